Context: an optimization exercise on an open-source flow, tuned for small area. The choices shown serve that exercise and are no tape-out recipe. At most, simulation tests tie the RTL to the original design; equivalence was not proved. Runs are listed by start time; runs that overlapped did not see each other's results, and the first one shown may already differ from the original design. Not every run is shown, and edits may drop behaviour that the tests do not exercise. No functional check of the RTL was part of run 4. The clock input has no modelled driver; a real chip could not lean on it and would need a root buffer or a full tree.

<file path="flow/config.mk">
export PLATFORM = sky130hd
export DESIGN_NAME = conectBox
export DESIGN_NICKNAME = conectBox
export VERILOG_FILES = /design/flow/design.v
export SDC_FILE = /design/flow/constraint.sdc
export NUM_CORES = 4
export LEC_CHECK = 0
export CAP_MARGIN = 20
export CORE_MARGIN = 2
export CORE_UTILIZATION = 40
export SLEW_MARGIN = 20
</file>
<file path="flow/constraint.sdc">
create_clock -name core_clock -period 5.0 [get_ports {iClock}]
set_input_delay 1.0000 -clock core_clock [delete_from_list [all_inputs] [get_ports {iClock}]]
set_output_delay 1.0000 -clock core_clock [all_outputs]
set_load 0.01 [all_outputs]
</file>
<file path="flow/design.v">
module drawBox(go, erase, iClock, iResetn, iColour, iX, iY, X_DIM, Y_DIM, oX, oY, oColour, oPlot, oDone);
   parameter X_SCREEN_PIXELS = 10'd640;
   parameter Y_SCREEN_PIXELS = 9'd480;
   input wire go, iResetn, erase, iClock;
   input wire [5:0] iColour;
   input wire [7:0] X_DIM, Y_DIM;
   input wire [7:0] iX;
   input wire [6:0] iY;
   output wire [7:0] oX;          
   output wire [6:0] oY;
   output wire [5:0] oColour;      
   output wire 	     oPlot;        
   output wire       oDone;        
   wire ld_count, ld_xyc, ld_draw;
  control c(go, iClock, iResetn, oDone,ld_count,ld_xyc,ld_draw);
  datapath d(iClock, iResetn, erase, iColour, iX, iY, X_DIM, Y_DIM ,ld_count, ld_xyc, ld_draw, oX, oY, oColour, oPlot, oDone);
endmodule
module control(go, iClock, iResetn, oDone,ld_count,ld_xyc,ld_draw);
input go, iClock, iResetn, oDone;
output reg ld_count, ld_xyc, ld_draw;
reg [5:0] current_state, next_state;
   localparam   
		START           =4'd1, 
		ACCEPT        = 4'd2,
                DRAW   = 4'd3;
  always@(*)
    begin: state_table
            case (current_state)
		START: next_state = go ? ACCEPT : START;
		ACCEPT: next_state = DRAW;
		DRAW: next_state = oDone ? START : DRAW;  
		default: next_state = START;
        endcase
    	end  
	always @(*)
    	begin: enable_signals
       ld_count=1'b0;
       ld_xyc = 1'b0;
       ld_draw = 1'b0;
  case (current_state)
	    START: ld_count=1'b1;
            ACCEPT: ld_xyc = 1'b1;
            DRAW: ld_draw = 1'b1;
       endcase
end  
    always@(posedge iClock)
    begin: state_FFs
        if(!iResetn)
            current_state <= START;
        else
            current_state <= next_state;
    end  
endmodule  
module datapath(iClock, iResetn, erase, iColour, iX, iY, X_DIM, Y_DIM ,ld_count, ld_xyc, ld_draw, oX, oY, oColour, oPlot, oDone);
   input iClock, iResetn, erase, ld_count, ld_xyc, ld_draw;
input[7:0] X_DIM, Y_DIM ;
   parameter X_SCREEN_PIXELS = 8'd160, 
             Y_SCREEN_PIXELS = 7'd120;
   input [5:0] iColour;
   input [7:0] iX;
   input [6:0] iY;
    output reg [7:0] oX;        
    output reg [6:0] oY;
    reg [7:0] oX1;          
    reg [6:0] oY1;
    output reg oDone; 
    reg [7:0] xDim, yDim;  
    output reg [5:0] oColour;  
    output oPlot; 
    reg [5:0] xcounter, ycounter;
assign oPlot= ld_draw;
	always @ (posedge iClock) 
	begin
	oDone<=(xcounter==(xDim) && ycounter==(yDim) &&(ld_draw) );
		if(ld_count)
		begin
		xcounter<=0;
		ycounter<=1;
		end
  		else if(ld_xyc)
		begin
		oX1<= iX;
		oX<= iX;
		oY<= iY;
		oY1<= iY;
	        oColour <= (erase ? 6'b111111 : iColour);  
		xDim <=X_DIM;  
		yDim <=Y_DIM;
		end
	else if(xcounter<=(xDim-1) && ycounter<=(yDim)&&(ld_draw) )
	begin
	oX<=oX1+xcounter;
	xcounter<=xcounter+1;
	end
	else if (xcounter>(xDim-1) && ycounter<=(yDim-1) && (ld_draw))
	begin
	oX<=oX1;
	oY<=oY1+ycounter;
	ycounter<=ycounter+1;
	xcounter<=1;
	end
	end
	endmodule
module moveBox(iColour, iResetn, iClock, moveNow, FINALDONE, counter, nextStep, stepsLeft, iX, iY, X_DIM, Y_DIM, oX, oY, oColour, oPlot, FrameCounter, oDone); 
   input wire [5:0] iColour;
   output wire [5:0] oColour;      
   input wire iResetn;
   input wire iClock;
   input [1:0] counter;
   input[7:0] stepsLeft;
   input nextStep;
   input wire [7:0] iX;
   input wire [6:0] iY;
   input wire [7:0] X_DIM, Y_DIM;
   input wire moveNow, FINALDONE;
   output wire [7:0] oX;          
   output wire [6:0] oY;
   output wire 	     oPlot;        
   output wire oDone;
   wire set, erase, go, _wait;
   output wire[6:0] FrameCounter;  
   parameter
     X_BOXSIZE = 8'd4,    
     Y_BOXSIZE = 7'd4,    
     X_SCREEN_PIXELS = 9,   
     Y_SCREEN_PIXELS = 7,   
     CLOCKS_PER_SECOND = 5000,  
     X_MAX = X_SCREEN_PIXELS - 1 - X_BOXSIZE,  
     Y_MAX = Y_SCREEN_PIXELS - 1 - Y_BOXSIZE,
     FRAMES_PER_UPDATE = 60,
     PULSES_PER_SIXTIETH_SECOND = CLOCKS_PER_SECOND / 60
	       ;
Control C_move(iResetn, iClock, oDone, counter, moveNow, nextStep, stepsLeft, FrameCounter, FINALDONE, set, erase, go, _wait);
Datapath D_move(iResetn, iClock, set, _wait, FrameCounter);
drawBox draw(go, erase, iClock, iResetn, iColour, iX, iY, X_DIM, Y_DIM, oX, oY, oColour, oPlot, oDone);  
endmodule
 module Control(iResetn, iClock, oDone, counter, moveNow, nextStep, stepsLeft, FrameCounter, FINALDONE, set, erase, go, _wait);
   input iResetn, iClock, oDone, moveNow, FINALDONE, nextStep;
   input [1:0] counter;
   input wire [6:0] FrameCounter;
   input wire [7:0] stepsLeft;
output reg set, erase, go, _wait;
reg [4:0] current_state, next_state;
   localparam 
		START=4'd0,	
		SET_UP=4'd1,
                DRAW = 4'd2,
                WAIT = 4'd3,
                CLEAR = 4'd4;
	always@(*)
    begin: state_table
            case (current_state)
		START: next_state=SET_UP;
		SET_UP: begin
		if(FINALDONE==1)
		next_state=WAIT;
		else
		next_state = counter ? CLEAR : DRAW;
		end
		DRAW: begin
		next_state= oDone ? SET_UP : DRAW;
		end
		WAIT: next_state= (((nextStep==1'b1 || stepsLeft!=0) && counter==2'b1 && FrameCounter==0 )|| moveNow==1) ? SET_UP : WAIT; 
	 	CLEAR: next_state= oDone ? SET_UP : CLEAR;
		default: next_state=START;
	endcase
	end
	always @(*)
    begin: enable_signals
	set=0;
	_wait=0;
	erase=0;
	go=0;
  case (current_state)
	   SET_UP: set=1;
           DRAW: begin
		erase=0;
		go=1;
		end
	   WAIT: _wait=1;
	   CLEAR: begin
		erase=1;
		go=1;
		end	
       endcase
end  
    always@(posedge iClock)
    begin: state_FFs
        if(!iResetn)  
            current_state <= START;
        else
            current_state <= next_state;
    end  
endmodule  
module Datapath(iResetn, iClock, set, _wait, FrameCounter);
input iResetn, iClock, set, _wait; 
output reg [6:0] FrameCounter;
   parameter
     X_BOXSIZE = 8'd4,    
     Y_BOXSIZE = 7'd4,    
     X_SCREEN_PIXELS = 9,   
     Y_SCREEN_PIXELS = 7,   
     CLOCKS_PER_SECOND = 5000,  
     X_MAX = X_SCREEN_PIXELS - 1 - X_BOXSIZE,  
     Y_MAX = Y_SCREEN_PIXELS - 1 - Y_BOXSIZE,
     STEP_SIZE=8'd2,
     FRAMES_PER_UPDATE = 7'd100,
     PULSES_PER_SIXTIETH_SECOND = CLOCKS_PER_SECOND / 60
	       ;
always @ (posedge iClock)
begin
	if (set==1)
	begin
	FrameCounter<=FRAMES_PER_UPDATE;
	end
	else if (_wait==1)
	begin
	FrameCounter<=FrameCounter-1;
	end
end
endmodule
module conectBox(iResetn, iClock, nextStep, up, down, left, right, oX, oY, oColour, oPlot);
parameter CHARACTER_WIDTH=7'd12;
input iResetn, iClock, nextStep, up, down, left, right;
output oPlot;
output wire [7:0] oX;
output wire [6:0] oY;
output wire [5:0] oColour;  
wire oDone, body, face, Leye, Reye, moveNow, FINALDONE;
wire start, increm;
wire [7:0]  iX;
wire [6:0]  iY;
wire [6:0] FrameCounter;
wire [7:0] stepsLeft;
wire [5:0] iColour;
wire [1:0] counter;
wire [7:0] X_DIM, Y_DIM;
cData cdata(iResetn, iClock, start, body, face, Leye, Reye, FINALDONE ,increm, up, down, left, right, iX, iY, X_DIM, Y_DIM, iColour, counter, stepsLeft, moveNow);
cControl ccontrol(iResetn, iClock, nextStep, oDone, counter, FrameCounter, stepsLeft, start, body, face, Leye, Reye, FINALDONE, increm);
moveBox move(iColour, iResetn, iClock, moveNow, FINALDONE, counter, nextStep, stepsLeft, iX, iY, X_DIM, Y_DIM, oX, oY, oColour, oPlot, FrameCounter, oDone); 
endmodule
module cControl(iResetn, iClock, nextStep, oDone, counter, FrameCounter, stepsLeft, start, body, face, Leye, Reye, FINALDONE, increm);
input iResetn, iClock, nextStep, oDone;
input [1:0] counter;
input [6:0] FrameCounter;
input [7:0] stepsLeft;
output reg start, body, face, Leye, Reye, FINALDONE, increm;
reg [4:0] current_state, next_state;
localparam 
		START=5'd0,
		loadBODY=5'd1,
		BODY=5'd2,
		loadFACE=5'd3,
                FACE = 5'd4,
		loadL_EYE=5'd5,
                L_EYE = 5'd6,
		loadR_EYE=5'd7,
                R_EYE = 5'd8, 
                WAIT =5'd9,
		INCREM=5'd10;
	always@(*)
    begin: state_table
            case (current_state)
		START: next_state=loadBODY;
		loadBODY: next_state=BODY;
		BODY: next_state=oDone ? loadFACE : BODY;
		loadFACE: next_state=FACE;
		FACE: next_state=oDone ? loadL_EYE : FACE;
		loadL_EYE: next_state=L_EYE;
		L_EYE: next_state=oDone ? loadR_EYE : L_EYE;
		loadR_EYE: next_state=R_EYE;
	 	R_EYE: next_state=oDone ? WAIT : R_EYE;
		WAIT: begin 
		if((nextStep==1'b1 || stepsLeft!=1'b0) && counter==2'b1)
		next_state= FrameCounter==0 ? loadBODY : WAIT ;
		else
		next_state=counter? WAIT: INCREM;
		end
		INCREM: next_state=loadBODY;
		default: next_state=START;
	endcase
	end
	always @(*)
    begin: enable_signals
	start=1'b0;
	body=1'b0;
	face=1'b0; 
	Leye=1'b0;
	Reye=1'b0; 
	FINALDONE=1'b0;
	increm=1'b0;
  case (current_state)
	   START: start=1'b1;
	   loadBODY: begin
                body=1'b1;
                end
           loadFACE: begin
		face=1'b1;
		end
	   loadL_EYE: begin
		Leye=1'b1;
		end
	   loadR_EYE: begin
		Reye=1'b1; 
		end	
	WAIT: begin
		FINALDONE=1'b1;  
		end
	INCREM: begin
		increm=1'b1;
		end	
       endcase
end  
    always@(posedge iClock)
    begin: state_FFs
        if(!iResetn)  
            current_state <= START;
        else
            current_state <= next_state;
    end  
endmodule
module cData(iResetn, iClock, start, body, face, Leye, Reye, FINALDONE ,increm, up, down, left, right, iX, iY, X_DIM, Y_DIM, iColour, counter, stepsLeft, moveNow);  
parameter CHARACTER_WIDTH=7'd12,
	  START_X=8'd20,
	  START_Y=7'd20,
	  STEP_SIZE=8'd2;
input iResetn, iClock, start, body, face, Leye, Reye, FINALDONE ,increm, up, down, left, right;
output reg [7:0] iX;
output reg [6:0] iY;
output reg [5:0] iColour;
output reg [1:0] counter;
output reg [7:0] stepsLeft;
output reg moveNow;
output reg [7:0] X_DIM, Y_DIM;
reg [7:0] ix;
reg [6:0] iy;
always @ (posedge iClock)
begin
if(start==1)
begin
ix<=START_X;
iy<=START_Y;
counter<=2'b0;
stepsLeft<=0;
moveNow<=0;
end
else if(body==1)
begin
begin
iX<=ix+CHARACTER_WIDTH/2'd3;  
iY<=iy+CHARACTER_WIDTH-1;
iColour<=6'b101011;
X_DIM<=CHARACTER_WIDTH/2'd3;
Y_DIM<=CHARACTER_WIDTH;
end
begin
if(stepsLeft==0 && counter==1)
stepsLeft<=STEP_SIZE;
end
moveNow<=0;
end
else if(face==1)
begin
iX<=ix;
iY<=iy;
iColour<=6'b111100;
X_DIM<=CHARACTER_WIDTH;
Y_DIM<=CHARACTER_WIDTH-2;
end
else if (Leye==1)
begin
iX<=ix+CHARACTER_WIDTH/5;
iY<=iy+CHARACTER_WIDTH/4;
iColour<=6'b111111;
X_DIM<=CHARACTER_WIDTH/3'd5;
Y_DIM<=CHARACTER_WIDTH/3'd5;
end
else if (Reye==1)
begin
iX<=ix+CHARACTER_WIDTH*3/5;
iY<=iy+CHARACTER_WIDTH/4;
iColour<=6'b111111;
X_DIM<=CHARACTER_WIDTH/3'd5;
Y_DIM<=CHARACTER_WIDTH/3'd5;
begin 
if(counter==1)
begin
stepsLeft<=stepsLeft-1;
counter<=2'd0;
end
else  
counter<=2'd1;
end
end
else if (increm==1)
begin
moveNow<=1;
begin
if(up==1)
iy<=iy-3;
else if(down==1)
iy<=iy+3;
else if(right==1)
ix<=ix+3;
else if(left==1)
ix<=ix-3;
end
end
end
endmodule 
</file>
<file path="flow/run.sh">
#!/bin/bash
# synth_recipe.tcl (not shown) runs the flow's synth.tcl, then flattens the netlist and writes it again
# the make line also repeats each setting of config.mk as NAME=value (left out here)
make -C /OpenROAD-flow-scripts/flow DESIGN_CONFIG=/design/flow/config.mk WORK_HOME=/design/flow/orfs CLKGATE_MAP_FILE= SYNTH_SCRIPT=/design/flow/synth_recipe.tcl finish
</file>
==> results of run 1 <==
## registers in the layout, summed over array words and instances (netlist names), 7 cells and up
signal                    count
cdata.iX                      8
cdata.iY                      7
cdata.ix                      8
cdata.iy                      7
cdata.stepsLeft               8
move.D_move.FrameCounter      7
move.draw.d.oX                8
move.draw.d.oX1               8
move.draw.d.oY                7
move.draw.d.oY1               7
## worst max-delay path, stage by stage (launching register included)
cell and delay, ps:
edfxtp_1 450, or3_1 450, ha_1 320, and3_1 190
a221o_1 150, and3_1 320, nor3_1 90, buf_4 180
nor2_1 360, o21ai_0 500
## synthesized netlist by cell type, types with 4 or more instances
cell,n
xor2_1,21
o21ai_1,7
a21oi_1,35
o31ai_1,6
nor4_1,8
o211ai_1,4
a221o_1,4
inv_1,41
mux2i_1,9
o21a_1,4
edfxtp_1,58
ha_1,47
nand2b_1,12
and3_1,9
dfxtp_1,54
nor3_1,12
buf_4,4
nor2b_1,8
nand2_1,56
clkbuf_1,18
nor3b_1,4
nor2_1,56
a211oi_1,4
a31oi_1,4
o21ai_0,31
nand4_1,8
nand3_1,16
xnor2_1,27
a21o_1,10
## through the flow
step / worst slack, ps / instances / hold slack, ps / utilization (%) / cell area [sq um]
final: 1603 / 849 / 439.8 / 45.78 / 6959
after global placement: 1803 / 833 / 407.9 / 43.95 / 6681
after CTS: 1598 / 849 / 442.5 / 45.78 / 6959
after floorplan: 1953 / 637 / 400.3 / - / 6237
after detailed placement: 1600 / 833 / 421.0 / 43.95 / 6681
after global routing: 1395 / 849 / 456.4 / 45.78 / 6959
## cell families (layout without fill, tap and decap cells)
group	after synthesis	after routing	share of synthesized area, %
XOR/XNOR	48	48	6.744
flip-flops	112	112	45.28
other	1	2	0.06016
multiplexers	10	10	1.626
AO/OA/AOI/OAI	131	131	13.53
AND/OR/NAND/NOR	216	216	17.90
adder cells (fa/ha/maj)	51	51	10.56
buffers and inverters	67	91	4.295
## path summary, 6_finish.rpt
check	slack, ps	end	cells past startpoint	from
max reg2reg	1600	move.draw.d.oX[1]$_DFFE_PP_	9	move.draw.d.xDim[2]$_DFFE_PP_
min reg2reg	440	move.draw.d.xDim[3]$_DFFE_PP_	0	cdata.X_DIM[3]$_SDFFCE_PP0P_
min	440	move.draw.d.xDim[3]$_DFFE_PP_	0	cdata.X_DIM[3]$_SDFFCE_PP0P_
max	1600	move.draw.d.oX[1]$_DFFE_PP_	9	move.draw.d.xDim[2]$_DFFE_PP_
## metal layers
layer,track usage [%],vias to the layer above,share of wire [%]
met3,2.703,22,2.4
met5,0,-,0
li1,-,2314,-
met1,20.83,2194,48
met2,26.86,63,47
met4,7.992,0,2.5
## layout make-up
class / count / area, sq um / share of cell area, %
Inverter: 44 / 165.2 / 2.373
Clock inverter: 7 / 52.55 / 0.7551
Clock buffer: 9 / 225.2 / 3.236
Sequential cell: 112 / 2823 / 40.56
Tap cell: 188 / 235.2 / 3.380
Multi-Input combinational cell: 458 / 3161 / 45.42
Timing Repair Buffer: 31 / 297.8 / 4.279
==> results.toml, run 1 <==
[global_routing]
grt_overflow = 0
grt_pass1_vias = 4394
grt_max_degree = 47
grt_pass1_wl_um = 21220
antenna_found_initial = 0
grt_usage_pct = 16.30

[place]
hpwl_um = 9490
io_buffers = 26
place.gp.congestion = 0.8751

[die]
rows = 45
core_sq_mm = 0.01520
pin_count = 29
initial_core_util_pct = 41.00
die-area_sq_mm = 0.01660
fp.dieH_um = 128.8
die_width_um = 128.8

[timing]
slew_headroom_pct = 30.56
setup_tns_ps = 0
post-route-period-util_pct = 67.93
max_freq_mhz = 294.4
setup_viol = 0
rsz0062_at_grt = "no"
period_minus_slack_ps = 3397
hold_violations = 0
drv_slew = 0
fin_skew_ps = 8.311
worstMarginPinSlew_ps = 1031

[layout]
drive_above_1_share_pct = 5.598
layout_commonest_cell = "edfxtp_1"
antenna_cells = 0
final_cell_mix = "edfxtp_1 (58), nor2_1 (56), nand2_1 (56)"
layout-area-overhead-vs-synth_pct = 11.64
fin_nets = 713
fillers = 1408

[run]
max_cap_violations = 0

[synthesis]
ys_warn_count = 6
synth_top_cell_area_share_pct = 27.94
synth_cells = 636
synth-async-reset-ratio_pct = 0
ys_seq_area_share_pct = 45.28
syn_area_per_cell_sq_um = 9.801
synth_cell_types = 70
synth_edf_count = 58
ys.flop_type = "edfxtp_1"
synth.area.top_cells = "edfxtp_1 (28%), dfxtp_1 (17%), ha_1 (9.4%)"
syn-cell-area_sq_mm = 0.006233
yosys.area.top_type = "edfxtp_1"
ys_ff_latch = 112

[detailed_routing]
drc = 0
vias = 4593
drtIter0Drc = 284
wire_per_inst_um = 15.00
dr.pass1.iters = 4
ant_nets = 0
wl_um = 12740
vias_per_cell = 5.410

[clock_tree]
clock-root-buffer = "clkbuf_16"
cts_num_sinks = 112
clk_pin_slew_ps = 80
cts_inserted_buffers = 9
worstSkewPairLatency_ps = 360
htreeDepth = 3
cts_buffer_depth = 2
cts_resized = 0
cts_setup_buffers = 0
cts_tree = "done"
ctsHoldBuffers = 0

[setup_path]
cp_data_arrival_time_ps = 3370
crit_type = "reg2reg"
critPathCaptureType = "flip-flop"
worstPathMaxFanout = 12
startpoint_type = "flip-flop"
required_ps = 4970

[hold_path]
min_path_type = "reg2reg"

[status]
status = "no timing/DRC/antenna violations"
Power of run 1 is not shown: the default activity estimate is doubtful for this run.
==> run 2: changes to the inputs <==
==> flow/design.v (replaced) <==
module conectBox(iResetn, iClock, nextStep, up, down, left, right, oX, oY, oColour, oPlot);
input iResetn, iClock, nextStep, up, down, left, right;
output oPlot;
output [7:0] oX;
output [6:0] oY;
output [5:0] oColour;
localparam PRE=3'd0, RUN=3'd1, POST=3'd2, GAP=3'd3, TAIL=3'd4, GO=3'd5;
reg [7:0] ix;
reg [6:0] iy;
reg erase, pend;
reg [1:0] r;
reg [2:0] ph;
reg [3:0] sx;
reg [4:0] sy;
reg [6:0] tc;
function [3:0] xb; input [1:0] k; case (k) 2'd0: xb=4'd4; 2'd1: xb=4'd0; 2'd2: xb=4'd2; default: xb=4'd7; endcase endfunction
function [3:0] xe; input [1:0] k; case (k) 2'd0: xe=4'd7; 2'd1: xe=4'd11; 2'd2: xe=4'd3; default: xe=4'd8; endcase endfunction
function [4:0] yb; input [1:0] k; case (k) 2'd0: yb=5'd11; 2'd1: yb=5'd0; default: yb=5'd3; endcase endfunction
function [4:0] ye; input [1:0] k; case (k) 2'd0: ye=5'd22; 2'd1: ye=5'd9; default: ye=5'd4; endcase endfunction
assign oPlot = (ph == PRE) | (ph == RUN) | (ph == POST);
assign oX = ix + sx;
assign oY = iy + sy;
assign oColour = (erase | r[1]) ? 6'b111111 : (r[0] ? 6'b111100 : 6'b101011);
always @(posedge iClock) begin
  if (!iResetn) begin
    ix <= 8'd20; iy <= 7'd20;
    erase <= 1'b0; pend <= 1'b0;
    ph <= GO; tc <= 7'd0;
  end else begin
    case (ph)
      PRE: ph <= RUN;
      RUN: begin
        if (sx == xe(r)) begin
          if (sy == ye(r)) ph <= POST;
          else begin sx <= xb(r); sy <= sy + 5'd1; end
        end else sx <= sx + 4'd1;
      end
      POST: begin
        tc <= 7'd0;
        ph <= (r == 2'd3) ? TAIL : GAP;
      end
      GAP: begin
        tc <= tc + 7'd1;
        if (tc[1]) begin
          ph <= PRE; r <= r + 2'd1; sx <= xb(r + 2'd1); sy <= yb(r + 2'd1);
        end
      end
      TAIL: begin
        tc <= tc + 7'd1;
        if (erase) begin
          if (tc == 7'd1) begin
            ph <= GO; tc <= 7'd0; erase <= 1'b0; pend <= ~pend;
            if (up) iy <= iy - 7'd3;
            else if (down) iy <= iy + 7'd3;
            else if (right) ix <= ix + 8'd3;
            else if (left) ix <= ix - 8'd3;
          end
        end else if (tc == 7'd101 && (nextStep || pend)) begin
          ph <= GO; tc <= 7'd1; erase <= 1'b1;
        end
      end
      default: begin  
        tc <= tc + 7'd1;
        if (tc == 7'd3) begin
          ph <= PRE; r <= 2'd0; sx <= xb(2'd0); sy <= yb(2'd0);
        end
      end
    endcase
  end
end
endmodule
==> run 2 against run 1 <==
  * Still clean
  * Synthesized area shrank 52%
  * Global-route usage grew 0.18 points
  * Via count shrank 47%
==> results.toml, run 2 <==
[die]
initial_core_util_pct = 41.21
die_width_um = 90.21
pin_count = 29
fp.dieH_um = 90.21
core_sq_mm = 0.007214
die-area_sq_mm = 0.008138
rows = 31

[layout]
final_cell_mix = "ha_1 (31), dfxtp_1 (27), nand2_1 (26), clkdlybuf4s50_1 (26), nor2_1 (22)"
largest_register_ffs = 8
antenna_cells = 0
drive_above_1_share_pct = 4.420
fin_nets = 403
top_regs = "ix: 8 flops, iy: 7 flops, tc: 7 flops"
layout_commonest_cell = "ha_1"
layout-area-overhead-vs-synth_pct = 14.06
fin_util_pct = 47.00
top_register = "ix"
fillers = 720

[global_routing]
antenna_found_initial = 0
grt_pass1_vias = 2334
grt_max_degree = 32
grt_overflow = 0
grt_pass1_wl_um = 11040
grt_usage_pct = 16.48

[detailed_routing]
wl_um = 6385
wire_per_inst_um = 13.85
drc = 0
dr.pass1.iters = 4
vias = 2421
ant_nets = 0
drtIter0Drc = 93
vias_per_cell = 5.252

[clock_tree]
cts_inserted_buffers = 5
ctsHoldBuffers = 0
htreeDepth = 2
cts_resized = 0
clock-root-buffer = "clkbuf_8"
cts_buffer_depth = 2
clk_pin_slew_ps = 90
cts_setup_buffers = 0
worstSkewPairLatency_ps = 290
cts_tree = "done"
cts_num_sinks = 38

[timing]
slew_headroom_pct = 39.95
fin_skew_ps = 17.35
hold_violations = 0
rsz0062_at_grt = "no"
period_minus_slack_ps = 3855
hold_slack_ps = 486.9
worstMarginPinSlew_ps = 892.5
drv_slew = 0
setup_tns_ps = 0
max_freq_mhz = 259.4
setup_viol = 0
post-route-period-util_pct = 77.11

[setup_path]
critPathMaxStageDelay_ps = 550
cp_data_arrival_time_ps = 2860
critPathCaptureType = "primary output"
slowest_stage = "clkdlybuf4s50_1"
startpoint_type = "flip-flop"
crit_chain = "ha_1 -> fa_1 -> a21o_1 -> a21oi_1 -> nor2b_1 -> o21ai_0 -> xnor2_1 -> clkdlybuf4s50_1"
worstPathMaxFanout = 6
crit_type = "reg2out"
required_ps = 4000

[synthesis]
ys_seq_area_share_pct = 29.29
yosys.area.top_type = "dfxtp_1"
synth_cells = 342
synth-async-reset-ratio_pct = 0
syn-cell-area_sq_mm = 0.002973
synth_edf_count = 11
ys.flop_type = "dfxtp_1"
synth_cell_types = 54
synth_top_cell_area_share_pct = 18.18
syn_area_per_cell_sq_um = 8.693
synth.area.top_cells = "dfxtp_1 (18%), ha_1 (13%), edfxtp_1 (11%)"
yosysMostFrequentCell = "ha_1"
ys_ff_latch = 38
synthTopCellsByCount = "ha_1 (31), dfxtp_1 (27), nand2_1 (26)"
ys_warn_count = 1

[place]
hpwl_um = 4807
place.gp.congestion = 0.7939
io_buffers = 26

[run]
max_cap_violations = 0

[hold_path]
min_path_type = "reg2reg"

[status]
status = "no timing/DRC/antenna violations"
## run 2: changes by cell type after synthesis, moves of 7 or more
| cell | delta |
|---|---|
| ha_1 | -16 |
| dfxtp_1 | -27 |
| inv_1 | -25 |
| o21ai_1 | -7 |
| nor2_1 | -34 |
| clkbuf_1 | -8 |
| nor3_1 | -7 |
| edfxtp_1 | -47 |
| xnor2_1 | -9 |
| nand2_1 | -30 |
| and3_1 | -9 |
| xor2_1 | -10 |
| o21ai_0 | -12 |
| a21oi_1 | -19 |
## run 2: area by class of cell
class	instances	area, sq um	share of cell area [%]
repair buffers	27	267.8	7.897
multi-input cells	273	1962	57.86
flip-flops and latches	38	870.8	25.68
clock buffers	7	76.32	2.251
clock inverters	1	30.03	0.8856
well taps	99	123.9	3.653
inverters	16	60.06	1.771
## run 2: metrics by stage
step           std cells  setup slack (ps)  area [sq um]
2_1_floorplan        343              2172          2977
3_3_place_gp         453              1491          3284
3_5_place_dp         453              1471          3284
4_1_cts              461              1116          3391
5_1_grt              461              1006          3391
6_report             461              1145          3391
## run 2: worst max-delay path: cells and delay by family, from the launching register on
family | cells | cell delay (ps)
AOI/OAI and AO/OA | 3 | 660
xor gates and xnor gates | 1 | 150
adders and majority gates | 2 | 660
buffers and inverters | 1 | 550
DFF | 1 | 480
and+or+nand+nor | 1 | 70
## run 2: logic make-up (layout without fill, tap and decap cells)
logic type               Yosys count  count (layout)  share of synthesized area (%)
buffers and inverters             32              51                          4.840
AO/OA/AOI/OAI                     82              82                          18.18
multiplexers                       5               5                          1.726
XOR/XNOR                          29              29                          8.544
flip-flops                        38              38                          29.29
AND/OR/NAND/NOR                  120             120                          21.55
adder cells (fa/ha/maj)           35              35                          15.74
other                              1               2                         0.1261
## run 2: path summary, 6_finish.rpt
kind                 startpoint            endpoint  slack [ps]  cells after the start
min          iy[6]$_SDFFE_PN0P_  iy[6]$_SDFFE_PN0P_         490                      2
min reg2reg  iy[6]$_SDFFE_PN0P_  iy[6]$_SDFFE_PN0P_         490                      2
max reg2reg  r[0]$_SDFFCE_PP0P_     sy[4]$_DFFE_PP_        2260                      5
max             sy[0]$_DFFE_PP_               oY[6]        1140                      8
## run 2: per-layer routing
layer	share of wire (%)	global-route usage [%]	up-vias
met5	0	0	-
met4	1.1	5.128	0
met3	2.1	2.682	5
met2	46	26.94	27
met1	50	22.32	1120
li1	-	-	1269
Power of run 2 is not shown: the default activity estimate is doubtful for this run.
==> run 3: changes to the inputs <==
==> flow/design.v (replaced) <==
module conectBox(iResetn, iClock, nextStep, up, down, left, right, oX, oY, oColour, oPlot);
input iResetn, iClock, nextStep, up, down, left, right;
output oPlot;
output [7:0] oX;
output [6:0] oY;
output [5:0] oColour;
localparam PRE=3'd0, RUN=3'd1, POST=3'd2, GAP=3'd3, TAIL=3'd4, GO=3'd5;
reg [7:0] cx;
reg [6:0] cy;
reg erase, pend;
reg [1:0] r;
reg [2:0] ph;
reg [3:0] xc;
reg [3:0] yc;
wire [3:0] xl = (r == 2'd0) ? 4'd3 : (r == 2'd1) ? 4'd11 : 4'd1;
wire [3:0] yl = (r == 2'd0) ? 4'd11 : (r == 2'd1) ? 4'd9 : 4'd1;
wire run = (ph == RUN);
wire rowend = run ? (xc == xl) : (xc == 4'd15);
wire [3:0] xcn = (run & rowend) ? 4'd0 : xc + 4'd1;
wire [3:0] ycn = yc + {3'd0, rowend};
reg [7:0] dx;
reg [6:0] dy;
reg [2:0] phn;
reg ld0, rinc, etog, mv;
always @(*) begin
  dx = 8'd0; dy = 7'd0; phn = ph; ld0 = 1'b0; rinc = 1'b0; etog = 1'b0; mv = 1'b0;
  case (ph)
    PRE: begin phn = RUN; ld0 = 1'b1; end
    RUN: begin
      if (rowend) begin
        if (yc == yl) phn = POST;
        else begin dx = -{4'd0, xl}; dy = 7'd1; end
      end else dx = 8'd1;
    end
    POST: begin
      ld0 = 1'b1;
      phn = (r == 2'd3) ? TAIL : GAP;
      case (r)
        2'd0: begin dx = -8'd7; dy = -7'd22; end
        2'd1: begin dx = -8'd9; dy = -7'd6; end
        2'd2: begin dx = 8'd4; dy = -7'd1; end
        default: begin dx = -8'd4; dy = 7'd7; end
      endcase
    end
    GAP: if (xc == 4'd2) begin phn = PRE; ld0 = 1'b1; rinc = 1'b1; end
    TAIL: begin
      if (erase) begin
        if (xc == 4'd1) begin
          phn = GO; ld0 = 1'b1; etog = 1'b1; mv = 1'b1;
          if (up) dy = -7'd3;
          else if (down) dy = 7'd3;
          else if (right) dx = 8'd3;
          else if (left) dx = -8'd3;
        end
      end else if ({yc[2:0], xc} == 7'd101 && (nextStep || pend)) begin
        phn = GO; ld0 = 1'b1; etog = 1'b1;
      end
    end
    default: if (xc == 4'd3) begin phn = PRE; ld0 = 1'b1; rinc = 1'b1; end
  endcase
end
assign oPlot = (ph == PRE) | (ph == RUN) | (ph == POST);
assign oX = cx;
assign oY = cy;
assign oColour = (erase | r[1]) ? 6'b111111 : (r[0] ? 6'b111100 : 6'b101011);
always @(posedge iClock) begin
  if (!iResetn) begin
    cx <= 8'd24; cy <= 7'd31;
    erase <= 1'b0; pend <= 1'b0;
    r <= 2'd3; ph <= GO; xc <= 4'd0; yc <= 4'd0;
  end else begin
    cx <= cx + dx;
    cy <= cy + dy;
    ph <= phn;
    if (rinc) r <= r + 2'd1;
    if (etog) erase <= ~erase;
    if (mv) pend <= ~pend;
    if (ld0) begin
      xc <= {3'd0, (ph == TAIL) & ~erase};
      yc <= 4'd0;
    end else begin
      xc <= xcn;
      yc <= ycn;
    end
  end
end
endmodule
==> run 3 against run 2 <==
  * Still clean on timing, DRC and antenna
  * Fmax rose by 11%
  * Worst hold slack improved by 80 ps
  * Register-to-register slack got worse by 750 ps
  * Non-clock buffer count down 1
  * Synthesized cell count down 30%
  * Flip-flop and latch count fell by 8
  * Setup slack improved by 370 ps
  * Largest cell class unchanged
  * Highest routed layer unchanged
==> results.toml, run 3 <==
[status]
status = "no timing/DRC/antenna violations"

[layout]
antenna_cells = 0
layout_commonest_cell = "dfxtp_1"
top_regs = "cx: 8 flops, cy: 7 flops"
drive_above_1_share_pct = 5.660
fin_nets = 297
layout-area-overhead-vs-synth_pct = 18.02
final_cell_mix = "dfxtp_1 (30), clkdlybuf4s50_1 (26), ha_1 (24)"
largest_register_ffs = 8
design_area_sq_mm = 0.002482
top_register = "cx"

[clock_tree]
worstSkewPairLatency_ps = 290
cts_num_sinks = 30
ctsHoldBuffers = 0
htreeDepth = 2
cts_tree = "done"
cts_inserted_buffers = 5
clock-root-buffer = "clkbuf_8"
clk_pin_slew_ps = 70
cts_buffer_depth = 2
cts_setup_buffers = 0
cts_resized = 0

[setup_path]
rr_endpoint = "cx[7]$_SDFF_PN0_"
startpoint_type = "flip-flop"
cp_num_buf_inv = 2
reg2reg_slack_ps = 1510
required_ps = 5180
critPathCaptureType = "flip-flop"
crit_chain = "inv_1 -> ha_1 -> nor4bb_1 -> a311o_2 -> nand3_1 -> nor2_1 -> a222oi_1 -> inv_1 -> ha_1 -> a21oi_1 -> nor2_1 -> o21ai_0 -> or3b_1 -> xor2_1 -> and2_1"
slowest_stage = "dfxtp_1"
reg2reg_from = "r[0]$_SDFFE_PN1P_"
path_delay_family = "compound AO/OA/AOI/OAI gates"
worstPathMaxFanout = 7
cp_data_arrival_time_ps = 3670
crit_type = "reg2reg"
critPathMaxStageDelay_ps = 450
reg2regPathDepth = 15

[timing]
setup_tns_ps = 0
hold_violations = 0
hold_slack_ps = 567.2
drv_slew = 0
period_minus_slack_ps = 3488
slew_headroom_pct = 45.33
fin_skew_ps = 2.177
max_freq_mhz = 286.7
post-route-period-util_pct = 69.76
setup_viol = 0
rsz0062_at_grt = "no"
worstMarginPinSlew_ps = 817.5

[synthesis]
synthTopCellsByCount = "dfxtp_1 (30), ha_1 (24), nand2_1 (20), nor2_1 (20)"
yosysMostFrequentCell = "dfxtp_1"
yosys.area.top_type = "dfxtp_1"
synth_edf_count = 0
syn_area_per_cell_sq_um = 8.764
synth_cells = 240
synth-async-reset-ratio_pct = 0
synth_cell_types = 56
ys_warn_count = 1
synth_top_cell_area_share_pct = 28.55
ys_ff_latch = 30
syn-cell-area_sq_mm = 0.002103
ys.flop_type = "dfxtp_1"
ys_seq_area_share_pct = 28.55
synth.area.top_cells = "dfxtp_1 (29%), ha_1 (14%), xnor2_1 (4.2%)"

[global_routing]
antenna_found_initial = 0
grt_max_degree = 26
grt_pass1_wl_um = 7645
grt_pass1_vias = 1647
grt_usage_pct = 16.23
grt_overflow = 0

[hold_path]
hold-path-endpoint = "cy[0]$_SDFF_PN1_"
min_from = "cy[0]$_SDFF_PN1_"
min_path_type = "reg2reg"
min_path_cells = 2

[detailed_routing]
wl_um = 4275
ant_nets = 0
wire_per_inst_um = 12.76
dr.pass1.iters = 4
drc = 0
vias_per_cell = 5.078
vias = 1701
drtIter0Drc = 123

[place]
dpl-instance-area_sq_mm = 0.002391
io_buffers = 26
hpwl_um = 3254
place.gp.congestion = 0.7694

[die]
fp.dieH_um = 76.52
rows = 26
core_sq_mm = 0.005075
die_width_um = 76.52
pin_count = 29
die-area_sq_mm = 0.005855
initial_core_util_pct = 41.44

[run]
max_cap_violations = 0
==> run 3: cell types whose count changed in the layout (fill, tap and decap cells not counted), sizes merged, moves of 5 or more <==
cell    previous run  this run
nor2b             12         6
xor2              11         6
inv               16         9
edfxtp            11         0
xnor2             18        10
ha                31        24
nand2             26        20
or4                5         0
and2               4        12
a21o               7         2
nand3             15         9
a211oi             8         0
==> run 3: routing by layer <==
layer	vias to the layer above	track usage [%]	routed length [um]	share of wire [%]
li1	886	-	-	-
met1	780	22.20	2151	50
met2	28	24.69	1918	45
met3	7	3.673	136	3.2
met4	0	6.545	68	1.6
met5	-	0	0	0
==> run 3: how the worst max path moves through the flow <==
| stage | startpoint | end | slack (ps) | cells after the start |
|---|---|---|---|---|
| floorplan | r[0]$_SDFFE_PN1P_ | cx[7]$_SDFF_PN0_ | 1790 | 15 |
| global placement | up | cx[7]$_SDFF_PN0_ | 1520 | 11 |
| detailed placement | up | cx[7]$_SDFF_PN0_ | 1500 | 11 |
| CTS | r[0]$_SDFFE_PN1P_ | cx[7]$_SDFF_PN0_ | 1500 | 15 |
| global route | r[0]$_SDFFE_PN1P_ | cx[7]$_SDFF_PN0_ | 1180 | 15 |
| finish | r[0]$_SDFFE_PN1P_ | cx[7]$_SDFF_PN0_ | 1510 | 15 |
==> run 3: cells by family (layout without fill, tap and decap cells) <==
family / after synthesis / count (layout) / synth area share [%]
fa+ha+maj: 26 / 26 / 16.18
flops: 30 / 30 / 28.55
compound gates: 56 / 56 / 19.45
simple gates: 91 / 91 / 23.20
xor+xnor: 17 / 17 / 7.793
other cells: 1 / 2 / 0.1783
buf+inv: 19 / 43 / 4.640
==> run 3: area by class of cell <==
class                   count  area (sq um)
repair buffers             26         260.3
clock buffers               7         86.33
clock inverters             1         5.005
inverters                   9         33.78
flip-flops and latches     30         600.6
multi-input cells         192          1409
well taps                  70         87.58
fillers                   513          2592
==> run 3: through the flow <==
stage / util [%] / worst slack (ps) / std cells
6_report: 48.92 / 1512 / 335
5_1_grt: 48.92 / 1182 / 335
4_1_cts: 48.92 / 1500 / 335
3_5_place_dp: 47.12 / 1498 / 327
3_3_place_gp: 47.12 / 1520 / 327
2_1_floorplan: - / 1792 / 241
==> run 3: tightest hold or removal path, cell delays in order (launching register included) <==
cell      delay, ps
dfxtp_1         330
ha_1            120
nand2b_1         80
Power of run 3 is not shown: the default activity estimate is doubtful for this run.
==> run 4: changes to the inputs <==
--- a/flow/design.v
+++ b/flow/design.v
@@ -14,10 +14,19 @@
 reg [3:0] yc;
 wire [3:0] xl = (r == 2'd0) ? 4'd3 : (r == 2'd1) ? 4'd11 : 4'd1;
 wire [3:0] yl = (r == 2'd0) ? 4'd11 : (r == 2'd1) ? 4'd9 : 4'd1;
+function [7:0] add8; input [7:0] a; input [7:0] b; integer i; reg c;
+  begin c = 1'b0; for (i = 0; i < 8; i = i + 1) begin add8[i] = a[i] ^ b[i] ^ c; c = (a[i] & b[i]) | (c & (a[i] ^ b[i])); end end
+endfunction
+function [6:0] add7; input [6:0] a; input [6:0] b; integer i; reg c;
+  begin c = 1'b0; for (i = 0; i < 7; i = i + 1) begin add7[i] = a[i] ^ b[i] ^ c; c = (a[i] & b[i]) | (c & (a[i] ^ b[i])); end end
+endfunction
+function [3:0] inc4; input [3:0] a; input ci; integer i; reg c;
+  begin c = ci; for (i = 0; i < 4; i = i + 1) begin inc4[i] = a[i] ^ c; c = a[i] & c; end end
+endfunction
 wire run = (ph == RUN);
 wire rowend = run ? (xc == xl) : (xc == 4'd15);
-wire [3:0] xcn = (run & rowend) ? 4'd0 : xc + 4'd1;
-wire [3:0] ycn = yc + {3'd0, rowend};
+wire [3:0] xcn = (run & rowend) ? 4'd0 : inc4(xc, 1'b1);
+wire [3:0] ycn = inc4(yc, rowend);
 reg [7:0] dx;
 reg [6:0] dy;
 reg [2:0] phn;
@@ -69,8 +78,8 @@
     erase <= 1'b0; pend <= 1'b0;
     r <= 2'd3; ph <= GO; xc <= 4'd0; yc <= 4'd0;
   end else begin
-    cx <= cx + dx;
-    cy <= cy + dy;
+    cx <= add8(cx, dx);
+    cy <= add7(cy, dy);
     ph <= phn;
     if (rinc) r <= r + 2'd1;
     if (etog) erase <= ~erase;
--- a/flow/config.mk
+++ b/flow/config.mk
@@ -8,4 +8,7 @@
 export CAP_MARGIN = 20
 export CORE_MARGIN = 2
 export CORE_UTILIZATION = 40
+export CTS_BUF_LIST = sky130_fd_sc_hd__clkbuf_4
+export CTS_CLUSTER_DIAMETER = 500
+export CTS_CLUSTER_SIZE = 50
 export SLEW_MARGIN = 20
==> run 4 against run 3 <==
  * Still clean on timing, DRC and antenna
  * Setup slack worse by 1200 ps
  * Global-route usage up 0.61 points
  * Fmax shrank 25%
==> results.toml, run 4 <==
[place]
io_buffers = 26
dpl-instance-area_sq_mm = 0.002252
place.gp.congestion = 0.7349
dp_cells = 280
hpwl_um = 3024
place_ws_ps = 143.2

[clock_tree]
cts_setup_buffers = 0
cts_inserted_buffers = 5
ctsHoldBuffers = 0
cts_num_sinks = 30
cts_buffer_depth = 2
cts_tree = "done"
clock-root-buffer = "clkbuf_4"
worstSkewPairLatency_ps = 340
cts_resized = 0
htreeDepth = 2
clk_pin_slew_ps = 90

[hold_path]
min_path_type = "reg2reg"

[global_routing]
grt_usage_pct = 16.84
antenna_found_initial = 0
grt_overflow = 0
grt_max_degree = 21
grt_pass1_vias = 1465
grt_pass1_wl_um = 7010

[die]
die_width_um = 74.57
initial_core_util_pct = 41.89
fp.dieH_um = 74.57
die-area_sq_mm = 0.005560
rows = 25
pin_count = 29
core_sq_mm = 0.004755

[timing]
max_freq_mhz = 214.4
worstMarginPinSlew_ps = 540.2
fin_skew_ps = 9.424
slew_headroom_pct = 63.94
rsz0062_at_grt = "no"
post-route-period-util_pct = 93.30
drv_slew = 0
setup_slack_ps = 334.8
hold_violations = 0
setup_tns_ps = 0
period_minus_slack_ps = 4665
setup_viol = 0

[setup_path]
crit_type = "reg2reg"
cp_data_arrival_time_ps = 4930
worstPathMaxFanout = 6
startpoint_type = "flip-flop"
required_ps = 5270
critPathCaptureType = "flip-flop"

[layout]
fin_nets = 251
antenna_cells = 0
top_regs = "cx: 8 flops, cy: 7 flops"
final_cell_mix = "dfxtp_1 (30), clkdlybuf4s50_1 (26), nor2_1 (13), nand2_1 (13), ha_1 (13)"
layout-area-overhead-vs-synth_pct = 15.14
top_register = "cx"
largest_register_ffs = 8
layout_commonest_cell = "dfxtp_1"
drive_above_1_share_pct = 11.87
layout.cells.non_filler = 286
fillers = 486
design_area_sq_mm = 0.002293

[detailed_routing]
met1_length_um = 2005
wl_met2_um = 1742
vias = 1446
drtIter0Drc = 107
wl_um = 3987
drc = 0
highest-signal-layer = "met4"
dr.pass1.iters = 4
ant_nets = 0
wire_per_inst_um = 13.94
vias_per_cell = 5.056
met3_wirelength_um = 162

[synthesis]
synth-simple-area-share_pct = 25.13
synthMuxAreaShare_pct = 1.068
synth_cell_types = 54
synth_xor_area_share_pct = 3.957
synth_compound_area_share_pct = 13.82
ys.flop_type = "dfxtp_1"
synth_cells = 197
ys_ff_latch = 30
ys_seq_area_share_pct = 30.15
synth.area.top_cells = "dfxtp_1 (30%), fa_1 (11%), ha_1 (8.2%)"
synthTopCellsByCount = "dfxtp_1 (30), ha_1 (13), nand2_1 (13), nor2_1 (13), fa_1 (11)"
synth_top_cell_area_share_pct = 30.15
syn-cell-area_sq_mm = 0.001992
synth_top_family_by_area = "simple AND/OR/NAND/NOR gates"
synth-adder-area-share_pct = 19.22
ys_warn_count = 1
syn_area_per_cell_sq_um = 10.11
yosys.area.top_type = "dfxtp_1"
synth_edf_count = 0
synth-async-reset-ratio_pct = 0
yosysMostFrequentCell = "dfxtp_1"

[run]
max_cap_violations = 0

[status]
status = "no timing/DRC/antenna violations"
[run 4: cell types whose count changed after synthesis, sizes merged, moves of 6 or more]
cell	before	now
a21oi	13	5
ha	24	13
nand2	20	13
fa	2	11
o21ai	15	6
nor2b	6	0
nor2	21	13
[run 4: final cells by class]
cell class	count	area [sq um]	share of cell area, %
clock buffers	5	37.54	1.637
clock inverters	1	3.754	0.1637
inverters	9	33.78	1.473
multi-input cells	147	1266	55.21
flip-flops and latches	30	600.6	26.19
well taps	67	83.83	3.655
repair buffers	27	267.8	11.67
[run 4: path summary, 6_finish.rpt]
path | startpoint | endpoint | slack (ps) | depth (start not counted)
setup reg to reg | r[0]$_SDFFE_PN1P_ | cx[7]$_SDFF_PN0_ | 330 | 19
hold reg to reg | pend$_SDFFE_PN0P_ | pend$_SDFFE_PN0P_ | 550 | 2
setup / recovery | r[0]$_SDFFE_PN1P_ | cx[7]$_SDFF_PN0_ | 330 | 19
hold / removal | pend$_SDFFE_PN0P_ | pend$_SDFFE_PN0P_ | 550 | 2
[run 4: per-stage QoR]
step	hold slack, ps	util [%]
2_1_floorplan	484.4	-
3_3_place_gp	527.7	47.37
3_5_place_dp	528.0	47.37
4_1_cts	556.1	48.24
5_1_grt	621.6	48.24
6_report	547.0	48.24
[run 4: cell families (layout without fill, tap and decap cells)]
| kind of cell | after synthesis | after routing |
|---|---|---|
| simple gates | 75 | 75 |
| compound gates | 35 | 35 |
| flops | 30 | 30 |
| fa+ha+maj | 24 | 24 |
| buf+inv | 21 | 42 |
| xor+xnor | 9 | 9 |
| mux | 2 | 2 |
| other cells | 1 | 2 |
[run 4: worst max-delay path, cell delays in order, from the launching register on]
cell	delay, ps
dfxtp_1	430
inv_1	100
ha_1	300
xor2_1	210
o31ai_4	320
nand3_1	120
nand2_1	120
nand3_1	90
ha_1	180
inv_1	60
fa_1	160
inv_1	50
fa_1	370
fa_1	390
fa_1	380
fa_1	380
fa_1	390
xor2_1	160
or2_2	270
mux2i_1	120
[run 4: per-layer routing]
layer,vias to the layer above,GRT usage (%)
li1,726,-
met1,681,23.58
met2,31,24.68
met3,8,3.794
met4,0,7.738
met5,-,0
Power of run 4 is not shown: the default activity estimate is doubtful for this run.
==> run 5: changes to the inputs <==
==> flow/design.v (replaced) <==
module conectBox(iResetn, iClock, nextStep, up, down, left, right, oX, oY, oColour, oPlot);
input iResetn, iClock, nextStep, up, down, left, right;
output oPlot;
output [7:0] oX;
output [6:0] oY;
output [5:0] oColour;
localparam RUN=2'd0, IDLE=2'd1, WAIT=2'd2;
reg [7:0] cx;
reg [6:0] cy;
reg erase, pend;
reg [1:0] r;
reg [1:0] ph;
reg [3:0] xc;
reg [3:0] yc;
function [7:0] add8; input [7:0] a; input [7:0] b; integer i; reg c;
  begin c = 1'b0; for (i = 0; i < 8; i = i + 1) begin add8[i] = a[i] ^ b[i] ^ c; c = (a[i] & b[i]) | (c & (a[i] ^ b[i])); end end
endfunction
function [6:0] add7; input [6:0] a; input [6:0] b; integer i; reg c;
  begin c = 1'b0; for (i = 0; i < 7; i = i + 1) begin add7[i] = a[i] ^ b[i] ^ c; c = (a[i] & b[i]) | (c & (a[i] ^ b[i])); end end
endfunction
function [3:0] inc4; input [3:0] a; input ci; integer i; reg c;
  begin c = ci; for (i = 0; i < 4; i = i + 1) begin inc4[i] = a[i] ^ c; c = a[i] & c; end end
endfunction
wire [3:0] xl = {r == 2'd1, 1'b0, ~r[1], 1'b1};
wire [3:0] yl = {~r[1], 1'b0, r == 2'd0, 1'b1};
wire r3 = (r == 2'd3);
wire run = (ph == RUN);
wire x15 = (xc == 4'd15);
wire rowend = run & (xc == xl);
wire last = (yc == yl);
reg [7:0] dx;
reg [6:0] dy;
reg [1:0] phn;
reg [3:0] xcn;
reg [3:0] ycn;
reg start;
always @(*) begin
  dx = 8'd0; dy = 7'd0; phn = ph; start = 1'b0;
  xcn = inc4(xc, 1'b1);
  ycn = inc4(yc, run ? rowend : x15);
  case (ph)
    RUN: begin
      if (rowend) begin
        if (last) begin phn = IDLE; xcn = 4'd15; end
        else begin dx = -{4'd0, xl}; dy = 7'd1; xcn = 4'd0; end
      end else if (!x15) dx = 8'd1;
    end
    IDLE: begin
      if (x15) begin
        if (r3 & ~erase) phn = WAIT;
        case (r)
          2'd0: begin dx = -8'd7; dy = -7'd22; end
          2'd1: begin dx = -8'd9; dy = -7'd6; end
          2'd2: begin dx = 8'd4; dy = -7'd1; end
          default: begin dx = -8'd4; dy = 7'd7; end
        endcase
      end
      if (xc == 4'd1 && r3 && erase) begin
        if (up) dy = -7'd3;
        else if (down) dy = 7'd3;
        else if (right) dx = 8'd3;
        else if (left) dx = -8'd3;
      end
      if (xc == {1'b0, r3, ~r3, r3}) begin
        phn = RUN; start = 1'b1; xcn = 4'd15; ycn = 4'd0;
      end
    end
    default: begin
      if (yc[2:0] == 3'd1 && xc == 4'd5 && (nextStep || pend)) begin
        phn = IDLE; xcn = 4'd3;
      end
    end
  endcase
end
assign oPlot = run | ((ph == IDLE) & x15);
assign oX = cx;
assign oY = cy;
assign oColour = (erase | r[1]) ? 6'b111111 : (r[0] ? 6'b111100 : 6'b101011);
always @(posedge iClock) begin
  if (!iResetn) begin
    cx <= 8'd24; cy <= 7'd31;
    erase <= 1'b1; pend <= 1'b1;
    r <= 2'd3; ph <= IDLE; xc <= 4'd2;
  end else begin
    cx <= add8(cx, dx);
    cy <= add7(cy, dy);
    ph <= phn;
    xc <= xcn;
    yc <= ycn;
    if (start) begin
      r <= r + 2'd1;
      if (r3) begin
        erase <= ~erase;
        if (erase) pend <= ~pend;
      end
    end
  end
end
endmodule
==> run 5 against run 4 <==
  * Flip-flop and latch count is 1 lower
  * Die area shrank 8.5%
  * Still clean on timing, DRC and antenna
  * Critical path depth is the same
==> results.toml, run 5 <==
[global_routing]
grt_pass1_vias = 1425
grt-busiest-layer = "met2"
grt_max_degree = 27
grt_pass1_wl_um = 6665
grt_overflow = 0
antenna_found_initial = 0
grt_usage_pct = 16.87
grtUsageMet3_pct = 3.797
use_met1_pct = 20.98
grtUsageMet2_pct = 28.60

[synthesis]
synthTopCellsByCount = "dfxtp_1 (25), ha_1 (14), nor2_1 (13)"
synth_cell_types = 43
synth.area.top_cells = "dfxtp_1 (28%), fa_1 (12%), ha_1 (9.7%)"
syn-cell-area_sq_mm = 0.001813
ys_seq_area_share_pct = 34.23
ys_warn_count = 1
synth_top_cell_area_share_pct = 27.61
ys_ff_latch = 29
synth_edf_count = 4
ys.flop_type = "dfxtp_1"
syn_area_per_cell_sq_um = 9.853
yosys.area.top_type = "dfxtp_1"
synth_cells = 184
yosysMostFrequentCell = "dfxtp_1"
synth-async-reset-ratio_pct = 0

[detailed_routing]
ant_nets = 0
dr.pass1.iters = 6
vias = 1393
drtIter0Drc = 79
wire_per_inst_um = 14.60
vias_per_cell = 5.217
wl_um = 3898
drc = 0

[die]
fp.dieH_um = 71.33
core_sq_mm = 0.004354
die_width_um = 71.33
initial_core_util_pct = 41.64
rows = 24
die-area_sq_mm = 0.005087
pin_count = 29

[timing]
period_minus_slack_ps = 4685
drv_slew = 0
setup_viol = 0
fin_skew_ps = 11.03
slew_headroom_pct = 54.89
max_freq_mhz = 213.5
rsz0062_at_grt = "no"
setup_tns_ps = 0
hold_violations = 0
worstMarginPinSlew_ps = 671.5
post-route-period-util_pct = 93.69

[layout]
fillers = 417
ff_latch_area_sq_um = 620.6
top_regs = "cx: 8 flops, cy: 7 flops"
largest_register_ffs = 8
top_register = "cx"
layout_commonest_cell = "clkdlybuf4s50_1"
final_cell_mix = "clkdlybuf4s50_1 (26), dfxtp_1 (25), ha_1 (14)"
layout.cells.non_filler = 267
antenna_cells = 0
layout-area-overhead-vs-synth_pct = 20.98
multi_input_area_sq_mm = 0.001124
drive_above_1_share_pct = 9.302
fin_nets = 246

[setup_path]
required_ps = 5230
critPathCaptureType = "flip-flop"
startpoint_type = "flip-flop"
crit_type = "reg2reg"
reg2reg_slack_ps = 320
crit_start = "r[0]$_SDFFE_PN1P_"
cpMostUsedCell = "fa_1"
reg2regPathDepth = 19
worstPathMaxFanout = 6
slowest_stage = "dfxtp_1"
reg2reg_from = "r[0]$_SDFFE_PN1P_"
critPathMaxStageDelay_ps = 450
rr_endpoint = "cx[7]$_SDFF_PN0_"
crit_chain = "inv_1 -> ha_1 -> xnor2_1 -> nor3b_2 -> nand2_1 -> a21oi_1 -> a311oi_1 -> ha_1 -> inv_1 -> fa_1 -> inv_1 -> fa_1 -> fa_1 -> fa_1 -> fa_1 -> fa_1 -> xnor2_1 -> and2_1 -> mux2_2"
crit_end = "cx[7]$_SDFF_PN0_"
cp_data_arrival_time_ps = 4920

[hold_path]
min_path_type = "reg2reg"

[clock_tree]
htreeDepth = 2
cts_resized = 0
ctsHoldBuffers = 0
cts_setup_buffers = 0
cts_num_sinks = 29
cts_tree = "done"
cts_buffer_depth = 2
cts_inserted_buffers = 5
clock-root-buffer = "clkbuf_4"
worstSkewPairLatency_ps = 330
clk_pin_slew_ps = 100

[place]
dp_cells = 259
hpwl_um = 2932
io_buffers = 26
place.gp.congestion = 0.8728

[run]
max_cap_violations = 0

[status]
status = "no timing/DRC/antenna violations"
[run 5: cell types whose count changed after synthesis, moves of 4 or more]
| cell | before | now |
|---|---|---|
| a21oi_1 | 5 | 12 |
| a31oi_1 | 0 | 4 |
| dfxtp_1 | 30 | 25 |
| edfxtp_1 | 0 | 4 |
| o211ai_1 | 7 | 2 |
| xnor2_1 | 5 | 9 |
[run 5: layout make-up]
cell class / instances / share of cell area, %
multi-input cells: 139 / 51.23
flip-flops and latches: 29 / 28.29
repair buffers: 30 / 13.23
well taps: 52 / 2.966
clock buffers: 8 / 2.738
inverters: 9 / 1.540
[run 5: stage by stage]
step / hold WS [ps] / worst slack [ps] / area [sq um] / utilization, %
3_3_place_gp: 485.7 / 183.1 / 2120 / 48.68
5_1_grt: 522.5 / 2.741 / 2193 / 50.37
2_1_floorplan: 465.8 / 428.9 / 1817 / -
3_5_place_dp: 489.0 / 38.96 / 2120 / 48.68
4_1_cts: 510.3 / 183.1 / 2180 / 50.06
6_report: 504.5 / 315.4 / 2193 / 50.37
[run 5: kinds of logic (layout without fill, tap and decap cells)]
kind of cell,after synthesis,count (layout),share of synthesized area [%]
and+or+nand+nor,63,63,19.94
buffers and inverters,17,47,4.762
AOI/OAI and AO/OA,36,36,12.49
adders and majority gates,25,25,21.81
xor gates and xnor gates,11,11,5.314
muxes,2,2,1.242
DFF,29,29,34.23
other,1,2,0.2068
[run 5: critical path, delay by kind of cell, from the launching register on]
| kind | cells | cell delay, ps |
|---|---|---|
| adders and majority gates | 8 | 2580 |
| and+or+nand+nor | 3 | 480 |
| DFF | 1 | 450 |
| xor gates and xnor gates | 2 | 360 |
| buffers and inverters | 3 | 260 |
| muxes | 1 | 250 |
| AOI/OAI and AO/OA | 2 | 230 |
[run 5: routing by layer]
metal | vias to the layer above | wire (um)
li1 | 691 | -
met1 | 676 | 1845
met2 | 22 | 1893
met3 | 4 | 111
met4 | 0 | 48
met5 | - | 0
[run 5: worst min-delay path by stage]
| stage | end | cells past startpoint | slack, ps | start |
|---|---|---|---|---|
| finish | pend$_SDFFE_PN1P_ | 2 | 500 | pend$_SDFFE_PN1P_ |
| global route | pend$_SDFFE_PN1P_ | 2 | 520 | pend$_SDFFE_PN1P_ |
| CTS | pend$_SDFFE_PN1P_ | 2 | 510 | pend$_SDFFE_PN1P_ |
| detailed placement | pend$_SDFFE_PN1P_ | 2 | 490 | pend$_SDFFE_PN1P_ |
| global placement | pend$_SDFFE_PN1P_ | 2 | 490 | pend$_SDFFE_PN1P_ |
| floorplan | pend$_SDFFE_PN1P_ | 2 | 470 | pend$_SDFFE_PN1P_ |
Power of run 5 is not shown: the default activity estimate is doubtful for this run.
==> run 6: changes to the inputs <==
--- a/flow/design.v
+++ b/flow/design.v
@@ -21,9 +21,11 @@
 function [3:0] inc4; input [3:0] a; input ci; integer i; reg c;
   begin c = ci; for (i = 0; i < 4; i = i + 1) begin inc4[i] = a[i] ^ c; c = a[i] & c; end end
 endfunction
-wire [3:0] xl = {r == 2'd1, 1'b0, ~r[1], 1'b1};
-wire [3:0] yl = {~r[1], 1'b0, r == 2'd0, 1'b1};
-wire r3 = (r == 2'd3);
+wire body = ~r[1] & ~r[0];
+wire face = ~r[1] & r[0];
+wire r3 = r[1] & ~r[0];
+wire [3:0] xl = {face, 1'b0, ~r[1], 1'b1};
+wire [3:0] yl = {~r[1], 1'b0, body, 1'b1};
 wire run = (ph == RUN);
 wire x15 = (xc == 4'd15);
 wire rowend = run & (xc == xl);
@@ -49,9 +51,9 @@
       if (x15) begin
         if (r3 & ~erase) phn = WAIT;
         case (r)
-          2'd0: begin dx = -8'd7; dy = -7'd22; end
-          2'd1: begin dx = -8'd9; dy = -7'd6; end
-          2'd2: begin dx = 8'd4; dy = -7'd1; end
+          2'b00: begin dx = -8'd7; dy = -7'd22; end
+          2'b01: begin dx = -8'd9; dy = -7'd6; end
+          2'b11: begin dx = 8'd4; dy = -7'd1; end
           default: begin dx = -8'd4; dy = 7'd7; end
         endcase
       end
@@ -76,19 +78,19 @@
 assign oX = cx;
 assign oY = cy;
 assign oColour = (erase | r[1]) ? 6'b111111 : (r[0] ? 6'b111100 : 6'b101011);
+always @(posedge iClock) yc <= ycn;
 always @(posedge iClock) begin
   if (!iResetn) begin
     cx <= 8'd24; cy <= 7'd31;
     erase <= 1'b1; pend <= 1'b1;
-    r <= 2'd3; ph <= IDLE; xc <= 4'd2;
+    r <= 2'b10; ph <= IDLE; xc <= 4'd2;
   end else begin
     cx <= add8(cx, dx);
     cy <= add7(cy, dy);
     ph <= phn;
     xc <= xcn;
-    yc <= ycn;
     if (start) begin
-      r <= r + 2'd1;
+      r <= {r[0], ~r[1]};
       if (r3) begin
         erase <= ~erase;
         if (erase) pend <= ~pend;
==> flow/flow/run.sh (new file) <==
#!/bin/bash
# The standard layout (standard.sh), except that the port buffers are
# made from the smallest buffer cell instead of the default one.
set -euo pipefail
export BUFFER_PORTS_ARGS="-buffer_cell sky130_fd_sc_hd__buf_1"
bash standard.sh > standard.log 2>&1
==> flow/standard.sh (new file) <==
#!/bin/bash
# synth_recipe.tcl (not shown) runs the flow's synth.tcl, then flattens the netlist and writes it again
# the make line also repeats each setting of config.mk as NAME=value (left out here)
make -C /OpenROAD-flow-scripts/flow DESIGN_CONFIG=/design/flow/config.mk WORK_HOME=/design/flow/orfs CLKGATE_MAP_FILE= SYNTH_SCRIPT=/design/flow/synth_recipe.tcl "${@:-finish}"
removed: flow/run.sh
==> run 6 against run 5 <==
  * Die area fell by 2.4%
  * Synthesized cell count is 1.1% higher
  * Sequential share of layout area increased by 1.2 points
  * Flip-flop and latch count did not move
  * Design area decreased by 10%
  * Core utilization decreased by 4.5 points
  * Synthesized area fell by 2.6%
  * Register-to-register slack better by 260 ps
  * Routed wire length is 9.0% lower
  * Via count fell by 3.2%
  * Critical path type unchanged
  * Largest cell class unchanged
==> results.toml, run 6 <==
[status]
status = "no timing/DRC/antenna violations"

[clock_tree]
cts_tree = "done"
worstSkewPairLatency_ps = 330
cts_buffer_depth = 2
cts_inserted_buffers = 5
cts_setup_buffers = 0
clock-root-buffer = "clkbuf_4"
cts_num_sinks = 29
ctsHoldBuffers = 0
cts_resized = 0
clk_pin_slew_ps = 100
htreeDepth = 2

[layout]
top_register = "cx"
layout_commonest_cell = "dfxtp_1"
largest_register_ffs = 8
fillers = 450
fin_nets = 238
antenna_cells = 0
top_regs = "cx: 8 flops, cy: 7 flops"
drive_above_1_share_pct = 7.042
layout-area-overhead-vs-synth_pct = 11.54
final_cell_mix = "dfxtp_1 (29), buf_1 (26), nand2_1 (18)"

[setup_path]
worstPathMaxFanout = 4
critPathCaptureType = "flip-flop"
required_ps = 5260
crit_type = "reg2reg"
startpoint_type = "flip-flop"
cp_data_arrival_time_ps = 4690

[timing]
setup_tns_ps = 0
setup_slack_ps = 575.1
slew_headroom_pct = 33.83
setup_viol = 0
hold_violations = 0
drv_slew = 0
worstMarginPinSlew_ps = 992.5
fin_skew_ps = 10.97
max_freq_mhz = 226.0
period_minus_slack_ps = 4425
rsz0062_at_grt = "no"
post-route-period-util_pct = 88.50

[detailed_routing]
vias = 1349
dr.pass1.iters = 4
ant_nets = 0
wl_um = 3546
drtIter0Drc = 74
wire_per_inst_um = 13.38
vias_per_cell = 5.091
drc = 0

[synthesis]
synth-async-reset-ratio_pct = 0
synth_cells = 186
synth_top_family_by_area = "simple AND/OR/NAND/NOR gates"
syn_area_per_cell_sq_um = 9.498
yosysMostFrequentCell = "dfxtp_1"
ys_ff_latch = 29
synth-simple-area-share_pct = 25.28
ys_seq_area_share_pct = 32.86
synth_cell_types = 45
synth_top_cell_area_share_pct = 32.86
synthTopCellsByCount = "dfxtp_1 (29), nand2_1 (18), fa_1 (11)"
syn-cell-area_sq_mm = 0.001767
ys.flop_type = "dfxtp_1"
synth-adder-area-share_pct = 18.13
synth_xor_area_share_pct = 3.966
synth_compound_area_share_pct = 12.32
synthMuxAreaShare_pct = 2.337
yosys.area.top_type = "dfxtp_1"
synth.area.top_cells = "dfxtp_1 (33%), fa_1 (12%), ha_1 (5.7%)"
ys_warn_count = 1
synth_edf_count = 0

[die]
fp.dieH_um = 70.46
rows = 24
die_width_um = 70.46
pin_count = 29
die-area_sq_mm = 0.004965
core_sq_mm = 0.004294
initial_core_util_pct = 41.14

[global_routing]
grt_pass1_wl_um = 6072
grt_usage_pct = 15.64
grt_max_degree = 27
antenna_found_initial = 0
grt_overflow = 0
grt_pass1_vias = 1313

[place]
io_buffers = 26
place_ws_ps = 539.4
place.gp.congestion = 0.9090
hpwl_um = 2664

[run]
max_cap_violations = 0

[hold_path]
min_path_type = "reg2reg"
[run 6: layout make-up]
class	instances	area [sq um]	share of cell area, %
Inverter	8	30.03	1.524
Sequential cell	29	580.6	29.46
Multi-Input combinational cell	140	1104	56.00
Timing Repair Buffer	28	112.6	5.714
Clock inverter	2	33.78	1.714
Clock buffer	6	45.04	2.286
Tap cell	52	65.06	3.302
[run 6: cells by family (layout without fill, tap and decap cells)]
kind of cell,after synthesis,after routing
AOI/OAI and AO/OA,34,34
xor gates and xnor gates,8,8
adders and majority gates,19,19
buffers and inverters,18,44
DFF,29,29
muxes,4,4
other,1,2
and+or+nand+nor,73,73
[run 6: layer usage]
layer  global-route usage, %  vias up  share of wire (%)
met5                       0        -                  0
met4                   5.769        0                1.5
met3                   5.051        6                4.6
met2                   25.05       23                 47
met1                   19.64      634                 47
li1                        -      686                  -
[run 6: path summary, 6_finish.rpt]
path,slack (ps),cells past startpoint,start,to
worst max-delay path,580,17,yc[3]$_DFF_P_,cx[7]$_SDFF_PN0_
worst max register to register,580,17,yc[3]$_DFF_P_,cx[7]$_SDFF_PN0_
worst min register to register,550,1,xc[0]$_SDFF_PN0_,xc[0]$_SDFF_PN0_
worst min-delay path,550,1,xc[0]$_SDFF_PN0_,xc[0]$_SDFF_PN0_
[run 6: through the flow]
stage | instance area, sq um | util, % | hold slack, ps | cells
global route | 1971 | 45.89 | 591.2 | 265
global placement | 1892 | 44.06 | 518.7 | 257
floorplan | 1770 | - | 484.0 | 187
CTS | 1971 | 45.89 | 550.7 | 265
detailed placement | 1892 | 44.06 | 530.3 | 257
finish | 1971 | 45.89 | 554.7 | 265
[run 6: critical path, cell delays in order (launching register included)]
cell and delay [ps]:
dfxtp_1 390, or4bb_1 490, o22ai_1 240, and2_1 260
or3_1 130, a21oi_1 70, ha_1 190, inv_1 60
fa_1 150, inv_1 50, fa_1 370, fa_1 380
fa_1 390, fa_1 380, fa_1 380, xor2_1 160
nand2b_1 140, mux2i_1 150
Power of run 6 is not shown: the default activity estimate is doubtful for this run.
==> run 7: changes to the inputs <==
==> flow/flow/run.sh (replaced) <==
#!/bin/bash
# The standard layout (standard.sh) with two changes:
#  - synthesis is ORFS's synthesis exactly as standard.sh runs it, except that
#    ABC maps the logic between the registers with an area-oriented script
#    (flow/abc_area_iter.script); registers and their names are unchanged;
#  - the port buffers are made from the smallest buffer cell.
set -euo pipefail
here=$(pwd)
mkdir -p mysynth
# ORFS's synth.tcl with only the ABC script replaced
sed "s|log_cmd abc {\*}\$abc_args|log_cmd abc -script $here/flow/abc_area_iter.script {*}[lrange \$abc_args 2 end]|" \
  "$FLOW_HOME/scripts/synth.tcl" > mysynth/synth.tcl
grep -q "abc_area_iter.script" mysynth/synth.tcl
# The standard flow's synthesis script, sourcing that copy
sed "s|source \$::env(SCRIPTS_DIR)/synth.tcl|source $here/mysynth/synth.tcl|" synth_recipe.tcl > mysynth/synth_recipe.tcl
grep -q "mysynth/synth.tcl" mysynth/synth_recipe.tcl
sed "s|SYNTH_SCRIPT=[^ ]*|SYNTH_SCRIPT=$here/mysynth/synth_recipe.tcl|" standard.sh > mysynth/standard.sh
grep -q "mysynth/synth_recipe.tcl" mysynth/standard.sh
export BUFFER_PORTS_ARGS="-buffer_cell sky130_fd_sc_hd__buf_1"
bash mysynth/standard.sh > standard.log 2>&1
==> flow/flow/abc_area_iter.script (new file) <==
strash
dc2
&get -n
&st
&dch -f
&nf -R 1000
&put
strash
dc2
&get -n
&st
&dch -f
&nf -R 1000
&put
topo
==> run 7 against run 6 <==
  * Sequential share of layout area increased by 2.1 points
  * Critical path depth grew 4
  * Fmax shrank 4.1%
  * Design area fell by 6.8%
  * Register-to-register slack worse by 190 ps
==> results.toml, run 7 <==
[synthesis]
synth_cells = 175
ys_seq_area_share_pct = 35.89
syn_area_per_cell_sq_um = 9.245
synth_edf_count = 0
ys_warn_count = 1
synth_top_cell_area_share_pct = 35.89
synth_cell_types = 36
synth-async-reset-ratio_pct = 0
synthTopCellsByCount = "dfxtp_1 (29), nand2_1 (20), nor2_1 (18)"
syn-cell-area_sq_mm = 0.001618
yosys.area.top_type = "dfxtp_1"
synth.area.top_cells = "dfxtp_1 (36%), fa_1 (14%), ha_1 (6.2%)"
yosysMostFrequentCell = "dfxtp_1"
ys_ff_latch = 29
ys.flop_type = "dfxtp_1"

[clock_tree]
ctsHoldBuffers = 0
cts_inserted_buffers = 5
worstSkewPairLatency_ps = 330
clk_pin_slew_ps = 90
cts_buffer_depth = 2
cts_tree = "done"
cts_num_sinks = 29
htreeDepth = 2
clock-root-buffer = "clkbuf_4"

[hold_path]
min_path_type = "reg2reg"
min_from = "pend$_SDFFE_PN1P_"
min_path_cells = 2
hold-path-endpoint = "pend$_SDFFE_PN1P_"

[global_routing]
grt_overflow = 0
grt_usage_pct = 16.80
grt_pass1_wl_um = 5589
grt_max_degree = 26
grt_pass1_vias = 1211
antenna_found_initial = 0

[die]
pin_count = 29
rows = 23
initial_core_util_pct = 41.03
fp.dieH_um = 67.60
die_width_um = 67.60
core_sq_mm = 0.003943
die-area_sq_mm = 0.004569

[setup_path]
reg2regPathDepth = 21
rr_endpoint = "cx[7]$_SDFF_PN0_"
critPathCaptureType = "flip-flop"
critPathMaxStageDelay_ps = 400
crit_chain = "clkinv_1 -> ha_1 -> nor2b_1 -> nand4b_1 -> nor3_1 -> nand2_1 -> o211ai_1 -> a221o_1 -> ha_1 -> clkinv_1 -> fa_1 -> clkinv_1 -> fa_1 -> fa_1 -> fa_1 -> fa_1 -> fa_1 -> xor2_1 -> nand2_1 -> nand2_1 -> nor2_1"
reg2reg_slack_ps = 390
worstPathMaxFanout = 5
required_ps = 5230
startpoint_type = "flip-flop"
slowest_stage = "dfxtp_1"
crit_type = "reg2reg"
cp.depth = 21
reg2reg_from = "xc[1]$_SDFF_PN1_"
cp_data_arrival_time_ps = 4840
path_delay_family = "adder cells"
cp_num_buf_inv = 3
cpMostUsedCell = "fa_1"

[timing]
slew_headroom_pct = 31.42
setup_slack_ps = 387.8
setup_viol = 0
drv_slew = 0
fin_skew_ps = 9.951
worstMarginPinSlew_ps = 1029
setup_tns_ps = 0
period_minus_slack_ps = 4612
rsz0062_at_grt = "no"
max_freq_mhz = 216.8
hold_violations = 0
post-route-period-util_pct = 92.24

[layout]
layout.cells.non_filler = 260
largest_register_ffs = 8
final_cell_mix = "dfxtp_1 (29), buf_1 (26), nand2_1 (20)"
top_regs = "cx: 8 flops, cy: 7 flops"
fillers = 399
top_register = "cx"
fin_nets = 235
layout_commonest_cell = "dfxtp_1"
drive_above_1_share_pct = 5.714
fin_util_pct = 46.59
layout-area-overhead-vs-synth_pct = 13.53
antenna_cells = 0

[detailed_routing]
drc = 0
vias_per_cell = 4.931
vias = 1282
wl_um = 3138
wire_per_inst_um = 12.07
drtIter0Drc = 68
dr.pass1.iters = 4
ant_nets = 0

[place]
place.gp.congestion = 0.8227
place_ws_ps = 253.6
hpwl_um = 2348
dp_cells = 251
io_buffers = 26

[run]
max_cap_violations = 0

[status]
status = "no timing/DRC/antenna violations"
## run 7: cell types whose count changed after synthesis, moves of 3 or more
cell / previous run / this run
nor2_1: 7 / 18
and2_1: 9 / 0
inv_1: 8 / 0
clkinv_1: 0 / 6
and2_0: 0 / 5
nor2b_1: 5 / 9
buf_2: 3 / 0
clkbuf_1: 3 / 0
nand3b_1: 3 / 0
nand4bb_1: 3 / 0
## run 7: final cells by class
| cell class | count | area (sq um) | share of cell area (%) |
|---|---|---|---|
| multi-input cells | 137 | 988.4 | 53.81 |
| well taps | 50 | 62.56 | 3.406 |
| inverters | 6 | 22.52 | 1.226 |
| clock buffers | 6 | 45.04 | 2.452 |
| clock inverters | 2 | 10.01 | 0.5450 |
| repair buffers | 30 | 127.6 | 6.948 |
| flip-flops and latches | 29 | 580.6 | 31.61 |
## run 7: timing repair
item	in CTS	in global routing
gates resized for setup	0	0
endpoints found under the setup margin	0	1
setup buffers	0	1
## run 7: worst max path at each step
stage,from,end,slack [ps]
after floorplan,down,cx[7]$_SDFF_PN0_,640
after global placement,down,cx[7]$_SDFF_PN0_,370
after detailed placement,down,cx[7]$_SDFF_PN0_,250
after CTS,xc[1]$_SDFF_PN1_,cx[7]$_SDFF_PN0_,310
after global routing,xc[1]$_SDFF_PN1_,cx[7]$_SDFF_PN0_,50
final,xc[1]$_SDFF_PN1_,cx[7]$_SDFF_PN0_,390
## run 7: metal layers
layer / part of all wire [%] / track usage, % / vias to the layer above
met5: 0 / 0 / -
met4: 1.7 / 6.122 / 0
met3: 3.6 / 5.500 / 5
met2: 47 / 25.86 / 20
met1: 48 / 21.91 / 598
li1: - / - / 659
## run 7: kinds of logic after synthesis
| group | after synthesis | synth area share (%) |
|---|---|---|
| flops | 29 | 35.89 |
| other cells | 1 | 0.2318 |
| mux | 1 | 0.6187 |
| fa+ha+maj | 19 | 19.80 |
| buf+inv | 10 | 3.248 |
| xor+xnor | 7 | 3.790 |
| compound gates | 33 | 13.38 |
| simple gates | 75 | 23.05 |
## run 7: worst register-to-register path, stage by stage (launching register included)
cell      delay (ps)
dfxtp_1          400
clkinv_1         120
ha_1             200
nor2b_1          140
nand4b_1         180
nor3_1           100
nand2_1          150
o211ai_1         110
a221o_1          320
ha_1             190
clkinv_1          50
fa_1             150
clkinv_1          70
fa_1             380
fa_1             380
fa_1             390
fa_1             390
fa_1             380
xor2_1           180
nand2_1           70
nand2_1          100
nor2_1            50
## run 7: stage by stage
step | area (sq um) | hold WS (ps)
5_1_grt | 1837 | 548.6
6_report | 1837 | 517.3
2_1_floorplan | 1622 | 463.9
3_5_place_dp | 1774 | 489.2
3_3_place_gp | 1774 | 488.9
4_1_cts | 1829 | 518.7
Power of run 7 is not shown: the default activity estimate is doubtful for this run.
==> run 8: changes to the inputs <==
--- a/flow/flow/run.sh
+++ b/flow/flow/run.sh
@@ -16,5 +16,6 @@
 grep -q "mysynth/synth.tcl" mysynth/synth_recipe.tcl
 sed "s|SYNTH_SCRIPT=[^ ]*|SYNTH_SCRIPT=$here/mysynth/synth_recipe.tcl|" standard.sh > mysynth/standard.sh
 grep -q "mysynth/synth_recipe.tcl" mysynth/standard.sh
+export CTS_ARGS="-sink_clustering_enable -repair_clock_nets -buf_list sky130_fd_sc_hd__clkbuf_4 -sink_clustering_size 50 -sink_clustering_max_diameter 500 -dont_use_dummy_load"
 export BUFFER_PORTS_ARGS="-buffer_cell sky130_fd_sc_hd__buf_1"
 bash mysynth/standard.sh > standard.log 2>&1
==> run 8 against run 7 <==
  * Non-clock buffer count decreased by 1
  * Die area unchanged
  * Global-route usage increased by 0.11 points
  * Synthesized cell count unchanged
  * Fmax decreased by 0.53%
  * Final cell count decreased by 1.5%
  * Sequential share of layout area increased by 0.44 points
==> results.toml, run 8 <==
[clock_tree]
cts_num_sinks = 29
cts_setup_buffers = 0
ctsHoldBuffers = 0
cts_inserted_buffers = 5
cts_buffer_depth = 2
clock-root-buffer = "clkbuf_4"
htreeDepth = 2
cts_tree = "done"
worstSkewPairLatency_ps = 320
cts_resized = 0
clk_pin_slew_ps = 90

[synthesis]
synth_xor_area_share_pct = 3.790
syn_area_per_cell_sq_um = 9.245
synth_edf_count = 0
synth-simple-area-share_pct = 23.05
synth_cells = 175
synth.area.top_cells = "dfxtp_1 (36%), fa_1 (14%), ha_1 (6.2%)"
synth_cell_types = 36
yosys.area.top_type = "dfxtp_1"
yosysMostFrequentCell = "dfxtp_1"
synth-adder-area-share_pct = 19.80
synthMuxAreaShare_pct = 0.6187
synth-async-reset-ratio_pct = 0
ys.flop_type = "dfxtp_1"
ys_warn_count = 1
synth_top_cell_area_share_pct = 35.89
ys_ff_latch = 29
synth_top_family_by_area = "simple AND/OR/NAND/NOR gates"
syn-cell-area_sq_mm = 0.001618
synth_compound_area_share_pct = 13.38
ys_seq_area_share_pct = 35.89
synthTopCellsByCount = "dfxtp_1 (29), nand2_1 (20), nor2_1 (18)"

[timing]
fin_skew_ps = 17.72
max_freq_mhz = 215.7
drv_slew = 0
worstMarginPinSlew_ps = 1026
period_minus_slack_ps = 4637
post-route-period-util_pct = 92.74
setup_tns_ps = 0
hold_violations = 0
slew_headroom_pct = 31.62
setup_viol = 0
rsz0062_at_grt = "no"

[die]
fp.dieH_um = 67.60
initial_core_util_pct = 41.03
die-area_sq_mm = 0.004569
die_width_um = 67.60
pin_count = 29
core_sq_mm = 0.003943
rows = 23

[detailed_routing]
vias = 1294
dr.pass1.iters = 4
wire_per_inst_um = 12.14
ant_nets = 0
wl_um = 3109
drtIter0Drc = 57
drc = 0
vias_per_cell = 5.055

[hold_path]
min_path_type = "reg2reg"
min_from = "pend$_SDFFE_PN1P_"
hold-path-endpoint = "pend$_SDFFE_PN1P_"
min_path_cells = 2

[setup_path]
reg2reg_from = "xc[1]$_SDFF_PN1_"
reg2regPathDepth = 21
reg2reg_slack_ps = 360
rr_endpoint = "cx[7]$_SDFF_PN0_"
required_ps = 5230
cp_data_arrival_time_ps = 4870
critPathCaptureType = "flip-flop"
crit_type = "reg2reg"
startpoint_type = "flip-flop"
worstPathMaxFanout = 5

[place]
hpwl_um = 2348
io_buffers = 26
place.gp.congestion = 0.8227

[layout]
fin_nets = 234
largest_register_ffs = 8
top_regs = "cx: 8 flops, cy: 7 flops"
drive_above_1_share_pct = 3.883
top_register = "cx"
antenna_cells = 0
final_cell_mix = "dfxtp_1 (29), buf_1 (26), nand2_1 (20)"
layout-area-overhead-vs-synth_pct = 11.99
layout_commonest_cell = "dfxtp_1"

[global_routing]
grt_usage_pct = 16.91
grt_max_degree = 26
grt_overflow = 0
grt_pass1_wl_um = 5616
grt_pass1_vias = 1225
antenna_found_initial = 0

[run]
max_cap_violations = 0

[status]
status = "no timing/DRC/antenna violations"
[run 8: routing by layer]
| metal | part of all wire [%] | vias to the layer above | track usage, % |
|---|---|---|---|
| li1 | - | 655 | - |
| met2 | 47 | 30 | 26.23 |
| met5 | 0 | - | 0 |
| met1 | 46 | 603 | 21.60 |
| met3 | 5.0 | 6 | 5.500 |
| met4 | 1.8 | 0 | 6.888 |
[run 8: kinds of logic (layout without fill, tap and decap cells)]
| family | Yosys count | count (layout) |
|---|---|---|
| xor gates and xnor gates | 7 | 7 |
| DFF | 29 | 29 |
| adders and majority gates | 19 | 19 |
| AOI/OAI and AO/OA | 33 | 33 |
| muxes | 1 | 1 |
| other | 1 | 2 |
| buffers and inverters | 10 | 40 |
| and+or+nand+nor | 75 | 75 |
[run 8: layout make-up]
cell class                      count  area [sq um]
Clock buffer                        5         37.54
Fill cell                         399          2131
Inverter                            6         22.52
Multi-Input combinational cell    137         988.4
Sequential cell                    29         580.6
Tap cell                           50         62.56
Timing Repair Buffer               29         120.1
[run 8: critical path, cell delays in order, from the launching register on]
cell,delay (ps)
dfxtp_1,390
clkinv_1,120
ha_1,200
nor2b_1,140
nand4b_1,210
nor3_1,120
nand2_1,160
o211ai_1,110
a221o_1,310
ha_1,190
clkinv_1,50
fa_1,150
clkinv_1,70
fa_1,370
fa_1,380
fa_1,390
fa_1,390
fa_1,380
xor2_1,180
nand2_1,70
nand2_1,100
nor2_1,50
[run 8: per-stage QoR]
| step | util, % | setup WS (ps) | hold slack [ps] | cells | instance area, sq um |
|---|---|---|---|---|---|
| after CTS | 45.95 | 332.8 | 514.8 | 256 | 1812 |
| final | 45.95 | 363.2 | 515.0 | 256 | 1812 |
| after detailed placement | 45.00 | 253.6 | 489.2 | 251 | 1774 |
| after global routing | 45.95 | 19.01 | 544.4 | 256 | 1812 |
| after global placement | 45.00 | 371.6 | 488.9 | 251 | 1774 |
| after floorplan | - | 640.2 | 463.9 | 176 | 1622 |
[run 8: how the worst max path moves through the flow]
stage	cells past startpoint	slack (ps)	start	end
5_1_grt	21	20	xc[1]$_SDFF_PN1_	cx[7]$_SDFF_PN0_
3_5_place_dp	18	250	down	cx[7]$_SDFF_PN0_
6_report	21	360	xc[1]$_SDFF_PN1_	cx[7]$_SDFF_PN0_
3_3_place_gp	18	370	down	cx[7]$_SDFF_PN0_
4_1_cts	21	330	xc[1]$_SDFF_PN1_	cx[7]$_SDFF_PN0_
2_1_floorplan	17	640	down	cx[7]$_SDFF_PN0_
Power of run 8 is not shown: the default activity estimate is doubtful for this run.
==> run 9: changes to the inputs <==
--- a/flow/config.mk
+++ b/flow/config.mk
@@ -11,4 +11,5 @@
 export CTS_BUF_LIST = sky130_fd_sc_hd__clkbuf_4
 export CTS_CLUSTER_DIAMETER = 500
 export CTS_CLUSTER_SIZE = 50
+export GPL_TIMING_DRIVEN = 0
 export SLEW_MARGIN = 20
==> run 9 against run 8 <==
  * Clock skew down 0.92 ps
  * Worst hold slack better by 8.2 ps
  * Flip-flop and latch count unchanged
  * Critical path type unchanged
==> results.toml, run 9 <==
[synthesis]
synth-simple-area-share_pct = 23.05
synthTopCellsByCount = "dfxtp_1 (29), nand2_1 (20), nor2_1 (18)"
synth_edf_count = 0
synth_cells = 175
synthMuxAreaShare_pct = 0.6187
synth-async-reset-ratio_pct = 0
syn_area_per_cell_sq_um = 9.245
yosysMostFrequentCell = "dfxtp_1"
synth-adder-area-share_pct = 19.80
yosys.area.top_type = "dfxtp_1"
synth_cell_types = 36
ys_ff_latch = 29
synth_top_family_by_area = "simple AND/OR/NAND/NOR gates"
ys_seq_area_share_pct = 35.89
ys.flop_type = "dfxtp_1"
syn-cell-area_sq_mm = 0.001618
synth_xor_area_share_pct = 3.790
ys_warn_count = 1
synth_top_cell_area_share_pct = 35.89
synth.area.top_cells = "dfxtp_1 (36%), fa_1 (14%), ha_1 (6.2%)"
synth_compound_area_share_pct = 13.38

[global_routing]
grt_pass1_vias = 1187
grt_pass1_wl_um = 5533
grt_overflow = 0
grt_max_degree = 26
grt_usage_pct = 16.78
antenna_found_initial = 0

[setup_path]
cp_data_arrival_time_ps = 4910
reg2reg_from = "r[0]$_SDFFE_PN0P_"
critPathMaxStageDelay_ps = 480
worstPathMaxFanout = 8
cpMostUsedCell = "fa_1"
startpoint_type = "flip-flop"
slowest_stage = "dfxtp_1"
critPathCaptureType = "flip-flop"
crit_start = "r[0]$_SDFFE_PN0P_"
crit_chain = "nor2b_1 -> xor2_1 -> nor4_2 -> nor3_1 -> a221o_1 -> ha_1 -> clkinv_1 -> fa_1 -> clkinv_1 -> fa_1 -> fa_1 -> fa_1 -> fa_1 -> fa_1 -> xor2_1 -> nand2_1 -> nand2_1 -> nor2_1"
crit_type = "reg2reg"
required_ps = 5240

[detailed_routing]
vias = 1293
wl_um = 3175
wire_per_inst_um = 12.31
vias_per_cell = 5.012
ant_nets = 0
dr.pass1.iters = 4
drtIter0Drc = 47
drc = 0

[timing]
slew_headroom_pct = 40.26
period_minus_slack_ps = 4673
max_freq_mhz = 214.0
fin_skew_ps = 16.81
post-route-period-util_pct = 93.46
setup_tns_ps = 0
hold_violations = 0
rsz0062_at_grt = "no"
drv_slew = 0
setup_viol = 0
worstMarginPinSlew_ps = 888.6

[hold_path]
min_from = "pend$_SDFFE_PN1P_"
min_path_type = "reg2reg"

[clock_tree]
clk_pin_slew_ps = 90
worstSkewPairLatency_ps = 330
cts_inserted_buffers = 5
cts_num_sinks = 29
clock-root-buffer = "clkbuf_4"
cts_buffer_depth = 2
cts_tree = "done"
htreeDepth = 2

[status]
status = "no timing/DRC/antenna violations"

[layout]
fin_nets = 236
drive_above_1_share_pct = 6.250
layout-area-overhead-vs-synth_pct = 13.46
top_regs = "cx: 8 flops, cy: 7 flops"
antenna_cells = 0
top_register = "cx"
largest_register_ffs = 8
final_cell_mix = "dfxtp_1 (28), buf_1 (25), nand2_1 (20)"
layout_commonest_cell = "dfxtp_1"

[die]
die-area_sq_mm = 0.004569
initial_core_util_pct = 41.03
fp.dieH_um = 67.60
core_sq_mm = 0.003943
rows = 23
pin_count = 29
die_width_um = 67.60

[place]
hpwl_um = 2273
io_buffers = 26
place.gp.congestion = 0.8076

[run]
max_cap_violations = 0
run 9: cell count changes in the layout (fill, tap and decap cells not counted):
cell,previous run,this run
clkbuf_2,0,1
nor4_2,0,1
nor4_1,1,0
dfxtp_1,29,28
buf_4,3,5
buf_1,26,25
dfxtp_2,0,1
run 9: metal layers:
metal / track usage (%) / up-vias / part of all wire, %
met5: 0 / - / 0
met4: 6.888 / 0 / 1.6
met3: 5.500 / 5 / 4.8
met2: 25.49 / 23 / 44
met1: 21.85 / 608 / 49
li1: - / 657 / -
run 9: cell type report:
| class | count | area [sq um] |
|---|---|---|
| timing repair buffer | 27 | 106.4 |
| clock buffer | 5 | 37.54 |
| inverter | 6 | 22.52 |
| multi-input combinational | 137 | 994.7 |
| fill | 404 | 2107 |
| buffer | 4 | 30.03 |
| sequential | 29 | 581.8 |
| tap | 50 | 62.56 |
run 9: worst max-delay path: cells and delay by family (launching register included):
family                     cells  cell delay [ps]
xor gates and xnor gates       2              330
buffers and inverters          2              120
AOI/OAI and AO/OA              1              390
and+or+nand+nor                6              970
adders and majority gates      7             2290
DFF                            1              480
run 9: timing repair:
item,CTS,global route
hold buffers,0,0
resized for setup,0,2
setup buffers,0,1
setup endpoints to repair,0,2
run 9: path summary, 6_finish.rpt:
kind                        to  slack [ps]  depth (start not counted)
max           cx[7]$_SDFF_PN0_         330                         18
min          pend$_SDFFE_PN1P_         520                          2
max reg2reg   cx[7]$_SDFF_PN0_         330                         18
min reg2reg  pend$_SDFFE_PN1P_         520                          2
run 9: cell families (layout without fill, tap and decap cells):
logic type      count (synthesis)  in the layout
simple gates                   75             75
compound gates                 33             33
flops                          29             29
fa+ha+maj                      19             19
buf+inv                        10             42
xor+xnor                        7              7
other cells                     1              2
mux                             1              1
run 9: metrics by stage:
step                      hold slack [ps]  instances  area [sq um]  utilization [%]  setup slack [ps]
after global placement              485.5        252          1782            45.19             150.0
final                               523.2        258          1836            46.56             327.2
after CTS                           520.2        257          1819            46.14             124.1
after global routing                559.0        258          1836            46.56             5.510
after detailed placement            497.0        252          1782            45.19             163.0
after floorplan                     463.9        176          1622                -             640.2
Power of run 9 is not shown: the default activity estimate is doubtful for this run.
==> run 10: changes to the inputs <==
--- a/flow/config.mk
+++ b/flow/config.mk
@@ -5,11 +5,11 @@
 export SDC_FILE = /design/flow/constraint.sdc
 export NUM_CORES = 4
 export LEC_CHECK = 0
-export CAP_MARGIN = 20
+export CAP_MARGIN = 0
 export CORE_MARGIN = 2
 export CORE_UTILIZATION = 40
 export CTS_BUF_LIST = sky130_fd_sc_hd__clkbuf_4
 export CTS_CLUSTER_DIAMETER = 500
 export CTS_CLUSTER_SIZE = 50
 export GPL_TIMING_DRIVEN = 0
-export SLEW_MARGIN = 20
+export SLEW_MARGIN = 0
==> run 10 against run 9 <==
  * Global-route usage is the same
  * Register-to-register slack is essentially flat
  * First-iteration DRC count is the same
  * Clock skew is the same
  * Design area is essentially flat
  * Final cell count is the same
  * Setup slack lost 5.4 ps
  * Still clean
  * Critical path depth is the same
==> results.toml, run 10 <==
[detailed_routing]
ant_nets = 0
dr.pass1.iters = 4
drtIter0Drc = 47
vias_per_cell = 5.012
drc = 0
wl_um = 3174
wire_per_inst_um = 12.30
vias = 1293

[setup_path]
slowest_stage = "dfxtp_1"
startpoint_type = "flip-flop"
required_ps = 5240
critPathMaxStageDelay_ps = 480
cp_data_arrival_time_ps = 4920
cpMostUsedCell = "fa_1"
critPathCaptureType = "flip-flop"
crit_chain = "nor2b_1 -> xor2_1 -> nor4_2 -> nor3_1 -> a221o_1 -> ha_1 -> clkinv_1 -> fa_1 -> clkinv_1 -> fa_1 -> fa_1 -> fa_1 -> fa_1 -> fa_1 -> xor2_1 -> nand2_1 -> nand2_1 -> nor2_1"
crit_type = "reg2reg"
worstPathMaxFanout = 8
reg2regPathDepth = 18

[clock_tree]
clock-root-buffer = "clkbuf_4"
cts_tree = "done"
clk_pin_slew_ps = 90
cts_buffer_depth = 2
cts_inserted_buffers = 5
htreeDepth = 2
worstSkewPairLatency_ps = 330
cts_num_sinks = 29

[layout]
layout.cells.non_filler = 258
antenna_cells = 0
top_register = "cx"
multi_input_area_sq_um = 994.7
top_regs = "cx: 8 flops, cy: 7 flops"
ff_latch_area_sq_um = 581.8
final_cell_mix = "dfxtp_1 (28), buf_1 (26), nand2_1 (20)"
layout-area-overhead-vs-synth_pct = 13.38
largest_register_ffs = 8
design_area_sq_mm = 0.001834
fillers = 404
drive_above_1_share_pct = 5.769
layout_commonest_cell = "dfxtp_1"
fin_nets = 236

[global_routing]
grt_overflow = 0
grt_pass1_vias = 1187
antenna_found_initial = 0
grt_pass1_wl_um = 5533
grt_usage_pct = 16.78
grt_max_degree = 26

[timing]
drv_slew = 0
slew_headroom_pct = 28.29
fin_skew_ps = 16.81
period_minus_slack_ps = 4678
max_freq_mhz = 213.8
setup_viol = 0
hold_violations = 0
worstMarginPinSlew_ps = 1076
post-route-period-util_pct = 93.56

[synthesis]
syn_area_per_cell_sq_um = 9.245
synth-async-reset-ratio_pct = 0
synth_cell_types = 36
syn-cell-area_sq_mm = 0.001618
yosysMostFrequentCell = "dfxtp_1"
synth_edf_count = 0
yosys.area.top_type = "dfxtp_1"
synthTopCellsByCount = "dfxtp_1 (29), nand2_1 (20), nor2_1 (18)"
ys.flop_type = "dfxtp_1"
synth_cells = 175
synth_top_cell_area_share_pct = 35.89
ys_ff_latch = 29
synth.area.top_cells = "dfxtp_1 (36%), fa_1 (14%), ha_1 (6.2%)"
ys_seq_area_share_pct = 35.89
ys_warn_count = 1

[hold_path]
min_path_type = "reg2reg"
min_path_cells = 2

[die]
die_width_um = 67.60
core_sq_mm = 0.003943
initial_core_util_pct = 41.03
pin_count = 29
rows = 23
die-area_sq_mm = 0.004569
fp.dieH_um = 67.60

[place]
dp_cells = 252
io_buffers = 26
hpwl_um = 2273
place.gp.congestion = 0.8076
dpl-instance-area_sq_mm = 0.001782

[status]
status = "no timing/DRC/antenna violations"

[run]
max_cap_violations = 0
==> run 10: cell counts after synthesis <==
Identical to the previous run, type by type.
==> run 10: layer usage <==
layer / share of wire (%) / vias to the layer above / track usage (%)
met1: 49 / 608 / 21.85
met3: 4.8 / 5 / 5.500
met2: 44 / 23 / 25.49
met4: 1.6 / 0 / 6.888
li1: - / 657 / -
met5: 0 / - / 0
==> run 10: cells by family after synthesis <==
| logic type | after synthesis | share of synthesized area [%] |
|---|---|---|
| muxes | 1 | 0.6187 |
| DFF | 29 | 35.89 |
| buffers and inverters | 10 | 3.248 |
| and+or+nand+nor | 75 | 23.05 |
| xor gates and xnor gates | 7 | 3.790 |
| adders and majority gates | 19 | 19.80 |
| AOI/OAI and AO/OA | 33 | 13.38 |
| other | 1 | 0.2318 |
==> run 10: final timing paths <==
path,startpoint,end,slack (ps)
worst max-delay path,r[0]$_SDFFE_PN0P_,cx[7]$_SDFF_PN0_,320
worst min-delay path,pend$_SDFFE_PN1P_,pend$_SDFFE_PN1P_,520
worst max register to register,r[0]$_SDFFE_PN0P_,cx[7]$_SDFF_PN0_,320
worst min register to register,pend$_SDFFE_PN1P_,pend$_SDFFE_PN1P_,520
==> run 10: worst max-delay path: cells and delay by family, from the launching register on <==
kind / cells / cell delay [ps]
buf+inv: 2 / 120
xor+xnor: 2 / 330
simple gates: 6 / 980
compound gates: 1 / 390
flops: 1 / 480
fa+ha+maj: 7 / 2290
==> run 10: cell type report <==
class                           instances  share of cell area [%]
Timing Repair Buffer                   27                   5.730
Inverter                                6                   1.228
Clock buffer                            5                   2.046
Sequential cell                        29                   31.72
Tap cell                               50                   3.411
Multi-Input combinational cell        137                   54.23
Buffer                                  4                   1.637
==> run 10: through the flow <==
step                util (%)  TNS, ps  hold WS [ps]  setup slack, ps
floorplan                  -        0         463.9            640.2
global placement       45.19        0         485.5            150.0
detailed placement     45.19        0         497.0            163.0
CTS                    46.14        0         520.2            124.1
global route           46.52   -1.675         559.0           -1.675
finish                 46.52        0         523.2            321.8
==> run 10: timing repair <==
item                                    CTS  global route
gates resized for setup                   0             2
hold endpoints to repair                  0             0
endpoints found under the setup margin    0             2
buffers inserted                          0             1
hold buffers                              0             0
Power of run 10 is not shown: the default activity estimate is doubtful for this run.
==> run 11: changes to the inputs <==
--- a/flow/config.mk
+++ b/flow/config.mk
@@ -11,5 +11,4 @@
 export CTS_BUF_LIST = sky130_fd_sc_hd__clkbuf_4
 export CTS_CLUSTER_DIAMETER = 500
 export CTS_CLUSTER_SIZE = 50
-export GPL_TIMING_DRIVEN = 0
 export SLEW_MARGIN = 0
==> run 11 against run 10 <==
  * Synthesized area did not move
  * Synthesized cell count did not move
  * Routed wire length fell by 2.0%
  * Highest routed layer unchanged
  * Critical path type unchanged
  * Setup slack improved by 41 ps
  * Still clean on timing, DRC and antenna
==> results.toml, run 11 <==
[status]
status = "no timing/DRC/antenna violations"

[timing]
setup_tns_ps = 0
period_minus_slack_ps = 4637
slew_headroom_pct = 31.62
worstMarginPinSlew_ps = 1026
hold_violations = 0
post-route-period-util_pct = 92.74
rsz0062_at_grt = "no"
fin_skew_ps = 17.72
drv_slew = 0
setup_viol = 0
max_freq_mhz = 215.7

[synthesis]
ys_ff_latch = 29
synthTopCellsByCount = "dfxtp_1 (29), nand2_1 (20), nor2_1 (18)"
syn-cell-area_sq_mm = 0.001618
syn_area_per_cell_sq_um = 9.245
synth_top_family_by_area = "simple AND/OR/NAND/NOR gates"
yosys.area.top_type = "dfxtp_1"
synth_xor_area_share_pct = 3.790
synth-simple-area-share_pct = 23.05
yosysMostFrequentCell = "dfxtp_1"
synth_top_cell_area_share_pct = 35.89
synth_cells = 175
synth_compound_area_share_pct = 13.38
synth.area.top_cells = "dfxtp_1 (36%), fa_1 (14%), ha_1 (6.2%)"
ys_seq_area_share_pct = 35.89
synth_edf_count = 0
ys_warn_count = 1
ys.flop_type = "dfxtp_1"
synth-async-reset-ratio_pct = 0
synth_cell_types = 36
synthMuxAreaShare_pct = 0.6187
synth-adder-area-share_pct = 19.80

[run]
max_cap_violations = 0

[setup_path]
reg2reg_slack_ps = 360
critPathCaptureType = "flip-flop"
cp_data_arrival_time_ps = 4870
worstPathMaxFanout = 5
startpoint_type = "flip-flop"
slowest_stage = "dfxtp_1"
required_ps = 5230
cpMostUsedCell = "fa_1"
crit_chain = "clkinv_1 -> ha_1 -> nor2b_1 -> nand4b_1 -> nor3_1 -> nand2_1 -> o211ai_1 -> a221o_1 -> ha_1 -> clkinv_1 -> fa_1 -> clkinv_1 -> fa_1 -> fa_1 -> fa_1 -> fa_1 -> fa_1 -> xor2_1 -> nand2_1 -> nand2_1 -> nor2_1"
critPathMaxStageDelay_ps = 390
crit_type = "reg2reg"

[detailed_routing]
vias_per_cell = 5.055
ant_nets = 0
dr.pass1.iters = 4
wl_um = 3109
vias = 1294
drc = 0
wire_per_inst_um = 12.14
drtIter0Drc = 57

[layout]
final_cell_mix = "dfxtp_1 (29), buf_1 (26), nand2_1 (20)"
fin_nets = 234
layout_commonest_cell = "dfxtp_1"
fillers = 399
top_register = "cx"
layout-area-overhead-vs-synth_pct = 11.99
top_regs = "cx: 8 flops, cy: 7 flops"
drive_above_1_share_pct = 3.883
largest_register_ffs = 8
antenna_cells = 0

[clock_tree]
clk_pin_slew_ps = 90
ctsHoldBuffers = 0
cts_setup_buffers = 0
cts_inserted_buffers = 5
worstSkewPairLatency_ps = 320
clock-root-buffer = "clkbuf_4"
cts_tree = "done"
cts_resized = 0
htreeDepth = 2
cts_buffer_depth = 2
cts_num_sinks = 29

[global_routing]
grt_pass1_wl_um = 5616
grt_overflow = 0
grt_pass1_vias = 1225
grt_usage_pct = 16.91
antenna_found_initial = 0
grt_max_degree = 26

[die]
pin_count = 29
core_sq_mm = 0.003943
initial_core_util_pct = 41.03
die-area_sq_mm = 0.004569
fp.dieH_um = 67.60
die_width_um = 67.60
rows = 23

[place]
hpwl_um = 2348
io_buffers = 26
place.gp.congestion = 0.8227

[hold_path]
min_path_type = "reg2reg"
==> run 11: per-stage QoR <==
step | hold WS, ps | worst slack [ps] | util (%) | std cells | instance area, sq um
global placement | 488.9 | 371.6 | 45.00 | 251 | 1774
detailed placement | 489.2 | 253.6 | 45.00 | 251 | 1774
CTS | 514.8 | 332.8 | 45.95 | 256 | 1812
finish | 515.0 | 363.2 | 45.95 | 256 | 1812
floorplan | 463.9 | 640.2 | - | 176 | 1622
global route | 544.4 | 19.01 | 45.95 | 256 | 1812
==> run 11: cells by family (layout without fill, tap and decap cells) <==
group,count (synthesis),after routing
fa+ha+maj,19,19
other cells,1,2
buf+inv,10,40
xor+xnor,7,7
flops,29,29
simple gates,75,75
mux,1,1
compound gates,33,33
==> run 11: layout make-up <==
| type | instances | area (sq um) | area share [%] |
|---|---|---|---|
| Multi-Input combinational cell | 137 | 988.4 | 54.56 |
| Clock buffer | 5 | 37.54 | 2.072 |
| Sequential cell | 29 | 580.6 | 32.04 |
| Timing Repair Buffer | 29 | 120.1 | 6.630 |
| Inverter | 6 | 22.52 | 1.243 |
| Tap cell | 50 | 62.56 | 3.453 |
==> run 11: layer usage <==
metal | wire (um) | global-route usage, %
met1 | 1445 | 21.60
met2 | 1452 | 26.23
met3 | 154 | 5.500
met4 | 55 | 6.888
met5 | 0 | 0
==> run 11: worst paths after layout <==
check,from,end,depth (start not counted)
setup reg to reg,xc[1]$_SDFF_PN1_,cx[7]$_SDFF_PN0_,21
hold reg to reg,pend$_SDFFE_PN1P_,pend$_SDFFE_PN1P_,2
setup / recovery,xc[1]$_SDFF_PN1_,cx[7]$_SDFF_PN0_,21
hold / removal,pend$_SDFFE_PN1P_,pend$_SDFFE_PN1P_,2
==> run 11: worst max-delay path: cells and delay by family, from the launching register on <==
family | cells | cell delay, ps
AO/OA/AOI/OAI | 2 | 420
XOR/XNOR | 1 | 180
buffers and inverters | 3 | 240
adder cells (fa/ha/maj) | 8 | 2450
AND/OR/NAND/NOR | 7 | 850
flip-flops | 1 | 390
Power of run 11 is not shown: the default activity estimate is doubtful for this run.
==> run 12: changes to the inputs <==
--- a/flow/flow/run.sh
+++ b/flow/flow/run.sh
@@ -16,6 +16,6 @@
 grep -q "mysynth/synth.tcl" mysynth/synth_recipe.tcl
 sed "s|SYNTH_SCRIPT=[^ ]*|SYNTH_SCRIPT=$here/mysynth/synth_recipe.tcl|" standard.sh > mysynth/standard.sh
 grep -q "mysynth/synth_recipe.tcl" mysynth/standard.sh
-export CTS_ARGS="-sink_clustering_enable -repair_clock_nets -buf_list sky130_fd_sc_hd__clkbuf_4 -sink_clustering_size 50 -sink_clustering_max_diameter 500 -dont_use_dummy_load"
+export CTS_ARGS="-repair_clock_nets -buf_list sky130_fd_sc_hd__clkbuf_8 -root_buf sky130_fd_sc_hd__clkbuf_8 -dont_use_dummy_load"
 export BUFFER_PORTS_ARGS="-buffer_cell sky130_fd_sc_hd__buf_1"
 bash mysynth/standard.sh > standard.log 2>&1
--- a/flow/config.mk
+++ b/flow/config.mk
@@ -5,10 +5,10 @@
 export SDC_FILE = /design/flow/constraint.sdc
 export NUM_CORES = 4
 export LEC_CHECK = 0
-export CAP_MARGIN = 0
+export CAP_MARGIN = 20
 export CORE_MARGIN = 2
 export CORE_UTILIZATION = 40
 export CTS_BUF_LIST = sky130_fd_sc_hd__clkbuf_4
 export CTS_CLUSTER_DIAMETER = 500
 export CTS_CLUSTER_SIZE = 50
-export SLEW_MARGIN = 0
+export SLEW_MARGIN = 20
==> run 12 against run 11 <==
  * Fmax up 0.11%
  * Routed wire length up 0.68%
  * Die area unchanged
  * Worst hold slack worse by 7.1 ps
  * Clock-buffer cell count unchanged
  * First-iteration DRC count down 11%
  * Core utilization up 0.79 points
  * Final cell count unchanged
  * Non-clock buffer count unchanged
  * Global-route usage down 0.42 points
  * Register-to-register slack about the same
  * Sequential share of layout area down 0.54 points
  * Critical path type unchanged
==> results.toml, run 12 <==
[status]
status = "no timing/DRC/antenna violations"

[detailed_routing]
wl_um = 3130
dr.pass1.iters = 4
vias = 1281
drtIter0Drc = 51
drc = 0
ant_nets = 0
vias_per_cell = 5.004
wire_per_inst_um = 12.23

[setup_path]
required_ps = 5170
slowest_stage = "fa_1"
path_delay_family = "adder cells"
cpMostUsedCell = "fa_1"
crit_type = "reg2reg"
cp_num_buf_inv = 3
critPathMaxStageDelay_ps = 390
critPathCaptureType = "flip-flop"
cp_data_arrival_time_ps = 4800
startpoint_type = "flip-flop"
crit_chain = "clkinv_1 -> ha_1 -> nor2b_1 -> nand4b_1 -> nor3_1 -> nand2_1 -> o211ai_1 -> a221o_1 -> ha_1 -> clkinv_1 -> fa_1 -> clkinv_1 -> fa_1 -> fa_1 -> fa_1 -> fa_1 -> fa_1 -> xor2_1 -> nand2_1 -> nand2_1 -> nor2_1"
worstPathMaxFanout = 5

[synthesis]
synth_cells = 175
ys_seq_area_share_pct = 35.89
synth_cell_types = 36
ys_warn_count = 1
ys_ff_latch = 29
synthTopCellsByCount = "dfxtp_1 (29), nand2_1 (20), nor2_1 (18)"
syn-cell-area_sq_mm = 0.001618
ys.flop_type = "dfxtp_1"
yosys.area.top_type = "dfxtp_1"
syn_area_per_cell_sq_um = 9.245
synth.area.top_cells = "dfxtp_1 (36%), fa_1 (14%), ha_1 (6.2%)"
synth-async-reset-ratio_pct = 0
yosysMostFrequentCell = "dfxtp_1"
synth_top_cell_area_share_pct = 35.89
synth_edf_count = 0

[global_routing]
grt_max_degree = 26
grt_pass1_vias = 1205
antenna_found_initial = 0
grt_pass1_wl_um = 5554
grt_overflow = 0
grt_usage_pct = 16.49

[die]
die-area_sq_mm = 0.004569
fp.dieH_um = 67.60
rows = 23
core_sq_mm = 0.003943
die_width_um = 67.60
pin_count = 29
initial_core_util_pct = 41.03

[run]
max_cap_violations = 0

[place]
io_buffers = 26
hpwl_um = 2348
place.gp.congestion = 0.8227

[clock_tree]
cts_buffer_depth = 2
worstSkewPairLatency_ps = 270
htreeDepth = 2
clk_pin_slew_ps = 60
cts_inserted_buffers = 5
cts_setup_buffers = 0
clock-root-buffer = "clkbuf_8"
cts_resized = 0
cts_tree = "done"
cts_num_sinks = 29
ctsHoldBuffers = 0

[layout]
top_register = "cx"
multi_input_area_sq_um = 988.4
antenna_cells = 0
top_regs = "cx: 8 flops, cy: 7 flops"
final_cell_mix = "dfxtp_1 (29), buf_1 (26), nand2_1 (20)"
fillers = 394
layout_commonest_cell = "dfxtp_1"
layout-area-overhead-vs-synth_pct = 13.92
fin_nets = 234
largest_register_ffs = 8
drive_above_1_share_pct = 3.883
ff_latch_area_sq_um = 580.6

[hold_path]
min_path_type = "reg2reg"

[timing]
setup_viol = 0
worstMarginPinSlew_ps = 1049
slew_headroom_pct = 30.05
hold_violations = 0
max_freq_mhz = 215.9
fin_skew_ps = 9.708
setup_tns_ps = 0
post-route-period-util_pct = 92.63
period_minus_slack_ps = 4632
drv_slew = 0
rsz0062_at_grt = "no"
==> run 12: changes by cell type in the layout (fill, tap and decap cells not counted) <==
cell	delta
clkbuf_4	-5
clkbuf_8	+5
==> run 12: final timing paths <==
path,start,to,slack (ps),depth (start not counted)
max,xc[1]$_SDFF_PN1_,cx[7]$_SDFF_PN0_,370,21
min,pend$_SDFFE_PN1P_,pend$_SDFFE_PN1P_,510,2
min reg2reg,pend$_SDFFE_PN1P_,pend$_SDFFE_PN1P_,510,2
max reg2reg,xc[1]$_SDFF_PN1_,cx[7]$_SDFF_PN0_,370,21
==> run 12: area by class of cell <==
cell class / instances / share of cell area [%]
multi-input cells: 137 / 53.63
clock buffers: 5 / 3.734
inverters: 6 / 1.222
well taps: 50 / 3.394
repair buffers: 29 / 6.517
flip-flops and latches: 29 / 31.50
==> run 12: metrics by stage <==
stage	setup slack [ps]	instances	area, sq um	util, %	hold slack (ps)
floorplan	640.2	176	1622	-	463.9
global placement	371.6	251	1774	45.00	488.9
detailed placement	253.6	251	1774	45.00	489.2
CTS	328.6	256	1843	46.75	508.9
global route	15.89	256	1843	46.75	537.4
finish	368.5	256	1843	46.75	507.9
==> run 12: metal layers <==
metal	share of wire, %	global-route usage, %	up-vias
met5	0	0	-
met4	1.4	6.122	0
met2	47	25.74	22
li1	-	-	654
met3	3.9	4.000	5
met1	47	22.01	600
==> run 12: kinds of logic after synthesis <==
kind of cell / share of synthesized area, %
compound gates: 13.38
xor+xnor: 3.790
other cells: 0.2318
fa+ha+maj: 19.80
buf+inv: 3.248
simple gates: 23.05
flops: 35.89
mux: 0.6187
==> run 12: worst reg2reg max path, cell delays in order, from the launching register on <==
cell and delay (ps):
dfxtp_1 380, clkinv_1 120, ha_1 200, nor2b_1 140
nand4b_1 210, nor3_1 120, nand2_1 160, o211ai_1 110
a221o_1 310, ha_1 190, clkinv_1 50, fa_1 150
clkinv_1 70, fa_1 370, fa_1 380, fa_1 390
fa_1 390, fa_1 380, xor2_1 180, nand2_1 70
nand2_1 100, nor2_1 50
Power of run 12 is not shown: the default activity estimate is doubtful for this run.
==> run 13: changes to the inputs <==
--- a/flow/flow/run.sh
+++ b/flow/flow/run.sh
@@ -16,6 +16,6 @@
 grep -q "mysynth/synth.tcl" mysynth/synth_recipe.tcl
 sed "s|SYNTH_SCRIPT=[^ ]*|SYNTH_SCRIPT=$here/mysynth/synth_recipe.tcl|" standard.sh > mysynth/standard.sh
 grep -q "mysynth/synth_recipe.tcl" mysynth/standard.sh
-export CTS_ARGS="-repair_clock_nets -buf_list sky130_fd_sc_hd__clkbuf_8 -root_buf sky130_fd_sc_hd__clkbuf_8 -dont_use_dummy_load"
+export CTS_ARGS="-sink_clustering_enable -repair_clock_nets -buf_list sky130_fd_sc_hd__clkbuf_8 -root_buf sky130_fd_sc_hd__clkbuf_8 -sink_clustering_size 100 -sink_clustering_max_diameter 1000 -sink_clustering_levels 1 -dont_use_dummy_load"
 export BUFFER_PORTS_ARGS="-buffer_cell sky130_fd_sc_hd__buf_1"
 bash mysynth/standard.sh > standard.log 2>&1
==> run 13 against run 12 <==
  * Still clean
  * Critical path depth is the same
  * Sequential share of layout area is the same
  * Worst hold slack is the same
  * Design area is the same
  * Clock skew is the same
  * Setup slack is the same
  * Via count is the same
  * Largest cell class unchanged
==> results.toml, run 13 <==
[timing]
hold_violations = 0
worstMarginPinSlew_ps = 1049
drv_slew = 0
post-route-period-util_pct = 92.63
setup_tns_ps = 0
max_freq_mhz = 215.9
setup_viol = 0
rsz0062_at_grt = "no"
fin_skew_ps = 9.708
period_minus_slack_ps = 4632
slew_headroom_pct = 30.05

[layout]
drive_above_1_share_pct = 3.883
layout_commonest_cell = "dfxtp_1"
ff_latch_area_sq_um = 580.6
fin_nets = 234
layout.cells.non_filler = 256
top_regs = "cx: 8 flops, cy: 7 flops"
multi_input_area_sq_um = 988.4
fillers = 394
top_register = "cx"
antenna_cells = 0
final_cell_mix = "dfxtp_1 (29), buf_1 (26), nand2_1 (20)"
layout-area-overhead-vs-synth_pct = 13.92
largest_register_ffs = 8

[die]
die-area_sq_mm = 0.004569
core_sq_mm = 0.003943
rows = 23
fp.dieH_um = 67.60
die_width_um = 67.60
initial_core_util_pct = 41.03
pin_count = 29

[synthesis]
ys.flop_type = "dfxtp_1"
synth_cell_types = 36
synth.area.top_cells = "dfxtp_1 (36%), fa_1 (14%), ha_1 (6.2%)"
ys_seq_area_share_pct = 35.89
synth_top_cell_area_share_pct = 35.89
synthTopCellsByCount = "dfxtp_1 (29), nand2_1 (20), nor2_1 (18)"
synth-async-reset-ratio_pct = 0
ys_ff_latch = 29
ys_warn_count = 1
yosys.area.top_type = "dfxtp_1"
syn_area_per_cell_sq_um = 9.245
synth_cells = 175
yosysMostFrequentCell = "dfxtp_1"
synth_edf_count = 0
syn-cell-area_sq_mm = 0.001618

[clock_tree]
cts_num_sinks = 29
cts_buffer_depth = 2
clock-root-buffer = "clkbuf_8"
cts_inserted_buffers = 5
cts_tree = "done"
worstSkewPairLatency_ps = 270
cts_resized = 0
cts_setup_buffers = 0
htreeDepth = 2
clk_pin_slew_ps = 60
ctsHoldBuffers = 0

[global_routing]
grt_pass1_vias = 1205
grt_overflow = 0
grt_pass1_wl_um = 5554
grt_usage_pct = 16.49
grt_max_degree = 26
antenna_found_initial = 0

[detailed_routing]
vias = 1281
drtIter0Drc = 51
vias_per_cell = 5.004
ant_nets = 0
dr.pass1.iters = 4
wire_per_inst_um = 12.23
wl_um = 3130
drc = 0

[setup_path]
critPathCaptureType = "flip-flop"
startpoint_type = "flip-flop"
crit_type = "reg2reg"
required_ps = 5170
worstPathMaxFanout = 5
cp_data_arrival_time_ps = 4800

[place]
hpwl_um = 2348
place.gp.congestion = 0.8227
io_buffers = 26
dp_cells = 251

[run]
max_cap_violations = 0

[hold_path]
min_path_type = "reg2reg"

[status]
status = "no timing/DRC/antenna violations"
-- run 13: cells by family after synthesis --
family                     after synthesis  synth area share (%)
DFF                                     29                 35.89
AOI/OAI and AO/OA                       33                 13.38
adders and majority gates               19                 19.80
xor gates and xnor gates                 7                 3.790
other                                    1                0.2318
muxes                                    1                0.6187
and+or+nand+nor                         75                 23.05
buffers and inverters                   10                 3.248
-- run 13: metrics by stage --
step | utilization [%] | setup slack [ps] | instance area [sq um] | hold WS, ps
after floorplan | - | 640.2 | 1622 | 463.9
after global placement | 45.00 | 371.6 | 1774 | 488.9
after detailed placement | 45.00 | 253.6 | 1774 | 489.2
after CTS | 46.75 | 328.6 | 1843 | 508.9
after global routing | 46.75 | 15.89 | 1843 | 537.4
final | 46.75 | 368.5 | 1843 | 507.9
-- run 13: critical path: stages (launching register included) --
cell and delay [ps]:
dfxtp_1 380, clkinv_1 120, ha_1 200, nor2b_1 140
nand4b_1 210, nor3_1 120, nand2_1 160, o211ai_1 110
a221o_1 310, ha_1 190, clkinv_1 50, fa_1 150
clkinv_1 70, fa_1 370, fa_1 380, fa_1 390
fa_1 390, fa_1 380, xor2_1 180, nand2_1 70
nand2_1 100, nor2_1 50
-- run 13: layout make-up --
| cell class | instances | share of cell area (%) |
|---|---|---|
| Inverter | 6 | 1.222 |
| Clock buffer | 5 | 3.734 |
| Timing Repair Buffer | 29 | 6.517 |
| Tap cell | 50 | 3.394 |
| Multi-Input combinational cell | 137 | 53.63 |
| Sequential cell | 29 | 31.50 |
-- run 13: metal layers --
layer  global-route usage, %  up-vias  routed length, um
met2                   25.74       22               1482
met3                   4.000        5                123
met4                   6.122        0                 44
met1                   22.01      600               1480
met5                       0        -                  0
li1                        -      654                  -
-- run 13: path summary, 6_finish.rpt --
| path | start | endpoint | slack [ps] | cells past startpoint |
|---|---|---|---|---|
| worst max-delay path | xc[1]$_SDFF_PN1_ | cx[7]$_SDFF_PN0_ | 370 | 21 |
| worst min-delay path | pend$_SDFFE_PN1P_ | pend$_SDFFE_PN1P_ | 510 | 2 |
| worst max register to register | xc[1]$_SDFF_PN1_ | cx[7]$_SDFF_PN0_ | 370 | 21 |
| worst min register to register | pend$_SDFFE_PN1P_ | pend$_SDFFE_PN1P_ | 510 | 2 |
Power of run 13 is not shown: the default activity estimate is doubtful for this run.
==> run 14: changes to the inputs <==
--- a/flow/flow/run.sh
+++ b/flow/flow/run.sh
@@ -16,6 +16,7 @@
 grep -q "mysynth/synth.tcl" mysynth/synth_recipe.tcl
 sed "s|SYNTH_SCRIPT=[^ ]*|SYNTH_SCRIPT=$here/mysynth/synth_recipe.tcl|" standard.sh > mysynth/standard.sh
 grep -q "mysynth/synth_recipe.tcl" mysynth/standard.sh
-export CTS_ARGS="-sink_clustering_enable -repair_clock_nets -buf_list sky130_fd_sc_hd__clkbuf_8 -root_buf sky130_fd_sc_hd__clkbuf_8 -sink_clustering_size 100 -sink_clustering_max_diameter 1000 -sink_clustering_levels 1 -dont_use_dummy_load"
+export CTS_ARGS="-sink_clustering_enable -repair_clock_nets -buf_list sky130_fd_sc_hd__clkbuf_4 -sink_clustering_size 50 -sink_clustering_max_diameter 500 -dont_use_dummy_load"
+export GPL_KEEP_OVERFLOW=0
 export BUFFER_PORTS_ARGS="-buffer_cell sky130_fd_sc_hd__buf_1"
 bash mysynth/standard.sh > standard.log 2>&1
==> run 14 against run 13 <==
  * Still clean
  * Fmax barely moved
  * Critical path depth stayed put
  * Register-to-register slack about the same
  * Synthesized cell count did not move
  * Core utilization down 1.3 points
  * Critical path type unchanged
  * Largest cell class unchanged
==> results.toml, run 14 <==
[global_routing]
grt_overflow = 0
antenna_found_initial = 0
grt_usage_pct = 16.36
grt_max_degree = 26
grt_pass1_wl_um = 5402
grt_pass1_vias = 1145

[detailed_routing]
dr.pass1.iters = 4
ant_nets = 0
drc = 0
vias = 1280
wire_per_inst_um = 12.53
wl_um = 3170
drtIter0Drc = 99
vias_per_cell = 5.059

[setup_path]
crit_chain = "clkinv_1 -> ha_1 -> nor2b_1 -> nand4b_1 -> nor3_1 -> nand2_1 -> o211ai_1 -> a221o_1 -> ha_1 -> clkinv_1 -> fa_1 -> clkinv_1 -> fa_1 -> fa_1 -> fa_1 -> fa_1 -> fa_1 -> xor2_1 -> nand2_1 -> nand2_1 -> nor2_1"
critPathMaxStageDelay_ps = 390
cpMostUsedCell = "fa_1"
slowest_stage = "dfxtp_1"
cp_data_arrival_time_ps = 4850
crit_type = "reg2reg"
worstPathMaxFanout = 5
required_ps = 5220
startpoint_type = "flip-flop"
critPathCaptureType = "flip-flop"

[timing]
fin_skew_ps = 8.188
period_minus_slack_ps = 4629
post-route-period-util_pct = 92.58
slew_headroom_pct = 31.93
worstMarginPinSlew_ps = 1021
max_freq_mhz = 216.0
drv_slew = 0
rsz0062_at_grt = "no"
hold_violations = 0
setup_tns_ps = 0
setup_slack_ps = 370.8
setup_viol = 0
hold_slack_ps = 510.5

[synthesis]
yosys.area.top_type = "dfxtp_1"
synth_cells = 175
ys_ff_latch = 29
synth_cell_types = 36
yosysMostFrequentCell = "dfxtp_1"
synth_edf_count = 0
synth_top_cell_area_share_pct = 35.89
ys_seq_area_share_pct = 35.89
synthTopCellsByCount = "dfxtp_1 (29), nand2_1 (20), nor2_1 (18)"
ys.flop_type = "dfxtp_1"
synth-async-reset-ratio_pct = 0
syn-cell-area_sq_mm = 0.001618
ys_warn_count = 1
syn_area_per_cell_sq_um = 9.245
synth.area.top_cells = "dfxtp_1 (36%), fa_1 (14%), ha_1 (6.2%)"

[clock_tree]
worstSkewPairLatency_ps = 320
clock-root-buffer = "clkbuf_4"
clk_pin_slew_ps = 90
ctsHoldBuffers = 0
cts_tree = "done"
cts_inserted_buffers = 5
cts_buffer_depth = 2
cts_num_sinks = 29
htreeDepth = 2

[die]
fp.dieH_um = 67.60
die_width_um = 67.60
die-area_sq_mm = 0.004569
rows = 23
core_sq_mm = 0.003943
initial_core_util_pct = 41.03
pin_count = 29

[run]
max_cap_violations = 0

[layout]
antenna_cells = 0
largest_register_ffs = 8
drive_above_1_share_pct = 2.956
fillers = 383
fin_nets = 231
top_regs = "cx: 8 flops, cy: 7 flops"
fin_util_pct = 45.41
final_cell_mix = "dfxtp_1 (28), buf_1 (26), nand2_1 (20)"
layout-area-overhead-vs-synth_pct = 10.67
layout_commonest_cell = "dfxtp_1"
top_register = "cx"

[place]
place_ws_ps = 251.8
io_buffers = 26
hpwl_um = 2393
place.gp.congestion = 0.8037

[hold_path]
min_path_type = "reg2reg"

[status]
status = "no timing/DRC/antenna violations"
## run 14: changes by cell type in the layout (fill, tap and decap cells not counted), sizes merged
cell  before  now
buf       29   26
## run 14: worst max-delay path: cells and delay by family (launching register included)
| kind | cells | cell delay (ps) |
|---|---|---|
| xor+xnor | 1 | 170 |
| simple gates | 7 | 880 |
| buf+inv | 3 | 240 |
| fa+ha+maj | 8 | 2460 |
| flops | 1 | 390 |
| compound gates | 2 | 420 |
## run 14: logic make-up (layout without fill, tap and decap cells)
logic type | count (synthesis) | after routing | share of synthesized area [%]
buffers and inverters | 10 | 37 | 3.248
and+or+nand+nor | 75 | 75 | 23.05
DFF | 29 | 29 | 35.89
adders and majority gates | 19 | 19 | 19.80
muxes | 1 | 1 | 0.6187
other | 1 | 2 | 0.2318
xor gates and xnor gates | 7 | 7 | 3.790
AOI/OAI and AO/OA | 33 | 33 | 13.38
## run 14: area by class of cell
cell class / instances / area [sq um] / share of cell area [%]
repair buffers: 26 / 97.59 / 5.451
clock buffers: 5 / 37.54 / 2.096
well taps: 50 / 62.56 / 3.494
multi-input cells: 137 / 988.4 / 55.21
flip-flops and latches: 29 / 581.8 / 32.49
inverters: 6 / 22.52 / 1.258
## run 14: final timing paths
kind / cells past startpoint / from / slack (ps) / to
min reg2reg: 2 / pend$_SDFFE_PN1P_ / 510 / pend$_SDFFE_PN1P_
min: 2 / pend$_SDFFE_PN1P_ / 510 / pend$_SDFFE_PN1P_
max: 21 / xc[1]$_SDFF_PN1_ / 370 / cx[7]$_SDFF_PN0_
max reg2reg: 21 / xc[1]$_SDFF_PN1_ / 370 / cx[7]$_SDFF_PN0_
## run 14: timing repair
action	in CTS	in global routing
setup buffers	0	0
setup endpoints to repair	0	1
hold endpoints to repair	0	0
resized for setup	0	1
## run 14: metrics by stage
| step | instances | area (sq um) |
|---|---|---|
| 2_1_floorplan | 176 | 1622 |
| 3_3_place_gp | 248 | 1752 |
| 3_5_place_dp | 248 | 1752 |
| 4_1_cts | 253 | 1789 |
| 5_1_grt | 253 | 1790 |
| 6_report | 253 | 1790 |
## run 14: per-layer routing
layer	wire, um	global-route usage (%)	vias to the layer above
met2	1522	23.90	28
li1	-	-	648
met5	0	0	-
met4	57	6.888	0
met3	164	5.500	5
met1	1425	21.95	599
Power of run 14 is not shown: the default activity estimate is doubtful for this run.
==> run 15: changes to the inputs <==
--- a/flow/flow/run.sh
+++ b/flow/flow/run.sh
@@ -17,6 +17,5 @@
 sed "s|SYNTH_SCRIPT=[^ ]*|SYNTH_SCRIPT=$here/mysynth/synth_recipe.tcl|" standard.sh > mysynth/standard.sh
 grep -q "mysynth/synth_recipe.tcl" mysynth/standard.sh
 export CTS_ARGS="-sink_clustering_enable -repair_clock_nets -buf_list sky130_fd_sc_hd__clkbuf_4 -sink_clustering_size 50 -sink_clustering_max_diameter 500 -dont_use_dummy_load"
-export GPL_KEEP_OVERFLOW=0
 export BUFFER_PORTS_ARGS="-buffer_cell sky130_fd_sc_hd__buf_1"
 bash mysynth/standard.sh > standard.log 2>&1
==> flow/flow/abc_area_iter.script (replaced) <==
strash
&get -n
&deepsyn -T 60
&put
strash
&get -n
&st
&dch -f
&nf -R 1000
&put
topo
==> run 15 against run 14 <==
  * Global-route usage fell by 1.0 points
  * Non-clock buffer count grew 2
  * Register-to-register slack better by 340 ps
  * Design area shrank 4.3%
  * Worst hold slack gained 1.1 ps
  * Final cell count shrank 6.3%
  * First-iteration DRC count shrank 54%
  * Routed wire length decreased by 9.8%
  * Flip-flop and latch count stayed put
  * Critical path type unchanged
  * Largest cell class unchanged
==> results.toml, run 15 <==
[layout]
final_cell_mix = "dfxtp_1 (29), buf_1 (26), nand2_1 (11), nor2_1 (11), fa_1 (11)"
antenna_cells = 0
largest_register_ffs = 8
top_register = "cx"
layout_commonest_cell = "dfxtp_1"
fillers = 360
ff_latch_area_sq_um = 580.6
top_regs = "cx: 8 flops, cy: 7 flops"
multi_input_area_sq_um = 897.1
drive_above_1_share_pct = 3.704
fin_nets = 217
layout-area-overhead-vs-synth_pct = 12.02

[timing]
setup_viol = 0
fin_skew_ps = 11.70
drv_slew = 0
hold_violations = 0
worstMarginPinSlew_ps = 860.7
rsz0062_at_grt = "no"
period_minus_slack_ps = 4286
post-route-period-util_pct = 85.73
setup_tns_ps = 0
slew_headroom_pct = 42.50
max_freq_mhz = 233.3

[hold_path]
min_path_type = "reg2reg"
min_path_cells = 2
hold-path-endpoint = "pend$_SDFFE_PN1P_"
min_from = "pend$_SDFFE_PN1P_"

[synthesis]
synth-async-reset-ratio_pct = 0
ys.flop_type = "dfxtp_1"
synth_top_cell_area_share_pct = 37.94
synth.area.top_cells = "dfxtp_1 (38%), fa_1 (14%), ha_1 (6.5%)"
synthTopCellsByCount = "dfxtp_1 (29), fa_1 (11), nand2_1 (11), nor2_1 (11), nand2b_1 (10)"
yosys.area.top_type = "dfxtp_1"
yosysMostFrequentCell = "dfxtp_1"
ys_seq_area_share_pct = 37.94
ys_warn_count = 1
synth_cells = 159
ys_ff_latch = 29
synth_cell_types = 32
syn_area_per_cell_sq_um = 9.624
synth_edf_count = 0
syn-cell-area_sq_mm = 0.001530

[global_routing]
grt_max_degree = 22
antenna_found_initial = 0
grt-busiest-layer = "met2"
grt_pass1_vias = 1088
grt_overflow = 0
grtUsageMet3_pct = 5.281
use_met1_pct = 19.59
grtUsageMet2_pct = 23.99
grt_usage_pct = 15.33
grt_pass1_wl_um = 4981

[die]
initial_core_util_pct = 41.80
core_sq_mm = 0.003661
fp.dieH_um = 65.85
pin_count = 29
die-area_sq_mm = 0.004336
die_width_um = 65.85
rows = 22

[detailed_routing]
dr.pass1.iters = 4
wl_um = 2859
wire_per_inst_um = 12.06
ant_nets = 0
vias = 1181
drc = 0
drtIter0Drc = 46
vias_per_cell = 4.983

[setup_path]
reg2reg_from = "r[1]$_SDFFE_PN1P_"
required_ps = 5210
startpoint_type = "flip-flop"
cp_data_arrival_time_ps = 4500
slowest_stage = "dfxtp_1"
rr_endpoint = "cx[7]$_SDFF_PN0_"
critPathMaxStageDelay_ps = 520
cpMostUsedCell = "fa_1"
worstPathMaxFanout = 9
crit_chain = "clkinv_1 -> nand2_1 -> a21oi_1 -> nand2b_1 -> nor4_1 -> a41oi_1 -> nand3_1 -> ha_1 -> clkinv_1 -> fa_1 -> clkinv_1 -> fa_1 -> fa_1 -> fa_1 -> fa_1 -> fa_1 -> o21ai_0 -> a21oi_1"
reg2regPathDepth = 18
reg2reg_slack_ps = 710
critPathCaptureType = "flip-flop"
crit_type = "reg2reg"

[clock_tree]
worstSkewPairLatency_ps = 310
cts_inserted_buffers = 5
htreeDepth = 2
cts_buffer_depth = 2
cts_num_sinks = 29
clk_pin_slew_ps = 80
cts_tree = "done"
cts_setup_buffers = 0
clock-root-buffer = "clkbuf_4"
ctsHoldBuffers = 0
cts_resized = 0

[run]
max_cap_violations = 0

[place]
hpwl_um = 2251
io_buffers = 26
place.gp.congestion = 0.8362

[status]
status = "no timing/DRC/antenna violations"
[run 15: changes by cell type in the layout (fill, tap and decap cells not counted), moves of 2 or more]
cell / change
or2_0: +2
nor3_1: +3
nand2_1: -9
o211a_1: -2
o21ai_0: +2
a21o_1: -2
buf_4: +2
o22ai_1: -2
nand3_1: +2
nor2_1: -7
[run 15: how the worst max path moves through the flow]
stage	startpoint	end	slack (ps)	cells after the start
final	r[1]$_SDFFE_PN1P_	cx[7]$_SDFF_PN0_	710	18
after global routing	r[1]$_SDFFE_PN1P_	cx[7]$_SDFF_PN0_	390	17
after CTS	r[1]$_SDFFE_PN1P_	cx[7]$_SDFF_PN0_	700	18
after detailed placement	up	cy[6]$_SDFF_PN0_	640	13
after global placement	up	cx[7]$_SDFF_PN0_	710	15
after floorplan	down	cx[7]$_SDFF_PN0_	960	14
[run 15: logic make-up (layout without fill, tap and decap cells)]
logic type      count (synthesis)  count (layout)  synth area share [%]
simple gates                   64              64                 22.16
buf+inv                        11              40                 3.680
compound gates                 28              28                 11.04
other cells                     1               2                0.2451
xor+xnor                        7               7                 4.007
flops                          29              29                 37.94
fa+ha+maj                      19              19                 20.93
[run 15: routing by layer]
layer  part of all wire, %  routed length (um)
met3                   5.5                 157
met5                     0                   0
met2                    46                1301
met4                   1.7                  50
met1                    47                1350
[run 15: worst max-delay path: cells and delay by family, from the launching register on]
family / cells / cell delay (ps)
adders and majority gates: 7 / 2260
buffers and inverters: 3 / 340
AOI/OAI and AO/OA: 4 / 560
DFF: 1 / 520
and+or+nand+nor: 4 / 500
[run 15: cell type report]
class                   count  share of cell area, %
clock buffers               5                  2.190
inverters                   7                  1.533
repair buffers             28                  6.569
flip-flops and latches     29                  33.87
multi-input cells         120                  52.34
well taps                  48                  3.504
[run 15: metrics by stage]
step                instances  instance area, sq um  hold WS [ps]  util (%)  worst slack [ps]
floorplan                 160                  1534         463.9         -             961.6
global placement          232                  1677         492.5     45.80             714.7
CTS                       237                  1714         515.3     46.82             704.4
global route              237                  1714         555.8     46.82             391.6
detailed placement        232                  1677         489.4     45.80             639.0
finish                    237                  1714         511.6     46.82             713.7
Power of run 15 is not shown: the default activity estimate is doubtful for this run.
==> run 16: changes to the inputs <==
==> flow/flow/run.sh (replaced) <==
#!/bin/bash
# The standard layout (standard.sh) with these changes:
#  - synthesis is ORFS's synthesis exactly as standard.sh runs it, except that
#    ABC maps the logic between the registers with an area-oriented script
#    (flow/abc_area.script); the registers and their names are unchanged;
#  - the port buffers are made from the smallest buffer cell;
#  - clock tree synthesis adds no dummy loads;
#  - timing-driven global placement does not keep its trial buffers.
set -euo pipefail
here=$(pwd)
mkdir -p mysynth
# ORFS's synth.tcl with only the ABC script replaced
sed "s|log_cmd abc {\*}\$abc_args|log_cmd abc -script $here/flow/abc_area.script {*}[lrange \$abc_args 2 end]|" \
  "$FLOW_HOME/scripts/synth.tcl" > mysynth/synth.tcl
grep -q "flow/abc_area.script" mysynth/synth.tcl
# The standard flow's synthesis script, sourcing that copy
sed "s|source \$::env(SCRIPTS_DIR)/synth.tcl|source $here/mysynth/synth.tcl|" synth_recipe.tcl > mysynth/synth_recipe.tcl
grep -q "mysynth/synth.tcl" mysynth/synth_recipe.tcl
sed "s|SYNTH_SCRIPT=[^ ]*|SYNTH_SCRIPT=$here/mysynth/synth_recipe.tcl|" standard.sh > mysynth/standard.sh
grep -q "mysynth/synth_recipe.tcl" mysynth/standard.sh
export BUFFER_PORTS_ARGS="-buffer_cell sky130_fd_sc_hd__buf_1"
export CTS_ARGS="-sink_clustering_enable -repair_clock_nets -buf_list sky130_fd_sc_hd__clkbuf_4 -sink_clustering_size 50 -sink_clustering_max_diameter 500 -dont_use_dummy_load"
export GPL_KEEP_OVERFLOW=0
bash mysynth/standard.sh > standard.log 2>&1
==> flow/flow/abc_area.script (new file) <==
strash
&get -n
&deepsyn -T 60
&put
strash
&get -n
&st
&dch -f
&nf -R 1000
&put
topo
removed: flow/flow/abc_area_iter.script
==> run 16 against run 15 <==
  * Clock skew increased by 4.7 ps
  * Core utilization decreased by 0.41 points
  * Via count decreased by 0.85%
  * Synthesized cell count unchanged
  * Largest cell class unchanged
  * Routed wire length increased by 3.3%
  * First-iteration DRC count increased by 50%
  * Critical path depth unchanged
  * Sequential share of layout area increased by 0.30 points
  * Die area unchanged
==> results.toml, run 16 <==
[setup_path]
required_ps = 5220
worstPathMaxFanout = 9
critPathCaptureType = "flip-flop"
startpoint_type = "flip-flop"
reg2reg_slack_ps = 580
reg2regPathDepth = 18
rr_endpoint = "cx[7]$_SDFF_PN0_"
reg2reg_from = "r[1]$_SDFFE_PN1P_"
cp_data_arrival_time_ps = 4640
crit_type = "reg2reg"

[layout]
layout_commonest_cell = "dfxtp_1"
fin_nets = 215
final_cell_mix = "dfxtp_1 (29), buf_1 (26), nand2_1 (11), nor2_1 (11), fa_1 (11)"
antenna_cells = 0
largest_register_ffs = 8
drive_above_1_share_pct = 2.674
top_regs = "cx: 8 flops, cy: 7 flops"
fillers = 373
layout-area-overhead-vs-synth_pct = 11.04
layout.cells.non_filler = 235
top_register = "cx"

[synthesis]
synth_top_cell_area_share_pct = 37.94
synth_edf_count = 0
ys.flop_type = "dfxtp_1"
synth_cell_types = 32
synth.area.top_cells = "dfxtp_1 (38%), fa_1 (14%), ha_1 (6.5%)"
synth-async-reset-ratio_pct = 0
synthTopCellsByCount = "dfxtp_1 (29), fa_1 (11), nand2_1 (11), nor2_1 (11), nand2b_1 (10)"
ys_ff_latch = 29
syn_area_per_cell_sq_um = 9.624
ys_warn_count = 1
syn-cell-area_sq_mm = 0.001530
ys_seq_area_share_pct = 37.94
synth_cells = 159
yosys.area.top_type = "dfxtp_1"
yosysMostFrequentCell = "dfxtp_1"

[timing]
fin_skew_ps = 16.38
worstMarginPinSlew_ps = 949.6
setup_viol = 0
post-route-period-util_pct = 88.47
slew_headroom_pct = 36.11
hold_violations = 0
rsz0062_at_grt = "no"
setup_tns_ps = 0
max_freq_mhz = 226.1
drv_slew = 0
period_minus_slack_ps = 4423

[run]
max_cap_violations = 0

[hold_path]
hold-path-endpoint = "pend$_SDFFE_PN1P_"
min_from = "pend$_SDFFE_PN1P_"
min_path_type = "reg2reg"
min_path_cells = 2

[clock_tree]
ctsHoldBuffers = 0
cts_tree = "done"
worstSkewPairLatency_ps = 320
htreeDepth = 2
cts_inserted_buffers = 5
cts_num_sinks = 29
cts_setup_buffers = 0
clock-root-buffer = "clkbuf_4"
clk_pin_slew_ps = 90
cts_resized = 0
cts_buffer_depth = 2

[detailed_routing]
ant_nets = 0
drtIter0Drc = 69
vias_per_cell = 4.983
wl_um = 2952
vias = 1171
wire_per_inst_um = 12.56
drc = 0
dr.pass1.iters = 4

[global_routing]
grt_pass1_vias = 1139
grt_overflow = 0
grt_max_degree = 22
antenna_found_initial = 0
grt_pass1_wl_um = 5285
grt_usage_pct = 16.44

[place]
hpwl_um = 2300
place.gp.congestion = 0.8193
io_buffers = 26
dp_cells = 230

[die]
pin_count = 29
rows = 22
die-area_sq_mm = 0.004336
initial_core_util_pct = 41.80
die_width_um = 65.85
core_sq_mm = 0.003661
fp.dieH_um = 65.85

[status]
status = "no timing/DRC/antenna violations"
[run 16: cell types whose count changed in the layout (fill, tap and decap cells not counted)]
cell / delta
buf_4: -2
[run 16: worst max path at each step]
stage,end,startpoint,depth (start not counted),slack (ps)
2_1_floorplan,cx[7]$_SDFF_PN0_,down,14,960
3_3_place_gp,cy[6]$_SDFF_PN0_,up,13,680
3_5_place_dp,cy[6]$_SDFF_PN0_,up,13,560
4_1_cts,cx[7]$_SDFF_PN0_,r[1]$_SDFFE_PN1P_,18,600
5_1_grt,cx[7]$_SDFF_PN0_,r[1]$_SDFFE_PN1P_,18,210
6_report,cx[7]$_SDFF_PN0_,r[1]$_SDFFE_PN1P_,18,580
[run 16: metal layers]
layer  routed length, um  vias to the layer above  GRT usage [%]  part of all wire [%]
met5                   0                        -              0                     0
met4                  60                        0          7.031                   2.0
met3                 166                        7          5.281                   5.6
met2                1363                       30          25.88                    46
met1                1362                      539          20.63                    46
li1                    -                      595              -                     -
[run 16: cells by family (layout without fill, tap and decap cells)]
logic type,Yosys count,count (layout),share of synthesized area (%)
buffers and inverters,11,38,3.680
and+or+nand+nor,64,64,22.16
DFF,29,29,37.94
xor gates and xnor gates,7,7,4.007
adders and majority gates,19,19,20.93
other,1,2,0.2451
AOI/OAI and AO/OA,28,28,11.04
[run 16: area by class of cell]
class,instances,area (sq um),share of cell area [%]
multi-input combinational,120,897.1,52.80
inverter,7,26.28,1.546
timing repair buffer,26,97.59,5.744
clock buffer,5,37.54,2.209
tap,48,60.06,3.535
sequential,29,580.6,34.17
[run 16: through the flow]
stage | setup WS [ps] | utilization [%] | cell area, sq um | hold slack, ps
final | 576.7 | 46.41 | 1699 | 513.8
after global placement | 682.9 | 45.39 | 1662 | 492.0
after CTS | 601.8 | 46.41 | 1699 | 517.4
after floorplan | 961.6 | - | 1534 | 463.9
after detailed placement | 563.0 | 45.39 | 1662 | 489.3
after global routing | 207.2 | 46.41 | 1699 | 564.3
[run 16: worst max-delay path: stages, from the launching register on]
cell and delay [ps]:
dfxtp_1 530, clkinv_1 220, nand2_1 160, a21oi_1 90
nand2b_1 130, nor4_1 130, a41oi_1 270, nand3_1 120
ha_1 190, clkinv_1 50, fa_1 150, clkinv_1 80
fa_1 380, fa_1 390, fa_1 400, fa_1 420
fa_1 390, o21ai_0 170, a21oi_1 60
Power of run 16 is not shown: the default activity estimate is doubtful for this run.
==> run 17: changes to the inputs <==
==> flow/flow/run.sh (replaced) <==
#!/bin/bash
# The standard layout (standard.sh) with two changes:
#  - synthesis is ORFS's synthesis exactly as standard.sh runs it, except that
#    ABC maps the logic between the registers with an area-oriented script
#    (flow/abc_area_iter.script); registers and their names are unchanged;
#  - the port buffers are made from the smallest buffer cell.
set -euo pipefail
here=$(pwd)
mkdir -p mysynth
# ORFS's synth.tcl with only the ABC script replaced
sed "s|log_cmd abc {\*}\$abc_args|log_cmd abc -script $here/flow/abc_area_iter.script {*}[lrange \$abc_args 2 end]|" \
  "$FLOW_HOME/scripts/synth.tcl" > mysynth/synth.tcl
grep -q "abc_area_iter.script" mysynth/synth.tcl
# The standard flow's synthesis script, sourcing that copy
sed "s|source \$::env(SCRIPTS_DIR)/synth.tcl|source $here/mysynth/synth.tcl|" synth_recipe.tcl > mysynth/synth_recipe.tcl
grep -q "mysynth/synth.tcl" mysynth/synth_recipe.tcl
sed "s|SYNTH_SCRIPT=[^ ]*|SYNTH_SCRIPT=$here/mysynth/synth_recipe.tcl|" standard.sh > mysynth/standard.sh
grep -q "mysynth/synth_recipe.tcl" mysynth/standard.sh
export CTS_ARGS="-sink_clustering_enable -repair_clock_nets -buf_list sky130_fd_sc_hd__clkbuf_4 -sink_clustering_size 50 -sink_clustering_max_diameter 500 -dont_use_dummy_load"
export GPL_KEEP_OVERFLOW=0
export BUFFER_PORTS_ARGS="-buffer_cell sky130_fd_sc_hd__buf_1"
bash mysynth/standard.sh > standard.log 2>&1
==> flow/flow/abc_area_iter.script (new file) <==
strash
dc2
&get -n
&st
&dch -f
&nf -R 1000
&put
strash
dc2
&get -n
&st
&dch -f
&nf -R 1000
&put
topo
--- a/flow/config.mk
+++ b/flow/config.mk
@@ -7,8 +7,9 @@
 export LEC_CHECK = 0
 export CAP_MARGIN = 20
 export CORE_MARGIN = 2
-export CORE_UTILIZATION = 40
+export CORE_UTILIZATION = 65
 export CTS_BUF_LIST = sky130_fd_sc_hd__clkbuf_4
 export CTS_CLUSTER_DIAMETER = 500
 export CTS_CLUSTER_SIZE = 50
+export PLACE_DENSITY = 0.75
 export SLEW_MARGIN = 20
removed: flow/flow/abc_area.script
==> run 17 against run 16 <==
  * Die area is 33% lower
  * Register-to-register slack worse by 180 ps
  * Critical endpoint unchanged
  * Critical path depth stayed put
  * Routed wire length is 6.9% higher
  * Still clean
  * Non-clock buffer count is 2 higher
  * Synthesized area is 5.7% higher
  * Worst hold slack better by 23 ps
  * Setup slack worse by 180 ps
  * Design area is 5.2% higher
==> results.toml, run 17 <==
[timing]
worstMarginPinSlew_ps = 990.4
setup_tns_ps = 0
rsz0062_at_grt = "no"
hold_slack_ps = 536.9
max_freq_mhz = 217.4
hold_violations = 0
post-route-period-util_pct = 91.99
setup_viol = 0
slew_headroom_pct = 33.97
fin_skew_ps = 23.91
drv_slew = 0
period_minus_slack_ps = 4599

[synthesis]
yosysMostFrequentCell = "dfxtp_1"
synthTopCellsByCount = "dfxtp_1 (29), nand2_1 (20), nor2_1 (18)"
syn-cell-area_sq_mm = 0.001618
ys.flop_type = "dfxtp_1"
synthMuxAreaShare_pct = 0.6187
ys_warn_count = 1
yosys.area.top_type = "dfxtp_1"
syn_area_per_cell_sq_um = 9.245
synth_top_cell_area_share_pct = 35.89
synth-simple-area-share_pct = 23.05
synth-async-reset-ratio_pct = 0
synth_compound_area_share_pct = 13.38
synth_top_family_by_area = "simple AND/OR/NAND/NOR gates"
synth_xor_area_share_pct = 3.790
synth.area.top_cells = "dfxtp_1 (36%), fa_1 (14%), ha_1 (6.2%)"
ys_seq_area_share_pct = 35.89
ys_ff_latch = 29
synth_cells = 175
synth_edf_count = 0
synth-adder-area-share_pct = 19.80
synth_cell_types = 36

[layout]
fillers = 188
top_regs = "cx: 8 flops, cy: 7 flops"
fin_nets = 233
ff_latch_area_sq_um = 581.8
multi_input_area_sq_um = 994.7
final_cell_mix = "dfxtp_1 (28), buf_1 (26), nand2_1 (20)"
antenna_cells = 0
top_register = "cx"
fin_util_pct = 74.14
drive_above_1_share_pct = 4.390
layout_commonest_cell = "dfxtp_1"
largest_register_ffs = 8
layout-area-overhead-vs-synth_pct = 10.44

[detailed_routing]
drc = 0
drtIter0Drc = 47
vias = 1334
ant_nets = 0
wire_per_inst_um = 13.43
wl_um = 3156
vias_per_cell = 5.677
dr.pass1.iters = 4

[die]
fp.dieH_um = 53.89
die_width_um = 53.89
initial_core_util_pct = 67.13
die-area_sq_mm = 0.002904
pin_count = 29
rows = 18
core_sq_mm = 0.002410

[setup_path]
crit_start = "r[0]$_SDFFE_PN0P_"
required_ps = 5230
startpoint_type = "flip-flop"
worstPathMaxFanout = 8
reg2reg_slack_ps = 400
rr_endpoint = "cx[7]$_SDFF_PN0_"
reg2reg_from = "r[0]$_SDFFE_PN0P_"
cp_data_arrival_time_ps = 4830
crit_type = "reg2reg"
crit_end = "cx[7]$_SDFF_PN0_"
critPathCaptureType = "flip-flop"
reg2regPathDepth = 18

[run]
max_cap_violations = 0

[place]
place.gp.congestion = 0.7799
io_buffers = 26
hpwl_um = 2386

[clock_tree]
cts_buffer_depth = 2
cts_tree = "done"
cts_num_sinks = 29
clock-root-buffer = "clkbuf_4"
worstSkewPairLatency_ps = 330
clk_pin_slew_ps = 90
htreeDepth = 2
cts_inserted_buffers = 5

[global_routing]
grt_usage_pct = 26.07
grt_max_degree = 26
grt_pass1_wl_um = 5237
grt_pass1_vias = 1236
antenna_found_initial = 0
grt_overflow = 0

[hold_path]
min_path_type = "reg2reg"

[status]
status = "no timing/DRC/antenna violations"
-- run 17: cell type report --
class                   instances  share of cell area, %
clock buffers                   5                  2.101
inverters                       6                  1.261
multi-input cells             137                  55.67
flip-flops and latches         29                  32.56
well taps                      30                  2.101
repair buffers                 28                  6.303
-- run 17: layer usage --
metal  routed length (um)  track usage, %  vias to the layer above
met5                    0               0                        -
met4                   69           11.97                        0
met3                  195           9.167                        8
met2                 1558           45.53                       52
met1                 1333           27.92                      617
li1                     -               -                      657
-- run 17: logic make-up (layout without fill, tap and decap cells) --
logic type	after synthesis	after routing
multiplexers	1	1
AND/OR/NAND/NOR	75	75
XOR/XNOR	7	7
AO/OA/AOI/OAI	33	33
other	1	2
flip-flops	29	29
adder cells (fa/ha/maj)	19	19
buffers and inverters	10	39
-- run 17: critical path: stages, from the launching register on --
cell and delay [ps]:
dfxtp_1 450, nor2b_1 340, xor2_1 150, nor4_2 260, nor3_1 140, a221o_1 370, ha_1 180, clkinv_1 50
fa_1 160, clkinv_1 70, fa_1 380, fa_1 390, fa_1 390, fa_1 380, fa_1 380, xor2_1 170
nand2_1 80, nand2_1 110, nor2_1 60
-- run 17: repair_timing --
action / 4_1_cts / 5_1_grt
setup buffers: 0 / 2
hold buffers: 0 / 0
setup endpoints to repair: 0 / 1
gates resized for setup: 0 / 2
-- run 17: worst min-delay path by stage --
stage	from	end	cells after the start
2_1_floorplan	pend$_SDFFE_PN1P_	pend$_SDFFE_PN1P_	2
3_3_place_gp	pend$_SDFFE_PN1P_	pend$_SDFFE_PN1P_	2
3_5_place_dp	pend$_SDFFE_PN1P_	pend$_SDFFE_PN1P_	2
4_1_cts	pend$_SDFFE_PN1P_	pend$_SDFFE_PN1P_	2
5_1_grt	pend$_SDFFE_PN1P_	pend$_SDFFE_PN1P_	2
6_report	pend$_SDFFE_PN1P_	pend$_SDFFE_PN1P_	2
-- run 17: metrics by stage --
step	instance area [sq um]	setup WS [ps]	cells
finish	1787	400.6	235
global route	1787	75.48	235
CTS	1764	212.2	233
detailed placement	1727	219.4	228
global placement	1727	358.7	228
floorplan	1622	640.2	176
Power of run 17 is not shown: the default activity estimate is doubtful for this run.
==> run 18: changes to the inputs <==
==> flow/flow/run.sh (replaced) <==
#!/bin/bash
# The standard layout (standard.sh) with these changes:
#  - synthesis is ORFS's synthesis exactly as standard.sh runs it, except that
#    ABC maps the logic between the registers with an area-oriented script
#    (flow/abc_area.script); the registers and their names are unchanged;
#  - the port buffers are made from the smallest buffer cell;
#  - clock tree synthesis adds no dummy loads;
#  - timing-driven global placement does not keep its trial buffers.
set -euo pipefail
here=$(pwd)
mkdir -p mysynth
# ORFS's synth.tcl with only the ABC script replaced
sed "s|log_cmd abc {\*}\$abc_args|log_cmd abc -script $here/flow/abc_area.script {*}[lrange \$abc_args 2 end]|" \
  "$FLOW_HOME/scripts/synth.tcl" | sed "s/^  extract_fa {\*}\[dont_use_extract_fa_args\]/  # extract_fa skipped/" > mysynth/synth.tcl
grep -q "extract_fa skipped" mysynth/synth.tcl
grep -q "flow/abc_area.script" mysynth/synth.tcl
# The standard flow's synthesis script, sourcing that copy
sed "s|source \$::env(SCRIPTS_DIR)/synth.tcl|source $here/mysynth/synth.tcl|" synth_recipe.tcl > mysynth/synth_recipe.tcl
grep -q "mysynth/synth.tcl" mysynth/synth_recipe.tcl
sed "s|SYNTH_SCRIPT=[^ ]*|SYNTH_SCRIPT=$here/mysynth/synth_recipe.tcl|" standard.sh > mysynth/standard.sh
grep -q "mysynth/synth_recipe.tcl" mysynth/standard.sh
export BUFFER_PORTS_ARGS="-buffer_cell sky130_fd_sc_hd__buf_1"
export CTS_ARGS="-sink_clustering_enable -repair_clock_nets -buf_list sky130_fd_sc_hd__clkbuf_4 -sink_clustering_size 50 -sink_clustering_max_diameter 500 -dont_use_dummy_load"
export GPL_KEEP_OVERFLOW=0
bash mysynth/standard.sh > standard.log 2>&1
==> flow/flow/abc_area.script (new file) <==
strash
&get -n
&deepsyn -T 60
&put
strash
&get -n
&st
&dch -f
&nf -R 1000
&put
topo
--- a/flow/config.mk
+++ b/flow/config.mk
@@ -7,9 +7,8 @@
 export LEC_CHECK = 0
 export CAP_MARGIN = 20
 export CORE_MARGIN = 2
-export CORE_UTILIZATION = 65
+export CORE_UTILIZATION = 40
 export CTS_BUF_LIST = sky130_fd_sc_hd__clkbuf_4
 export CTS_CLUSTER_DIAMETER = 500
 export CTS_CLUSTER_SIZE = 50
-export PLACE_DENSITY = 0.75
 export SLEW_MARGIN = 20
removed: flow/flow/abc_area_iter.script
==> run 18 against run 17 <==
  * Still clean
  * Via count up 9.5%
  * First-iteration DRC count up 23%
  * Core utilization down 28 points
  * Highest routed layer unchanged
  * Non-clock buffer count down 2
  * Critical endpoint unchanged
  * Final cell count up 18%
  * Register-to-register slack better by 630 ps
==> results.toml, run 18 <==
[status]
status = "no timing/DRC/antenna violations"

[timing]
setup_tns_ps = 0
drv_slew = 0
post-route-period-util_pct = 79.37
period_minus_slack_ps = 3968
hold_violations = 0
max_freq_mhz = 252.0
rsz0062_at_grt = "no"
setup_slack_ps = 1032
slew_headroom_pct = 53.20
worstMarginPinSlew_ps = 702.0
setup_viol = 0
fin_skew_ps = 17.17

[global_routing]
grt_pass1_wl_um = 5892
grt_max_degree = 18
antenna_found_initial = 0
grt_overflow = 0
grt_pass1_vias = 1338
grt_usage_pct = 17.73

[synthesis]
ys_ff_latch = 29
synth_compound_area_share_pct = 24.59
synth-async-reset-ratio_pct = 0
ys_seq_area_share_pct = 38.16
synth-simple-area-share_pct = 27.06
synth_cell_types = 39
synth-adder-area-share_pct = 0.6579
synth.area.top_cells = "dfxtp_1 (38%), o21ai_0 (7.2%), nor2_1 (6.9%)"
synth_xor_area_share_pct = 4.030
synthTopCellsByCount = "dfxtp_1 (29), nor2_1 (28), o21ai_0 (22)"
yosys.area.top_type = "dfxtp_1"
ys.flop_type = "dfxtp_1"
synth_top_cell_area_share_pct = 38.16
syn-cell-area_sq_mm = 0.001521
synth_edf_count = 0
synthMuxAreaShare_pct = 1.316
synth_cells = 201
ys_warn_count = 1
synth_top_family_by_area = "simple AND/OR/NAND/NOR gates"
yosysMostFrequentCell = "dfxtp_1"
syn_area_per_cell_sq_um = 7.569

[layout]
ff_latch_area_sq_um = 580.6
top_regs = "cx: 8 flops, cy: 7 flops"
final_cell_mix = "dfxtp_1 (29), nor2_1 (28), buf_1 (26)"
top_register = "cx"
layout-area-overhead-vs-synth_pct = 11.10
drive_above_1_share_pct = 2.183
antenna_cells = 0
fin_nets = 238
fin_util_pct = 46.17
multi_input_area_sq_um = 884.6
largest_register_ffs = 8
fillers = 412
layout_commonest_cell = "dfxtp_1"

[die]
die_width_um = 65.68
pin_count = 29
initial_core_util_pct = 41.56
die-area_sq_mm = 0.004313
fp.dieH_um = 65.68
core_sq_mm = 0.003661
rows = 22

[detailed_routing]
vias = 1461
wire_per_inst_um = 12.39
vias_per_cell = 5.274
drc = 0
dr.pass1.iters = 4
wl_um = 3431
drtIter0Drc = 58
ant_nets = 0

[setup_path]
critPathMaxStageDelay_ps = 480
reg2reg_slack_ps = 1030
slowest_stage = "dfxtp_1"
crit_chain = "nor2b_1 -> a32oi_1 -> nor4_1 -> a21o_1 -> nand2_1 -> nand3_1 -> nor2_1 -> a21o_1 -> nor2_1 -> xnor2_1 -> or2_0 -> o21ai_0 -> nor2_1 -> o21bai_1 -> or3_1 -> mux2i_1 -> o21ai_0 -> a21oi_1"
worstPathMaxFanout = 8
cp_data_arrival_time_ps = 4230
cpMostUsedCell = "nor2_1"
critPathCaptureType = "flip-flop"
crit_type = "reg2reg"
required_ps = 5260
startpoint_type = "flip-flop"

[clock_tree]
cts_inserted_buffers = 5
cts_buffer_depth = 2
htreeDepth = 2
cts_resized = 0
clk_pin_slew_ps = 90
worstSkewPairLatency_ps = 330
cts_num_sinks = 29
cts_tree = "done"
ctsHoldBuffers = 0
clock-root-buffer = "clkbuf_4"
cts_setup_buffers = 0

[place]
place.gp.congestion = 0.8374
hpwl_um = 2568
place_ws_ps = 1049
io_buffers = 26

[hold_path]
min_path_type = "reg2reg"

[run]
max_cap_violations = 0
run 18: logic make-up (layout without fill, tap and decap cells):
group           after synthesis  after routing
simple gates                 87             87
fa+ha+maj                     1              1
mux                           2              2
buf+inv                      12             39
compound gates               62             62
xor+xnor                      7              7
flops                        29             29
other cells                   1              2
run 18: worst paths after layout:
| path | from | cells past startpoint | endpoint |
|---|---|---|---|
| setup / recovery | r[0]$_SDFFE_PN0P_ | 18 | cx[7]$_SDFF_PN0_ |
| hold / removal | cx[7]$_SDFF_PN0_ | 1 | cx[7]$_SDFF_PN0_ |
| setup reg to reg | r[0]$_SDFFE_PN0P_ | 18 | cx[7]$_SDFF_PN0_ |
| hold reg to reg | cx[7]$_SDFF_PN0_ | 1 | cx[7]$_SDFF_PN0_ |
run 18: final cells by class:
type                       instances  area share (%)
sequential                        29           34.34
clock buffer                       5           2.221
timing repair buffer              26           5.774
multi-input combinational        161           52.33
inverter                           8           1.776
tap                               48           3.553
run 18: routing by layer:
layer,global-route usage [%],vias up,routed length [um]
met3,5.308,6,166
li1,-,769,-
met2,27.15,28,1507
met1,23.45,658,1701
met4,6.510,0,56
met5,0,-,0
run 18: stage by stage:
stage / hold WS [ps] / area, sq um / instances
2_1_floorplan: 464.3 / 1525 / 202
3_3_place_gp: 442.4 / 1653 / 272
3_5_place_dp: 450.3 / 1653 / 272
4_1_cts: 461.5 / 1690 / 277
5_1_grt: 485.9 / 1690 / 277
6_report: 457.3 / 1690 / 277
run 18: worst max-delay path: cells and delay by family (launching register included):
kind	cells	cell delay (ps)
AOI/OAI and AO/OA	7	1090
xor gates and xnor gates	1	160
DFF	1	480
muxes	1	170
and+or+nand+nor	9	2010
Power of run 18 is not shown: the default activity estimate is doubtful for this run.
==> run 19: changes to the inputs <==
==> flow/flow/abc_area.script (replaced) <==
strash
&get -n
&deepsyn -T 60
&put
strash
dch -f
amap
topo
==> run 19 against run 18 <==
  * Clock-buffer cell count unchanged
  * Setup slack worse by 92 ps
  * Non-clock buffer count unchanged
  * Still clean on timing, DRC and antenna
  * Critical path depth rose by 1
  * Clock skew is 9.6 ps lower
  * Critical path type unchanged
  * Routed wire length down 0.47%
==> results.toml, run 19 <==
[layout]
layout_commonest_cell = "nor2_1"
fin_nets = 259
final_cell_mix = "nor2_1 (44), clkinv_1 (30), o21ai_0 (30)"
top_register = "cx"
antenna_cells = 0
drive_above_1_share_pct = 2.000
largest_register_ffs = 8
layout-area-overhead-vs-synth_pct = 11.19
top_regs = "cx: 8 flops, cy: 7 flops"

[timing]
drv_slew = 0
setup_slack_ps = 940.0
worstMarginPinSlew_ps = 677.8
rsz0062_at_grt = "no"
hold_violations = 0
fin_skew_ps = 7.599
setup_viol = 0
slew_headroom_pct = 54.33
period_minus_slack_ps = 4060
setup_tns_ps = 0
max_freq_mhz = 246.3
post-route-period-util_pct = 81.20

[synthesis]
yosys.area.top_type = "dfxtp_1"
synth_cells = 222
synth.area.top_cells = "dfxtp_1 (38%), nor2_1 (11%), o21ai_0 (10%)"
ys_ff_latch = 29
synth_top_cell_area_share_pct = 38.47
synth_cell_types = 29
ys.flop_type = "dfxtp_1"
synthTopCellsByCount = "nor2_1 (44), clkinv_1 (30), o21ai_0 (30)"
ys_warn_count = 1
yosysMostFrequentCell = "nor2_1"
synth-async-reset-ratio_pct = 0
ys_seq_area_share_pct = 38.47
syn_area_per_cell_sq_um = 6.797
synth_edf_count = 0
syn-cell-area_sq_mm = 0.001509

[setup_path]
critPathMaxStageDelay_ps = 390
reg2reg_slack_ps = 940
cp_data_arrival_time_ps = 4310
rr_endpoint = "cx[7]$_SDFF_PN0_"
startpoint_type = "flip-flop"
required_ps = 5250
crit_chain = "clkinv_1 -> nor2_1 -> clkinv_1 -> o32a_1 -> nor3_1 -> a21oi_1 -> o21ai_0 -> or3_1 -> o21ai_0 -> o21bai_1 -> o21ai_0 -> nor2_1 -> a21oi_1 -> and2_0 -> o21bai_1 -> nor3_1 -> a22o_1 -> o21ai_0 -> a21oi_1"
reg2reg_from = "r[0]$_SDFFE_PN0P_"
cpMostUsedCell = "o21ai_0"
reg2regPathDepth = 19
slowest_stage = "o32a_1"
worstPathMaxFanout = 4
critPathCaptureType = "flip-flop"
crit_type = "reg2reg"

[clock_tree]
clk_pin_slew_ps = 90
cts_buffer_depth = 2
cts_num_sinks = 29
cts_inserted_buffers = 5
cts_resized = 0
cts_tree = "done"
clock-root-buffer = "clkbuf_4"
cts_setup_buffers = 0
ctsHoldBuffers = 0
worstSkewPairLatency_ps = 320
htreeDepth = 2

[detailed_routing]
dr.pass1.iters = 4
vias = 1488
ant_nets = 0
wire_per_inst_um = 11.46
wl_um = 3415
drc = 0
vias_per_cell = 4.993
drtIter0Drc = 49

[global_routing]
grt_pass1_wl_um = 6161
grt_overflow = 0
grt_usage_pct = 18.66
grt_max_degree = 15
grt_pass1_vias = 1423
antenna_found_initial = 0

[die]
die-area_sq_mm = 0.004280
initial_core_util_pct = 41.53
pin_count = 29
core_sq_mm = 0.003633
die_width_um = 65.42
rows = 22
fp.dieH_um = 65.42

[hold_path]
min_path_type = "reg2reg"
hold-path-endpoint = "cy[6]$_SDFF_PN0_"
min_from = "cy[6]$_SDFF_PN0_"
min_path_cells = 1

[place]
place_ws_ps = 1067
hpwl_um = 2697
io_buffers = 26
place.gp.congestion = 0.9334

[status]
status = "no timing/DRC/antenna violations"

[run]
max_cap_violations = 0
run 19: changes by cell type after synthesis, moves of 4 or more:
cell | before | now
xnor2_1 | 6 | 0
nand2_1 | 21 | 25
clkinv_1 | 8 | 30
nor2_1 | 28 | 44
o21ai_0 | 22 | 30
a211oi_1 | 0 | 5
a21o_1 | 5 | 0
run 19: stage by stage:
step	instances	cell area, sq um	hold slack [ps]	util, %
after floorplan	223	1513	433.2	-
after global placement	293	1640	433.9	45.14
after detailed placement	293	1640	448.5	45.14
after CTS	298	1678	459.6	46.18
after global routing	298	1678	480.7	46.18
final	298	1678	455.6	46.18
run 19: worst max-delay path by stage:
stage | startpoint | to | slack (ps)
floorplan | r[0]$_SDFFE_PN0P_ | cx[7]$_SDFF_PN0_ | 1600
detailed placement | r[0]$_SDFFE_PN0P_ | cx[7]$_SDFF_PN0_ | 1070
finish | r[0]$_SDFFE_PN0P_ | cx[7]$_SDFF_PN0_ | 940
global placement | r[0]$_SDFFE_PN0P_ | cx[7]$_SDFF_PN0_ | 1190
CTS | r[0]$_SDFFE_PN0P_ | cx[7]$_SDFF_PN0_ | 1000
global route | r[0]$_SDFFE_PN0P_ | cx[7]$_SDFF_PN0_ | 450
run 19: cells by family after synthesis:
group | Yosys count | synth area share [%]
other | 1 | 0.2485
flip-flops | 29 | 38.47
AO/OA/AOI/OAI | 68 | 26.62
AND/OR/NAND/NOR | 90 | 25.21
buffers and inverters | 34 | 9.453
run 19: area by class of cell:
cell class	count	area [sq um]
fill	398	1956
tap	48	60.06
inverter	30	112.6
multi-input combinational	160	789.5
sequential	29	580.6
clock buffer	5	37.54
timing repair buffer	26	97.59
run 19: worst max-delay path, delay by kind of cell (launching register included):
family / cells / cell delay, ps
AOI/OAI and AO/OA: 11 / 2070
and+or+nand+nor: 6 / 1300
DFF: 1 / 360
buffers and inverters: 2 / 260
run 19: layer usage:
layer / part of all wire [%] / wire length [um] / track usage (%) / vias to the layer above
met5: 0 / 0 / 0 / -
met4: 1.3 / 45 / 7.813 / 0
met3: 5.2 / 178 / 4.452 / 6
met2: 42 / 1422 / 28.57 / 34
met1: 52 / 1768 / 25.11 / 641
li1: - / - / - / 807
Power of run 19 is not shown: the default activity estimate is doubtful for this run.
==> run 20: changes to the inputs <==
--- a/flow/flow/run.sh
+++ b/flow/flow/run.sh
@@ -1,10 +1,10 @@
 #!/bin/bash
 # The standard layout (standard.sh) with these changes:
 #  - synthesis is ORFS's synthesis exactly as standard.sh runs it, except that
-#    ABC maps the logic between the registers with an area-oriented script
-#    (flow/abc_area.script); the registers and their names are unchanged;
+#    adders are left to ABC (no extract_fa) and ABC maps the logic between the
+#    registers with an area-oriented script (flow/abc_area.script); the
+#    registers and their names are unchanged;
 #  - the port buffers are made from the smallest buffer cell;
-#  - clock tree synthesis adds no dummy loads;
 #  - timing-driven global placement does not keep its trial buffers.
 set -euo pipefail
 here=$(pwd)
@@ -22,4 +22,5 @@
 export BUFFER_PORTS_ARGS="-buffer_cell sky130_fd_sc_hd__buf_1"
 export CTS_ARGS="-sink_clustering_enable -repair_clock_nets -buf_list sky130_fd_sc_hd__clkbuf_4 -sink_clustering_size 50 -sink_clustering_max_diameter 500 -dont_use_dummy_load"
 export GPL_KEEP_OVERFLOW=0
+export POST_CTS_TCL=$here/flow/noroot.tcl
 bash mysynth/standard.sh > standard.log 2>&1
==> flow/flow/noroot.tcl (new file) <==
set block [ord::get_db_block]
set clkport_net [$block findNet iClock]
set roots {}
foreach it [$clkport_net getITerms] {
  lappend roots [$it getInst]
}
if { [llength $roots] != 1 } {
  puts "noroot: clock port drives [llength $roots] pins, tree left as it is"
} else {
  set root [lindex $roots 0]
  set rootnet [[$root findITerm X] getNet]
  set leaves {}
  set ok 1
  foreach it [$rootnet getITerms] {
    set inst [$it getInst]
    if { $inst == $root } { continue }
    if { [[$it getMTerm] getName] != "A" || ![string match "sky130_fd_sc_hd__clkbuf_*" [[$inst getMaster] getName]] } { set ok 0 }
    lappend leaves $it
  }
  if { !$ok || [llength $leaves] > 4 || [llength $leaves] < 1 } {
    puts "noroot: root drives [llength $leaves] loads that are not all clock buffers, tree left as it is"
  } else {
    foreach it $leaves {
      $it disconnect
      $it connect $clkport_net
    }
    [$root findITerm A] disconnect
    [$root findITerm X] disconnect
    odb::dbInst_destroy $root
    odb::dbNet_destroy $rootnet
    puts "noroot: removed clock root buffer, clock port now drives [llength $leaves] leaf buffers"
    estimate_parasitics -placement
  }
}
==> run 20 against run 19 <==
  * Routed wire length down 0.82%
  * Critical path type unchanged
  * Sequential share of layout area increased by 0.16 points
  * Highest routed layer unchanged
  * Critical path depth unchanged
  * Largest cell class unchanged
  * Clock-buffer cell count is 1 lower
  * Critical endpoint unchanged
==> results.toml, run 20 <==
[status]
status = "no timing/DRC/antenna violations"

[clock_tree]
clk_pin_slew_ps = 80
worstSkewPairLatency_ps = 150
cts_num_sinks = 29

[setup_path]
cpMostUsedCell = "o21ai_0"
crit_chain = "clkinv_1 -> nor2_1 -> clkinv_1 -> o32a_1 -> nor3_1 -> a21oi_1 -> o21ai_0 -> or3_1 -> o21ai_0 -> o21bai_1 -> o21ai_0 -> nor2_1 -> a21oi_1 -> and2_0 -> o21bai_1 -> nor3_1 -> a22o_1 -> o21ai_0 -> a21oi_1"
startpoint_type = "flip-flop"
worstPathMaxFanout = 4
critPathMaxStageDelay_ps = 390
reg2reg_from = "r[0]$_SDFFE_PN0P_"
reg2regPathDepth = 19
rr_endpoint = "cx[7]$_SDFF_PN0_"
reg2reg_slack_ps = 950
crit_type = "reg2reg"
critPathCaptureType = "flip-flop"
cp_data_arrival_time_ps = 4130
required_ps = 5080
slowest_stage = "o32a_1"
cp.depth = 19
cp_num_buf_inv = 2
path_delay_family = "compound AO/OA/AOI/OAI gates"

[run]
max_cap_violations = 0

[layout]
layout-area-overhead-vs-synth_pct = 10.70
drive_above_1_share_pct = 1.606
antenna_cells = 0
design_area_sq_mm = 0.001670
top_regs = "cx: 8 flops, cy: 7 flops"
final_cell_mix = "nor2_1 (44), clkinv_1 (30), o21ai_0 (30)"
largest_register_ffs = 8
top_register = "cx"
layout_commonest_cell = "nor2_1"
fin_nets = 258

[synthesis]
synthTopCellsByCount = "nor2_1 (44), clkinv_1 (30), o21ai_0 (30)"
synth_top_cell_area_share_pct = 38.47
synth_edf_count = 0
ys.flop_type = "dfxtp_1"
synth_cell_types = 29
syn-cell-area_sq_mm = 0.001509
syn_area_per_cell_sq_um = 6.797
ys_warn_count = 1
synth.area.top_cells = "dfxtp_1 (38%), nor2_1 (11%), o21ai_0 (10%)"
ys_seq_area_share_pct = 38.47
ys_ff_latch = 29
synth_cells = 222
synth-async-reset-ratio_pct = 0
yosys.area.top_type = "dfxtp_1"
yosysMostFrequentCell = "nor2_1"

[detailed_routing]
ant_nets = 0
vias_per_cell = 5.013
wl_um = 3387
dr.pass1.iters = 4
drtIter0Drc = 51
wire_per_inst_um = 11.40
drc = 0
vias = 1489

[die]
die_width_um = 65.42
initial_core_util_pct = 41.53
fp.dieH_um = 65.42
rows = 22
core_sq_mm = 0.003633
pin_count = 29
die-area_sq_mm = 0.004280

[place]
place_ws_ps = 1067
place.gp.congestion = 0.9334
io_buffers = 26
dpl-instance-area_sq_mm = 0.001640
hpwl_um = 2697

[global_routing]
antenna_found_initial = 0
grt_pass1_wl_um = 6120
grt_usage_pct = 18.33
grt_overflow = 0
grt_max_degree = 15
grt_pass1_vias = 1406

[timing]
worstMarginPinSlew_ps = 677.3
rsz0062_at_grt = "no"
hold_violations = 0
fin_skew_ps = 7.060
setup_viol = 0
setup_tns_ps = 0
setup_slack_ps = 953.0
max_freq_mhz = 247.1
period_minus_slack_ps = 4047
slew_headroom_pct = 54.37
post-route-period-util_pct = 80.94
drv_slew = 0

[hold_path]
min_path_type = "reg2reg"
min_path_cells = 1
min_from = "cy[6]$_SDFF_PN0_"
hold-path-endpoint = "cy[6]$_SDFF_PN0_"
-- run 20: cell counts after synthesis --
Identical to the previous run, type by type.
-- run 20: per-layer routing --
layer	track usage, %	share of wire, %	vias to the layer above	wire length (um)
li1	-	-	810	-
met1	25.11	53	646	1793
met2	28.57	41	28	1401
met3	4.966	4.5	5	154
met4	4.688	1.1	0	38
met5	0	0	-	0
-- run 20: area by class of cell --
type / instances / area [sq um]
Fill cell: 400 / 1963
Multi-Input combinational cell: 160 / 789.5
Sequential cell: 29 / 580.6
Inverter: 30 / 112.6
Timing Repair Buffer: 26 / 97.59
Tap cell: 48 / 60.06
Clock buffer: 4 / 30.03
-- run 20: logic make-up after synthesis --
kind of cell           after synthesis  synth area share [%]
and+or+nand+nor                     90                 25.21
AOI/OAI and AO/OA                   68                 26.62
buffers and inverters               34                 9.453
DFF                                 29                 38.47
other                                1                0.2485
-- run 20: how the worst max path moves through the flow --
| stage | from | slack (ps) | endpoint |
|---|---|---|---|
| floorplan | r[0]$_SDFFE_PN0P_ | 1600 | cx[7]$_SDFF_PN0_ |
| global placement | r[0]$_SDFFE_PN0P_ | 1190 | cx[7]$_SDFF_PN0_ |
| detailed placement | r[0]$_SDFFE_PN0P_ | 1070 | cx[7]$_SDFF_PN0_ |
| global route | r[0]$_SDFFE_PN0P_ | 450 | cx[7]$_SDFF_PN0_ |
| finish | r[0]$_SDFFE_PN0P_ | 950 | cx[7]$_SDFF_PN0_ |
-- run 20: metrics by stage --
stage	hold WS, ps	std cells	utilization [%]
after floorplan	433.2	223	-
after global placement	433.9	293	45.14
after detailed placement	448.5	293	45.14
after global routing	480.7	297	45.97
final	455.6	297	45.97
Power of run 20 is not shown: the default activity estimate is doubtful for this run.
==> run 21: changes to the inputs <==
==> flow/flow/abc_area.script (replaced) <==
strash
&get -n
&deepsyn -T 60
&put
strash
dch -f
amap -F 4 -A 8
topo
==> run 21 against run 20 <==
  * Clock-buffer cell count unchanged
  * Synthesized area increased by 0.25%
  * Die area up 0.23%
  * Register-to-register slack better by 150 ps
  * Flip-flop and latch count did not move
  * Critical path depth grew 4
  * Clock skew grew 0.81 ps
  * Final cell count fell by 0.67%
==> results.toml, run 21 <==
[status]
status = "no timing/DRC/antenna violations"

[layout]
drive_above_1_share_pct = 1.619
antenna_cells = 0
multi_input_area_sq_um = 789.5
top_register = "cx"
ff_latch_area_sq_um = 580.6
top_regs = "cx: 8 flops, cy: 7 flops"
final_cell_mix = "nor2_1 (47), clkinv_1 (31), dfxtp_1 (29)"
fillers = 377
fin_nets = 256
layout_commonest_cell = "nor2_1"
layout-area-overhead-vs-synth_pct = 10.67
design_area_sq_mm = 0.001674
largest_register_ffs = 8

[place]
dpl-instance-area_sq_mm = 0.001644
io_buffers = 26
place.gp.congestion = 0.8818
hpwl_um = 2557

[detailed_routing]
ant_nets = 0
wire_per_inst_um = 11.04
drtIter0Drc = 65
dr.pass1.iters = 4
vias = 1472
vias_per_cell = 4.990
wl_um = 3258
drc = 0

[synthesis]
syn_area_per_cell_sq_um = 6.876
syn-cell-area_sq_mm = 0.001513
synth_cell_types = 29
yosysMostFrequentCell = "nor2_1"
synth_top_cell_area_share_pct = 38.38
synth_cells = 220
ys_warn_count = 1
ys.flop_type = "dfxtp_1"
yosys.area.top_type = "dfxtp_1"
synth-async-reset-ratio_pct = 0
ys_seq_area_share_pct = 38.38
synth.area.top_cells = "dfxtp_1 (38%), nor2_1 (12%), clkinv_1 (7.7%)"
synthTopCellsByCount = "nor2_1 (47), clkinv_1 (31), dfxtp_1 (29)"
ys_ff_latch = 29
synth_edf_count = 0

[setup_path]
required_ps = 5060
cpMostUsedCell = "nor2_1"
crit_type = "reg2reg"
crit_chain = "clkinv_1 -> nor2_1 -> clkinv_1 -> nor3_1 -> a31oi_1 -> nor3_1 -> a21oi_1 -> o21ai_0 -> nor2_1 -> o21ai_0 -> o21ai_0 -> and2_0 -> nor2_1 -> nor2_1 -> a21oi_1 -> nand2_1 -> clkinv_1 -> o21bai_1 -> nor2_1 -> nand2_1 -> o22ai_1 -> nor2_1 -> a211oi_1"
critPathMaxStageDelay_ps = 380
startpoint_type = "flip-flop"
slowest_stage = "dfxtp_1"
worstPathMaxFanout = 3
critPathCaptureType = "flip-flop"
cp_data_arrival_time_ps = 3950

[die]
die_width_um = 65.50
rows = 22
core_sq_mm = 0.003661
pin_count = 29
fp.dieH_um = 65.50
initial_core_util_pct = 41.32
die-area_sq_mm = 0.004290

[global_routing]
grt_pass1_wl_um = 5747
antenna_found_initial = 0
grt_usage_pct = 17.34
grtUsageMet3_pct = 3.425
grt_overflow = 0
grt_max_degree = 15
use_met1_pct = 23.75
grt_pass1_vias = 1338
grt-busiest-layer = "met2"
grtUsageMet2_pct = 27.04

[run]
max_cap_violations = 0

[timing]
post-route-period-util_pct = 77.85
fin_skew_ps = 7.868
worstMarginPinSlew_ps = 694.8
max_freq_mhz = 256.9
setup_viol = 0
drv_slew = 0
slew_headroom_pct = 53.19
rsz0062_at_grt = "no"
hold_violations = 0
setup_tns_ps = 0
period_minus_slack_ps = 3893

[clock_tree]
cts_num_sinks = 29
clk_pin_slew_ps = 80
worstSkewPairLatency_ps = 150

[hold_path]
min_path_type = "reg2reg"
## run 21: path summary, 6_finish.rpt
| kind | to | startpoint | slack, ps | cells after the start |
|---|---|---|---|---|
| worst max-delay path | cx[7]$_SDFF_PN0_ | r[0]$_SDFFE_PN0P_ | 1110 | 23 |
| worst max register to register | cx[7]$_SDFF_PN0_ | r[0]$_SDFFE_PN0P_ | 1110 | 23 |
| worst min-delay path | cx[7]$_SDFF_PN0_ | cx[7]$_SDFF_PN0_ | 470 | 1 |
| worst min register to register | cx[7]$_SDFF_PN0_ | cx[7]$_SDFF_PN0_ | 470 | 1 |
## run 21: cells by family (layout without fill, tap and decap cells)
kind of cell / count (synthesis) / in the layout / synth area share (%)
AND/OR/NAND/NOR: 89 / 89 / 25.31
other: 1 / 2 / 0.2479
AO/OA/AOI/OAI: 66 / 66 / 26.39
flip-flops: 29 / 29 / 38.38
buffers and inverters: 35 / 61 / 9.677
## run 21: layout make-up
cell class,count,area share (%)
multi-input cells,157,47.16
flip-flops and latches,29,34.68
inverters,31,6.951
repair buffers,26,5.830
well taps,48,3.587
clock buffers,4,1.794
## run 21: critical path, delay by kind of cell, from the launching register on
kind | cells | cell delay, ps
AOI/OAI and AO/OA | 9 | 1390
buffers and inverters | 3 | 340
DFF | 1 | 380
and+or+nand+nor | 11 | 1700
## run 21: layer usage
layer  part of all wire (%)  up-vias
met5                      0        -
met4                    1.2        0
met3                    6.1        5
met2                     41       39
met1                     51      623
li1                       -      805
## run 21: through the flow
stage                     setup slack, ps  utilization [%]  hold WS, ps  cells
after detailed placement             1147            44.91        454.6    291
after global placement               1200            44.91        452.2    291
after floorplan                      1750                -        445.0    221
final                                1107            45.73        465.2    295
after global routing                490.9            45.73        485.1    295
Power of run 21 is not shown: the default activity estimate is doubtful for this run.
==> run 22: changes to the inputs <==
--- a/flow/design.v
+++ b/flow/design.v
@@ -49,6 +49,7 @@
     end
     IDLE: begin
       if (x15) begin
+        xcn = {2'b00, ~r3, ~r3};
         if (r3 & ~erase) phn = WAIT;
         case (r)
           2'b00: begin dx = -8'd7; dy = -7'd22; end
@@ -57,13 +58,13 @@
           default: begin dx = -8'd4; dy = 7'd7; end
         endcase
       end
-      if (xc == 4'd1 && r3 && erase) begin
+      if (xc == 4'd1) begin
         if (up) dy = -7'd3;
         else if (down) dy = 7'd3;
         else if (right) dx = 8'd3;
         else if (left) dx = -8'd3;
       end
-      if (xc == {1'b0, r3, ~r3, r3}) begin
+      if (xc == 4'd5) begin
         phn = RUN; start = 1'b1; xcn = 4'd15; ycn = 4'd0;
       end
     end
==> flow/flow/abc_area.script (replaced) <==
strash
&get -n
&deepsyn -T 60
&put
strash
dch -f
amap
topo
==> run 22 against run 21 <==
  * Via count decreased by 2.6%
  * Non-clock buffer count unchanged
  * Synthesized cell count decreased by 4.1%
  * Core utilization decreased by 0.34 points
  * Global-route usage decreased by 0.57 points
==> results.toml, run 22 <==
[status]
status = "no timing/DRC/antenna violations"

[layout]
fin_nets = 247
layout_commonest_cell = "nor2_1"
drive_above_1_share_pct = 1.681
antenna_cells = 0
multi_input_area_sq_um = 763.2
ff_latch_area_sq_um = 580.6
largest_register_ffs = 8
top_regs = "cx: 8 flops, cy: 7 flops"
layout-area-overhead-vs-synth_pct = 10.94
final_cell_mix = "nor2_1 (38), dfxtp_1 (29), clkinv_1 (28)"
fillers = 399
design_area_sq_mm = 0.001637
top_register = "cx"

[synthesis]
synthTopCellsByCount = "nor2_1 (38), dfxtp_1 (29), clkinv_1 (28)"
ys_warn_count = 1
yosys.area.top_type = "dfxtp_1"
synth_top_cell_area_share_pct = 39.36
synth.area.top_cells = "dfxtp_1 (39%), nor2_1 (9.7%), o21ai_0 (8.1%)"
yosysMostFrequentCell = "nor2_1"
synth_edf_count = 0
ys_seq_area_share_pct = 39.36
synth-async-reset-ratio_pct = 0
syn_area_per_cell_sq_um = 6.991
synth_cells = 211
ys_ff_latch = 29
ys.flop_type = "dfxtp_1"
synth_cell_types = 31
syn-cell-area_sq_mm = 0.001475

[setup_path]
reg2reg_slack_ps = 1140
worstPathMaxFanout = 5
cp_data_arrival_time_ps = 3890
critPathCaptureType = "flip-flop"
reg2regPathDepth = 20
startpoint_type = "flip-flop"
crit_type = "reg2reg"
reg2reg_from = "r[0]$_SDFFE_PN0P_"
required_ps = 5040
crit_start = "r[0]$_SDFFE_PN0P_"
crit_end = "cy[6]$_SDFF_PN0_"
rr_endpoint = "cy[6]$_SDFF_PN0_"

[clock_tree]
worstSkewPairLatency_ps = 150
clk_pin_slew_ps = 90
cts_num_sinks = 29

[place]
place.gp.congestion = 0.8888
dpl-instance-area_sq_mm = 0.001607
hpwl_um = 2551
io_buffers = 26

[global_routing]
antenna_found_initial = 0
grt_pass1_vias = 1295
grt_max_degree = 14
grt_usage_pct = 16.76
grt_pass1_wl_um = 5464
grt_overflow = 0

[run]
max_cap_violations = 0

[detailed_routing]
ant_nets = 0
vias_per_cell = 5.010
dr.pass1.iters = 4
drtIter0Drc = 37
vias = 1433
drc = 0
wire_per_inst_um = 11.34
wl_um = 3243

[timing]
hold_violations = 0
max_freq_mhz = 259.3
hold_slack_ps = 453.2
drv_slew = 0
slew_headroom_pct = 49.85
worstMarginPinSlew_ps = 742.8
setup_viol = 0
period_minus_slack_ps = 3857
setup_tns_ps = 0
rsz0062_at_grt = "no"
fin_skew_ps = 17.13
post-route-period-util_pct = 77.14

[hold_path]
min_path_type = "reg2reg"
min_from = "cx[7]$_SDFF_PN0_"

[die]
initial_core_util_pct = 40.91
fp.dieH_um = 64.73
pin_count = 29
rows = 22
die-area_sq_mm = 0.004190
core_sq_mm = 0.003606
die_width_um = 64.73
==> run 22: cell types whose count changed in the layout (fill, tap and decap cells not counted), sizes merged, moves of 3 or more <==
cell	delta
a211oi	-3
a21oi	+3
clkinv	-3
nand2	+7
nor2	-9
o21a	-3
==> run 22: worst min path at each step <==
stage                        endpoint  slack [ps]  depth (start not counted)
finish               cx[7]$_SDFF_PN0_         450                          1
global route         cy[6]$_SDFF_PN0_         490                          2
detailed placement   cy[6]$_SDFF_PN0_         450                          2
floorplan           pend$_SDFFE_PN1P_         450                          1
global placement     cx[7]$_SDFF_PN0_         440                          1
==> run 22: through the flow <==
step                      worst slack [ps]  util, %  std cells
after floorplan                       1648        -        212
after global placement                1368    44.55        282
after detailed placement              1235    44.55        282
after global routing                 487.3    45.39        286
final                                 1143    45.39        286
==> run 22: critical path, cell delays in order (launching register included) <==
cell,delay (ps)
dfxtp_1,380
clkinv_1,150
nor2_1,150
o221ai_1,130
a2111oi_0,570
clkinv_1,260
nor2_1,240
clkinv_1,120
nand3b_1,160
a21oi_1,110
a21oi_1,210
nand2_1,70
o21ai_0,100
nor2_1,80
a21oi_1,170
nand2_1,120
o21ai_0,220
nor2b_1,200
o22ai_1,100
o21ai_0,140
a21oi_1,50
==> run 22: cell type report <==
class                           count  area share, %
Timing Repair Buffer               26          5.963
Tap cell                           48          3.670
Clock buffer                        4          1.835
Multi-Input combinational cell    151          46.64
Inverter                           28          6.422
Sequential cell                    29          35.47
==> run 22: per-layer routing <==
layer  track usage (%)  routed length [um]  vias to the layer above
met1             20.63                1620                      619
li1                  -                   -                      780
met4             4.787                  43                        0
met5                 0                   0                        -
met3             4.514                 148                        4
met2             28.61                1430                       30
==> run 22: cell families (layout without fill, tap and decap cells) <==
group / after synthesis / after routing / share of synthesized area, %
buf+inv: 32 / 58 / 9.160
compound gates: 68 / 68 / 27.99
simple gates: 81 / 81 / 23.24
other cells: 1 / 2 / 0.2542
flops: 29 / 29 / 39.36
Power of run 22 is not shown: the default activity estimate is doubtful for this run.
==> run 23: changes to the inputs <==
==> flow/design.v (replaced) <==
module conectBox(iResetn, iClock, nextStep, up, down, left, right, oX, oY, oColour, oPlot);
input iResetn, iClock, nextStep, up, down, left, right;
output oPlot;
output [7:0] oX;
output [6:0] oY;
output [5:0] oColour;
reg [7:0] cx;
reg [6:0] cy;
reg w;
reg [3:0] xc;
reg [1:0] yhi, ylo;
wire [3:0] yc = {yhi, ylo};
reg [1:0] r;
reg erase, pend;
function [7:0] add8; input [7:0] a; input [7:0] b; integer i; reg c;
  begin c = 1'b0; for (i = 0; i < 8; i = i + 1) begin add8[i] = a[i] ^ b[i] ^ c; c = (a[i] & b[i]) | (c & (a[i] ^ b[i])); end end
endfunction
function [6:0] add7; input [6:0] a; input [6:0] b; integer i; reg c;
  begin c = 1'b0; for (i = 0; i < 7; i = i + 1) begin add7[i] = a[i] ^ b[i] ^ c; c = (a[i] & b[i]) | (c & (a[i] ^ b[i])); end end
endfunction
function [3:0] inc4; input [3:0] a; input ci; integer i; reg c;
  begin c = ci; for (i = 0; i < 4; i = i + 1) begin inc4[i] = a[i] ^ c; c = a[i] & c; end end
endfunction
wire face = ~r[1] & r[0];
wire r3 = r[1] & ~r[0];
wire [1:0] rn = {r[0], ~r[1]};
wire [3:0] xl = {face, 1'b0, ~r[1], 1'b1};
wire [3:0] ys = {rn[1], 1'b1, rn[1] | rn[0], 1'b0};
wire draw = yc[3] | yc[2];
wire run = ~w & draw;
wire idle = ~w & ~draw;
wire x15 = (xc == 4'd15);
wire rowend = (xc == xl);
wire last = (yc == 4'd15);
reg [7:0] dx;
reg [6:0] dy;
reg wn;
reg [3:0] xcn;
reg [3:0] ycn;
reg start;
reg [3:0] yci;
always @(*) begin
  yci = inc4({1'b0, yc[2:0]}, run ? rowend : x15);
  yci[3] = yc[3] ^ (~w & (run ? rowend : x15) & yc[2] & yc[1] & yc[0]);
  dx = 8'd0; dy = 7'd0; wn = w; start = 1'b0;
  xcn = inc4(xc, 1'b1);
  ycn = yci;
  if (run) begin
    if (rowend) begin
      if (last) xcn = 4'd15;
      else begin dx = -{4'd0, xl}; dy = 7'd1; xcn = 4'd0; end
    end else if (!x15) dx = 8'd1;
  end else if (idle) begin
    if (x15) begin
      xcn = r3 ? {~erase, ~erase, 1'b0, ~erase} : 4'd3;
      if (r3 & ~erase) wn = 1'b1;
      case (r)
        2'b00: begin dx = -8'd7; dy = -7'd22; end
        2'b01: begin dx = -8'd9; dy = -7'd6; end
        2'b11: begin dx = 8'd4; dy = -7'd1; end
        default: begin dx = -8'd4; dy = 7'd7; end
      endcase
    end
    if (xc == 4'd1) begin
      if (up) dy = -7'd3;
      else if (down) dy = 7'd3;
      else if (right) dx = 8'd3;
      else if (left) dx = -8'd3;
    end
    if (xc == 4'd5) begin
      start = 1'b1; xcn = 4'd15; ycn = ys;
    end
  end else begin
    if (yc[2:0] == 3'd0 && xc == 4'd2 && (nextStep || pend)) wn = 1'b0;
  end
end
assign oPlot = ~w & (draw | x15);
assign oX = cx;
assign oY = cy;
assign oColour = (erase | r[1]) ? 6'b111111 : (r[0] ? 6'b111100 : 6'b101011);
always @(posedge iClock) ylo <= ycn[1:0];
always @(posedge iClock) begin
  if (!iResetn) begin
    cx <= 8'd24; cy <= 7'd31;
    erase <= 1'b1; pend <= 1'b1;
    r <= 2'b10; w <= 1'b0; xc <= 4'd2; yhi <= 2'b00;
  end else begin
    cx <= add8(cx, dx);
    cy <= add7(cy, dy);
    w <= wn;
    xc <= xcn;
    yhi <= ycn[3:2];
    if (start) begin
      r <= rn;
      if (r3) begin
        erase <= ~erase;
        if (erase) pend <= ~pend;
      end
    end
  end
end
endmodule
--- a/flow/flow/noroot.tcl
+++ b/flow/flow/noroot.tcl
@@ -20,15 +20,31 @@
   if { !$ok || [llength $leaves] > 4 || [llength $leaves] < 1 } {
     puts "noroot: root drives [llength $leaves] loads that are not all clock buffers, tree left as it is"
   } else {
+    # a leaf with many registers gets a stronger buffer, to keep its slew low
+    set swapped 0
     foreach it $leaves {
       $it disconnect
       $it connect $clkport_net
+      set leaf [$it getInst]
+      set fanout [expr { [llength [[[$leaf findITerm X] getNet] getITerms]] - 1 }]
+      if { $fanout > 16 } {
+        $leaf swapMaster [[ord::get_db] findMaster sky130_fd_sc_hd__clkbuf_16]
+        set swapped 1
+      } elseif { $fanout > 9 } {
+        $leaf swapMaster [[ord::get_db] findMaster sky130_fd_sc_hd__clkbuf_8]
+        set swapped 1
+      }
+      puts "noroot: leaf [$leaf getName] drives $fanout registers, is [[$leaf getMaster] getName]"
     }
     [$root findITerm A] disconnect
     [$root findITerm X] disconnect
     odb::dbInst_destroy $root
     odb::dbNet_destroy $rootnet
     puts "noroot: removed clock root buffer, clock port now drives [llength $leaves] leaf buffers"
+    if { $swapped } {
+      detailed_placement
+      check_placement -verbose
+    }
     estimate_parasitics -placement
   }
 }
==> run 23 against run 22 <==
  * Still clean on timing, DRC and antenna
  * Flip-flop and latch count fell by 1
  * Synthesized cell count rose by 2.4%
  * Fmax fell by 15%
  * Worst hold slack got worse by 2.5 ps
  * First-iteration DRC count rose by 78%
  * Critical endpoint unchanged
==> results.toml, run 23 <==
[die]
core_sq_mm = 0.003606
pin_count = 29
initial_core_util_pct = 41.05
die-area_sq_mm = 0.004203
rows = 22
fp.dieH_um = 64.83
die_width_um = 64.83

[layout]
largest_register_ffs = 8
top_register = "cx"
drive_above_1_share_pct = 3.719
layout_commonest_cell = "nor2_1"
fin_nets = 251
antenna_cells = 0
layout-area-overhead-vs-synth_pct = 12.76
top_regs = "cx: 8 flops, cy: 7 flops, xc: 4 flops"
final_cell_mix = "nor2_1 (41), clkinv_1 (29), dfxtp_1 (27)"

[synthesis]
ys_ff_latch = 28
synthTopCellsByCount = "nor2_1 (42), clkinv_1 (30), dfxtp_1 (28)"
yosysMostFrequentCell = "nor2_1"
ys.flop_type = "dfxtp_1"
synth-async-reset-ratio_pct = 0
ys_warn_count = 1
synth_cells = 216
syn_area_per_cell_sq_um = 6.853
synth_edf_count = 0
synth_cell_types = 30
yosys.area.top_type = "dfxtp_1"
synth_top_cell_area_share_pct = 37.87
syn-cell-area_sq_mm = 0.001480
ys_seq_area_share_pct = 37.87
synth.area.top_cells = "dfxtp_1 (38%), nor2_1 (11%), clkinv_1 (7.6%)"

[status]
status = "no timing/DRC/antenna violations"

[global_routing]
grt-busiest-layer = "met2"
grt_pass1_wl_um = 5658
grtUsageMet3_pct = 2.257
grt_overflow = 0
grt_max_degree = 16
antenna_found_initial = 0
grt_pass1_vias = 1283
grt_usage_pct = 16.99
use_met1_pct = 22.45
grtUsageMet2_pct = 27.96

[setup_path]
crit_type = "reg2reg"
startpoint_type = "flip-flop"
cp_num_buf_inv = 2
critPathMaxStageDelay_ps = 470
slowest_stage = "dfxtp_1"
worstPathMaxFanout = 7
cp_data_arrival_time_ps = 4570
crit_start = "r[0]$_SDFFE_PN0P_"
required_ps = 5050
reg2reg_slack_ps = 480
reg2reg_from = "r[0]$_SDFFE_PN0P_"
path_delay_family = "compound AO/OA/AOI/OAI gates"
critPathCaptureType = "flip-flop"

[detailed_routing]
ant_nets = 0
drc = 0
wl_um = 3312
vias = 1481
vias_per_cell = 5.107
drtIter0Drc = 66
dr.pass1.iters = 5
wire_per_inst_um = 11.42

[hold_path]
min_from = "cy[6]$_SDFF_PN0_"
min_path_type = "reg2reg"

[timing]
hold_violations = 0
slew_headroom_pct = 51.51
drv_slew = 0
period_minus_slack_ps = 4525
fin_skew_ps = 8.149
worstMarginPinSlew_ps = 721.8
hold_slack_ps = 450.7
setup_viol = 0
max_freq_mhz = 221.0
post-route-period-util_pct = 90.49

[run]
max_cap_violations = 0

[clock_tree]
cts_num_sinks = 28
clk_pin_slew_ps = 90
worstSkewPairLatency_ps = 150

[place]
hpwl_um = 2564
io_buffers = 26
place.gp.congestion = 0.8444
-- run 23: cell types whose count changed after synthesis, moves of 3 or more --
| cell | change |
|---|---|
| nand2_1 | -7 |
| nand3_1 | +4 |
| nor2_1 | +4 |
| o22ai_1 | +3 |
-- run 23: cell families after synthesis --
| logic type | count (synthesis) | synth area share (%) |
|---|---|---|
| AND/OR/NAND/NOR | 85 | 25.02 |
| flip-flops | 28 | 37.87 |
| AO/OA/AOI/OAI | 68 | 27.22 |
| buffers and inverters | 34 | 9.637 |
| other | 1 | 0.2533 |
-- run 23: worst register-to-register path: cells and delay by family, from the launching register on --
| family | cells | cell delay [ps] |
|---|---|---|
| buffers and inverters | 2 | 310 |
| AO/OA/AOI/OAI | 14 | 2160 |
| AND/OR/NAND/NOR | 11 | 1510 |
| flip-flops | 1 | 470 |
-- run 23: routing by layer --
| metal | up-vias | part of all wire, % | wire length [um] |
|---|---|---|---|
| met5 | - | 0 | 0 |
| met4 | 0 | 2.7 | 90 |
| met3 | 9 | 5.3 | 176 |
| met2 | 52 | 45 | 1484 |
| met1 | 623 | 47 | 1561 |
| li1 | 797 | - | - |
-- run 23: final cells by class --
cell class                      instances  area (sq um)
Timing Repair Buffer                   27         105.1
Tap cell                               48         60.06
Clock buffer                            2         27.53
Fill cell                             379          1937
Multi-Input combinational cell        155         802.0
Sequential cell                        28         561.8
Inverter                               30         112.6
-- run 23: path summary, 6_finish.rpt --
check                          end  depth (start not counted)
setup reg to reg  cy[6]$_SDFF_PN0_                         27
hold / removal    cy[6]$_SDFF_PN0_                          1
hold reg to reg   cy[6]$_SDFF_PN0_                          1
setup / recovery  cy[6]$_SDFF_PN0_                         27
-- run 23: stage by stage --
stage,setup TNS [ps],setup WS [ps],cell area [sq um],utilization (%),cells
final,0,475.3,1669,46.29,290
after global routing,-29.32,-29.32,1669,46.29,290
after floorplan,0,714.4,1484,-,217
after global placement,0,231.5,1612,44.69,287
after detailed placement,0,179.5,1612,44.69,287
Power of run 23 is not shown: the default activity estimate is doubtful for this run.

-- separate check: timing with driven ports --
How much do the figures lean on ideal ports? The routed layouts below were timed once more, with nothing changed but the port constraints. Step 1 assumes that a clkbuf_16 drives the clock port and a buf_2 every other input. Step 2 also shifts input and output timing later by t, the mid clock arrival at the registers, as if the neighbouring blocks saw the same clock. Three values: no drivers, after step 1, after step 2; two values: the first two.
run | t (ns) | slack for setup (ns) | slew at the worst register clock pin (ns)
run 1 | 0.396 | 1.603 / 1.603 / 1.603 | 0.08 / 0.08
run 2 | 0.316 | 1.145 / 1.115 / 1.430 | 0.09 / 0.09
run 3 | 0.314 | 1.512 / 1.512 / 1.497 | 0.07 / 0.07
run 4 | 0.356 | 0.335 / 0.335 / 0.152 | 0.10 / 0.10
run 5 | 0.349 | 0.315 / 0.315 / 0.027 | 0.10 / 0.10
run 6 | 0.346 | 0.575 / 0.575 / 0.568 | 0.10 / 0.10
run 7 | 0.353 | 0.388 / 0.388 / 0.284 | 0.10 / 0.10
run 8 | 0.339 | 0.363 / 0.363 / 0.289 | 0.09 / 0.09
run 9 | 0.347 | 0.327 / 0.327 / 0.327 | 0.09 / 0.09
run 10 | 0.347 | 0.322 / 0.322 / 0.322 | 0.09 / 0.09
run 11 | 0.339 | 0.363 / 0.363 / 0.289 | 0.09 / 0.09
run 12 | 0.295 | 0.368 / 0.369 / 0.281 | 0.06 / 0.06
run 13 | 0.295 | 0.368 / 0.369 / 0.281 | 0.06 / 0.06
run 14 | 0.341 | 0.371 / 0.371 / 0.288 | 0.09 / 0.09
run 15 | 0.331 | 0.714 / 0.714 / 0.648 | 0.08 / 0.08
run 16 | 0.336 | 0.577 / 0.577 / 0.576 | 0.09 / 0.09
run 17 | 0.342 | 0.401 / 0.401 / 0.298 | 0.09 / 0.09
run 18 | 0.344 | 1.032 / 1.031 / 1.031 | 0.09 / 0.09
run 19 | 0.340 | 0.940 / 0.940 / 0.940 | 0.09 / 0.09
run 20 | 0.188 | 0.953 / 0.953 / 0.953 | 0.08 / 0.08
run 21 | 0.190 | 1.107 / 1.108 / 1.108 | 0.09 / 0.09
run 22 | 0.189 | 1.143 / 1.143 / 1.143 | 0.09 / 0.09
run 23 | 0.184 | 0.475 / 0.475 / 0.475 | 0.10 / 0.10
After both steps every run listed still meets setup and hold. The setup slack of run 5, which loses most, moves by 0.000 ns with the drivers and by -0.288 ns with both steps.
